This is an optimization exercise on Yosys and OpenROAD, whose aim is small area, not a production implementation.
RTL that was checked went through simulation tests only; none was proved equivalent to the original.
The runs stand in the order in which they began. Some may have run side by side, so a run need not build on the results above it, and the first need not be the original design.
Some runs may be left out. An edit can pass the tests and still lose a function that they never use.
Function not checked in runs 3 to 5: the RTL went through the layout flow alone.

File: flow/constraint.sdc
create_clock -name core_clock -period 10.0 [get_ports {CLK}]
set_input_delay 2.0000 -clock core_clock [delete_from_list [all_inputs] [get_ports {CLK}]]
set_output_delay 2.0000 -clock core_clock [all_outputs]
set_load 0.01 [all_outputs]
File: flow/ROM.mem
52 // R
65 // e
73 // s
55 // U
4C // L
74 // t
2D // -
20 // space
45 // E 
72 // r
52 // R
6F // o
72 // r
3A // :
20 // space
66 // f
6F // o
72 // r
6D // m
61 // a
54 // T
20 // space
44 // D
61 // a
54 // T
61 // a
65 // e
52 // R
72 // r
6F // o
72 // r
3A // :
20 // space
70 // p
61 // a
52 // R
69 // i
54 // T
79 // y
20 // space
55 // U
41 // A
72 // r
74 // t
65 // e
72 // r
72 // r
4F // O
72 // r
3A // :
20 // space
66 // f
6F // o
52 // R
4D // M
61 // a
54 // T
20 // space
64 // d
41 // A
74 // t
61 // a
20 // space
55 // U
61 // a
52 // R
54 // T
45 // E
52 // R
52 // R
2D // -
55 // U
41 // A
72 // r
54 // T
00
00
00
00
00
00
00
00
00
00
00
00
00
00
00
00
00
00
00
00
00
00
00
00
00
00
00
00
00
00
00
00
00
00
00
00
00
00
00
00
00
00
00
00
00
00
00
00
00
00
00
00
File: flow/design.v
`timescale 1ns / 1ps
module VS_RST_SYNC(
    input CLK,
    input SYS_NRST,
    output RST
    );
reg [1:0] SYNC;
always@(posedge CLK, negedge SYS_NRST)
    if(~SYS_NRST) SYNC <= 2'b11;
    else SYNC <= {SYNC[0], 1'b0};
assign RST = SYNC[1];
endmodule
`timescale 1ns / 1ps
module VS_FREQ_DIV #(
    parameter div=100000
)(
    input CLK,
    input RST,
    output reg CE_1KHz
);
reg [$clog2(div)-1:0] CNT;
always@(posedge CLK, posedge RST)
    if (RST) begin
        CNT <= 0;
        CE_1KHz <= 1'b0;
    end
    else if (CNT == div - 1) begin
        CNT <= 0;
        CE_1KHz <= 1'b1;
    end
    else begin
        CNT <= CNT + 1'b1;
        CE_1KHz <= 1'b0;
    end
endmodule
`timescale 1ns / 1ps
module M_BTN_FILTER_V10(
    input      CLK,                      
    input      CE,                       
    input      BTN_IN,                   
    input      RST,                      
    output     BTN_OUT,                  
    output reg BTN_CEO                   
    );
 parameter [3:0] CNTR_WIDTH = 4;         
 reg [CNTR_WIDTH - 1:0] FLTR_CNT;
 reg BTN_D, BTN_S1, BTN_S2;
 always @ (posedge CLK, posedge RST)
  if(RST) FLTR_CNT <= {CNTR_WIDTH{1'b0}};
  else
   if(!(BTN_S1 ^ BTN_S2))                
    FLTR_CNT <= {CNTR_WIDTH{1'b0}};      
   else if(CE)                           
    FLTR_CNT <= FLTR_CNT + 1;            
 always @ (posedge CLK, posedge RST)
  if(RST)
   begin
    BTN_D  <= 1'b0;
    BTN_S1 <= 1'b0;
   end
  else
   begin
    BTN_D  <= BTN_IN;
    BTN_S1 <= BTN_D;
   end
 always @ (posedge CLK, posedge RST)
  if(RST) BTN_S2 <= 1'b0;
  else if(&(FLTR_CNT) & CE) BTN_S2 <= BTN_S1;
 always @ (posedge CLK, posedge RST)
  if(RST) BTN_CEO <= 1'b0;
  else BTN_CEO <= &(FLTR_CNT) & CE & BTN_S1;
 assign BTN_OUT = BTN_S2;
endmodule
`timescale 1ns / 1ps
module VS_DTR(
    input CLK,
    input D,
    input RST,
    output reg Q
    );
always@(posedge CLK, posedge RST)
    if (RST)
        Q<=1'b1;
    else
        Q<= D;
endmodule
`timescale 1ns / 1ps
module VS_RG(
    input CLK,
    input D,
    input RST,
    output Q
    );
wire QD1;    
wire QD2; 
VS_DTR DTR_0(
    .CLK(CLK),
    .D(D),
    .RST(RST),
    .Q(QD1)
);
VS_DTR DTR_1(
    .CLK(CLK),
    .D(QD1),
    .RST(RST),
    .Q(QD2)
);
VS_DTR DTR_2(
    .CLK(CLK),
    .D(QD2),
    .RST(RST),
    .Q(Q)
);
endmodule
`timescale 1ns / 1ps
module VS_SYNC(
    input CLK,
    input RXD,
    input RST,
    output RXD_RG
    );
VS_RG RG(
    .CLK(CLK),
    .D(RXD),
    .RST(RST),
    .Q(RXD_RG)
);
endmodule
`timescale 1ns / 1ps
module VS_RX_C(
    input CLK,
    input RST,
    input UART_CE,
    input RXCT_R,
    output RX_CE
    );
reg [3:0] RX_SAMP_CT;
always@(posedge CLK, posedge RST)
    if (RST) RX_SAMP_CT <= 0;
    else if (RXCT_R) RX_SAMP_CT <= 0;
    else if (UART_CE) RX_SAMP_CT <= RX_SAMP_CT + 1'b1;
assign RX_CE = UART_CE & (RX_SAMP_CT == 4'h7);
endmodule
`timescale 1ns / 1ps
module VS_TX_C(
    input CLK,
    input RST,
    input UART_CE,
    input TXCT_R,
    output TX_CE
);
reg [3:0] TX_SAMP_CT;
always@(posedge CLK, posedge RST)
    if (RST) TX_SAMP_CT <= 0;
    else if (TXCT_R) TX_SAMP_CT <= 0;
    else if (UART_CE) TX_SAMP_CT <= TX_SAMP_CT + 1'b1;
assign TX_CE = UART_CE & (TX_SAMP_CT == 4'hf);
endmodule
`timescale 1ns / 1ps
module VS_RX_FSM(
    input RXD_RG,
    input CLK,
    input RST,
    output reg RX_DATA_EN,
    output reg [9:0] RX_DATA_T,
    output reg RXCT_R,
    input RX_CE
);
reg [2:0] RX_STATE;
reg [2:0] RX_DATA_CT;
localparam
    IDLE = 3'd0,
    RSTRB = 3'd1,
    RDT = 3'd2,
    RPARB = 3'd3,
    RSTB1 = 3'd4,
    RSTB2 = 3'd5,
    WEND = 3'd6;
always@(posedge CLK, posedge RST)
    if (RST) begin
        RX_DATA_EN <= 1'b0;
        RX_DATA_T <= 10'h000;
        RX_DATA_CT <= {3{1'b0}};
        RXCT_R <= 1'b1;
        RX_STATE <= IDLE;
    end
    else case (RX_STATE)
        IDLE: begin
            if (~RXD_RG) begin
                RX_DATA_EN <= 1'b0;
                RX_DATA_T[9] <= 1'b0;
                RXCT_R <= 1'b0;
                RX_STATE <= RSTRB;
            end
            else RX_DATA_EN <= 1'b0;
        end
        RSTRB: begin
            if (RX_CE) begin
                if(RXD_RG) begin
                    RXCT_R <= 1'b1;
                    RX_STATE <= IDLE;
                end
                else RX_STATE <= RDT;
            end
        end
        RDT: begin
            if (RX_CE) begin
                RX_DATA_T[7:0] <= {RXD_RG, RX_DATA_T[7:1]};
                RX_DATA_CT <= RX_DATA_CT + 1'b1;
                if (RX_DATA_CT == 4'h7) RX_STATE <= RPARB;
            end
        end
        RPARB: begin
            if (RX_CE) begin
                RX_DATA_T[8] <= RXD_RG ^ (^RX_DATA_T[7:0]);
                RX_STATE <= RSTB1;
            end
        end
        RSTB1: begin
            if (RX_CE) begin
                RX_DATA_T[9] <= ~RXD_RG;
                RX_STATE <= RSTB2;
            end
        end
        RSTB2: begin
             if (RX_CE) begin
                if (RXD_RG) begin
                    RX_DATA_EN <= 1'b1;
                    RXCT_R <= 1'b1;
                    RX_STATE <= IDLE;
                end
                else begin
                    RX_DATA_T[9] <= 1'b1;
                    RX_STATE <= WEND;
                end
            end
        end
        WEND: begin
            if (RXD_RG) begin
                RX_DATA_EN <= 1'b1;
                RXCT_R <= 1'b1;
                RX_STATE <= IDLE;
            end
        end
        default: RX_STATE <= IDLE;
    endcase
endmodule
`timescale 1ns / 1ps
module VS_TX_FSM(
    input CLK,
    input RST,
    input UART_CE,
    input TX_CE,
    output reg TXCT_R,
    input TX_RDY_T,
    input [7:0] TX_DATA_R,
    output reg TX_RDY_R,
    output reg TXD
);
reg [2:0] TX_STATE;
reg [7:0] TX_DATA;
reg TX_PAR_BIT_RG;
reg [2:0] TX_DATA_CT;
localparam 
    IDLE = 3'd0,
    WCE = 3'd1,
    TSTRB = 3'd2,
    TDT = 3'd3,
    TPARB = 3'd4,
    TSTB1 = 3'd5,
    TSTB2 = 3'd6;
always@(posedge CLK, posedge RST)
    if (RST) begin
        TX_DATA <= 8'h00;
        TX_PAR_BIT_RG <= 1'b0;
        TX_RDY_R <= 1'b1;
        TX_DATA_CT <= 3'b000;
        TXD <= 1'b1;
        TXCT_R <= 1'b1;
        TX_STATE <= IDLE;
    end
    else case(TX_STATE)
        IDLE: begin
            if(TX_RDY_T) begin
                TX_DATA <= TX_DATA_R;
                TX_PAR_BIT_RG <= (^TX_DATA_R[7:0]);
                TX_RDY_R <= 1'b0;
                if(UART_CE) begin
                    TXD <= 1'b0;
                    TXCT_R <= 1'b0;
                    TX_STATE <= TSTRB;
                end
                else TX_STATE <= WCE;
            end
        end
        WCE: begin
           if(UART_CE) begin
                TXD <= 1'b0;
                TXCT_R <= 1'b0;
                TX_STATE <= TSTRB;
            end
        end
        TSTRB: begin
            if(TX_CE) begin
                TXD <= TX_DATA[0];
                TX_DATA <= {1'b0, TX_DATA[7:1]};
                TX_STATE <= TDT;
            end
        end
        TDT: begin
            if (TX_CE) begin
                TX_DATA <= {1'b0, TX_DATA[7:1]};
                TX_DATA_CT <= TX_DATA_CT + 1'b1;
                if(TX_DATA_CT == 4'h7) begin
                    TXD <= TX_PAR_BIT_RG;
                    TX_STATE <= TPARB;
                end
                else TXD <= TX_DATA[0];
            end 
        end
        TPARB: begin
            if (TX_CE) begin
                TXD <= 1'b1;
                TX_STATE <= TSTB1;
            end
        end
        TSTB1: begin
            if(TX_CE) begin
                TXD <= 1'b1;
                TX_STATE <= TSTB2;
            end
        end
        TSTB2: begin
            if(TX_CE) begin
                TX_RDY_R <= 1'b1;
                TXCT_R <= 1'b1;
                TX_STATE <= IDLE;
            end
        end
        default: TX_STATE <= IDLE;
    endcase
endmodule
`timescale 1ns / 1ps
module VS_UART(
    input CLK,
    input RST,
    input RXD,
    output TXD,
    output RX_DATA_EN,
    output [9:0]RX_DATA_T,
    input TX_RDY_T,
    input [7:0] TX_DATA_R,
    output TX_RDY_R
    );
wire RXD_RG;
wire UART_CE;
wire RXCT_R;
wire RX_CE;
wire TXCT_R;
wire TX_CE;
VS_SYNC SYNC(
    .CLK(CLK),
    .RST(RST),
    .RXD(RXD),
    .RXD_RG(RXD_RG)
);
VS_FREQ_DIV #(.div(10)) FREQ_DIV(   
    .CLK(CLK),
    .RST(RST),
    .CE_1KHz(UART_CE)
);
VS_RX_FSM RX_FSM(
    .RXD_RG(RXD_RG),
    .CLK(CLK),
    .RST(RST),
    .RX_DATA_EN(RX_DATA_EN),
    .RX_DATA_T(RX_DATA_T),
    .RXCT_R(RXCT_R),
    .RX_CE(RX_CE)
);
VS_TX_FSM TX_FSM(
    .CLK(CLK),
    .RST(RST),
    .TXD(TXD),
    .UART_CE(UART_CE),
    .TX_CE(TX_CE),
    .TXCT_R(TXCT_R),
    .TX_RDY_T(TX_RDY_T),
    .TX_DATA_R(TX_DATA_R),
    .TX_RDY_R(TX_RDY_R)
);
VS_RX_C RX_C(
    .CLK(CLK),
    .RST(RST),
    .UART_CE(UART_CE),
    .RXCT_R(RXCT_R),
    .RX_CE(RX_CE)
);
VS_TX_C TX_C(
    .CLK(CLK),
    .RST(RST),
    .UART_CE(UART_CE),
    .TX_CE(TX_CE),
    .TXCT_R(TXCT_R)
);
endmodule
`timescale 1ns / 1ps
module VS_GEN_ERR(
    input [9:0] RX_DATA_T,
    input GEN_FRT_ERR,
    input GEN_PAR_ERR,
    output [9:0] DATA
    );
assign DATA[0] = RX_DATA_T[0];
assign DATA[1] = RX_DATA_T[1];
assign DATA[2] = RX_DATA_T[2];
assign DATA[3] = RX_DATA_T[3];
assign DATA[4] = RX_DATA_T[4];
assign DATA[5] = RX_DATA_T[5];
assign DATA[6] = RX_DATA_T[6];
assign DATA[7] = RX_DATA_T[7];
assign DATA[8] = RX_DATA_T[8]^GEN_PAR_ERR;
assign DATA[9] = RX_DATA_T[9]^GEN_FRT_ERR;
endmodule
`timescale 1ns / 1ps
module VS_DC_ASCII_HEX(
    input [7:0] ASCII,
    output reg [3:0] HEX,
    output reg HEX_FLG
    );
always@(ASCII)
    case(ASCII)
        8'h30: begin HEX=4'h0; HEX_FLG=1'b1;end
        8'h31: begin HEX=4'h1; HEX_FLG=1'b1;end
        8'h32: begin HEX=4'h2; HEX_FLG=1'b1;end
        8'h33: begin HEX=4'h3; HEX_FLG=1'b1;end
        8'h34: begin HEX=4'h4; HEX_FLG=1'b1;end
        8'h35: begin HEX=4'h5; HEX_FLG=1'b1;end
        8'h36: begin HEX=4'h6; HEX_FLG=1'b1;end
        8'h37: begin HEX=4'h7; HEX_FLG=1'b1;end
        8'h38: begin HEX=4'h8; HEX_FLG=1'b1;end
        8'h39: begin HEX=4'h9; HEX_FLG=1'b1;end
        8'h41,8'h61: begin HEX=4'hA; HEX_FLG=1'b1;end
        8'h42,8'h62: begin HEX=4'hB; HEX_FLG=1'b1;end
        8'h43,8'h63: begin HEX=4'hC; HEX_FLG=1'b1;end
        8'h44,8'h64: begin HEX=4'hD; HEX_FLG=1'b1;end
        8'h45,8'h65: begin HEX=4'hE; HEX_FLG=1'b1;end
        8'h46,8'h66: begin HEX=4'hF; HEX_FLG=1'b1;end
        default: begin HEX=4'h0; HEX_FLG=1'b0; end 
    endcase 
endmodule
`timescale 1ns / 1ps
module VS_DC_HEX_ASCII(
    input [3:0] HEX,
    output reg [7:0] ASCII
);
always@(HEX)
    case(HEX)
        4'h0: ASCII = 8'h30;
        4'h1: ASCII = 8'h31;
        4'h2: ASCII = 8'h32;
        4'h3: ASCII = 8'h33;
        4'h4: ASCII = 8'h34;
        4'h5: ASCII = 8'h35;
        4'h6: ASCII = 8'h36;
        4'h7: ASCII = 8'h37;
        4'h8: ASCII = 8'h38;
        4'h9: ASCII = 8'h39;
        4'hA: ASCII = 8'h41;
        4'hB: ASCII = 8'h42;
        4'hC: ASCII = 8'h43;
        4'hD: ASCII = 8'h44;
        4'hE: ASCII = 8'h45;
        4'hF: ASCII = 8'h46;
    endcase
endmodule
`timescale 1ns / 1ps
module VS_ROM(
    input [6:0] ADDR,
    output [7:0] DATA
    );
reg [7:0] ROM0 [0:127];
initial begin
    $readmemh("ROM.mem",ROM0);
end
assign DATA = ROM0[ADDR];
endmodule
`timescale 1ns / 1ps
module VS_FSM(
    input CLK,
    input RST,
    input RX_DATA_EN,
    input [9:0] RX_DATA_R,
    output reg TX_RDY_T,
    output reg [7:0] TX_DATA_T,
    input TX_RDY_R,
    output [7:0]ASCII_DATA,
    input HEX_FLAG,
    input [3:0]DC_HEX_DATA,
    output reg [3:0]HEX_DATA,
    input [7:0]DC_ASCII_DATA,
    output reg [6:0]ADDR,
    input [7:0]DATA
    );
reg [3:0] STATE;
reg [83:0] RES_REG;
reg [4:0] RES_CT;
reg [83:0] DATA_REG;
reg [4:0] DATA_CT;
reg [6:0] END_ADDR;
reg RES_FLG;
wire [6:0] RES_A0;
wire [6:0] RES_A1;
reg [6:0] ERR_A0_MX;
reg [6:0] ERR_A1_MX;
assign ASCII_DATA[7:0] = RX_DATA_R[7:0];
assign RES_A0 = 6'd0;
assign RES_A1 = 6'd7;
always@(*)
    case (RES_CT)
        0: HEX_DATA = RES_REG[83:80];
        1: HEX_DATA = RES_REG[79:76];
        2: HEX_DATA = RES_REG[75:72];
        3: HEX_DATA = RES_REG[71:68];
        4: HEX_DATA = RES_REG[67:64];
        5: HEX_DATA = RES_REG[63:60];
        6: HEX_DATA = RES_REG[59:56];
        7: HEX_DATA = RES_REG[55:52];
        8: HEX_DATA = RES_REG[51:48];
        9: HEX_DATA = RES_REG[47:44];
        10: HEX_DATA = RES_REG[43:40];
        11: HEX_DATA = RES_REG[39:36];
        12: HEX_DATA = RES_REG[35:32];
        13: HEX_DATA = RES_REG[31:28];
        14: HEX_DATA = RES_REG[27:24];
        15: HEX_DATA = RES_REG[23:20];
        16: HEX_DATA = RES_REG[19:16];
        17: HEX_DATA = RES_REG[15:12];
        18: HEX_DATA = RES_REG[11:8];
        19: HEX_DATA = RES_REG[7:4];
        20: HEX_DATA = RES_REG[3:0];
        default: HEX_DATA = 0;
    endcase
always@(*)
    case(RX_DATA_R[9:8])
        2'b00: begin 
            ERR_A0_MX = 7'd8;
            ERR_A1_MX = 7'd25;
        end
        2'b01: begin    
            ERR_A0_MX = 7'd26;
            ERR_A1_MX = 7'd43;
        end
        2'b10: begin 
            ERR_A0_MX = 7'd44;
            ERR_A1_MX = 7'd66;
        end
        2'b11: begin 
            ERR_A0_MX = 7'd67;
            ERR_A1_MX = 7'd74;
        end
    endcase
localparam
    IDLE = 4'd0,
    RDT = 4'd1,
    RCR = 4'd2,
    RLF = 4'd3,
    TRES = 4'd4,
    TMEM = 4'd5,
    TDT = 4'd6,
    TCR = 4'd7,
    TLF = 4'd8;
always@ (posedge CLK, posedge RST)
    if (RST) begin
        TX_DATA_T <= 8'h00;
        TX_RDY_T <= 1'b0;
        DATA_CT <= {5{1'b0}};
        RES_CT <= {5{1'b0}};
        RES_REG <= {84{1'b1}};  
        DATA_REG <= {84{1'b0}};
        ADDR <= {7{1'b0}};
        END_ADDR <= {7{1'b0}};
        RES_FLG <= 1'b0;
        STATE <= IDLE;
    end
    else case(STATE)
        IDLE: begin
            if (RX_DATA_EN) begin
                if (RX_DATA_R[9] | RX_DATA_R[8] | ~HEX_FLAG) begin
                    ADDR <= ERR_A0_MX;
                    END_ADDR <= ERR_A1_MX;
                    STATE <= TRES;
                end
                else if (HEX_FLAG) begin
                    ADDR <= RES_A0;
                    END_ADDR <= RES_A1;
                    DATA_REG <= {DATA_REG[79:0], DC_HEX_DATA};
                    DATA_CT <= DATA_CT + 1'b1;
                    STATE <= RDT;
                end
            end
        end
        RDT: begin
            if (RX_DATA_EN) begin
                if (RX_DATA_R[9] | RX_DATA_R[8] | ~HEX_FLAG) begin
                    DATA_CT <= {5{1'b0}};
                    ADDR <= ERR_A0_MX;
                    END_ADDR <= ERR_A1_MX;
                    STATE <= TRES;
                end
                else if (HEX_FLAG) begin
                    DATA_REG <= {DATA_REG[79:0], DC_HEX_DATA};
                    DATA_CT <= DATA_CT +'b1;
                    if (DATA_CT == 20) begin  
                        DATA_CT <= {5{1'b0}};
                        STATE <= RCR;
                    end
                end
            end
        end
        RCR: begin
            if (RX_DATA_EN) begin
                if (RX_DATA_R[9] | RX_DATA_R[8] | RX_DATA_R[7:0] != 8'h0D) begin
                    ADDR <= ERR_A0_MX;
                    END_ADDR <= ERR_A1_MX;
                    STATE <= TRES;
                end
                else if (RX_DATA_R[7:0] == 8'h0D) STATE <= RLF;
            end
        end
        RLF: begin
            if (RX_DATA_EN) begin
                if (RX_DATA_R[9] | RX_DATA_R[8] | RX_DATA_R[7:0] != 8'h0A) begin
                    ADDR <= ERR_A0_MX;
                    END_ADDR <= ERR_A1_MX;
                    STATE <= TRES;
                end
                else if (RX_DATA_R[7:0] == 8'h0A) begin
                    RES_REG <= RES_REG - DATA_REG;
                    RES_FLG <= 1'b1;
                    STATE <= TRES;
                end
            end
        end
        TRES: begin
            TX_DATA_T <= DATA;
            TX_RDY_T <= 1'b1;
            ADDR <= ADDR + 1'b1;
            STATE <= TMEM;
        end
        TMEM: begin
            if (TX_RDY_R) begin
                if (ADDR == END_ADDR + 1) begin
                    if (RES_FLG) begin
                        RES_FLG <= 1'b0;
                        TX_DATA_T <= DC_ASCII_DATA;
                        RES_CT <= RES_CT + 1'b1;
                        STATE <= TDT;
                    end
                    else begin
                        TX_DATA_T <= 8'h0D;
                        STATE <= TCR;
                    end
                end
                else begin
                    TX_DATA_T <= DATA;
                    ADDR <= ADDR + 1'b1;
                end
            end
        end
        TDT: begin
            if (TX_RDY_R) begin
                if (RES_CT == 21) begin  
                    TX_DATA_T <= 8'h0D;
                    RES_CT <= {5{1'b0}};
                    STATE <= TCR;
                end
                else begin
                    TX_DATA_T <= DC_ASCII_DATA;
                    RES_CT <= RES_CT + 1'b1;
                end
            end
        end
        TCR: begin
            if (TX_RDY_R) begin
                TX_DATA_T <= 8'h0A;
                STATE <= TLF;
            end
        end
        TLF: begin
            if (TX_RDY_R) begin
                TX_RDY_T <= 1'b0;
                STATE <= IDLE;
            end
        end
        default: STATE <= IDLE;
    endcase
endmodule
`timescale 1ns / 1ps
module VS_LR_TOP(
    input CLK,
    input SYS_NRST,
    input BTN_0,
    input BTN_1,
    input UART_RXD,
    output UART_TXD
    );
wire RST;
wire CE_1KHz;
wire GEN_FRT_ERR;
wire GEN_PAR_ERR;
wire RX_DATA_EN;
wire [9:0] RX_DATA;
wire [1:0] TX_RDY;
wire [7:0] TX_DATA;
wire [9:0] RX_DATA_ERR;
wire [7:0 ]ASCII_DATA;
wire HEX_FLAG;
wire [3:0] DC_HEX_DATA;
wire [3:0] HEX_DATA;
wire [7:0] DC_ASCII_DATA;
wire [6:0] ADDR;
wire [7:0] MEM_DATA;
VS_RST_SYNC RST_SYNC(
    .CLK(CLK),
    .SYS_NRST(SYS_NRST),
    .RST(RST)
);
VS_FREQ_DIV #(.div(100)) FREQ_DIV(   
    .CLK(CLK),
    .RST(RST),
    .CE_1KHz(CE_1KHz)
);
M_BTN_FILTER_V10 BTN_0_FILTER(
    .CLK(CLK),
    .CE(CE_1KHz),
    .BTN_IN(BTN_0),
    .RST(RST),
    .BTN_OUT(GEN_FRT_ERR)
);
M_BTN_FILTER_V10 BTN_1_FILTER(
    .CLK(CLK),
    .CE(CE_1KHz),
    .BTN_IN(BTN_1),
    .RST(RST),
    .BTN_OUT(GEN_PAR_ERR)
);
VS_UART UART(
    .CLK(CLK),
    .RST(RST),
    .RXD(UART_RXD),
    .TXD(UART_TXD),
    .RX_DATA_EN(RX_DATA_EN),
    .RX_DATA_T(RX_DATA),
    .TX_RDY_T(TX_RDY[1]),
    .TX_DATA_R(TX_DATA),
    .TX_RDY_R(TX_RDY[0])
);
VS_GEN_ERR GEN_ERR(
    .RX_DATA_T(RX_DATA),
    .GEN_FRT_ERR(GEN_FRT_ERR),
    .GEN_PAR_ERR(GEN_PAR_ERR),
    .DATA(RX_DATA_ERR)
);
VS_FSM FSM(
    .CLK(CLK),
    .RST(RST),
    .RX_DATA_EN(RX_DATA_EN),
    .RX_DATA_R(RX_DATA_ERR),
    .TX_RDY_T(TX_RDY[1]),
    .TX_DATA_T(TX_DATA),
    .TX_RDY_R(TX_RDY[0]),
    .ASCII_DATA(ASCII_DATA),
    .HEX_FLAG(HEX_FLAG),
    .DC_HEX_DATA(DC_HEX_DATA),
    .HEX_DATA(HEX_DATA),
    .DC_ASCII_DATA(DC_ASCII_DATA),
    .ADDR(ADDR),
    .DATA(MEM_DATA)
);
VS_DC_ASCII_HEX DC_ASCII_HEX(
    .ASCII(ASCII_DATA),
    .HEX(DC_HEX_DATA),
    .HEX_FLG(HEX_FLAG)
);
VS_DC_HEX_ASCII DC_HEX_ASCII(
    .HEX(HEX_DATA),
    .ASCII(DC_ASCII_DATA)
);
VS_ROM ROM(
    .ADDR(ADDR),
    .DATA(MEM_DATA)
);
endmodule
File: flow/config.mk
export PLATFORM = sky130hd
export DESIGN_NAME = VS_LR_TOP
export DESIGN_NICKNAME = VS_LR_TOP
export VERILOG_FILES = /design/flow/design.v
export SDC_FILE = /design/flow/constraint.sdc
export NUM_CORES = 4
export LEC_CHECK = 0
export CAP_MARGIN = 20
export CORE_MARGIN = 2
export CORE_UTILIZATION = 40
export PLACE_DENSITY = 0.6
export SLEW_MARGIN = 20
File: flow/run.sh
#!/bin/bash
# synth_recipe.tcl (not shown) runs the flow's synth.tcl, then flattens the netlist and writes it again
# the make line also repeats each setting of config.mk as NAME=value (left out here)
make -C /OpenROAD-flow-scripts/flow DESIGN_CONFIG=/design/flow/config.mk WORK_HOME=/design/flow/orfs CLKGATE_MAP_FILE= SYNTH_SCRIPT=/design/flow/synth_recipe.tcl finish
==> impl_metrics.toml, run 1 <==
[outcome]
outcome = "no timing/DRC/antenna violations"

[setup_path]
crit_family = "simple AND/OR/NAND/NOR gates"
cpMostUsedCell = "nor2_1"
reg2reg_slack_ps = 5770
critPathRequiredTime_ps = 10440
r2r_cells = 13
r2r_end = "FSM.DATA_CT[4]$_DFFE_PP0P_"
critPathKind = "reg -> reg"
cpMaxStageDelayCell = "buf_4"
cp.arrival_ps = 4670
max_stage_delay_ps = 690
cp_max_fo = 91
reg2reg_from = "UART.RX_FSM.RX_DATA_T[1]$_DFFE_PP0P_"
cp_cell_sequence = "inv_1 > ha_1 > or3_1 > a21oi_1 > o22ai_1 > o21bai_1 > nor2_1 > nand3_4 > buf_4 > nand2_1 > nand4_1 > xor2_1 > nor2_1"
cp-end-kind = "flop"
worst_setup_path_start_kind = "flop"
worst-path-buf-inv = 2

[finish]
design_area_um2 = 20900
layout_common_cells = "nand2_1, o21ai_0, dfrtp_1"
nets = 2397
layout_commonest_cell = "nand2_1"
drive_gt1_share_pct = 9.02
syn2layout_area_growth_pct = 8.09
antenna_cells = 0
final_cells = 2910
fill_cells = 4669

[placed_design]
place_congestion = 0.962
hpwl_mm = 37.3
place_inst = 2846
portBuffers = 5
place_area_um2 = 19700

[route]
wl_per_cell_um = 17.4
ant_nets = 0
drt_iter0_drc = 1568
via_per_inst = 5.71
num_vias = 16622
drt-total-wl_mm = 50.6
dr.pass1.iters = 6
drcViolationCount = 0

[timing]
post-route-period-util_pct = 42.3
clock-skew-final_ps = 25.3
clock.fmax_mhz = 236
grt_setup_unrepaired = "false"
finalHoldViolations = 0
final_max_slew_viol_count = 0
max_slew_margin_pct = 31.0
fin_crit_ps = 4230
setup_viol = 0
whs_ps = 351
worst_pin_slew_ps = 1040
fin_tns_setup_ps = 0

[worst_hold_path]
hp-start = "BTN_0_FILTER.BTN_D$_DFF_PP0_"
hold_depth = 0
hp-class = "reg -> reg"
holdPathEnd = "BTN_0_FILTER.BTN_S1$_DFF_PP0_"

[synthesis]
synth_enable_flop_cells = 0
synthSimpleGateAreaFrac_pct = 17.4
syn_area_um2 = 19300
ys_warn_count = 13
ys.flop_type = "dfrtp_1"
ys_types = 93
yosysSeqAreaShare_pct = 36.9
syn-num-nets = 2477
synth_xor_area_share_pct = 5.71
synthAdderAreaFrac_pct = 8.07
synth_area_per_cell_um2 = 8.23
synth_compound_gate_area_share_pct = 24.0
async_flop_share_pct = 100
synthMuxAreaShare_pct = 2.42
synthCells = 2348
synth-seq-cells = 280
synth_top_family_by_area = "compound AO/OA/AOI/OAI gates"

[clock_tree]
cts_buffers = 35
cts_setup_buffers = 0
clock-sinks = 280
clockBufferDepth = 3
post_cts_resized = 0
tritoncts = "yes"
cts_root_buf = "clkbuf_16"
clk_latency_ps = 560
hold_buffers = 0
htree_levels = 2
clkTransAtPathRegs_ps = 60

[flow_run]
maxCapViolCount = 0

[global_route]
grt-ovfl-total = 0
grt_max_degree = 169
antenna_found_initial = 1
grtUsageTotal_pct = 20.4
grt_pass1_vias = 15909
grt_pass1_wl_mm = 83.6

[floorplan]
fp.dieH_um = 224
pin_count = 6
rows = 80
die_w_um = 224
coreArea_um2 = 47700
dieArea_um2 = 50100
start_util_pct = 40.5
## area by class of cell
type	instances	area [um2]	share of cell area [%]
clock buffers	42	953	4.57
clock inverters	22	245	1.17
inverters	141	537	2.57
multi-input cells	1800	11100	53.4
flip-flops and latches	280	7120	34.1
well taps	615	769	3.69
repair buffers	10	100	0.479
## cells by family (layout without fill, tap and decap cells)
family                   Yosys count  count (layout)
AND/OR/NAND/NOR                  754             754
AO/OA/AOI/OAI                    751             751
flip-flops                       280             280
buffers and inverters            268             215
XOR/XNOR                         126             126
adder cells (fa/ha/maj)          124             124
multiplexers                      44              44
other                              1               1
## sequential cells by signal, summed over array words and instances (netlist names), 5 cells and up
name,cells
FREQ_DIV.CNT,7
FSM.ADDR,7
FSM.DATA_CT,5
FSM.DATA_REG,84
FSM.END_ADDR,7
FSM.RES_CT,5
FSM.RES_REG,84
FSM.TX_DATA_T,7
UART.RX_FSM.RX_DATA_T,10
UART.TX_FSM.TX_DATA,7
## synth_stat cells (17+ instances only)
| cell | count | share of area, % |
|---|---|---|
| dfrtp_1 | 187 | 24 |
| nand2_1 | 356 | 6.9 |
| nand2b_1 | 23 | 0.75 |
| o21ai_1 | 20 | 0.52 |
| o21a_1 | 20 | 0.78 |
| nor2b_1 | 20 | 0.65 |
| nand3_1 | 49 | 1.3 |
| nor2_1 | 158 | 3.1 |
| inv_1 | 141 | 2.7 |
| nor3_1 | 42 | 1.1 |
| a21oi_1 | 172 | 4.5 |
| nand4_1 | 37 | 1.2 |
| mux2_2 | 21 | 1.2 |
| a21o_1 | 31 | 1.2 |
| mux2i_1 | 23 | 1.2 |
| o21ai_0 | 284 | 7.4 |
| clkbuf_1 | 100 | 1.9 |
| xor2_1 | 62 | 2.8 |
| dfstp_2 | 93 | 13 |
| o21bai_1 | 17 | 0.66 |
| xnor2_1 | 64 | 2.9 |
| ha_1 | 123 | 8.0 |
| a211oi_1 | 30 | 1.2 |
| a31oi_1 | 28 | 0.91 |
## layer usage
metal | share of wire, % | track usage [%] | vias up
li1 | - | - | 8145
met4 | 2.7 | 5.85 | 0
met5 | 0 | 0 | -
met3 | 6.1 | 3.67 | 86
met2 | 44 | 32.1 | 468
met1 | 47 | 28.8 | 7923
## worst reg2reg max path, cell delays in order (launching register included)
cell	delay, ps
dfrtp_1	400
inv_1	100
ha_1	270
or3_1	380
a21oi_1	170
o22ai_1	110
o21bai_1	420
nor2_1	180
nand3_4	560
buf_4	760
nand2_1	380
nand4_1	200
xor2_1	160
nor2_1	50
## through the flow
stage / utilization, % / setup WS [ps]
2_1_floorplan: - / 2170
3_3_place_gp: 41.2 / 5900
3_5_place_dp: 41.2 / 5810
4_1_cts: 43.7 / 5800
5_1_grt: 43.7 / 5330
6_report: 43.7 / 5770
## worst max path at each step
stage	from	end	slack, ps	depth (start not counted)
floorplan	RST_SYNC.SYNC[1]$_DFF_PN1_	BTN_0_FILTER.BTN_D$_DFF_PP0_	2170	1
global placement	UART.RX_FSM.RX_DATA_T[1]$_DFFE_PP0P_	FSM.DATA_CT[4]$_DFFE_PP0P_	5900	13
detailed placement	UART.RX_FSM.RX_DATA_T[1]$_DFFE_PP0P_	FSM.DATA_CT[2]$_DFFE_PP0P_	5810	13
CTS	UART.RX_FSM.RX_DATA_T[1]$_DFFE_PP0P_	FSM.DATA_CT[4]$_DFFE_PP0P_	5800	13
global route	UART.RX_FSM.RX_DATA_T[1]$_DFFE_PP0P_	FSM.DATA_CT[4]$_DFFE_PP0P_	5330	13
finish	UART.RX_FSM.RX_DATA_T[1]$_DFFE_PP0P_	FSM.DATA_CT[4]$_DFFE_PP0P_	5770	13
Power of run 1 is not shown: the default activity estimate is doubtful for this run.
==> inputs of run 2 (changes only) <==
==> flow/design.v (replaced) <==
`timescale 1ns / 1ps
module VS_LR_TOP(
    input CLK,
    input SYS_NRST,
    input BTN_0,
    input BTN_1,
    input UART_RXD,
    output UART_TXD
    );
function [7:0] msg_char(input [8:0] idx);
    casez (idx)
        9'b?_??_11111: msg_char = 8'h0D;
        9'b?_??_11110: msg_char = 8'h0A;
        9'b0_00_10001: msg_char = 8'h45;  
        9'b0_00_10000: msg_char = 8'h72;  
        9'b0_00_01111: msg_char = 8'h52;  
        9'b0_00_01110: msg_char = 8'h6F;  
        9'b0_00_01101: msg_char = 8'h72;  
        9'b0_00_01100: msg_char = 8'h3A;  
        9'b0_00_01011: msg_char = 8'h20;  
        9'b0_00_01010: msg_char = 8'h66;  
        9'b0_00_01001: msg_char = 8'h6F;  
        9'b0_00_01000: msg_char = 8'h72;  
        9'b0_00_00111: msg_char = 8'h6D;  
        9'b0_00_00110: msg_char = 8'h61;  
        9'b0_00_00101: msg_char = 8'h54;  
        9'b0_00_00100: msg_char = 8'h20;  
        9'b0_00_00011: msg_char = 8'h44;  
        9'b0_00_00010: msg_char = 8'h61;  
        9'b0_00_00001: msg_char = 8'h54;  
        9'b0_00_00000: msg_char = 8'h61;  
        9'b0_01_10001: msg_char = 8'h65;  
        9'b0_01_10000: msg_char = 8'h52;  
        9'b0_01_01111: msg_char = 8'h72;  
        9'b0_01_01110: msg_char = 8'h6F;  
        9'b0_01_01101: msg_char = 8'h72;  
        9'b0_01_01100: msg_char = 8'h3A;  
        9'b0_01_01011: msg_char = 8'h20;  
        9'b0_01_01010: msg_char = 8'h70;  
        9'b0_01_01001: msg_char = 8'h61;  
        9'b0_01_01000: msg_char = 8'h52;  
        9'b0_01_00111: msg_char = 8'h69;  
        9'b0_01_00110: msg_char = 8'h54;  
        9'b0_01_00101: msg_char = 8'h79;  
        9'b0_01_00100: msg_char = 8'h20;  
        9'b0_01_00011: msg_char = 8'h55;  
        9'b0_01_00010: msg_char = 8'h41;  
        9'b0_01_00001: msg_char = 8'h72;  
        9'b0_01_00000: msg_char = 8'h74;  
        9'b0_10_10110: msg_char = 8'h65;  
        9'b0_10_10101: msg_char = 8'h72;  
        9'b0_10_10100: msg_char = 8'h72;  
        9'b0_10_10011: msg_char = 8'h4F;  
        9'b0_10_10010: msg_char = 8'h72;  
        9'b0_10_10001: msg_char = 8'h3A;  
        9'b0_10_10000: msg_char = 8'h20;  
        9'b0_10_01111: msg_char = 8'h66;  
        9'b0_10_01110: msg_char = 8'h6F;  
        9'b0_10_01101: msg_char = 8'h52;  
        9'b0_10_01100: msg_char = 8'h4D;  
        9'b0_10_01011: msg_char = 8'h61;  
        9'b0_10_01010: msg_char = 8'h54;  
        9'b0_10_01001: msg_char = 8'h20;  
        9'b0_10_01000: msg_char = 8'h64;  
        9'b0_10_00111: msg_char = 8'h41;  
        9'b0_10_00110: msg_char = 8'h74;  
        9'b0_10_00101: msg_char = 8'h61;  
        9'b0_10_00100: msg_char = 8'h20;  
        9'b0_10_00011: msg_char = 8'h55;  
        9'b0_10_00010: msg_char = 8'h61;  
        9'b0_10_00001: msg_char = 8'h52;  
        9'b0_10_00000: msg_char = 8'h54;  
        9'b0_11_00111: msg_char = 8'h45;  
        9'b0_11_00110: msg_char = 8'h52;  
        9'b0_11_00101: msg_char = 8'h52;  
        9'b0_11_00100: msg_char = 8'h2D;  
        9'b0_11_00011: msg_char = 8'h55;  
        9'b0_11_00010: msg_char = 8'h41;  
        9'b0_11_00001: msg_char = 8'h72;  
        9'b0_11_00000: msg_char = 8'h54;  
        9'b1_00_11100: msg_char = 8'h52;  
        9'b1_01_11100: msg_char = 8'h52;  
        9'b1_10_11100: msg_char = 8'h52;  
        9'b1_11_11100: msg_char = 8'h52;  
        9'b1_00_11011: msg_char = 8'h65;  
        9'b1_01_11011: msg_char = 8'h65;  
        9'b1_10_11011: msg_char = 8'h65;  
        9'b1_11_11011: msg_char = 8'h65;  
        9'b1_00_11010: msg_char = 8'h73;  
        9'b1_01_11010: msg_char = 8'h73;  
        9'b1_10_11010: msg_char = 8'h73;  
        9'b1_11_11010: msg_char = 8'h73;  
        9'b1_00_11001: msg_char = 8'h55;  
        9'b1_01_11001: msg_char = 8'h55;  
        9'b1_10_11001: msg_char = 8'h55;  
        9'b1_11_11001: msg_char = 8'h55;  
        9'b1_00_11000: msg_char = 8'h4C;  
        9'b1_01_11000: msg_char = 8'h4C;  
        9'b1_10_11000: msg_char = 8'h4C;  
        9'b1_11_11000: msg_char = 8'h4C;  
        9'b1_00_10111: msg_char = 8'h74;  
        9'b1_01_10111: msg_char = 8'h74;  
        9'b1_10_10111: msg_char = 8'h74;  
        9'b1_11_10111: msg_char = 8'h74;  
        9'b1_00_10110: msg_char = 8'h2D;  
        9'b1_01_10110: msg_char = 8'h2D;  
        9'b1_10_10110: msg_char = 8'h2D;  
        9'b1_11_10110: msg_char = 8'h2D;  
        9'b1_00_10101: msg_char = 8'h20;  
        9'b1_01_10101: msg_char = 8'h20;  
        9'b1_10_10101: msg_char = 8'h20;  
        9'b1_11_10101: msg_char = 8'h20;  
        default: msg_char = 8'h00;
    endcase
endfunction
reg [6:0] P;
wire pwrap = (P == 7'd83);
always @(posedge CLK, negedge SYS_NRST)
    if (!SYS_NRST) P <= 7'd0;
    else P <= pwrap ? 7'd0 : P + 1'b1;
reg B0, B1;
reg [4:0] C0, C1;
always @(posedge CLK, negedge SYS_NRST)
    if (!SYS_NRST) begin
        B0 <= 1'b0; C0 <= 5'd0;
    end
    else if (BTN_0 == B0) C0 <= 5'd0;
    else if (pwrap) begin
        if (C0[4] & C0[0]) begin B0 <= BTN_0; C0 <= 5'd0; end
        else C0 <= C0 + 1'b1;
    end
always @(posedge CLK, negedge SYS_NRST)
    if (!SYS_NRST) begin
        B1 <= 1'b0; C1 <= 5'd0;
    end
    else if (BTN_1 == B1) C1 <= 5'd0;
    else if (pwrap) begin
        if (C1[4] & C1[0]) begin B1 <= BTN_1; C1 <= 5'd0; end
        else C1 <= C1 + 1'b1;
    end
reg [4:0] CNT;
reg TXON;            
reg RSP;             
reg [7:0] T;         
reg [3:0] I;         
reg TXD;             
reg NB;              
reg [7:0] D;         
reg PE, FE;          
reg BR;              
reg [83:0] ACC;
reg [83:0] NR;
assign UART_TXD = TXD;
wire t_end = (T == 8'd159);
wire t_mid = (T == 8'd79);
wire init = (CNT == 5'd29);
wire [1:0] sel = {FE ^ B0, PE ^ B1};
wire err = sel[1] | sel[0];
wire [3:0] lo = D[3:0];
wire [3:0] hi = D[7:4];
wire is_dig = (hi == 4'h3) & (lo <= 4'h9);
wire is_let = ((hi == 4'h4) | (hi == 4'h6)) & (lo != 4'h0) & (lo <= 4'h6);
wire is_hex = is_dig | is_let;
wire is_cr = (D == 8'h0D);
wire is_lf = (D == 8'h0A);
wire [3:0] hval = lo + (D[6] ? 4'd9 : 4'd0);
wire ch_ok = (CNT[4:3] != 2'b11) ? is_hex :
             CNT[0] ? is_cr : is_lf;           
wire rx_act = ~TXON & ((I != 4'd0) | (T != 8'd0));
wire rx_done = rx_act & UART_RXD & ((I == 4'd11 & t_mid) | (I == 4'd12));
wire win = (P[6:2] == CNT);
wire win0 = win & (P[1:0] == 2'b00);
wire [7:0] mchar = msg_char({RSP, sel, CNT});
wire [3:0] tnib = ACC[3:0];
wire [7:0] dchar = (tnib > 4'd9) ? {4'h4, 1'b0, tnib[2:0] - 3'd1} : {4'h3, tnib};
wire digit = RSP & (CNT <= 5'd20);
wire [7:0] tch = digit ? dchar : mchar;
reg g;
always @(*)
    case (I)
        4'd0: g = tch[0];
        4'd1: g = tch[1];
        4'd2: g = tch[2];
        4'd3: g = tch[3];
        4'd4: g = tch[4];
        4'd5: g = tch[5];
        4'd6: g = tch[6];
        4'd7: g = tch[7];
        4'd8: g = ^tch;
        4'd11: g = (CNT == 5'd30);
        default: g = 1'b1;
    endcase
reg [4:0] err_start;
always @(*)
    case (sel)
        2'b00: err_start = 5'd17;
        2'b01: err_start = 5'd17;
        2'b10: err_start = 5'd22;
        2'b11: err_start = 5'd7;
    endcase
always @(posedge CLK, negedge SYS_NRST)
    if (!SYS_NRST) begin
        CNT <= 5'd29;
        TXON <= 1'b0;
        RSP <= 1'b0;
        T <= 8'd0;
        I <= 4'd0;
        TXD <= 1'b1;
    end
    else if (TXON) begin
        T <= t_end ? 8'd0 : T + 1'b1;
        if (t_end) begin
            TXD <= NB;
            if (I == 4'd11) begin
                I <= 4'd0;
                if (CNT == 5'd30) begin
                    TXON <= 1'b0;
                    RSP <= 1'b0;
                    CNT <= 5'd20;
                end
                else CNT <= CNT - 1'b1;
            end
            else I <= I + 1'b1;
        end
    end
    else begin
        if (init & pwrap) CNT <= 5'd20;
        if (RSP) begin
            if (pwrap) begin
                TXON <= 1'b1;
                CNT <= 5'd28;
                T <= 8'd0;
                I <= 4'd0;
                TXD <= 1'b0;
            end
        end
        else if (!rx_act) begin
            if (!UART_RXD) T <= 8'd1;
        end
        else if (rx_done) begin
            T <= 8'd0;
            I <= 4'd0;
            if (!err & ch_ok) begin
                if (CNT == 5'd30) RSP <= 1'b1;
                else CNT <= CNT - 1'b1;
            end
            else begin
                TXON <= 1'b1;
                CNT <= err_start;
                TXD <= 1'b0;
            end
        end
        else if (I == 4'd12) begin
            T <= 8'd0;
        end
        else begin
            T <= t_end ? 8'd0 : T + 1'b1;
            if (t_end) I <= I + 1'b1;
            if (t_mid) begin
                if (I == 4'd0) begin
                    if (UART_RXD) T <= 8'd0;     
                end
                else if (I == 4'd11) begin
                    I <= 4'd12;                   
                    T <= 8'd0;
                end
            end
        end
    end
always @(posedge CLK) begin
    if (rx_act & t_mid) begin
        if ((I != 4'd0) & (I <= 4'd8)) D <= {UART_RXD, D[7:1]};
        if (I == 4'd9) PE <= UART_RXD ^ (^D);
        if (I == 4'd10) FE <= ~UART_RXD;
        if (I == 4'd11) FE <= FE | ~UART_RXD;
    end
end
always @(posedge CLK)
    if (~digit | win0) NB <= g;
wire sub = TXON & RSP & (CNT == 5'd28) & (I == 4'd0) & (T < 8'd84);
wire a0 = ACC[0];
wire n0 = NR[0];
wire diff = a0 ^ n0 ^ BR;
wire bout = (~a0 & n0) | (~a0 & BR) | (n0 & BR);
always @(posedge CLK) begin
    BR <= sub & bout;
    ACC <= {init ? 1'b1 : sub ? diff : a0, ACC[83:1]};
    NR <= {win ? hval[P[1:0]] : n0, NR[83:1]};
end
endmodule
removed: flow/ROM.mem
==> run 2 against run 1 <==
Against the previous run:
- hold slack worse by 26 ps
- routed wire length fell by 68%
- sequential cell count shrank 61
- highest routed layer unchanged
- sequential share of layout area increased by 18 points
- design area down 57%
- via count shrank 67%
- clock skew down 11 ps
- register-to-register slack better by 640 ps
==> impl_metrics.toml, run 2 <==
[finish]
layout_commonest_cell = "dfxtp_1"
register_area_um2 = 4700
final_util_pct = 45.3
fill_cells = 1895
top_regs = "ACC: 84 flops, NR: 84 flops"
drive_gt1_share_pct = 8.91
syn2layout_area_growth_pct = 12.0
nets = 786
multi_input_area_um2 = 3110
antenna_cells = 0
layout_common_cells = "dfxtp_1, nor2_1, nand2_1"

[synthesis]
async_flop_share_pct = 17.8
synthCells = 752
synth_common_cells = "dfxtp_1, nor2_1, nand2_1, a21oi_1, o21ai_0"
syn-num-nets = 790
ys_warn_count = 1
synth-seq-cells = 219
synth_area_leaders = "dfxtp_1, dfrtp_1, ha_1, edfxtp_1, xnor2_1"
yosysSeqAreaShare_pct = 58.0
yosys.cell_count.top_type = "dfxtp_1"
synth_enable_flop_cells = 11
synth_area_per_cell_um2 = 10.8
ys_types = 80
yosys.area.top_type = "dfxtp_1"
yosysTopAreaCellShare_pct = 41.8
syn_area_um2 = 8100
ys.flop_type = "dfxtp_1"

[setup_path]
critPathRequiredTime_ps = 10410
critPathKind = "in -> reg"
cp-end-kind = "flop"
worst_setup_path_start_kind = "primary input"
cp.arrival_ps = 4060
cp_max_fo = 7

[floorplan]
die_w_um = 146
start_util_pct = 40.4
rows = 52
fp.dieH_um = 146
dieArea_um2 = 21400
coreArea_um2 = 20000
pin_count = 6

[route]
num_vias = 5463
wl_per_cell_um = 15.7
drt-total-wl_mm = 16.2
drcViolationCount = 0
drt_iter0_drc = 526
via_per_inst = 5.29
dr.pass1.iters = 5
ant_nets = 0

[worst_hold_path]
hp-class = "reg -> reg"

[timing]
fin_tns_setup_ps = 0
max_slew_margin_pct = 38.2
worst_pin_slew_ps = 927
post-route-period-util_pct = 36.5
finalHoldViolations = 0
fin_crit_ps = 3650
clock-skew-final_ps = 14.2
final_max_slew_viol_count = 0
grt_setup_unrepaired = "false"
setup_viol = 0
clock.fmax_mhz = 274

[global_route]
grt-ovfl-total = 0
grt_max_degree = 40
grt_pass1_wl_mm = 27.2
antenna_found_initial = 0
grtUsageTotal_pct = 15.2
grt_pass1_vias = 5245

[clock_tree]
htree_levels = 1
clockBufferDepth = 3
clk_latency_ps = 490
hold_buffers = 0
clkTransAtPathRegs_ps = 70
cts_buffers = 21
tritoncts = "yes"
cts_setup_buffers = 0
post_cts_resized = 0
clock-sinks = 219
cts_root_buf = "clkbuf_16"

[placed_design]
portBuffers = 5
place_congestion = 0.920
hpwl_mm = 10.6

[flow_run]
maxCapViolCount = 0

[outcome]
outcome = "no timing/DRC/antenna violations"
-- run 2: changes by cell type after synthesis, sizes merged, moves of 108 or more --
cell / previous run / this run
dfrtp: 187 / 34
dfxtp: 0 / 169
a21oi: 173 / 37
inv: 141 / 33
nand2: 359 / 54
o21ai: 305 / 41
-- run 2: through the flow --
| stage | cell area, um2 | setup WS, ps | hold slack, ps | std cells |
|---|---|---|---|---|
| after floorplan | 8100 | 6830 | 310 | 752 |
| after global placement | 8350 | 5980 | 313 | 995 |
| after detailed placement | 8350 | 5930 | 312 | 995 |
| after CTS | 9080 | 6370 | 325 | 1033 |
| after global routing | 9080 | 6190 | 326 | 1033 |
| final | 9080 | 6350 | 326 | 1033 |
-- run 2: layer usage --
layer | routed length (um) | global-route usage (%) | up-vias
li1 | - | - | 2637
met1 | 7780 | 22.0 | 2609
met2 | 7080 | 22.9 | 182
met3 | 834 | 2.69 | 35
met4 | 487 | 5.68 | 0
met5 | 0 | 0 | -
-- run 2: cell families (layout without fill, tap and decap cells) --
family          after synthesis  count (layout)  share of synthesized area [%]
compound gates              148             148                           12.3
xor+xnor                     39              39                           4.57
fa+ha+maj                    33              33                           5.19
buf+inv                      69              80                           3.63
flops                       219             219                           58.0
mux                           8               8                           1.16
simple gates                236             236                           15.2
-- run 2: path summary, 6_finish.rpt --
| kind | startpoint | endpoint | slack [ps] | depth (start not counted) |
|---|---|---|---|---|
| max | UART_RXD | CNT[3]$_DFFE_PN1P_ | 6350 | 8 |
| min | ACC[24]$_DFF_P_ | ACC[23]$_DFF_P_ | 330 | 0 |
| max reg2reg | CNT[0]$_DFFE_PN1P_ | NB$_DFFE_PP_ | 6410 | 11 |
| min reg2reg | ACC[24]$_DFF_P_ | ACC[23]$_DFF_P_ | 330 | 0 |
| max in group asynchronous | SYS_NRST | I[1]$_DFFE_PN0P_ | 7820 | 1 |
| min in group asynchronous | SYS_NRST | P[0]$_DFF_PN0_ | 1620 | 1 |
-- run 2: cell type report --
class | count | share of cell area [%]
timing repair buffer | 9 | 0.827
tap | 270 | 3.72
multi-input combinational | 464 | 34.3
clock buffer | 27 | 6.60
sequential | 219 | 51.7
clock inverter | 11 | 1.47
inverter | 33 | 1.36
-- run 2: critical path: stages --
cell             delay [ps]
clkdlybuf4s50_1         640
o2111ai_1               330
nor2_1                  270
a21oi_1                 120
or2_1                   260
o32ai_1                 180
a21oi_1                  70
o221ai_1                190
Power of run 2 is not shown: the default activity estimate is doubtful for this run.
==> inputs of run 3 (changes only) <==
==> flow/design.v (replaced) <==
`timescale 1ns / 1ps
module VS_LR_TOP(
    input CLK,
    input SYS_NRST,
    input BTN_0,
    input BTN_1,
    input UART_RXD,
    output UART_TXD
    );
reg [6:0] P;
wire pwrap = (P == 7'd83);
always @(posedge CLK, negedge SYS_NRST)
    if (!SYS_NRST) P <= 7'd0;
    else P <= pwrap ? 7'd0 : P + 1'b1;
reg [1:0] TD;
wire tick = pwrap & TD[1];
always @(posedge CLK, negedge SYS_NRST)
    if (!SYS_NRST) TD <= 2'd0;
    else if (pwrap) TD <= TD[1] ? 2'd0 : TD + 1'b1;
reg B0, B1;
reg [2:0] C0, C1;
always @(posedge CLK, negedge SYS_NRST)
    if (!SYS_NRST) begin
        B0 <= 1'b0; C0 <= 3'd0;
    end
    else if (BTN_0 == B0) C0 <= 3'd0;
    else if (tick) begin
        if (C0[2] & C0[1]) begin B0 <= BTN_0; C0 <= 3'd0; end
        else C0 <= C0 + 1'b1;
    end
always @(posedge CLK, negedge SYS_NRST)
    if (!SYS_NRST) begin
        B1 <= 1'b0; C1 <= 3'd0;
    end
    else if (BTN_1 == B1) C1 <= 3'd0;
    else if (tick) begin
        if (C1[2] & C1[1]) begin B1 <= BTN_1; C1 <= 3'd0; end
        else C1 <= C1 + 1'b1;
    end
reg [4:0] CNT;
reg TXON;            
reg RSP;             
reg [7:0] T;         
reg [3:0] I;         
reg TXD;             
reg NB;              
reg [7:0] D;         
reg PE, FE;          
reg BR;              
reg [83:0] ACC;
reg [83:0] NR;
assign UART_TXD = TXD;
wire t_end = (T == 8'd159);
wire t_mid = (T == 8'd79);
wire init = (CNT == 5'd29);
wire [1:0] sel = {FE ^ B0, PE ^ B1};
wire err = sel[1] | sel[0];
wire [3:0] lo = D[3:0];
wire [3:0] hi = D[7:4];
wire is_dig = (hi == 4'h3) & (lo <= 4'h9);
wire is_let = ((hi == 4'h4) | (hi == 4'h6)) & (lo != 4'h0) & (lo <= 4'h6);
wire is_hex = is_dig | is_let;
wire is_cr = (D == 8'h0D);
wire is_lf = (D == 8'h0A);
wire [3:0] hval = D[6] ? {1'b1, lo[2] | (lo[1] & lo[0]), lo[1] ^ lo[0], ~lo[0]} : lo;
wire ch_ok = (CNT[4:3] != 2'b11) ? is_hex :
             CNT[0] ? is_cr : is_lf;           
wire rx_act = ~TXON & ((I != 4'd0) | (T != 8'd0));
wire rx_done = rx_act & UART_RXD & ((I == 4'd11 & t_mid) | (I == 4'd12));
wire win = (P[6:2] == CNT);
wire win0 = win & (P[1:0] == 2'b00);
wire mch_0 = (CNT[0] & CNT[1] & CNT[3] & CNT[4]) | (~CNT[0] & ~CNT[1] & CNT[3] & ~RSP) | (CNT[0] & ~CNT[2] & ~CNT[3]) | (CNT[0] & ~CNT[2] & RSP) | (CNT[1] & ~CNT[2] & RSP) | (~CNT[0] & ~CNT[3] & RSP) | (CNT[0] & CNT[1] & ~CNT[3] & ~CNT[4]) | (CNT[0] & CNT[2] & CNT[3] & sel[0]) | (~CNT[1] & ~CNT[2] & ~CNT[3] & ~sel[0]) | (~CNT[0] & ~CNT[2] & ~CNT[4] & ~sel[0]) | (~CNT[1] & ~CNT[2] & ~CNT[4] & sel[0]);
wire mch_1 = (~CNT[0] & CNT[1] & CNT[3] & CNT[4]) | (~CNT[0] & CNT[1] & ~CNT[3] & ~RSP) | (~CNT[1] & CNT[3] & CNT[4] & ~RSP) | (~CNT[0] & CNT[2] & CNT[3] & CNT[4]) | (CNT[1] & ~CNT[3] & CNT[4] & ~sel[0] & ~RSP) | (~CNT[0] & ~CNT[1] & CNT[2] & ~CNT[3] & ~sel[0]) | (CNT[0] & CNT[1] & ~CNT[2] & ~CNT[4] & sel[0]) | (~CNT[0] & CNT[1] & ~CNT[2] & sel[0] & sel[1]) | (CNT[1] & CNT[2] & ~CNT[3] & CNT[4] & ~RSP);
wire mch_2 = (CNT[0] & CNT[1] & CNT[3] & CNT[4]) | (~CNT[0] & ~CNT[1] & ~CNT[2] & CNT[3]) | (CNT[1] & ~CNT[3] & RSP) | (CNT[0] & ~CNT[1] & CNT[2] & ~CNT[4]) | (CNT[0] & ~CNT[2] & RSP) | (CNT[0] & CNT[1] & CNT[3] & ~sel[0]) | (CNT[0] & ~CNT[2] & ~CNT[3] & ~sel[0]) | (~CNT[1] & ~CNT[4] & sel[0] & sel[1]) | (~CNT[0] & ~CNT[1] & CNT[2] & ~CNT[3] & ~sel[0]) | (~CNT[0] & ~CNT[1] & ~CNT[2] & sel[0]) | (~CNT[0] & ~CNT[2] & ~CNT[4] & sel[0] & ~sel[1]);
wire mch_3 = (CNT[1] & CNT[2] & CNT[3] & CNT[4]) | (~CNT[0] & CNT[1] & CNT[2] & CNT[4]) | (~CNT[0] & ~CNT[1] & ~CNT[2] & CNT[3] & CNT[4]) | (CNT[0] & ~CNT[2] & ~CNT[3] & ~sel[0]) | (CNT[0] & ~CNT[1] & ~CNT[2] & ~CNT[3]) | (CNT[0] & CNT[1] & CNT[2] & CNT[3] & sel[0]) | (CNT[0] & ~CNT[1] & ~CNT[2] & ~CNT[4] & sel[0]);
wire mch_4 = (~CNT[0] & CNT[1] & ~CNT[2] & CNT[4]) | (CNT[0] & CNT[1] & CNT[3] & ~CNT[4]) | (CNT[0] & ~CNT[1] & CNT[3] & CNT[4]) | (CNT[0] & CNT[1] & CNT[2] & ~CNT[3] & CNT[4]) | (~CNT[0] & CNT[1] & ~CNT[3] & ~RSP) | (~CNT[1] & CNT[2] & CNT[3] & CNT[4]) | (~CNT[0] & ~CNT[2] & ~CNT[4] & sel[0]) | (~CNT[1] & ~CNT[3] & ~CNT[4]) | (~CNT[0] & ~CNT[1] & ~CNT[3] & sel[0]) | (~CNT[0] & ~CNT[1] & ~CNT[2] & ~CNT[4]) | (CNT[0] & ~CNT[4] & sel[0] & ~sel[1]);
wire mch_5 = (CNT[2] & ~CNT[3] & CNT[4]) | (CNT[1] & ~CNT[2] & RSP) | (~CNT[0] & ~CNT[2] & ~sel[0] & ~sel[1] & ~RSP) | (CNT[0] & ~CNT[2] & sel[0] & ~sel[1] & ~RSP) | (CNT[1] & ~CNT[2] & CNT[3] & ~sel[0] & sel[1]) | (CNT[0] & ~CNT[1] & CNT[3] & sel[1] & ~RSP) | (CNT[0] & CNT[1] & ~CNT[3] & ~sel[0]) | (CNT[0] & ~CNT[3] & ~sel[1]) | (~CNT[0] & ~CNT[1] & ~CNT[3] & ~sel[0]) | (~CNT[0] & CNT[2] & ~CNT[3] & sel[0]) | (~CNT[0] & ~CNT[4] & ~sel[0] & ~sel[1]) | (CNT[1] & ~CNT[4] & sel[0] & ~sel[1]) | (~CNT[0] & CNT[1] & CNT[2] & CNT[3] & ~CNT[4]) | (~CNT[1] & CNT[3] & CNT[4] & sel[0] & ~RSP);
wire mch_6 = (~CNT[2] & CNT[4]) | (~CNT[0] & ~CNT[1]) | (CNT[0] & CNT[2] & ~CNT[4]) | (CNT[1] & ~CNT[2]) | (CNT[0] & CNT[1] & ~CNT[3]) | (~CNT[3] & ~CNT[4]);
wire msg_last = (~CNT[1] & ~CNT[3] & ~CNT[4] & ~RSP) | (~CNT[0] & ~CNT[2] & ~CNT[4] & ~sel[1] & ~RSP);
wire [6:0] mch = {mch_6, mch_5, mch_4, mch_3, mch_2, mch_1, mch_0};
wire [4:0] err_start = (sel == 2'b11) ? 5'd12 : 5'd27;
wire [3:0] tnib = ACC[3:0];
wire [7:0] dchar = (tnib > 4'd9) ? {4'h4, 1'b0, tnib[2:0] - 3'd1} : {4'h3, tnib};
wire digit = RSP & (CNT <= 5'd20);
wire [6:0] tch = digit ? dchar[6:0] : mch;
reg g;
always @(*)
    case (I)
        4'd0: g = tch[0];
        4'd1: g = tch[1];
        4'd2: g = tch[2];
        4'd3: g = tch[3];
        4'd4: g = tch[4];
        4'd5: g = tch[5];
        4'd6: g = tch[6];
        4'd7: g = 1'b0;
        4'd8: g = ^tch;
        4'd11: g = (CNT == 5'd30);
        default: g = 1'b1;
    endcase
always @(posedge CLK, negedge SYS_NRST)
    if (!SYS_NRST) begin
        CNT <= 5'd29;
        TXON <= 1'b0;
        RSP <= 1'b0;
        T <= 8'd0;
        I <= 4'd0;
        TXD <= 1'b1;
    end
    else if (TXON) begin
        T <= t_end ? 8'd0 : T + 1'b1;
        if (t_end) begin
            TXD <= NB;
            if (I == 4'd11) begin
                I <= 4'd0;
                if (CNT == 5'd30) begin
                    TXON <= 1'b0;
                    RSP <= 1'b0;
                    CNT <= 5'd20;
                end
                else if (msg_last) CNT <= 5'd31;
                else CNT <= CNT - 1'b1;
            end
            else I <= I + 1'b1;
        end
    end
    else begin
        if (init & pwrap) CNT <= 5'd20;
        if (RSP) begin
            if (pwrap) begin
                TXON <= 1'b1;
                CNT <= 5'd28;
                T <= 8'd0;
                I <= 4'd0;
                TXD <= 1'b0;
            end
        end
        else if (!rx_act) begin
            if (!UART_RXD) T <= 8'd1;
        end
        else if (rx_done) begin
            T <= 8'd0;
            I <= 4'd0;
            if (!err & ch_ok) begin
                if (CNT == 5'd30) RSP <= 1'b1;
                else CNT <= CNT - 1'b1;
            end
            else begin
                TXON <= 1'b1;
                CNT <= err_start;
                TXD <= 1'b0;
            end
        end
        else if (I == 4'd12) begin
            T <= 8'd0;
        end
        else begin
            T <= t_end ? 8'd0 : T + 1'b1;
            if (t_end) I <= I + 1'b1;
            if (t_mid) begin
                if (I == 4'd0) begin
                    if (UART_RXD) T <= 8'd0;     
                end
                else if (I == 4'd11) begin
                    I <= 4'd12;                   
                    T <= 8'd0;
                end
            end
        end
    end
always @(posedge CLK) begin
    if (rx_act & t_mid) begin
        if ((I != 4'd0) & (I <= 4'd8)) D <= {UART_RXD, D[7:1]};
        if (I == 4'd9) PE <= UART_RXD ^ (^D);
        if (I == 4'd10) FE <= ~UART_RXD;
        if (I == 4'd11) FE <= FE | ~UART_RXD;
    end
end
always @(posedge CLK)
    if (~digit | win0) NB <= g;
wire sub = TXON & RSP & (CNT == 5'd28) & (I == 4'd0) & (T < 8'd84);
wire a0 = ACC[0];
wire n0 = NR[0];
wire diff = a0 ^ n0 ^ BR;
wire bout = (~a0 & n0) | (~a0 & BR) | (n0 & BR);
always @(posedge CLK) begin
    BR <= sub & bout;
    ACC <= {init ? 1'b1 : sub ? diff : a0, ACC[83:1]};
    NR <= {win ? hval[P[1:0]] : n0, NR[83:1]};
end
endmodule
--- a/flow/config.mk
+++ b/flow/config.mk
@@ -10,2 +10,3 @@
 export CORE_UTILIZATION = 40
+export CTS_BUF_LIST = sky130_fd_sc_hd__clkbuf_4
 export PLACE_DENSITY = 0.6
==> run 3 against run 2 <==
Against the previous run:
- register-to-register slack lost 280 ps
- largest cell class unchanged
- routed wire length decreased by 2.2%
- non-clock buffer count shrank 3
- clock-buffer cell count increased by 56
- critical endpoint is now NB$_DFFE_PP_
==> impl_metrics.toml, run 3 <==
[synthesis]
synth_area_leaders = "dfxtp_1, dfrtp_1, ha_1, edfxtp_1, a21oi_1"
synth_common_cells = "dfxtp_1, nand2_1, nor2_1, a21oi_1"
ys_types = 72
synth_enable_flop_cells = 11
synth_area_per_cell_um2 = 11.1
yosys.cell_count.top_type = "dfxtp_1"
synthCells = 682
synth-seq-cells = 217
yosys.area.top_type = "dfxtp_1"
ys_warn_count = 1
yosysTopAreaCellShare_pct = 44.7
yosysSeqAreaShare_pct = 61.4
syn_area_um2 = 7570
async_flop_share_pct = 17.1
syn-num-nets = 718
ys.flop_type = "dfxtp_1"

[timing]
fin_crit_ps = 3870
post-route-period-util_pct = 38.7
clock.fmax_mhz = 258
max_slew_margin_pct = 35.8
whs_ps = 296
worst_pin_slew_ps = 956
setup_viol = 0
final_max_slew_viol_count = 0
fin_tns_setup_ps = 0
finalHoldViolations = 0
clock-skew-final_ps = 40.5
grt_setup_unrepaired = "false"

[worst_hold_path]
hp-class = "reg -> reg"
holdPathEnd = "ACC[5]$_DFF_P_"
hold_depth = 0
hp-start = "ACC[6]$_DFF_P_"

[route]
drcViolationCount = 0
dr.pass1.iters = 6
drt-total-wl_mm = 15.8
ant_nets = 0
wl_per_cell_um = 15.8
via_per_inst = 5.26
drt_iter0_drc = 376
num_vias = 5255

[finish]
final_cells = 999
layout_commonest_cell = "dfxtp_1"
register_area_um2 = 4650
nets = 757
top_regs = "ACC: 84 flops, NR: 84 flops"
layout_common_cells = "dfxtp_1, clkbuf_4, nand2_1"
design_area_um2 = 8520
drive_gt1_share_pct = 14.0
multi_input_area_um2 = 2690
syn2layout_area_growth_pct = 12.6
fill_cells = 1724

[clock_tree]
clk_latency_ps = 670
tritoncts = "yes"
cts_root_buf = "clkbuf_4"
cts_setup_buffers = 0
clock-sinks = 217
post_cts_resized = 0
cts_buffers = 53
hold_buffers = 0
clockBufferDepth = 3
htree_levels = 2
clkTransAtPathRegs_ps = 70

[floorplan]
rows = 50
dieArea_um2 = 20000
start_util_pct = 40.6
fp.dieH_um = 142
die_w_um = 142
pin_count = 6
coreArea_um2 = 18600

[global_route]
grt_pass1_vias = 5413
grt_pass1_wl_mm = 26.5
antenna_found_initial = 1
grt_max_degree = 38
grtUsageTotal_pct = 16.3
grt-ovfl-total = 0

[setup_path]
critPathRequiredTime_ps = 10420
r2r_cells = 10
reg2reg_slack_ps = 6130
r2r_end = "NB$_DFFE_PP_"
critPathKind = "reg -> reg"
worst_setup_path_start_kind = "flop"
cp_cell_sequence = "inv_1 > ha_1 > inv_1 > a311oi_2 > nor3_1 > a22oi_1 > o21ai_0 > o31ai_1 > nor4_1 > or3b_1"
cp.arrival_ps = 4290
cp_max_fo = 12
reg2reg_from = "CNT[1]$_DFFE_PN0P_"
max_stage_delay_ps = 570
cpMaxStageDelayCell = "dfrtp_1"
cpMostUsedCell = "inv_1"
cp-end-kind = "flop"

[outcome]
outcome = "no timing/DRC/antenna violations"

[flow_run]
maxCapViolCount = 0

[placed_design]
hpwl_mm = 9.93
place_inst = 900
place_area_um2 = 7820
place_congestion = 0.868
portBuffers = 5
## run 3: logic make-up after synthesis
| family | after synthesis | synth area share (%) |
|---|---|---|
| AO/OA/AOI/OAI | 158 | 14.1 |
| XOR/XNOR | 25 | 3.09 |
| adder cells (fa/ha/maj) | 31 | 5.22 |
| buffers and inverters | 58 | 3.01 |
| flip-flops | 217 | 61.4 |
| multiplexers | 9 | 1.22 |
| AND/OR/NAND/NOR | 184 | 11.9 |
## run 3: cell type report
cell class / instances / area share [%]
multi-input cells: 407 / 31.6
flip-flops and latches: 217 / 54.5
clock inverters: 15 / 0.852
clock buffers: 83 / 7.31
diodes: 1 / 0.0294
inverters: 36 / 1.59
well taps: 234 / 3.44
repair buffers: 6 / 0.617
## run 3: how the worst max path moves through the flow
stage	endpoint	start
after global routing	NB$_DFFE_PP_	CNT[1]$_DFFE_PN0P_
after CTS	UART_TXD	TXD$_DFFE_PN1P_
final	NB$_DFFE_PP_	CNT[1]$_DFFE_PN0P_
after detailed placement	T[7]$_DFFE_PN0P_	UART_RXD
after global placement	T[7]$_DFFE_PN0P_	UART_RXD
after floorplan	T[7]$_DFFE_PN0P_	UART_RXD
## run 3: per-layer routing
metal,track usage [%],up-vias,share of wire [%]
li1,-,2517,-
met1,21.8,2530,47
met2,24.3,167,44
met3,4.18,41,5.7
met4,8.53,0,3.0
met5,0,-,0
## run 3: through the flow
step | setup slack, ps | utilization [%]
after floorplan | 6870 | -
after global placement | 6030 | 41.9
after detailed placement | 6000 | 41.9
after CTS | 6180 | 45.7
after global routing | 6000 | 45.7
final | 6130 | 45.7
## run 3: critical path: cells and delay by family (launching register included)
kind / cells / cell delay (ps)
fa+ha+maj: 1 / 460
buf+inv: 2 / 570
compound gates: 4 / 1480
simple gates: 3 / 550
flops: 1 / 570
Power of run 3 is not shown: the default activity estimate is doubtful for this run.
==> inputs of run 4 (changes only) <==
--- a/flow/design.v
+++ b/flow/design.v
@@ -54,3 +54,2 @@
 wire t_mid = (T == 8'd79);
-wire init = (CNT == 5'd29);
 wire [1:0] sel = {FE ^ B0, PE ^ B1};
@@ -127,10 +126,10 @@
     else begin
-        if (init & pwrap) CNT <= 5'd20;
+        if (CNT == 5'd29 & ~RSP & pwrap) CNT <= 5'd20;   
         if (RSP) begin
             if (pwrap) begin
-                TXON <= 1'b1;
-                CNT <= 5'd28;
-                T <= 8'd0;
-                I <= 4'd0;
-                TXD <= 1'b0;
+                CNT <= CNT - 1'b1;
+                if (CNT == 5'd29) begin
+                    TXON <= 1'b1;
+                    TXD <= 1'b0;
+                end
             end
@@ -173,5 +172,8 @@
         if ((I != 4'd0) & (I <= 4'd8)) D <= {UART_RXD, D[7:1]};
-        if (I == 4'd9) PE <= UART_RXD ^ (^D);
-        if (I == 4'd10) FE <= ~UART_RXD;
-        if (I == 4'd11) FE <= FE | ~UART_RXD;
+        if (I == 4'd0) begin
+            PE <= 1'b0;
+            FE <= 1'b0;
+        end
+        if ((I != 4'd0) & (I <= 4'd9)) PE <= PE ^ UART_RXD;   
+        if (I >= 4'd10) FE <= FE | ~UART_RXD;  
     end
@@ -180,3 +182,5 @@
     if (~digit | win0) NB <= g;
-wire sub = TXON & RSP & (CNT == 5'd28) & (I == 4'd0) & (T < 8'd84);
+wire c29 = (CNT == 5'd29);
+wire sub = c29 & RSP;      
+wire init = c29 & ~RSP;    
 wire a0 = ACC[0];
@@ -187,3 +191,3 @@
     BR <= sub & bout;
-    ACC <= {init ? 1'b1 : sub ? diff : a0, ACC[83:1]};
+    ACC <= {c29 ? (init | diff) : a0, ACC[83:1]};
     NR <= {win ? hval[P[1:0]] : n0, NR[83:1]};
--- a/flow/config.mk
+++ b/flow/config.mk
@@ -10,3 +10,3 @@
 export CORE_UTILIZATION = 40
-export CTS_BUF_LIST = sky130_fd_sc_hd__clkbuf_4
+export CTS_BUF_LIST = sky130_fd_sc_hd__clkbuf_8
 export PLACE_DENSITY = 0.6
==> run 4 against run 3 <==
Against the previous run:
- core utilization about the same
- largest cell class unchanged
- worst setup slack improved by 270 ps
- still clean
- clock-buffer cell count shrank 41
==> impl_metrics.toml, run 4 <==
[finish]
syn2layout_area_growth_pct = 12.4
drive_gt1_share_pct = 11.4
antenna_cells = 0
top_regs = "ACC: 84 flops, NR: 84 flops"
design_area_um2 = 8480
final_util_pct = 45.7
layout_common_cells = "dfxtp_1, o21ai_0, nor2_1"
nets = 726
layout_commonest_cell = "dfxtp_1"
fill_cells = 1724

[floorplan]
dieArea_um2 = 20000
start_util_pct = 40.6
fp.dieH_um = 141
coreArea_um2 = 18600
die_w_um = 141
rows = 50
pin_count = 6

[placed_design]
place_area_um2 = 7720
place_congestion = 0.901
hpwl_mm = 9.52
portBuffers = 5

[synthesis]
ys_warn_count = 1
ys_types = 80
synth_area_per_cell_um2 = 11.0
synth-seq-cells = 217
synth_common_cells = "dfxtp_1, o21ai_0, nor2_1, nand2_1, a21oi_1"
syn_area_um2 = 7550
synth_enable_flop_cells = 11
synthCells = 684
yosys.area.top_type = "dfxtp_1"
synth_area_leaders = "dfxtp_1, dfrtp_1, edfxtp_1, o21ai_0, ha_1"
yosysTopAreaCellShare_pct = 44.8
syn-num-nets = 711
yosys.cell_count.top_type = "dfxtp_1"
yosysSeqAreaShare_pct = 61.5
async_flop_share_pct = 17.1
ys.flop_type = "dfxtp_1"

[setup_path]
cp-end-kind = "primary output"
worst_setup_path_start_kind = "flop"
critPathRequiredTime_ps = 8000
cp_max_fo = 3
r2r_end = "NB$_DFFE_PP_"
path_depth = 1
critPathKind = "reg -> out"
reg2reg_slack_ps = 6540
max_stage_delay_ps = 550
r2r_cells = 11
reg2reg_from = "CNT[0]$_DFFE_PN1P_"
worst-path-buf-inv = 1
crit_family = "buffers and inverters"
cp_cell_sequence = "clkdlybuf4s50_1"
cp.arrival_ps = 1610
cpMaxStageDelayCell = "clkdlybuf4s50_1"

[route]
ant_nets = 0
via_per_inst = 5.28
num_vias = 5064
drt-total-wl_mm = 14.9
dr.pass1.iters = 6
wl_per_cell_um = 15.5
drcViolationCount = 0
drt_iter0_drc = 388

[timing]
worst_pin_slew_ps = 969
grt_setup_unrepaired = "false"
clock-skew-final_ps = 16.3
fin_tns_setup_ps = 0
clock.fmax_mhz = 277
final_max_slew_viol_count = 0
fin_crit_ps = 3610
max_slew_margin_pct = 35.4
setup_viol = 0
post-route-period-util_pct = 36.1
finalHoldViolations = 0

[clock_tree]
clock-sinks = 217
clk_latency_ps = 530
cts_setup_buffers = 0
htree_levels = 2
hold_buffers = 0
tritoncts = "yes"
cts_buffers = 35
cts_root_buf = "clkbuf_8"
post_cts_resized = 0
clkTransAtPathRegs_ps = 70
clockBufferDepth = 3

[worst_hold_path]
hold_depth = 0
holdPathEnd = "ACC[41]$_DFF_P_"
hp-class = "reg -> reg"
hp-start = "ACC[42]$_DFF_P_"

[outcome]
outcome = "no timing/DRC/antenna violations"

[global_route]
antenna_found_initial = 0
grt-ovfl-total = 0
grt_pass1_wl_mm = 25.1
grt_max_degree = 38
grt_pass1_vias = 5068
grtUsageTotal_pct = 15.5

[flow_run]
maxCapViolCount = 0
-- run 4: cell types whose count changed after synthesis, moves of 4 or more --
cell,before,now
a21oi_2,0,4
a31oi_1,10,6
buf_2,8,4
clkbuf_8,0,4
ha_1,30,21
inv_1,34,24
nand2_1,48,43
nand2b_1,5,9
nor2_1,41,52
o2111ai_1,4,0
o211ai_1,10,3
o21ai_0,34,55
-- run 4: layer usage --
| layer | GRT usage, % | wire length (um) | share of wire, % | up-vias |
|---|---|---|---|---|
| met1 | 20.3 | 6930 | 47 | 2412 |
| met3 | 3.78 | 823 | 5.5 | 45 |
| met2 | 23.8 | 6600 | 44 | 167 |
| met4 | 8.53 | 528 | 3.5 | 0 |
| met5 | 0 | 0 | 0 | - |
| li1 | - | - | - | 2440 |
-- run 4: kinds of logic (layout without fill, tap and decap cells) --
kind of cell | Yosys count | in the layout | synth area share [%]
xor gates and xnor gates | 25 | 25 | 2.90
DFF | 217 | 217 | 61.5
AOI/OAI and AO/OA | 159 | 159 | 13.2
buffers and inverters | 53 | 95 | 3.63
muxes | 8 | 8 | 1.09
adders and majority gates | 22 | 22 | 3.75
and+or+nand+nor | 200 | 200 | 13.8
-- run 4: cell type report --
type	count	area (um2)	area share (%)
inverters	25	93.8	1.11
clock inverters	22	186	2.20
clock buffers	42	578	6.81
multi-input cells	414	2630	31.0
flip-flops and latches	217	4650	54.8
well taps	234	293	3.45
repair buffers	6	52.6	0.619
-- run 4: how the worst max path moves through the flow --
| stage | startpoint | endpoint | slack, ps |
|---|---|---|---|
| 2_1_floorplan | UART_RXD | T[3]$_DFFE_PN0P_ | 6810 |
| 3_3_place_gp | UART_RXD | T[3]$_DFFE_PN0P_ | 5970 |
| 3_5_place_dp | UART_RXD | T[3]$_DFFE_PN0P_ | 5870 |
| 4_1_cts | TXD$_DFFE_PN1P_ | UART_TXD | 6350 |
| 5_1_grt | UART_RXD | T[3]$_DFFE_PN0P_ | 6250 |
| 6_report | TXD$_DFFE_PN1P_ | UART_TXD | 6390 |
-- run 4: per-stage QoR --
| step | hold slack [ps] | setup WS [ps] | std cells |
|---|---|---|---|
| finish | 319 | 6390 | 960 |
| CTS | 318 | 6350 | 960 |
| global route | 322 | 6250 | 960 |
| floorplan | 310 | 6810 | 684 |
| detailed placement | 312 | 5870 | 896 |
| global placement | 312 | 5970 | 896 |
Power of run 4 is not shown: the default activity estimate is doubtful for this run.
==> inputs of run 5 (changes only) <==
--- a/flow/config.mk
+++ b/flow/config.mk
@@ -10,3 +10,2 @@
 export CORE_UTILIZATION = 40
-export CTS_BUF_LIST = sky130_fd_sc_hd__clkbuf_8
 export PLACE_DENSITY = 0.6
==> run 5 against run 4 <==
Against the previous run:
- still clean
- register-to-register slack hardly changed
- via count decreased by 1.8%
- hold slack gained 1.8 ps
- global-route usage is 0.48 points lower
- worst setup slack got worse by 1.3 ps
- routed wire length decreased by 1.9%
- critical path depth unchanged
- area after synthesis is the same
- non-clock buffer count unchanged
- synthesized cell count unchanged
- critical endpoint unchanged
- largest cell class unchanged
- highest routed layer unchanged
==> impl_metrics.toml, run 5 <==
[outcome]
outcome = "no timing/DRC/antenna violations"

[floorplan]
rows = 50
fp.dieH_um = 141
pin_count = 6
coreArea_um2 = 18600
dieArea_um2 = 20000
start_util_pct = 40.6
die_w_um = 141

[synthesis]
synth_enable_flop_cells = 11
yosys.cell_count.top_type = "dfxtp_1"
ys_warn_count = 1
synth_area_per_cell_um2 = 11.0
yosysTopAreaCellShare_pct = 44.8
yosys.area.top_type = "dfxtp_1"
ys.flop_type = "dfxtp_1"
synthCells = 684
ys_types = 80
yosysSeqAreaShare_pct = 61.5
synth_area_leaders = "dfxtp_1, dfrtp_1, edfxtp_1, o21ai_0, ha_1"
syn_area_um2 = 7550
async_flop_share_pct = 17.1
synth-seq-cells = 217
synth_common_cells = "dfxtp_1, o21ai_0, nor2_1, nand2_1, a21oi_1"
syn-num-nets = 711

[finish]
drive_gt1_share_pct = 10.3
multi_input_area_um2 = 2630
layout_common_cells = "dfxtp_1, o21ai_0, nor2_1"
layout_commonest_cell = "dfxtp_1"
syn2layout_area_growth_pct = 12.9
fill_cells = 1689
top_regs = "ACC: 84 flops, NR: 84 flops"
final_cells = 936
antenna_cells = 0
nets = 713
register_area_um2 = 4650

[setup_path]
r2r_end = "NB$_DFFE_PP_"
reg2reg_from = "CNT[1]$_DFFE_PN0P_"
critPathRequiredTime_ps = 8000
crit_end = "UART_TXD"
crit_family = "buffers and inverters"
reg2reg_slack_ps = 6550
critPathKind = "reg -> out"
max_stage_delay_ps = 560
cp-end-kind = "primary output"
worst-path-buf-inv = 1
cp_max_fo = 3
worstSetupStartpoint = "TXD$_DFFE_PN1P_"
cpMaxStageDelayCell = "clkdlybuf4s50_1"
cp_cell_sequence = "clkdlybuf4s50_1"
cp.arrival_ps = 1610
r2r_cells = 11
worst_setup_path_start_kind = "flop"
path_depth = 1

[global_route]
antenna_found_initial = 0
grtUsageTotal_pct = 15.1
grt_pass1_wl_mm = 24.7
grt_pass1_vias = 4912
grt-ovfl-total = 0
grt_max_degree = 38

[timing]
whs_ps = 321
finalHoldViolations = 0
worst_pin_slew_ps = 997
setup_viol = 0
final_max_slew_viol_count = 0
grt_setup_unrepaired = "false"
fin_crit_ps = 3610
max_slew_margin_pct = 33.5
fin_tns_setup_ps = 0
clock-skew-final_ps = 7.22
post-route-period-util_pct = 36.1
clock.fmax_mhz = 277

[placed_design]
portBuffers = 5
hpwl_mm = 9.52
place_congestion = 0.901
place_inst = 896

[route]
ant_nets = 0
via_per_inst = 5.31
drt-total-wl_mm = 14.6
drt_iter0_drc = 370
num_vias = 4971
drcViolationCount = 0
wl_per_cell_um = 15.6
dr.pass1.iters = 5

[clock_tree]
cts_setup_buffers = 0
htree_levels = 1
cts_buffers = 22
clockBufferDepth = 3
clk_latency_ps = 510
clock-sinks = 217
tritoncts = "yes"
hold_buffers = 0
cts_root_buf = "clkbuf_16"
post_cts_resized = 0
clkTransAtPathRegs_ps = 60

[worst_hold_path]
hp-class = "reg -> reg"

[flow_run]
maxCapViolCount = 0
## run 5: logic make-up after synthesis
group,synth area share [%]
AO/OA/AOI/OAI,13.2
AND/OR/NAND/NOR,13.8
flip-flops,61.5
multiplexers,1.09
buffers and inverters,3.63
XOR/XNOR,2.90
adder cells (fa/ha/maj),3.75
## run 5: through the flow
stage	instance area (um2)	util, %	worst slack [ps]
2_1_floorplan	7550	-	6810
3_3_place_gp	7720	41.5	5970
3_5_place_dp	7720	41.5	5870
4_1_cts	8520	45.9	6370
5_1_grt	8520	45.9	6220
6_report	8520	45.9	6390
## run 5: metal layers
metal | track usage (%) | vias to the layer above | part of all wire (%) | wire length (um)
li1 | - | 2406 | - | -
met1 | 20.4 | 2408 | 47 | 6900
met2 | 23.9 | 124 | 45 | 6590
met3 | 2.83 | 33 | 4.4 | 636
met4 | 6.00 | 0 | 3.3 | 487
met5 | 0 | - | 0 | 0
## run 5: worst min-delay path by stage
stage | startpoint | endpoint | slack [ps] | cells past startpoint
3_3_place_gp | ACC[6]$_DFF_P_ | ACC[5]$_DFF_P_ | 310 | 0
5_1_grt | NR[29]$_DFF_P_ | NR[28]$_DFF_P_ | 330 | 0
3_5_place_dp | ACC[46]$_DFF_P_ | ACC[45]$_DFF_P_ | 310 | 0
2_1_floorplan | ACC[11]$_DFF_P_ | ACC[10]$_DFF_P_ | 310 | 0
6_report | ACC[59]$_DFF_P_ | ACC[58]$_DFF_P_ | 320 | 0
4_1_cts | ACC[69]$_DFF_P_ | ACC[68]$_DFF_P_ | 320 | 0
## run 5: final cells by class
class	count	share of cell area, %
Sequential cell	217	54.5
Inverter	25	1.10
Timing Repair Buffer	6	0.617
Multi-Input combinational cell	414	30.9
Tap cell	234	3.44
Clock inverter	13	2.04
Clock buffer	27	7.40
Power of run 5 is not shown: the default activity estimate is doubtful for this run.
==> inputs of run 6 (changes only) <==
--- a/flow/design.v
+++ b/flow/design.v
@@ -99,2 +99,29 @@
     endcase
+wire i0 = (I == 4'd0);
+wire c29 = (CNT == 5'd29);
+wire i11 = (I == 4'd11);
+wire i12 = (I == 4'd12);
+wire c30 = (CNT == 5'd30);
+wire ok = ~err & ch_ok;                      
+wire rx_err = rx_done & ~ok;                 
+wire frame_end = TXON & t_end & i11;         
+wire tx_done = frame_end & c30;              
+wire res_go = RSP & ~TXON & pwrap & c29;     
+wire t_go = TXON | (~RSP & ~rx_done & ~i12 & ~(i0 & UART_RXD & ((T == 8'd0) | t_mid)));
+wire [7:0] T_n = (t_go & ~t_end) ? T + 1'b1 : 8'd0;
+wire [3:0] I_n = (rx_done | frame_end) ? 4'd0 : (t_end & ~i12) ? I + 1'b1 : I;
+reg [4:0] CNT_n;
+always @(*) begin
+    CNT_n = CNT;
+    if (TXON) begin
+        if (frame_end) CNT_n = c30 ? 5'd20 : msg_last ? 5'd31 : CNT - 1'b1;
+    end
+    else if (RSP) begin
+        if (pwrap) CNT_n = CNT - 1'b1;           
+    end
+    else if (c29) begin
+        if (pwrap) CNT_n = 5'd20;                
+    end
+    else if (rx_done) CNT_n = ~ok ? err_start : c30 ? CNT : CNT - 1'b1;
+end
 always @(posedge CLK, negedge SYS_NRST)
@@ -108,62 +135,9 @@
     end
-    else if (TXON) begin
-        T <= t_end ? 8'd0 : T + 1'b1;
-        if (t_end) begin
-            TXD <= NB;
-            if (I == 4'd11) begin
-                I <= 4'd0;
-                if (CNT == 5'd30) begin
-                    TXON <= 1'b0;
-                    RSP <= 1'b0;
-                    CNT <= 5'd20;
-                end
-                else if (msg_last) CNT <= 5'd31;
-                else CNT <= CNT - 1'b1;
-            end
-            else I <= I + 1'b1;
-        end
-    end
     else begin
-        if (CNT == 5'd29 & ~RSP & pwrap) CNT <= 5'd20;   
-        if (RSP) begin
-            if (pwrap) begin
-                CNT <= CNT - 1'b1;
-                if (CNT == 5'd29) begin
-                    TXON <= 1'b1;
-                    TXD <= 1'b0;
-                end
-            end
-        end
-        else if (!rx_act) begin
-            if (!UART_RXD) T <= 8'd1;
-        end
-        else if (rx_done) begin
-            T <= 8'd0;
-            I <= 4'd0;
-            if (!err & ch_ok) begin
-                if (CNT == 5'd30) RSP <= 1'b1;
-                else CNT <= CNT - 1'b1;
-            end
-            else begin
-                TXON <= 1'b1;
-                CNT <= err_start;
-                TXD <= 1'b0;
-            end
-        end
-        else if (I == 4'd12) begin
-            T <= 8'd0;
-        end
-        else begin
-            T <= t_end ? 8'd0 : T + 1'b1;
-            if (t_end) I <= I + 1'b1;
-            if (t_mid) begin
-                if (I == 4'd0) begin
-                    if (UART_RXD) T <= 8'd0;     
-                end
-                else if (I == 4'd11) begin
-                    I <= 4'd12;                   
-                    T <= 8'd0;
-                end
-            end
-        end
+        T <= T_n;
+        I <= I_n;
+        CNT <= CNT_n;
+        TXON <= TXON ? ~tx_done : (rx_err | res_go);
+        RSP <= RSP ? ~tx_done : (rx_done & ok & c30);
+        TXD <= (rx_err | res_go) ? 1'b0 : (TXON & t_end) ? NB : TXD;
     end
@@ -182,3 +156,2 @@
     if (~digit | win0) NB <= g;
-wire c29 = (CNT == 5'd29);
 wire sub = c29 & RSP;      
--- a/flow/config.mk
+++ b/flow/config.mk
@@ -10,2 +10,5 @@
 export CORE_UTILIZATION = 40
+export CTS_BUF_LIST = sky130_fd_sc_hd__clkbuf_8
+export CTS_CLUSTER_DIAMETER = 50
+export CTS_CLUSTER_SIZE = 20
 export PLACE_DENSITY = 0.6
==> run 6 against run 5 <==
Against the previous run:
- first-iteration DRC count shrank 8.6%
- largest cell class unchanged
- fmax increased by 0.82%
- sequential share of layout area up 5.1 points
- critical path depth stayed put
- hold slack better by 8.2 ps
- non-clock buffer count stayed put
- final cell count decreased by 8.2%
- area after synthesis decreased by 4.9%
- worst setup slack better by 29 ps
- highest routed layer unchanged
==> impl_metrics.toml, run 6 <==
[outcome]
outcome = "no timing/DRC/antenna violations"

[setup_path]
cp_max_fo = 2
r2r_cells = 10
critPathKind = "reg -> out"
reg2reg_slack_ps = 6570
max_stage_delay_ps = 560
cp-end-kind = "primary output"
r2r_end = "NB$_DFFE_PP_"
worstSetupStartpoint = "TXD$_DFFE_PN1P_"
crit_family = "flip-flops"
cp.arrival_ps = 1580
critPathRequiredTime_ps = 8000
cp_cell_sequence = "clkdlybuf4s50_1"
crit_end = "UART_TXD"
reg2reg_from = "CNT[0]$_DFFE_PN1P_"
worst-path-buf-inv = 1
worst_setup_path_start_kind = "flop"
cpMaxStageDelayCell = "dfstp_2"
path_depth = 1

[finish]
syn2layout_area_growth_pct = 8.56
top_regs = "ACC: 84 flops, NR: 84 flops"
register_area_um2 = 4650
layout_commonest_cell = "dfxtp_1"
drive_gt1_share_pct = 7.41
multi_input_area_um2 = 2320
layout_common_cells = "dfxtp_1, nor2_1, nand2_1"
antenna_cells = 0
fill_cells = 1590
nets = 652

[synthesis]
syn-num-nets = 650
async_flop_share_pct = 17.1
synth_area_per_cell_um2 = 11.5
ys.flop_type = "dfxtp_1"
yosys.cell_count.top_type = "dfxtp_1"
yosysSeqAreaShare_pct = 64.7
synthCells = 623
synth_area_leaders = "dfxtp_1, dfrtp_1, edfxtp_1, ha_1, o21ai_0"
yosys.area.top_type = "dfxtp_1"
ys_types = 72
synth-seq-cells = 217
syn_area_um2 = 7180
yosysTopAreaCellShare_pct = 47.1
synth_common_cells = "dfxtp_1, nor2_1, nand2_1, o21ai_0, dfrtp_1"
synth_enable_flop_cells = 11
ys_warn_count = 1

[timing]
post-route-period-util_pct = 35.8
clock.fmax_mhz = 279
worst_pin_slew_ps = 892
max_slew_margin_pct = 40.5
clock-skew-final_ps = 23.7
fin_tns_setup_ps = 0
finalHoldViolations = 0
grt_setup_unrepaired = "false"
setup_viol = 0
fin_crit_ps = 3580
fin_ws_ps = 6420
final_max_slew_viol_count = 0

[placed_design]
portBuffers = 5
place_worst_setup_slack_ps = 6250
place_congestion = 0.883
hpwl_mm = 8.55

[route]
num_vias = 4436
wl_per_cell_um = 15.3
via_per_inst = 5.16
ant_nets = 0
dr.pass1.iters = 5
drt-total-wl_mm = 13.1
drcViolationCount = 0
drt_iter0_drc = 338

[global_route]
grt_pass1_vias = 4174
grtUsageTotal_pct = 14.4
grt_max_degree = 38
grt-ovfl-total = 0
antenna_found_initial = 0
grt_pass1_wl_mm = 21.7

[floorplan]
rows = 48
dieArea_um2 = 19000
fp.dieH_um = 138
start_util_pct = 41.2
pin_count = 6
die_w_um = 138
coreArea_um2 = 17400

[clock_tree]
hold_buffers = 0
htree_levels = 1
cts_buffers = 18
clock-sinks = 217
post_cts_resized = 0
clockBufferDepth = 3
clk_latency_ps = 510
clkTransAtPathRegs_ps = 110
tritoncts = "yes"
cts_root_buf = "clkbuf_8"
cts_setup_buffers = 0

[worst_hold_path]
hp-class = "reg -> reg"

[flow_run]
maxCapViolCount = 0
[run 6: cell types whose count changed after synthesis, moves of 6 or more]
cell	change
a21oi_1	-11
buf_2	+6
nor2_1	-9
o211ai_1	+6
o21ai_0	-22
[run 6: kinds of logic (layout without fill, tap and decap cells)]
family	count (synthesis)	in the layout	share of synthesized area, %
xor gates and xnor gates	32	32	4.41
AOI/OAI and AO/OA	121	121	10.9
adders and majority gates	22	22	3.94
buffers and inverters	53	64	2.96
DFF	217	217	64.7
muxes	6	6	0.854
and+or+nand+nor	172	172	12.2
[run 6: cell type report]
cell class / instances / area share [%]
clock inverter: 9 / 1.40
clock buffer: 20 / 3.53
inverter: 29 / 1.40
tap: 225 / 3.61
multi-input combinational: 353 / 29.8
sequential: 217 / 59.6
timing repair buffer: 6 / 0.674
[run 6: stage by stage]
step,hold slack [ps],area [um2],cells,util [%]
2_1_floorplan,310,7180,623,-
3_3_place_gp,312,7410,830,42.5
3_5_place_dp,312,7410,830,42.5
4_1_cts,332,7790,859,44.7
5_1_grt,335,7790,859,44.7
6_report,329,7790,859,44.7
[run 6: how the worst min path moves through the flow]
stage / start / endpoint / slack [ps] / cells after the start
3_3_place_gp: NR[36]$_DFF_P_ / NR[35]$_DFF_P_ / 310 / 0
6_report: ACC[32]$_DFF_P_ / ACC[31]$_DFF_P_ / 330 / 0
5_1_grt: ACC[69]$_DFF_P_ / ACC[68]$_DFF_P_ / 340 / 0
2_1_floorplan: ACC[11]$_DFF_P_ / ACC[10]$_DFF_P_ / 310 / 0
4_1_cts: ACC[32]$_DFF_P_ / ACC[31]$_DFF_P_ / 330 / 0
3_5_place_dp: NR[27]$_DFF_P_ / NR[26]$_DFF_P_ / 310 / 0
[run 6: layer usage]
layer	part of all wire [%]	GRT usage [%]
met3	5.2	2.85
met4	2.4	4.14
met5	0	0
met2	43	21.2
met1	50	21.3
Power of run 6 is not shown: the default activity estimate is doubtful for this run.
==> inputs of run 7 (changes only) <==
==> flow/flow/run.sh (new file) <==
#!/bin/bash
# Own layout flow: the standard flow (standard.sh, unchanged synthesis,
# floorplan, power grid, placement, routing), with two settings changed:
#  - clock tree: no dummy loads, clkbuf_8 leaf buffers, sink clusters of 20
#  - port buffers: buf_1 (the standard flow picks a delay cell)
# Each tool's full output goes to standard.log (make) and the ORFS logs in
# orfs/logs/.
set -euo pipefail
export CTS_ARGS="-sink_clustering_enable -repair_clock_nets -dont_use_dummy_load -buf_list sky130_fd_sc_hd__clkbuf_8 -sink_clustering_size 20 -sink_clustering_max_diameter 50"
export BUFFER_PORTS_ARGS="-buffer_cell sky130_fd_sc_hd__buf_1"
bash standard.sh > standard.log 2>&1
==> flow/standard.sh (new file) <==
#!/bin/bash
# synth_recipe.tcl (not shown) runs the flow's synth.tcl, then flattens the netlist and writes it again
# the make line also repeats each setting of config.mk as NAME=value (left out here)
make -C /OpenROAD-flow-scripts/flow DESIGN_CONFIG=/design/flow/config.mk WORK_HOME=/design/flow/orfs CLKGATE_MAP_FILE= SYNTH_SCRIPT=/design/flow/synth_recipe.tcl "${@:-finish}"
--- a/flow/config.mk
+++ b/flow/config.mk
@@ -10,5 +10,2 @@
 export CORE_UTILIZATION = 40
-export CTS_BUF_LIST = sky130_fd_sc_hd__clkbuf_8
-export CTS_CLUSTER_DIAMETER = 50
-export CTS_CLUSTER_SIZE = 20
 export PLACE_DENSITY = 0.6
removed: flow/run.sh
==> run 7 against run 6 <==
Against the previous run:
- global-route usage is 0.53 points lower
- core utilization is 0.93 points lower
- fmax is 6.8% higher
- worst setup slack better by 230 ps
- die area stayed put
- sequential cell count stayed put
- hold slack worse by 37 ps
- clock skew is 26 ps higher
- clock-buffer cell count is 2 lower
- via count is 1.1% lower
==> impl_metrics.toml, run 7 <==
[outcome]
outcome = "no timing/DRC/antenna violations"

[setup_path]
r2r_cells = 10
r2r_end = "NB$_DFFE_PP_"
cp-end-kind = "flop"
cp.arrival_ps = 3550
reg2reg_from = "CNT[0]$_DFFE_PN1P_"
worst_setup_path_start_kind = "flop"
worstSetupStartpoint = "CNT[0]$_DFFE_PN1P_"
reg2reg_slack_ps = 6650
cp_max_fo = 19
critPathRequiredTime_ps = 10190
critPathKind = "reg -> reg"
crit_end = "NB$_DFFE_PP_"

[finish]
antenna_cells = 0
syn2layout_area_growth_pct = 6.31
multi_input_area_um2 = 2320
top_regs = "ACC: 84 flops, NR: 84 flops"
nets = 652
drive_gt1_share_pct = 6.10
fill_cells = 1617
layout_common_cells = "dfxtp_1, nor2_1, nand2_1"
register_area_um2 = 4650
layout_commonest_cell = "dfxtp_1"

[timing]
final_max_slew_viol_count = 0
clock-skew-final_ps = 49.8
fin_crit_ps = 3350
max_slew_margin_pct = 35.7
grt_setup_unrepaired = "false"
post-route-period-util_pct = 33.5
setup_viol = 0
fin_tns_setup_ps = 0
clock.fmax_mhz = 298
finalHoldViolations = 0
worst_pin_slew_ps = 964

[global_route]
antenna_found_initial = 0
grt-ovfl-total = 0
grtUsageTotal_pct = 13.8
grt_pass1_vias = 4166
grt_pass1_wl_mm = 21.0
grt_max_degree = 38

[route]
drt_iter0_drc = 357
via_per_inst = 5.17
wl_per_cell_um = 14.9
dr.pass1.iters = 5
num_vias = 4387
drt-total-wl_mm = 12.7
ant_nets = 0
drcViolationCount = 0

[synthesis]
syn-num-nets = 650
syn_area_um2 = 7180
yosys.area.top_type = "dfxtp_1"
yosys.cell_count.top_type = "dfxtp_1"
ys_warn_count = 1
synth_enable_flop_cells = 11
synthCells = 623
async_flop_share_pct = 17.1
yosysTopAreaCellShare_pct = 47.1
synth_area_leaders = "dfxtp_1, dfrtp_1, edfxtp_1, ha_1, o21ai_0"
synth_area_per_cell_um2 = 11.5
ys_types = 72
synth-seq-cells = 217
yosysSeqAreaShare_pct = 64.7
ys.flop_type = "dfxtp_1"
synth_common_cells = "dfxtp_1, nor2_1, nand2_1, o21ai_0, dfrtp_1"

[floorplan]
start_util_pct = 41.2
pin_count = 6
die_w_um = 138
dieArea_um2 = 19000
coreArea_um2 = 17400
fp.dieH_um = 138
rows = 48

[clock_tree]
htree_levels = 1
cts_setup_buffers = 0
clk_latency_ps = 500
clkTransAtPathRegs_ps = 100
cts_root_buf = "clkbuf_8"
hold_buffers = 0
post_cts_resized = 0
tritoncts = "yes"
clockBufferDepth = 3
cts_buffers = 18
clock-sinks = 217

[placed_design]
hpwl_mm = 8.40
place_congestion = 0.884
portBuffers = 5

[worst_hold_path]
hold_depth = 0
hp-class = "reg -> reg"

[flow_run]
maxCapViolCount = 0
-- run 7: cell counts after synthesis --
No cell type changed its count.
-- run 7: how the worst min path moves through the flow --
stage,from,to,slack (ps)
detailed placement,ACC[56]$_DFF_P_,ACC[55]$_DFF_P_,310
global placement,NR[36]$_DFF_P_,NR[35]$_DFF_P_,310
global route,ACC[19]$_DFF_P_,ACC[18]$_DFF_P_,290
CTS,ACC[19]$_DFF_P_,ACC[18]$_DFF_P_,300
floorplan,ACC[11]$_DFF_P_,ACC[10]$_DFF_P_,310
finish,ACC[19]$_DFF_P_,ACC[18]$_DFF_P_,290
-- run 7: stage by stage --
| stage | util, % | worst slack, ps | instances | instance area, um2 | hold slack [ps] |
|---|---|---|---|---|---|
| floorplan | - | 7030 | 623 | 7180 | 310 |
| global placement | 42.4 | 6700 | 830 | 7380 | 312 |
| detailed placement | 42.4 | 6650 | 830 | 7380 | 312 |
| CTS | 43.8 | 6670 | 848 | 7630 | 298 |
| global route | 43.8 | 6430 | 848 | 7630 | 288 |
| finish | 43.8 | 6650 | 848 | 7630 | 292 |
-- run 7: metal layers --
| metal | up-vias | global-route usage, % | wire, um |
|---|---|---|---|
| met4 | 0 | 4.31 | 306 |
| met5 | - | 0 | 0 |
| met1 | 2118 | 19.7 | 6310 |
| met3 | 22 | 3.33 | 681 |
| met2 | 109 | 20.8 | 5370 |
| li1 | 2138 | - | - |
-- run 7: logic make-up after synthesis --
| family | synth area share (%) |
|---|---|
| flops | 64.7 |
| simple gates | 12.2 |
| compound gates | 10.9 |
| buf+inv | 2.96 |
| xor+xnor | 4.41 |
| fa+ha+maj | 3.94 |
| mux | 0.854 |
-- run 7: final cells by class --
type | count | share of cell area (%)
Clock buffer | 18 | 3.25
Inverter | 29 | 1.43
Multi-Input combinational cell | 353 | 30.4
Sequential cell | 217 | 60.9
Tap cell | 225 | 3.69
Timing Repair Buffer | 6 | 0.361
-- run 7: critical path, cell delays in order (launching register included) --
cell      delay (ps)
dfstp_2          770
inv_1            190
ha_1             330
nand2b_1         210
a21o_1           240
a21o_2           230
or4_4            510
and4_4           210
nor3_2           130
xor2_1           160
o211ai_1         110
Power of run 7 is not shown: the default activity estimate is doubtful for this run.
==> inputs of run 8 (changes only) <==
--- a/flow/flow/run.sh
+++ b/flow/flow/run.sh
@@ -8,3 +8,3 @@
 set -euo pipefail
-export CTS_ARGS="-sink_clustering_enable -repair_clock_nets -dont_use_dummy_load -buf_list sky130_fd_sc_hd__clkbuf_8 -sink_clustering_size 20 -sink_clustering_max_diameter 50"
+export CTS_ARGS="-sink_clustering_enable -repair_clock_nets -dont_use_dummy_load -buf_list sky130_fd_sc_hd__clkbuf_4 -sink_clustering_size 12 -sink_clustering_max_diameter 40"
 export BUFFER_PORTS_ARGS="-buffer_cell sky130_fd_sc_hd__buf_1"
==> run 8 against run 7 <==
Against the previous run:
- still clean on timing, DRC and antenna
- fmax up 0.48%
- synthesized cell count unchanged
- critical path depth unchanged
- sequential share of layout area up 0.42 points
- hold slack better by 7.9 ps
- clock-buffer cell count up 8
- global-route usage about the same
- register-to-register slack better by 20 ps
- core utilization down 0.30 points
- routed wire length up 0.17%
- via count up 0.64%
==> impl_metrics.toml, run 8 <==
[outcome]
outcome = "no timing/DRC/antenna violations"

[global_route]
grt_pass1_wl_mm = 21.1
grt_max_degree = 38
antenna_found_initial = 0
grt_pass1_vias = 4248
grtUsageTotal_pct = 13.8
grt-ovfl-total = 0

[route]
wl_per_cell_um = 14.8
num_vias = 4415
drt-total-wl_mm = 12.7
drcViolationCount = 0
drt_iter0_drc = 367
ant_nets = 0
dr.pass1.iters = 5
via_per_inst = 5.16

[timing]
worst_pin_slew_ps = 973
post-route-period-util_pct = 33.4
setup_viol = 0
final_max_slew_viol_count = 0
fin_crit_ps = 3340
finalHoldViolations = 0
grt_setup_unrepaired = "false"
clock.fmax_mhz = 300
clock-skew-final_ps = 67.9
fin_tns_setup_ps = 0
max_slew_margin_pct = 35.1

[synthesis]
synthCells = 623
ys_types = 72
synth-seq-cells = 217
synth_common_cells = "dfxtp_1, nor2_1, nand2_1, o21ai_0, dfrtp_1"
yosys.area.top_type = "dfxtp_1"
yosys.cell_count.top_type = "dfxtp_1"
synth_area_per_cell_um2 = 11.5
ys_warn_count = 1
yosysSeqAreaShare_pct = 64.7
syn-num-nets = 650
synth_area_leaders = "dfxtp_1, dfrtp_1, edfxtp_1, ha_1, o21ai_0"
synth_enable_flop_cells = 11
ys.flop_type = "dfxtp_1"
yosysTopAreaCellShare_pct = 47.1
syn_area_um2 = 7180
async_flop_share_pct = 17.1

[finish]
antenna_cells = 0
multi_input_area_um2 = 2320
nets = 660
fill_cells = 1628
layout_common_cells = "dfxtp_1, nor2_1, nand2_1"
design_area_um2 = 7580
syn2layout_area_growth_pct = 5.58
layout_commonest_cell = "dfxtp_1"
register_area_um2 = 4650
drive_gt1_share_pct = 7.29
top_regs = "ACC: 84 flops, NR: 84 flops"

[clock_tree]
clockBufferDepth = 3
hold_buffers = 0
post_cts_resized = 0
tritoncts = "yes"
cts_setup_buffers = 0
clock-sinks = 217
clkTransAtPathRegs_ps = 110
cts_buffers = 26
htree_levels = 1
cts_root_buf = "clkbuf_4"
clk_latency_ps = 610

[setup_path]
critPathKind = "reg -> reg"
crit_family = "simple AND/OR/NAND/NOR gates"
cp_max_fo = 19
cp_cell_sequence = "inv_1 > ha_1 > nand2b_1 > a21o_1 > a21o_2 > or4_4 > and4_4 > nor3_2 > xor2_1 > o211ai_1"
critPathRequiredTime_ps = 10320
cp-end-kind = "flop"
cp.arrival_ps = 3660
cpMaxStageDelayCell = "dfstp_2"
worst_setup_path_start_kind = "flop"
max_stage_delay_ps = 770
worst-path-buf-inv = 1

[floorplan]
start_util_pct = 41.2
rows = 48
fp.dieH_um = 138
dieArea_um2 = 19000
pin_count = 6
die_w_um = 138
coreArea_um2 = 17400

[flow_run]
maxCapViolCount = 0

[placed_design]
place_area_um2 = 7380
place_congestion = 0.884
portBuffers = 5
hpwl_mm = 8.40

[worst_hold_path]
hp-class = "reg -> reg"
run 8: cell types whose count changed in the layout (fill, tap and decap cells not counted), sizes merged:
| cell | previous run | this run |
|---|---|---|
| clkbuf | 19 | 27 |
run 8: worst paths after layout:
check | from | end | slack (ps) | depth (start not counted)
min reg2reg | NR[3]$_DFF_P_ | NR[2]$_DFF_P_ | 300 | 0
max in group asynchronous | SYS_NRST | I[1]$_DFFE_PN0P_ | 7780 | 1
min in group asynchronous | SYS_NRST | P[2]$_DFF_PN0_ | 1550 | 1
max reg2reg | CNT[0]$_DFFE_PN1P_ | NB$_DFFE_PP_ | 6660 | 10
max | CNT[0]$_DFFE_PN1P_ | NB$_DFFE_PP_ | 6660 | 10
min | NR[3]$_DFF_P_ | NR[2]$_DFF_P_ | 300 | 0
run 8: cell families (layout without fill, tap and decap cells):
family                   after synthesis  count (layout)  share of synthesized area [%]
AND/OR/NAND/NOR                      172             172                           12.2
multiplexers                           6               6                          0.854
flip-flops                           217             217                           64.7
AO/OA/AOI/OAI                        121             121                           10.9
buffers and inverters                 53              61                           2.96
adder cells (fa/ha/maj)               22              22                           3.94
XOR/XNOR                              32              32                           4.41
run 8: worst reg2reg max path, delay by kind of cell (launching register included):
kind | cells | cell delay (ps)
compound gates | 3 | 580
xor+xnor | 1 | 160
fa+ha+maj | 1 | 330
buf+inv | 1 | 190
flops | 1 | 770
simple gates | 4 | 1050
run 8: per-layer routing:
metal  part of all wire [%]  vias up  global-route usage, %
met1                     50     2120                   19.4
met3                    5.7       27                   3.44
li1                       -     2167                      -
met4                    2.2        0                   4.02
met2                     43      101                   21.2
met5                      0        -                      0
run 8: layout make-up:
class	instances	area share [%]
clock buffer	26	2.58
tap	225	3.72
inverter	29	1.44
timing repair buffer	6	0.363
multi-input combinational	353	30.6
sequential	217	61.3
run 8: per-stage QoR:
stage | utilization [%] | hold WS [ps] | std cells | setup WS (ps)
finish | 43.5 | 300 | 856 | 6660
global route | 43.5 | 296 | 856 | 6450
CTS | 43.5 | 297 | 856 | 6650
detailed placement | 42.4 | 312 | 830 | 6650
global placement | 42.4 | 312 | 830 | 6700
floorplan | - | 310 | 623 | 7030
Power of run 8 is not shown: the default activity estimate is doubtful for this run.
==> inputs of run 9 (changes only) <==
--- a/flow/flow/run.sh
+++ b/flow/flow/run.sh
@@ -8,3 +8,3 @@
 set -euo pipefail
-export CTS_ARGS="-sink_clustering_enable -repair_clock_nets -dont_use_dummy_load -buf_list sky130_fd_sc_hd__clkbuf_4 -sink_clustering_size 12 -sink_clustering_max_diameter 40"
+export CTS_ARGS="-sink_clustering_enable -repair_clock_nets -dont_use_dummy_load -buf_list {sky130_fd_sc_hd__clkbuf_4 sky130_fd_sc_hd__clkbuf_8} -sink_clustering_size 16 -sink_clustering_max_diameter 45"
 export BUFFER_PORTS_ARGS="-buffer_cell sky130_fd_sc_hd__buf_1"
==> run 9 against run 8 <==
Against the previous run:
- first-iteration DRC count down 7.1%
- critical path type unchanged
- routed wire length up 0.17%
- clock-buffer cell count down 5
- sequential share of layout area down 0.75 points
- non-clock buffer count unchanged
- hold slack better by 11 ps
- area after synthesis unchanged
- worst setup slack worse by 1.8 ps
- final cell count down 0.58%
- design area up 1.2%
- sequential cell count unchanged
- synthesized cell count unchanged
==> impl_metrics.toml, run 9 <==
[timing]
final_max_slew_viol_count = 0
fin_crit_ps = 3340
clock-skew-final_ps = 43.5
finalHoldViolations = 0
clock.fmax_mhz = 299
worst_pin_slew_ps = 994
fin_tns_setup_ps = 0
max_slew_margin_pct = 33.7
grt_setup_unrepaired = "false"
setup_viol = 0
post-route-period-util_pct = 33.4

[clock_tree]
cts_root_buf = "clkbuf_8"
post_cts_resized = 0
clock-sinks = 217
htree_levels = 1
clk_latency_ps = 500
hold_buffers = 0
cts_buffers = 21
clkTransAtPathRegs_ps = 90
cts_setup_buffers = 0
tritoncts = "yes"
clockBufferDepth = 3

[route]
drt_iter0_drc = 341
num_vias = 4361
via_per_inst = 5.12
drt-total-wl_mm = 12.7
wl_per_cell_um = 14.9
ant_nets = 0
drcViolationCount = 0
dr.pass1.iters = 5

[synthesis]
yosys.area.top_type = "dfxtp_1"
yosysSeqAreaShare_pct = 64.7
synth_common_cells = "dfxtp_1, nor2_1, nand2_1, o21ai_0, dfrtp_1"
yosys.cell_count.top_type = "dfxtp_1"
synth_enable_flop_cells = 11
synth_area_per_cell_um2 = 11.5
synthCells = 623
ys.flop_type = "dfxtp_1"
ys_warn_count = 1
synth_area_leaders = "dfxtp_1, dfrtp_1, edfxtp_1, ha_1, o21ai_0"
async_flop_share_pct = 17.1
syn_area_um2 = 7180
synth-seq-cells = 217
ys_types = 72
syn-num-nets = 650
yosysTopAreaCellShare_pct = 47.1

[setup_path]
cpMaxStageDelayCell = "dfstp_2"
cp_cell_sequence = "inv_1 > ha_1 > nand2b_1 > a21o_1 > a21o_2 > or4_4 > and4_4 > nor3_2 > xor2_1 > o211ai_1"
critPathKind = "reg -> reg"
r2r_cells = 10
worst-path-buf-inv = 1
path_depth = 10
cp.arrival_ps = 3530
max_stage_delay_ps = 760
cp_max_fo = 19
worst_setup_path_start_kind = "flop"
cp-end-kind = "flop"
crit_family = "simple AND/OR/NAND/NOR gates"
critPathRequiredTime_ps = 10200

[global_route]
grtUsageTotal_pct = 13.8
grt_max_degree = 38
grt_pass1_vias = 4187
grt-ovfl-total = 0
grt_pass1_wl_mm = 21.0
antenna_found_initial = 0

[finish]
nets = 655
syn2layout_area_growth_pct = 6.89
layout_common_cells = "dfxtp_1, nor2_1, nand2_1"
drive_gt1_share_pct = 6.55
layout_commonest_cell = "dfxtp_1"
antenna_cells = 0
top_regs = "ACC: 84 flops, NR: 84 flops"

[flow_run]
maxCapViolCount = 0

[worst_hold_path]
hp-class = "reg -> reg"
hold_depth = 0

[placed_design]
hpwl_mm = 8.40
place_congestion = 0.884
portBuffers = 5

[floorplan]
start_util_pct = 41.2
fp.dieH_um = 138
dieArea_um2 = 19000
coreArea_um2 = 17400
pin_count = 6
die_w_um = 138
rows = 48

[outcome]
outcome = "no timing/DRC/antenna violations"
## run 9: cell count changes in the layout (fill, tap and decap cells not counted)
cell,previous run,this run
clkbuf_8,0,21
clkbuf_4,26,0
## run 9: layer usage
layer	vias up	share of wire (%)	GRT usage [%]
met3	26	5.4	3.51
met2	86	42	20.9
met4	0	1.7	3.80
met1	2108	51	19.7
met5	-	0	0
li1	2141	-	-
## run 9: cell type report
| cell class | count | area, um2 |
|---|---|---|
| Fill cell | 1611 | 9750 |
| Sequential cell | 217 | 4650 |
| Multi-Input combinational cell | 353 | 2320 |
| Clock buffer | 21 | 289 |
| Tap cell | 225 | 282 |
| Inverter | 29 | 109 |
| Timing Repair Buffer | 6 | 27.5 |
## run 9: worst paths after layout
kind | end | startpoint | slack, ps
max reg2reg | NB$_DFFE_PP_ | CNT[0]$_DFFE_PN1P_ | 6660
min | ACC[82]$_DFF_P_ | ACC[83]$_DFF_P_ | 310
min reg2reg | ACC[82]$_DFF_P_ | ACC[83]$_DFF_P_ | 310
min in group asynchronous | P[4]$_DFF_PN0_ | SYS_NRST | 1650
max | NB$_DFFE_PP_ | CNT[0]$_DFFE_PN1P_ | 6660
max in group asynchronous | I[0]$_DFFE_PN0P_ | SYS_NRST | 7680
## run 9: cells by family after synthesis
family / count (synthesis) / synth area share (%)
buffers and inverters: 53 / 2.96
adders and majority gates: 22 / 3.94
muxes: 6 / 0.854
and+or+nand+nor: 172 / 12.2
xor gates and xnor gates: 32 / 4.41
DFF: 217 / 64.7
AOI/OAI and AO/OA: 121 / 10.9
## run 9: stage by stage
stage | worst slack [ps] | cells | instance area [um2] | hold WS, ps | util (%)
6_report | 6660 | 851 | 7670 | 310 | 44.0
5_1_grt | 6430 | 851 | 7670 | 314 | 44.0
4_1_cts | 6670 | 851 | 7670 | 314 | 44.0
3_5_place_dp | 6650 | 830 | 7380 | 312 | 42.4
3_3_place_gp | 6700 | 830 | 7380 | 312 | 42.4
2_1_floorplan | 7030 | 623 | 7180 | 310 | -
Power of run 9 is not shown: the default activity estimate is doubtful for this run.
==> inputs of run 10 (changes only) <==
--- a/flow/design.v
+++ b/flow/design.v
@@ -42,3 +42,3 @@
 reg RSP;             
-reg [7:0] T;         
+reg [5:0] T;         
 reg [3:0] I;         
@@ -52,4 +52,5 @@
 assign UART_TXD = TXD;
-wire t_end = (T == 8'd159);
-wire t_mid = (T == 8'd79);
+wire tick4 = (P[1:0] == 2'b11);
+wire t_end = tick4 & (T == 6'd39);
+wire t_mid = tick4 & (T == 6'd19);
 wire [1:0] sel = {FE ^ B0, PE ^ B1};
@@ -66,4 +67,4 @@
              CNT[0] ? is_cr : is_lf;           
-wire rx_act = ~TXON & ((I != 4'd0) | (T != 8'd0));
-wire rx_done = rx_act & UART_RXD & ((I == 4'd11 & t_mid) | (I == 4'd12));
+wire rx_act = ~TXON & ((I != 4'd0) | (T != 6'd0));
+wire rx_done = rx_act & UART_RXD & ((I == 4'd11 & t_mid) | (I == 4'd12 & tick4));
 wire win = (P[6:2] == CNT);
@@ -109,4 +110,4 @@
 wire res_go = RSP & ~TXON & pwrap & c29;     
-wire t_go = TXON | (~RSP & ~rx_done & ~i12 & ~(i0 & UART_RXD & ((T == 8'd0) | t_mid)));
-wire [7:0] T_n = (t_go & ~t_end) ? T + 1'b1 : 8'd0;
+wire t_go = TXON | (~RSP & ~rx_done & ~i12 & ~(i0 & UART_RXD & ((T == 6'd0) | t_mid)));
+wire [5:0] T_n = (t_go & ~t_end) ? T + tick4 : 6'd0;
 wire [3:0] I_n = (rx_done | frame_end) ? 4'd0 : (t_end & ~i12) ? I + 1'b1 : I;
@@ -131,3 +132,3 @@
         RSP <= 1'b0;
-        T <= 8'd0;
+        T <= 6'd0;
         I <= 4'd0;
--- a/flow/flow/run.sh
+++ b/flow/flow/run.sh
@@ -8,3 +8,3 @@
 set -euo pipefail
-export CTS_ARGS="-sink_clustering_enable -repair_clock_nets -dont_use_dummy_load -buf_list {sky130_fd_sc_hd__clkbuf_4 sky130_fd_sc_hd__clkbuf_8} -sink_clustering_size 16 -sink_clustering_max_diameter 45"
+export CTS_ARGS="-sink_clustering_enable -repair_clock_nets -dont_use_dummy_load -buf_list sky130_fd_sc_hd__clkbuf_4 -sink_clustering_size 12 -sink_clustering_max_diameter 40"
 export BUFFER_PORTS_ARGS="-buffer_cell sky130_fd_sc_hd__buf_1"
==> run 10 against run 9 <==
Against the previous run:
- final cell count fell by 1.9%
- design area fell by 2.7%
- fmax rose by 2.8%
- clock skew rose by 44 ps
==> impl_metrics.toml, run 10 <==
[outcome]
outcome = "no timing/DRC/antenna violations"

[global_route]
grt_pass1_wl_mm = 21.3
grt_pass1_vias = 4255
antenna_found_initial = 0
grt-ovfl-total = 0
grtUsageTotal_pct = 14.1
grt_max_degree = 36

[finish]
nets = 639
multi_input_area_um2 = 2290
antenna_cells = 0
register_area_um2 = 4600
top_regs = "ACC: 84 flops, NR: 84 flops, D: 8 flops"
syn2layout_area_growth_pct = 5.59
fill_cells = 1629
layout_commonest_cell = "dfxtp_1"
layout_common_cells = "dfxtp_1, nand2_1, nor2_1"
drive_gt1_share_pct = 7.54

[clock_tree]
clkTransAtPathRegs_ps = 110
clock-sinks = 215
cts_setup_buffers = 0
cts_root_buf = "clkbuf_4"
clockBufferDepth = 3
hold_buffers = 0
post_cts_resized = 0
cts_buffers = 25
clk_latency_ps = 610
tritoncts = "yes"
htree_levels = 1

[placed_design]
portBuffers = 5
place_congestion = 0.852
hpwl_mm = 8.06

[floorplan]
start_util_pct = 40.9
pin_count = 6
die_w_um = 137
rows = 48
fp.dieH_um = 137
coreArea_um2 = 17300
dieArea_um2 = 18800

[setup_path]
cpMaxStageDelayCell = "dfrtp_1"
critPathKind = "reg -> reg"
cp-end-kind = "flop"
cpMostUsedCell = "xnor2_1"
reg2reg_from = "CNT[1]$_DFFE_PN0P_"
cp.arrival_ps = 3530
worst_setup_path_start_kind = "flop"
worstSetupStartpoint = "CNT[1]$_DFFE_PN0P_"
critPathRequiredTime_ps = 10280
max_stage_delay_ps = 740
cp_cell_sequence = "inv_1 > ha_1 > nand2b_1 > a21boi_2 > o311a_1 > a32oi_1 > xor2_1 > xnor2_1 > xnor2_1 > o21ai_1"
cp_max_fo = 16

[synthesis]
synth_area_per_cell_um2 = 11.7
synth_area_leaders = "dfxtp_1, dfrtp_1, edfxtp_1, ha_1, xnor2_1"
yosys.cell_count.top_type = "dfxtp_1"
yosys.area.top_type = "dfxtp_1"
syn_area_um2 = 7070
syn-num-nets = 631
synth_common_cells = "dfxtp_1, nand2_1, nor2_1, dfrtp_1, a21oi_1"
ys_warn_count = 1
async_flop_share_pct = 16.3
ys.flop_type = "dfxtp_1"
yosysTopAreaCellShare_pct = 47.9
synth_enable_flop_cells = 11
ys_types = 71
synth-seq-cells = 215
yosysSeqAreaShare_pct = 65.0
synthCells = 604

[route]
wl_per_cell_um = 14.9
num_vias = 4338
drt_iter0_drc = 387
via_per_inst = 5.20
drcViolationCount = 0
ant_nets = 0
dr.pass1.iters = 6
drt-total-wl_mm = 12.5

[worst_hold_path]
hp-start = "NR[5]$_DFF_P_"
hp-class = "reg -> reg"

[timing]
finalHoldViolations = 0
fin_crit_ps = 3250
setup_viol = 0
worst_pin_slew_ps = 888
clock.fmax_mhz = 308
grt_setup_unrepaired = "false"
fin_tns_setup_ps = 0
clock-skew-final_ps = 87.1
final_max_slew_viol_count = 0
max_slew_margin_pct = 40.8
post-route-period-util_pct = 32.5

[flow_run]
maxCapViolCount = 0
-- run 10: worst paths after layout --
kind / end / slack (ps) / cells after the start
min reg2reg: NR[4]$_DFF_P_ / 240 / 0
max reg2reg: NB$_DFFE_PP_ / 6750 / 10
min in group asynchronous: T[3]$_DFF_PN0_ / 1540 / 1
max in group asynchronous: P[1]$_DFF_PN0_ / 7860 / 1
min: NR[4]$_DFF_P_ / 240 / 0
max: NB$_DFFE_PP_ / 6750 / 10
-- run 10: logic make-up after synthesis --
| family | count (synthesis) | share of synthesized area, % |
|---|---|---|
| buffers and inverters | 48 | 2.71 |
| AOI/OAI and AO/OA | 113 | 11.0 |
| xor gates and xnor gates | 33 | 4.30 |
| muxes | 9 | 1.49 |
| and+or+nand+nor | 164 | 11.5 |
| adders and majority gates | 22 | 4.00 |
| DFF | 215 | 65.0 |
-- run 10: worst max-delay path: cells and delay by family, from the launching register on --
kind                       cells  cell delay (ps)
xor gates and xnor gates       3              550
buffers and inverters          1              250
adders and majority gates      1              370
DFF                            1              740
AOI/OAI and AO/OA              4              850
and+or+nand+nor                1              220
-- run 10: stage by stage --
step | cells | hold WS [ps] | area (um2) | util (%) | setup slack, ps
global placement | 810 | 312 | 7270 | 42.0 | 6450
finish | 835 | 241 | 7460 | 43.2 | 6750
global route | 835 | 227 | 7460 | 43.2 | 6480
floorplan | 604 | 310 | 7070 | - | 6790
detailed placement | 810 | 312 | 7270 | 42.0 | 6380
CTS | 835 | 246 | 7460 | 43.1 | 6690
-- run 10: area by class of cell --
type,instances,share of cell area [%]
Multi-Input combinational cell,341,30.7
Sequential cell,215,61.6
Inverter,24,1.21
Tap cell,225,3.77
Timing Repair Buffer,5,0.268
Clock buffer,25,2.51
-- run 10: layer usage --
metal  GRT usage, %  up-vias  share of wire, %
met1           20.7     2072                49
li1               -     2106                 -
met3           2.19       30               5.8
met5              0        -                 0
met2           21.0      130                42
met4           4.93        0               2.4
Power of run 10 is not shown: the default activity estimate is doubtful for this run.
==> inputs of run 11 (changes only) <==
==> flow/flow/run.sh (replaced) <==
#!/bin/bash
# Own layout flow: the standard flow (standard.sh) with these changes:
#  - synthesis: the standard script (synth_recipe.tcl) except that abc maps
#    the combinational logic with flow/area.script (flow/synth_area.tcl)
#  - clock tree: no dummy loads, clkbuf_4 buffers, sink clusters of 12
#  - port buffers: buf_1 (the standard flow picks a delay cell)
# Floorplan, power grid, placement and routing are the standard ones.
# make's output goes to standard.log; each tool's log is in orfs/logs/.
set -euo pipefail
W=$PWD
sed "s|SYNTH_SCRIPT=[^ ]*|SYNTH_SCRIPT=$W/flow/synth_area.tcl|" standard.sh > my_standard.sh
grep -q "SYNTH_SCRIPT=$W/flow/synth_area.tcl" my_standard.sh
export AREA_ABC_SCRIPT="$W/flow/area.script"
export CTS_ARGS="-sink_clustering_enable -repair_clock_nets -dont_use_dummy_load -buf_list sky130_fd_sc_hd__clkbuf_4 -sink_clustering_size 12 -sink_clustering_max_diameter 40"
export BUFFER_PORTS_ARGS="-buffer_cell sky130_fd_sc_hd__buf_1"
bash my_standard.sh > standard.log 2>&1
==> flow/flow/area.script (new file) <==
&get -n
&st
&deepsyn -T 60
&dch -f
&nf -R 1000 -p -F 8 -A 4 -a
&put
topo
stime -c
dnsize -c
==> flow/flow/synth_area.tcl (new file) <==
# synth_recipe.tcl (the standard synthesis) with one change: the final abc
# mapping of the combinational logic uses flow/area.script (area-oriented)
# instead of ORFS's speed script.  Registers, passes, flattening and renaming
# are as in the standard synthesis.
proc synth {args} { yosys synth -nofsm -noshare {*}$args }
proc abc {args} {
  set i [lsearch -exact $args -script]
  if { $i >= 0 } { lset args [expr {$i + 1}] $::env(AREA_ABC_SCRIPT) }
  yosys abc {*}$args
}
source $::env(SCRIPTS_DIR)/synth.tcl
# left out here: clear keep_hierarchy, flatten, clean up, hide names made inside functions, write 1_2_yosys.v
==> run 11 against run 10 <==
Against the previous run:
- non-clock buffer count grew 1
- synthesized cell count is 8.9% lower
- sequential cell count stayed put
- clock skew fell by 11 ps
- register-to-register slack lost 720 ps
- global-route usage is 0.53 points lower
- die area fell by 6.1%
- clock-buffer cell count stayed put
- critical path depth up 2
- via count shrank 7.9%
- routed wire length fell by 7.7%
- highest routed layer unchanged
==> impl_metrics.toml, run 11 <==
[outcome]
outcome = "no timing/DRC/antenna violations"

[clock_tree]
cts_buffers = 25
hold_buffers = 0
htree_levels = 1
cts_setup_buffers = 0
clock-sinks = 215
clkTransAtPathRegs_ps = 110
clockBufferDepth = 3
clk_latency_ps = 620
tritoncts = "yes"
post_cts_resized = 0
cts_root_buf = "clkbuf_4"

[placed_design]
portBuffers = 5
hpwl_mm = 7.53
place_congestion = 0.835

[floorplan]
coreArea_um2 = 16400
rows = 47
die_w_um = 133
pin_count = 6
start_util_pct = 40.4
dieArea_um2 = 17600
fp.dieH_um = 133

[setup_path]
reg2reg_slack_ps = 6030
worst_setup_path_start_kind = "flop"
cp_cell_sequence = "clkinv_1 > ha_1 > or2_0 > nand3_1 > a21boi_0 > nor4b_1 > a31oi_1 > xor2_1 > xnor2_1 > xnor2_1 > a221oi_1 > o32ai_1"
cpMaxStageDelayCell = "dfrtp_1"
critPathRequiredTime_ps = 10340
crit_family = "simple AND/OR/NAND/NOR gates"
reg2reg_from = "CNT[1]$_DFFE_PN0P_"
path_depth = 12
cp-end-kind = "flop"
worstSetupStartpoint = "CNT[1]$_DFFE_PN0P_"
critPathKind = "reg -> reg"
worst-path-buf-inv = 1
cp.arrival_ps = 4310
max_stage_delay_ps = 690
cp_max_fo = 14
crit_end = "NB$_DFFE_PP_"
cpMostUsedCell = "xnor2_1"
r2r_end = "NB$_DFFE_PP_"
r2r_cells = 12

[finish]
register_area_um2 = 4600
drive_gt1_share_pct = 5.51
layout_commonest_cell = "dfxtp_1"
top_regs = "ACC: 84 flops, NR: 84 flops, D: 8 flops"
layout_common_cells = "dfxtp_1, nor2_1, nand2_1"
final_util_pct = 43.4
multi_input_area_um2 = 1960
syn2layout_area_growth_pct = 7.44
fill_cells = 1536
nets = 610

[timing]
final_max_slew_viol_count = 0
fin_tns_setup_ps = 0
grt_setup_unrepaired = "false"
worst_pin_slew_ps = 926
finalHoldViolations = 0
max_slew_margin_pct = 38.3
setup_viol = 0
clock.fmax_mhz = 252
fin_crit_ps = 3970
clock-skew-final_ps = 75.8
post-route-period-util_pct = 39.7

[route]
drt-total-wl_mm = 11.5
dr.pass1.iters = 4
drt_iter0_drc = 213
wl_per_cell_um = 14.3
ant_nets = 0
num_vias = 3996
via_per_inst = 4.98
drcViolationCount = 0

[global_route]
grt_pass1_wl_mm = 19.6
grt_max_degree = 36
antenna_found_initial = 1
grt_pass1_vias = 3946
grt-ovfl-total = 0
grtUsageTotal_pct = 13.5

[flow_run]
maxCapViolCount = 0

[synthesis]
yosysSeqAreaShare_pct = 69.3
synth_area_per_cell_um2 = 12.1
syn-num-nets = 577
yosysTopAreaCellShare_pct = 51.0
syn_area_um2 = 6630
yosys.area.top_type = "dfxtp_1"
synth_area_leaders = "dfxtp_1, dfrtp_1, edfxtp_1, ha_1, nor2_1"
ys_types = 50
synthCells = 550
synth_common_cells = "dfxtp_1, nor2_1, nand2_1, dfrtp_1, o21ai_0"
synth-seq-cells = 215
async_flop_share_pct = 16.3
yosys.cell_count.top_type = "dfxtp_1"
synth_enable_flop_cells = 11
ys_warn_count = 1
ys.flop_type = "dfxtp_1"

[worst_hold_path]
hp-class = "reg -> reg"
## run 11: cell families after synthesis
family | after synthesis | share of synthesized area, %
and+or+nand+nor | 164 | 11.8
xor gates and xnor gates | 27 | 3.57
DFF | 215 | 69.3
muxes | 4 | 0.642
buffers and inverters | 20 | 1.13
adders and majority gates | 22 | 4.27
AOI/OAI and AO/OA | 98 | 9.23
## run 11: layer usage
layer,global-route usage (%),vias up,wire length [um]
met5,0,-,0
met4,5.20,0,284
met3,3.14,27,493
li1,-,1975,-
met1,19.2,1923,5830
met2,20.1,71,4900
## run 11: how the worst min path moves through the flow
stage | startpoint | depth (start not counted) | slack [ps] | endpoint
2_1_floorplan | ACC[11]$_DFF_P_ | 0 | 310 | ACC[10]$_DFF_P_
3_3_place_gp | ACC[27]$_DFF_P_ | 0 | 310 | ACC[26]$_DFF_P_
3_5_place_dp | NR[28]$_DFF_P_ | 0 | 310 | NR[27]$_DFF_P_
4_1_cts | ACC[81]$_DFF_P_ | 0 | 300 | ACC[80]$_DFF_P_
5_1_grt | NR[62]$_DFF_P_ | 0 | 300 | NR[61]$_DFF_P_
6_report | NR[62]$_DFF_P_ | 0 | 300 | NR[61]$_DFF_P_
## run 11: worst reg2reg max path: stages (launching register included)
cell and delay, ps:
dfrtp_1 690, clkinv_1 350, ha_1 380, or2_0 330
nand3_1 260, a21boi_0 280, nor4b_1 290, a31oi_1 190
xor2_1 210, xnor2_1 230, xnor2_1 100, a221oi_1 290
o32ai_1 120
## run 11: layout make-up
type                    count  area share, %
clock buffers              25           2.64
repair buffers              6          0.387
flip-flops and latches    215           64.5
well taps                 220           3.87
multi-input cells         315           27.5
diodes                      1         0.0351
inverters                  20           1.05
## run 11: through the flow
step / instance area [um2] / std cells / hold slack [ps] / setup WS (ps)
6_report: 7120 / 802 / 302 / 6030
5_1_grt: 7120 / 802 / 301 / 5730
4_1_cts: 7120 / 801 / 303 / 6120
3_5_place_dp: 6930 / 776 / 312 / 6080
3_3_place_gp: 6930 / 776 / 312 / 6190
2_1_floorplan: 6630 / 550 / 310 / 6560
Power of run 11 is not shown: the default activity estimate is doubtful for this run.
==> inputs of run 12 (changes only) <==
--- a/flow/config.mk
+++ b/flow/config.mk
@@ -9,4 +9,4 @@
 export CORE_MARGIN = 2
-export CORE_UTILIZATION = 40
-export PLACE_DENSITY = 0.6
+export CORE_UTILIZATION = 60
+export PLACE_DENSITY = 0.8
 export SLEW_MARGIN = 20
==> run 12 against run 11 <==
Against the previous run:
- clock skew up 19 ps
- hold slack worse by 23 ps
- sequential cell count unchanged
- global-route usage grew 6.4 points
- routed wire length fell by 1.2%
- largest cell class unchanged
- sequential share of layout area grew 1.0 points
- still clean on timing, DRC and antenna
- die area is 32% lower
==> impl_metrics.toml, run 12 <==
[timing]
max_slew_margin_pct = 40.1
final_max_slew_viol_count = 0
grt_setup_unrepaired = "false"
clock-skew-final_ps = 95.3
worst_pin_slew_ps = 899
post-route-period-util_pct = 37.5
clock.fmax_mhz = 267
setup_viol = 0
finalHoldViolations = 0
fin_crit_ps = 3750
fin_tns_setup_ps = 0

[setup_path]
cp.arrival_ps = 4010
cpMaxStageDelayCell = "dfrtp_1"
cp-end-kind = "flop"
max_stage_delay_ps = 620
reg2reg_slack_ps = 6250
worst_setup_path_start_kind = "flop"
cp_max_fo = 14
r2r_end = "NB$_DFFE_PP_"
critPathKind = "reg -> reg"
cpMostUsedCell = "xnor2_1"
critPathRequiredTime_ps = 10270
r2r_cells = 12
reg2reg_from = "CNT[1]$_DFFE_PN0P_"
cp_cell_sequence = "clkinv_1 > ha_1 > or2_0 > nand3_1 > a21boi_0 > nor4b_1 > a31oi_1 > xor2_1 > xnor2_1 > xnor2_1 > a221oi_1 > o32ai_1"

[synthesis]
ys_types = 50
ys_warn_count = 1
yosysSeqAreaShare_pct = 69.3
synth_area_per_cell_um2 = 12.1
syn_area_um2 = 6630
syn-num-nets = 577
yosysTopAreaCellShare_pct = 51.0
synth-seq-cells = 215
async_flop_share_pct = 16.3
synthCells = 550
ys.flop_type = "dfxtp_1"
synth_area_leaders = "dfxtp_1, dfrtp_1, edfxtp_1, ha_1, nor2_1"
synth_enable_flop_cells = 11
yosys.area.top_type = "dfxtp_1"
yosys.cell_count.top_type = "dfxtp_1"
synth_common_cells = "dfxtp_1, nor2_1, nand2_1, dfrtp_1, o21ai_0"

[floorplan]
start_util_pct = 61.4
die_w_um = 109
rows = 38
pin_count = 6
fp.dieH_um = 109
dieArea_um2 = 11900
coreArea_um2 = 10800

[route]
wl_per_cell_um = 15.8
via_per_inst = 5.59
drt-total-wl_mm = 11.4
drcViolationCount = 0
dr.pass1.iters = 5
drt_iter0_drc = 285
ant_nets = 0
num_vias = 4026

[placed_design]
portBuffers = 5
place_area_um2 = 6830
place_inst = 696
hpwl_mm = 7.42
place_congestion = 0.888

[finish]
final_cells = 720
final_util_pct = 65.0
top_regs = "ACC: 84 flops, NR: 84 flops, D: 8 flops"
syn2layout_area_growth_pct = 5.78
fill_cells = 809
antenna_cells = 0
design_area_um2 = 7010
nets = 609
layout_common_cells = "dfxtp_1, nor2_1, nand2_1"
drive_gt1_share_pct = 5.34
layout_commonest_cell = "dfxtp_1"

[worst_hold_path]
hp-start = "NR[6]$_DFF_P_"
holdPathEnd = "NR[5]$_DFF_P_"
hold_depth = 0
hp-class = "reg -> reg"

[clock_tree]
tritoncts = "yes"
hold_buffers = 0
clockBufferDepth = 3
cts_buffers = 24
clk_latency_ps = 600
cts_root_buf = "clkbuf_4"
htree_levels = 1
cts_setup_buffers = 0
clock-sinks = 215
clkTransAtPathRegs_ps = 100
post_cts_resized = 0

[global_route]
grtUsageTotal_pct = 19.9
grt_pass1_wl_mm = 18.7
antenna_found_initial = 0
grt_pass1_vias = 3975
grt-ovfl-total = 0
grt_max_degree = 36

[outcome]
outcome = "no timing/DRC/antenna violations"

[flow_run]
maxCapViolCount = 0
-- run 12: changes by cell type in the layout (fill, tap and decap cells not counted) --
cell      delta
diode_2      -1
clkbuf_4     -1
-- run 12: critical path, delay by kind of cell (launching register included) --
family	cells	cell delay (ps)
adder cells (fa/ha/maj)	1	360
flip-flops	1	620
buffers and inverters	1	330
AND/OR/NAND/NOR	3	830
XOR/XNOR	3	490
AO/OA/AOI/OAI	4	830
-- run 12: worst max path at each step --
stage	start	depth (start not counted)	to	slack, ps
floorplan	UART_RXD	7	CNT[2]$_DFFE_PN1P_	6560
global placement	UART_RXD	9	CNT[4]$_DFFE_PN1P_	6290
detailed placement	UART_RXD	10	CNT[4]$_DFFE_PN1P_	6060
CTS	CNT[1]$_DFFE_PN0P_	12	NB$_DFFE_PP_	6330
global route	CNT[1]$_DFFE_PN0P_	12	NB$_DFFE_PP_	5760
finish	CNT[1]$_DFFE_PN0P_	12	NB$_DFFE_PP_	6250
-- run 12: kinds of logic (layout without fill, tap and decap cells) --
family / after synthesis / after routing / synth area share [%]
xor+xnor: 27 / 27 / 3.57
mux: 4 / 4 / 0.642
fa+ha+maj: 22 / 22 / 4.27
compound gates: 98 / 98 / 9.23
simple gates: 164 / 164 / 11.8
buf+inv: 20 / 50 / 1.13
flops: 215 / 215 / 69.3
-- run 12: through the flow --
| step | worst slack, ps | hold WS, ps |
|---|---|---|
| floorplan | 6560 | 310 |
| global placement | 6290 | 313 |
| detailed placement | 6060 | 312 |
| CTS | 6330 | 274 |
| global route | 5760 | 286 |
| finish | 6250 | 279 |
-- run 12: final cells by class --
| class | instances | area [um2] | area share (%) |
|---|---|---|---|
| Timing Repair Buffer | 6 | 27.5 | 0.393 |
| Sequential cell | 215 | 4600 | 65.5 |
| Clock buffer | 24 | 180 | 2.57 |
| Multi-Input combinational cell | 315 | 1960 | 27.9 |
| Inverter | 20 | 75.1 | 1.07 |
| Tap cell | 140 | 175 | 2.50 |
-- run 12: routing by layer --
layer / GRT usage (%) / routed length (um)
met4: 9.62 / 393
met3: 3.77 / 637
met5: 0 / 0
met1: 28.2 / 5250
met2: 29.5 / 5070
Power of run 12 is not shown: the default activity estimate is doubtful for this run.
==> inputs of run 13 (changes only) <==
--- a/flow/config.mk
+++ b/flow/config.mk
@@ -9,4 +9,4 @@
 export CORE_MARGIN = 2
-export CORE_UTILIZATION = 60
-export PLACE_DENSITY = 0.8
+export CORE_UTILIZATION = 70
+export PLACE_DENSITY = 0.9
 export SLEW_MARGIN = 20
==> run 13 against run 12 <==
Against the previous run:
- worst setup slack worse by 110 ps
- synthesized cell count unchanged
- critical path depth unchanged
- die area decreased by 14%
- clock-buffer cell count down 1
- largest cell class unchanged
==> impl_metrics.toml, run 13 <==
[outcome]
outcome = "no timing/DRC/antenna violations"

[timing]
finalHoldViolations = 0
whs_ps = 282
worst_pin_slew_ps = 962
clock.fmax_mhz = 259
fin_tns_setup_ps = 0
setup_viol = 0
max_slew_margin_pct = 34.9
clock-skew-final_ps = 94.4
fin_ws_ps = 6150
final_max_slew_viol_count = 0
fin_crit_ps = 3850
grt_setup_unrepaired = "false"
post-route-period-util_pct = 38.5

[synthesis]
ys_warn_count = 1
synthSimpleGateAreaFrac_pct = 11.8
synth_area_per_cell_um2 = 12.1
synthAdderAreaFrac_pct = 4.27
synth_common_cells = "dfxtp_1, nor2_1, nand2_1, dfrtp_1, o21ai_0"
ys.flop_type = "dfxtp_1"
async_flop_share_pct = 16.3
syn_area_um2 = 6630
syn-num-nets = 577
synthMuxAreaShare_pct = 0.642
synth_top_family_by_area = "simple AND/OR/NAND/NOR gates"
synth_compound_gate_area_share_pct = 9.23
synth-seq-cells = 215
synth_enable_flop_cells = 11
yosys.cell_count.top_type = "dfxtp_1"
synth_area_leaders = "dfxtp_1, dfrtp_1, edfxtp_1, ha_1, nor2_1"
yosysSeqAreaShare_pct = 69.3
synth_xor_area_share_pct = 3.57
ys_types = 50
yosys.area.top_type = "dfxtp_1"
yosysTopAreaCellShare_pct = 51.0
synthCells = 550

[clock_tree]
hold_buffers = 0
clockBufferDepth = 3
htree_levels = 1
cts_buffers = 23
cts_setup_buffers = 0
tritoncts = "yes"
clk_latency_ps = 610
cts_root_buf = "clkbuf_4"
clock-sinks = 215
clkTransAtPathRegs_ps = 110
post_cts_resized = 0

[route]
via_per_inst = 6.21
drcViolationCount = 0
drt_iter0_drc = 490
ant_nets = 0
drt-total-wl_mm = 12.8
dr.pass1.iters = 5
num_vias = 4284
wl_per_cell_um = 18.6

[global_route]
grtUsageTotal_pct = 26.1
antenna_found_initial = 0
grt_pass1_vias = 4279
grt_max_degree = 36
grt_pass1_wl_mm = 21.1
grt-ovfl-total = 0

[floorplan]
dieArea_um2 = 10300
rows = 35
fp.dieH_um = 101
pin_count = 6
coreArea_um2 = 9200
start_util_pct = 72.1
die_w_um = 101

[finish]
antenna_cells = 0
top_regs = "ACC: 84 flops, NR: 84 flops, D: 8 flops"
syn2layout_area_growth_pct = 5.12
design_area_um2 = 6970
nets = 608
layout_commonest_cell = "dfxtp_1"
drive_gt1_share_pct = 5.18
fill_cells = 569
layout_common_cells = "dfxtp_1, nor2_1, nand2_1"
register_area_um2 = 4600
multi_input_area_um2 = 1960

[placed_design]
place_congestion = 0.959
hpwl_mm = 8.70
place_worst_setup_slack_ps = 6100
place_area_um2 = 6800
portBuffers = 5

[setup_path]
cp.arrival_ps = 4150
critPathKind = "reg -> reg"
worst_setup_path_start_kind = "flop"
critPathRequiredTime_ps = 10290
cp-end-kind = "flop"
cp_max_fo = 11

[worst_hold_path]
hp-class = "reg -> reg"

[flow_run]
maxCapViolCount = 0
## run 13: changes by cell type in the layout (fill, tap and decap cells not counted), sizes merged
cell and delta:
clkbuf -1
## run 13: final cells by class
type	count	share of cell area, %
inverter	20	1.08
clock buffer	23	2.48
multi-input combinational	315	28.1
timing repair buffer	6	0.395
tap	111	1.99
sequential	215	66.0
## run 13: cells by family (layout without fill, tap and decap cells)
kind of cell	Yosys count	after routing
flip-flops	215	215
AND/OR/NAND/NOR	164	164
AO/OA/AOI/OAI	98	98
XOR/XNOR	27	27
adder cells (fa/ha/maj)	22	22
buffers and inverters	20	49
multiplexers	4	4
## run 13: metal layers
layer | track usage (%) | vias up | routed length, um
li1 | - | 1964 | -
met1 | 34.9 | 2005 | 5290
met2 | 42.8 | 248 | 6020
met3 | 4.49 | 67 | 996
met4 | 10.6 | 0 | 516
met5 | 0 | - | 0
## run 13: through the flow
step	std cells	utilization, %
4_1_cts	690	75.8
2_1_floorplan	550	-
6_report	690	75.8
5_1_grt	690	75.8
3_5_place_dp	667	73.9
3_3_place_gp	667	73.9
## run 13: worst paths after layout
kind | startpoint | end | slack, ps | depth (start not counted)
setup / recovery | CNT[0]$_DFFE_PN1P_ | NB$_DFFE_PP_ | 6150 | 12
hold / removal | ACC[76]$_DFF_P_ | ACC[75]$_DFF_P_ | 280 | 0
setup reg to reg | CNT[0]$_DFFE_PN1P_ | NB$_DFFE_PP_ | 6150 | 12
hold reg to reg | ACC[76]$_DFF_P_ | ACC[75]$_DFF_P_ | 280 | 0
max in group asynchronous | SYS_NRST | I[1]$_DFFE_PN0P_ | 7860 | 1
min in group asynchronous | SYS_NRST | T[1]$_DFF_PN0_ | 1500 | 1
## run 13: critical path, cell delays in order, from the launching register on
cell and delay [ps]:
dfstp_2 670, clkinv_1 280, ha_1 380, or2_0 340, nand3_1 290, a21boi_0 270
nor4b_1 270, a31oi_1 160, xor2_1 190, xnor2_1 210, xnor2_1 120, a221oi_1 310
o32ai_1 120
Power of run 13 is not shown: the default activity estimate is doubtful for this run.
==> inputs of run 14 (changes only) <==
--- a/flow/design.v
+++ b/flow/design.v
@@ -27,4 +27,4 @@
     else if (tick) begin
-        if (C0[2] & C0[1]) begin B0 <= BTN_0; C0 <= 3'd0; end
-        else C0 <= C0 + 1'b1;
+        if (C0 == 3'b100) begin B0 <= BTN_0; C0 <= 3'd0; end
+        else C0 <= {C0[1:0], ~(C0[2] ^ C0[1])};
     end
@@ -36,4 +36,4 @@
     else if (tick) begin
-        if (C1[2] & C1[1]) begin B1 <= BTN_1; C1 <= 3'd0; end
-        else C1 <= C1 + 1'b1;
+        if (C1 == 3'b100) begin B1 <= BTN_1; C1 <= 3'd0; end
+        else C1 <= {C1[1:0], ~(C1[2] ^ C1[1])};
     end
@@ -112,3 +112,3 @@
 wire [5:0] T_n = (t_go & ~t_end) ? T + tick4 : 6'd0;
-wire [3:0] I_n = (rx_done | frame_end) ? 4'd0 : (t_end & ~i12) ? I + 1'b1 : I;
+wire [3:0] I_n = (rx_done | frame_end) ? 4'd0 : t_end ? I + 1'b1 : I;
 reg [4:0] CNT_n;
--- a/flow/config.mk
+++ b/flow/config.mk
@@ -9,4 +9,4 @@
 export CORE_MARGIN = 2
-export CORE_UTILIZATION = 70
-export PLACE_DENSITY = 0.9
+export CORE_UTILIZATION = 60
+export PLACE_DENSITY = 0.8
 export SLEW_MARGIN = 20
==> run 14 against run 13 <==
Against the previous run:
- hold slack improved by 6.1 ps
- still clean on timing, DRC and antenna
- via count fell by 4.8%
- routed wire length is 7.9% lower
- register-to-register slack got worse by 70 ps
- fmax down 1.7%
- sequential cell count stayed put
- highest routed layer unchanged
==> impl_metrics.toml, run 14 <==
[global_route]
grtUsageTotal_pct = 20.5
met3_usage_pct = 4.00
grt-ovfl-total = 0
met1_usage_pct = 30.0
grt-busiest-layer = "met2"
grtUsageMet2_pct = 30.9
antenna_found_initial = 0
grt_pass1_wl_mm = 19.2
grt_pass1_vias = 3822
grt_max_degree = 36

[finish]
antenna_cells = 0
multi_input_area_um2 = 1970
design_area_um2 = 7030
layout_common_cells = "dfxtp_1, nor2_1, nand2_1"
drive_gt1_share_pct = 5.31
layout_commonest_cell = "dfxtp_1"
fill_cells = 835
nets = 611
syn2layout_area_growth_pct = 5.76
top_regs = "ACC: 84 flops, NR: 84 flops, D: 8 flops"
register_area_um2 = 4600

[floorplan]
dieArea_um2 = 11900
die_w_um = 109
start_util_pct = 61.3
fp.dieH_um = 109
pin_count = 6
coreArea_um2 = 10800
rows = 38

[clock_tree]
hold_buffers = 0
clockBufferDepth = 3
tritoncts = "yes"
clkTransAtPathRegs_ps = 120
cts_root_buf = "clkbuf_4"
clock-sinks = 215
cts_setup_buffers = 0
cts_buffers = 24
clk_latency_ps = 600
post_cts_resized = 0
htree_levels = 1

[route]
via_per_inst = 5.63
num_vias = 4077
drt-total-wl_mm = 11.8
drcViolationCount = 0
drt_iter0_drc = 279
dr.pass1.iters = 5
wl_per_cell_um = 16.3
ant_nets = 0

[synthesis]
syn_area_um2 = 6640
synth_common_cells = "dfxtp_1, nor2_1, nand2_1, dfrtp_1, o21ai_0"
synthCells = 554
synth_area_per_cell_um2 = 12.0
synth_enable_flop_cells = 11
ys_types = 51
ys_warn_count = 1
synth-seq-cells = 215
async_flop_share_pct = 16.3
yosysTopAreaCellShare_pct = 50.9
yosys.area.top_type = "dfxtp_1"
syn-num-nets = 579
synth_area_leaders = "dfxtp_1, dfrtp_1, edfxtp_1, ha_1, nor2_1"
ys.flop_type = "dfxtp_1"
yosys.cell_count.top_type = "dfxtp_1"
yosysSeqAreaShare_pct = 69.2

[outcome]
outcome = "no timing/DRC/antenna violations"

[setup_path]
cp-end-kind = "flop"
reg2reg_from = "CNT[1]$_DFFE_PN0P_"
r2r_end = "NB$_DFFE_PP_"
critPathKind = "reg -> reg"
crit_end = "NB$_DFFE_PP_"
reg2reg_slack_ps = 6080
worstSetupStartpoint = "CNT[1]$_DFFE_PN0P_"
worst_setup_path_start_kind = "flop"
cp_max_fo = 12
critPathRequiredTime_ps = 10310
cp.arrival_ps = 4230
r2r_cells = 11

[timing]
fin_tns_setup_ps = 0
max_slew_margin_pct = 39.4
post-route-period-util_pct = 39.2
setup_viol = 0
clock.fmax_mhz = 255
fin_crit_ps = 3920
worst_pin_slew_ps = 910
finalHoldViolations = 0
clock-skew-final_ps = 110
grt_setup_unrepaired = "false"
fin_ws_ps = 6080
final_max_slew_viol_count = 0

[placed_design]
place_area_um2 = 6850
place_worst_setup_slack_ps = 5540
portBuffers = 5
place_congestion = 0.909
hpwl_mm = 7.86

[flow_run]
maxCapViolCount = 0

[worst_hold_path]
hp-class = "reg -> reg"
==> run 14: cell count changes after synthesis, moves of 3 or more <==
cell and delta:
nand2_1 -4, nand3_1 -8, nor2_1 +9, nor3_1 +6
nor4_1 -4, o211ai_1 +6, o21bai_1 +3, o22a_1 +3
==> run 14: worst min-delay path by stage <==
stage | start | to | slack [ps] | cells after the start
after floorplan | ACC[11]$_DFF_P_ | ACC[10]$_DFF_P_ | 310 | 0
after global placement | ACC[42]$_DFF_P_ | ACC[41]$_DFF_P_ | 310 | 0
after detailed placement | NR[71]$_DFF_P_ | NR[70]$_DFF_P_ | 310 | 0
after CTS | NR[80]$_DFF_P_ | NR[79]$_DFF_P_ | 290 | 0
after global routing | NR[80]$_DFF_P_ | NR[79]$_DFF_P_ | 280 | 0
final | NR[80]$_DFF_P_ | NR[79]$_DFF_P_ | 290 | 0
==> run 14: logic make-up (layout without fill, tap and decap cells) <==
kind of cell	count (synthesis)	count (layout)	synth area share, %
AOI/OAI and AO/OA	109	109	10.5
muxes	3	3	0.490
buffers and inverters	21	51	1.19
xor gates and xnor gates	25	25	3.30
adders and majority gates	20	20	3.88
and+or+nand+nor	161	161	11.4
DFF	215	215	69.2
==> run 14: routing by layer <==
| layer | vias up | wire length [um] |
|---|---|---|
| li1 | 1987 | - |
| met1 | 1927 | 5610 |
| met2 | 136 | 5200 |
| met3 | 27 | 688 |
| met4 | 0 | 316 |
| met5 | - | 0 |
==> run 14: stage by stage <==
| step | instances | hold WS [ps] | util [%] |
|---|---|---|---|
| after CTS | 724 | 289 | 64.8 |
| after global placement | 700 | 312 | 63.1 |
| after detailed placement | 700 | 312 | 63.1 |
| after global routing | 724 | 284 | 64.8 |
| after floorplan | 554 | 310 | - |
| final | 724 | 288 | 64.8 |
==> run 14: final cells by class <==
| class | instances | share of cell area [%] |
|---|---|---|
| Sequential cell | 215 | 65.4 |
| Tap cell | 140 | 2.49 |
| Multi-Input combinational cell | 318 | 28.0 |
| Inverter | 21 | 1.12 |
| Clock buffer | 24 | 2.56 |
| Timing Repair Buffer | 6 | 0.392 |
==> run 14: critical path: stages (launching register included) <==
cell and delay (ps):
dfrtp_1 710, clkinv_1 400, ha_1 390, or2_0 270, nand3_1 300, a21boi_0 290, nand3_1 170, nand2_1 100
o21ai_0 80, a2111oi_0 490, o32ai_1 180, a31o_1 230
Power of run 14 is not shown: the default activity estimate is doubtful for this run.
==> inputs of run 15 (changes only) <==
--- a/flow/design.v
+++ b/flow/design.v
@@ -27,4 +27,4 @@
     else if (tick) begin
-        if (C0 == 3'b100) begin B0 <= BTN_0; C0 <= 3'd0; end
-        else C0 <= {C0[1:0], ~(C0[2] ^ C0[1])};
+        if (C0 == 3'b100) B0 <= ~B0;           
+        C0 <= {C0[1:0], ~(C0[2] ^ C0[1])};     
     end
@@ -36,4 +36,4 @@
     else if (tick) begin
-        if (C1 == 3'b100) begin B1 <= BTN_1; C1 <= 3'd0; end
-        else C1 <= {C1[1:0], ~(C1[2] ^ C1[1])};
+        if (C1 == 3'b100) B1 <= ~B1;           
+        C1 <= {C1[1:0], ~(C1[2] ^ C1[1])};     
     end
--- a/flow/config.mk
+++ b/flow/config.mk
@@ -9,4 +9,4 @@
 export CORE_MARGIN = 2
-export CORE_UTILIZATION = 60
-export PLACE_DENSITY = 0.8
+export CORE_UTILIZATION = 40
+export PLACE_DENSITY = 0.6
 export SLEW_MARGIN = 20
==> run 15 against run 14 <==
Against the previous run:
- global-route usage fell by 6.7 points
- die area up 48%
- design area grew 1.7%
- core utilization shrank 21 points
- non-clock buffer count rose by 2
- area after synthesis about the same
- sequential share of layout area down 1.1 points
- fmax is 11% higher
- first-iteration DRC count decreased by 22%
- critical path type unchanged
- critical endpoint unchanged
==> impl_metrics.toml, run 15 <==
[route]
drt-total-wl_mm = 11.9
via_per_inst = 4.98
drcViolationCount = 0
drt_iter0_drc = 218
ant_nets = 0
num_vias = 4032
wl_per_cell_um = 14.7
dr.pass1.iters = 4

[clock_tree]
cts_root_buf = "clkbuf_4"
clkTransAtPathRegs_ps = 110
htree_levels = 1
cts_buffers = 25
cts_setup_buffers = 0
hold_buffers = 0
clk_latency_ps = 630
clock-sinks = 215
tritoncts = "yes"
clockBufferDepth = 3
post_cts_resized = 0

[timing]
finalHoldViolations = 0
max_slew_margin_pct = 36.9
fin_crit_ps = 3520
fin_tns_setup_ps = 0
setup_viol = 0
post-route-period-util_pct = 35.2
worst_pin_slew_ps = 947
final_max_slew_viol_count = 0
clock-skew-final_ps = 78.9
clock.fmax_mhz = 284
grt_setup_unrepaired = "false"

[finish]
syn2layout_area_growth_pct = 7.69
top_regs = "ACC: 84 flops, NR: 84 flops, D: 8 flops"
drive_gt1_share_pct = 5.94
final_util_pct = 43.6
layout_commonest_cell = "dfxtp_1"
nets = 616
multi_input_area_um2 = 1970
antenna_cells = 0
register_area_um2 = 4600
layout_common_cells = "dfxtp_1, nor2_1, nand2_1"
fill_cells = 1538

[floorplan]
pin_count = 6
start_util_pct = 40.4
rows = 47
coreArea_um2 = 16400
dieArea_um2 = 17600
die_w_um = 133
fp.dieH_um = 133

[synthesis]
yosysTopAreaCellShare_pct = 51.0
synthCells = 556
yosysSeqAreaShare_pct = 69.2
synth-seq-cells = 215
synth_enable_flop_cells = 11
ys_warn_count = 1
yosys.area.top_type = "dfxtp_1"
ys.flop_type = "dfxtp_1"
synth_area_per_cell_um2 = 11.9
yosys.cell_count.top_type = "dfxtp_1"
ys_types = 55
synth_common_cells = "dfxtp_1, nor2_1, nand2_1, dfrtp_1, o21ai_0"
syn_area_um2 = 6640
syn-num-nets = 581
synth_area_leaders = "dfxtp_1, dfrtp_1, edfxtp_1, ha_1, nor2_1"
async_flop_share_pct = 16.3

[global_route]
grt_pass1_wl_mm = 20.0
grtUsageTotal_pct = 13.8
grt_pass1_vias = 4006
grt-ovfl-total = 0
grt_max_degree = 36
antenna_found_initial = 0

[setup_path]
reg2reg_from = "CNT[0]$_DFFE_PN1P_"
r2r_end = "NB$_DFFE_PP_"
critPathKind = "reg -> reg"
r2r_cells = 13
max_stage_delay_ps = 760
worst_setup_path_start_kind = "flop"
worst-path-buf-inv = 2
critPathRequiredTime_ps = 10300
cp-end-kind = "flop"
reg2reg_slack_ps = 6480
cp.arrival_ps = 3820
cp_cell_sequence = "clkinv_1 > ha_1 > o21ai_0 > nor2_1 > nand2_1 > clkinv_1 > a221o_1 > xor2_1 > xnor2_1 > xnor2_1 > nand2_1 > o2111ai_1 > nand3_1"
cpMaxStageDelayCell = "dfstp_2"
crit_family = "flip-flops"
cp_max_fo = 18

[worst_hold_path]
hold_depth = 0
holdPathEnd = "ACC[37]$_DFF_P_"
hp-start = "ACC[38]$_DFF_P_"
hp-class = "reg -> reg"

[flow_run]
maxCapViolCount = 0

[placed_design]
hpwl_mm = 7.83
portBuffers = 5
place_congestion = 0.865

[outcome]
outcome = "no timing/DRC/antenna violations"
-- run 15: changes by cell type after synthesis, moves of 3 or more --
cell	previous run	this run
and3_1	6	3
nor2b_1	7	10
o211ai_1	7	2
nand2_1	37	45
a31oi_1	8	4
nor3b_1	0	4
nand3_1	9	13
-- run 15: cell type report --
type / instances / share of cell area [%]
Sequential cell: 215 / 64.3
Multi-Input combinational cell: 320 / 27.5
Tap cell: 220 / 3.85
Clock buffer: 25 / 2.63
Inverter: 21 / 1.10
Timing Repair Buffer: 8 / 0.595
-- run 15: per-layer routing --
metal,vias up,GRT usage [%],part of all wire (%)
met5,-,0,0
met4,0,4.96,3.1
met3,33,3.52,5.1
met2,82,20.9,43
met1,1922,19.3,49
li1,1995,-,-
-- run 15: worst reg2reg max path, stage by stage, from the launching register on --
cell       delay, ps
dfstp_2          760
clkinv_1         300
ha_1             330
o21ai_0          280
nor2_1           190
nand2_1          170
clkinv_1         100
a221o_1          340
xor2_1           160
xnor2_1          170
xnor2_1          190
nand2_1           70
o2111ai_1        100
nand3_1           90
-- run 15: worst max path at each step --
stage / from / endpoint / slack [ps] / cells past startpoint
2_1_floorplan: UART_RXD / CNT[1]$_DFFE_PN0P_ / 6850 / 5
3_3_place_gp: UART_RXD / CNT[1]$_DFFE_PN0P_ / 6430 / 6
3_5_place_dp: UART_RXD / CNT[1]$_DFFE_PN0P_ / 6320 / 6
4_1_cts: CNT[0]$_DFFE_PN1P_ / NB$_DFFE_PP_ / 6490 / 13
5_1_grt: CNT[0]$_DFFE_PN1P_ / NB$_DFFE_PP_ / 6170 / 13
6_report: CNT[0]$_DFFE_PN1P_ / NB$_DFFE_PP_ / 6480 / 13
-- run 15: cells by family (layout without fill, tap and decap cells) --
group | after synthesis | count (layout) | synth area share [%]
simple gates | 173 | 173 | 12.3
buf+inv | 21 | 54 | 1.19
xor+xnor | 23 | 23 | 3.04
fa+ha+maj | 20 | 20 | 3.88
mux | 4 | 4 | 0.641
flops | 215 | 215 | 69.2
compound gates | 100 | 100 | 9.73
-- run 15: per-stage QoR --
| step | hold WS (ps) | setup WS, ps | std cells | area, um2 |
|---|---|---|---|---|
| after floorplan | 310 | 6850 | 556 | 6640 |
| after CTS | 306 | 6490 | 809 | 7140 |
| after detailed placement | 312 | 6320 | 784 | 6950 |
| after global placement | 312 | 6430 | 784 | 6950 |
| after global routing | 299 | 6170 | 809 | 7150 |
| final | 306 | 6480 | 809 | 7150 |
Power of run 15 is not shown: the default activity estimate is doubtful for this run.

-- port drivers added, routing unchanged --
In the flow no input, the clock included, has a driving cell. The finished layouts below were timed again as built, in two steps.
Step 1 sets driving cells, clkbuf_16 on the clock port and buf_2 on the other inputs (assumed; they add their load-dependent delay and slew).
Step 2 adds t to the input delays and takes it off the output delays; t is the mean of the earliest and latest rising clock arrival at the registers after step 1. Input paths then give back, and output paths get back, about the clock's delay inside the block.
a / b / c = ideal ports / drivers / drivers and shift; a / b = the first two.
| run | t, ns | setup slack, ns | worst data-port slew with drivers (ns) | cell pins on the clock port's net |
|---|---|---|---|---|
| run 1 | 0.599 | 5.766 / 5.766 / 5.766 | 0.03 | 1 |
| run 2 | 0.524 | 6.348 / 6.355 / 5.832 | 0.04 | 1 |
| run 3 | 0.683 | 6.125 / 6.125 / 5.968 | 0.04 | 1 |
| run 4 | 0.556 | 6.391 / 6.351 / 5.859 | 0.04 | 1 |
| run 5 | 0.552 | 6.390 / 6.347 / 5.842 | 0.04 | 1 |
| run 6 | 0.534 | 6.419 / 6.380 / 6.248 | 0.04 | 1 |
| run 7 | 0.518 | 6.647 / 6.647 / 6.567 | 0.03 | 1 |
| run 8 | 0.609 | 6.663 / 6.663 / 6.575 | 0.03 | 1 |
| run 9 | 0.512 | 6.661 / 6.661 / 6.560 | 0.03 | 1 |
| run 10 | 0.600 | 6.752 / 6.728 / 6.336 | 0.04 | 1 |
| run 11 | 0.617 | 6.030 / 6.030 / 6.030 | 0.04 | 1 |
| run 12 | 0.582 | 6.253 / 6.253 / 5.990 | 0.04 | 1 |
| run 13 | 0.592 | 6.146 / 6.146 / 6.002 | 0.04 | 1 |
| run 14 | 0.580 | 6.077 / 6.077 / 5.519 | 0.04 | 1 |
| run 15 | 0.621 | 6.476 / 6.476 / 6.223 | 0.04 | 1 |
After both steps setup and hold are still met in every run listed. The setup slack of run 14, which loses most, moves by 0.000 ns with the drivers and by -0.558 ns with both steps.
